Background: an optimization exercise with open tools, aiming at small area. Do not read the settings as production practice.
The RTL was checked by simulation tests, not by an equivalence proof against the original design.
Runs are listed by start time; runs that overlapped did not see each other's results, and the first one shown may already differ from the original design.
Not every run is shown, and edits may drop behaviour that the tests do not exercise.
Power and IR drop assume default switching activity.

==> design.v <==
`timescale 1ns / 1ps
module memtiming
  (
    input logic clk,
    input logic rst,
    input logic ACT, PR, RD, RDA, REF, SRF, WR, WRA,
    output logic isACT,      
    output logic isPR,       
    output logic isRD,       
    output logic isWR,       
    output logic isReading   
  );
  localparam logic [3:0]
    S_IDLE = 4'd0,
    S_ACT  = 4'd1,
    S_BA1  = 4'd2,
    S_BA2  = 4'd3,
    S_PRE  = 4'd4,
    S_REFA = 4'd5,
    S_REFB = 4'd6,
    S_SR   = 4'd7,
    S_R    = 4'd8,
    S_RA   = 4'd9,
    S_W    = 4'd10,
    S_WA   = 4'd11;
  logic [3:0] state, nxt;
  logic [4:0] c, s;
  logic [2:0] e;
  logic sw;
  logic c15, c24, c31, s7, s8, s14, s24;
  assign c15 = &c[3:0];
  assign c24 = c[4] & c[3];
  assign c31 = &c;
  assign s8  = s[4] | s[3];
  assign s7  = s8 | (&s[2:0]);
  assign s14 = s[4] | (&s[3:1]);
  assign s24 = s[4] & s[3];
  always_comb begin
    nxt = state;
    case (state)
      S_IDLE: if (ACT) nxt = S_ACT;
              else if (REF) nxt = S_REFA;
              else if (SRF) nxt = S_SR;
      S_ACT:  if (c15) nxt = S_BA1;
      S_BA1:  if (WR && c24) nxt = S_W;
              else if (WRA && c24) nxt = S_WA;
              else if (RD && c31) nxt = S_R;
              else if (RDA && c31) nxt = S_RA;
              else if (PR && c31) nxt = S_PRE;
      S_BA2:  if (WR) nxt = S_W;
              else if (WRA) nxt = S_WA;
              else if (RD && e == 3'd0) nxt = S_R;
              else if (RDA && e == 3'd0) nxt = S_RA;
              else if (PR && c31) nxt = S_PRE;
      S_PRE:  if (c15) nxt = S_IDLE;
      S_REFA: if (c31) nxt = S_REFB;
      S_REFB: nxt = S_IDLE;
      S_R:    if (RDA) nxt = S_RA;
              else if (PR && s7 && c31) nxt = S_PRE;
              else if (WR) nxt = S_W;
              else if (s24) nxt = S_BA2;
              else if (WRA) nxt = S_WA;
      S_RA:   if ((s8 || (s7 && sw)) && c31) nxt = S_PRE;
      S_W:    if (WRA) nxt = S_WA;
              else if (PR && s14 && c31) nxt = S_PRE;
              else if (RD) nxt = S_R;
              else if (s24) nxt = S_BA2;
              else if (RDA) nxt = S_RA;
      S_WA:   if (s14 && c31) nxt = S_PRE;
      default: nxt = state;
    endcase
  end
  always_ff @(posedge clk)
    if (rst) state <= S_IDLE;
    else state <= nxt;
  logic rside, wside, rside_n, wside_n, same;
  assign rside   = state == S_R || state == S_RA;
  assign wside   = state == S_W || state == S_WA;
  assign rside_n = nxt == S_R || nxt == S_RA;
  assign wside_n = nxt == S_W || nxt == S_WA;
  assign same    = (rside && rside_n) || (wside && wside_n);
  logic [2:0] tcl1;
  assign tcl1 = (state == S_BA1) ? ~c[2:0] : e;
  always_ff @(posedge clk) begin
    if (state == S_IDLE || (nxt == S_PRE && state != S_PRE)) c <= '0;
    else if (!c31) c <= c + 1'b1;
    if (nxt == S_R) e <= tcl1;
    else e <= (tcl1 == 3'd0) ? 3'd0 : tcl1 - 1'b1;
    if (same) begin
      if (!s24) s <= s + 1'b1;
    end
    else begin
      s <= 5'd1;
      sw <= rside || wside;
    end
  end
  assign isACT = state == S_ACT;
  assign isPR = state == S_PRE;
  assign isRD = rside;
  assign isWR = wside;
  assign isReading = state == S_R;
endmodule
`timescale 1ns / 1ps
module TimingFSM
    #(parameter NBANKS = 8)
    (
    input logic clk,
    input logic reset_n,
    input logic [2:0] bank,
    input logic ACT, PR, RD, RDA, REF, SRF, WR, WRA,
    output logic [NBANKS-1:0] isACT, isPR, isRD, isWR, isReading
    );
    genvar b;
    generate
        for (b = 0; b < NBANKS; b = b + 1)
        begin:MT
            logic sel;
            assign sel = bank == b;
            memtiming MTi (
                .clk(clk), .rst(!reset_n),
                .ACT(sel && ACT), .PR(sel && PR), .RD(sel && RD), .RDA(sel && RDA),
                .REF(sel && REF), .SRF(sel && SRF), .WR(sel && WR), .WRA(sel && WRA),
                .isACT(isACT[b]), .isPR(isPR[b]), .isRD(isRD[b]), .isWR(isWR[b]),
                .isReading(isReading[b])
            );
        end
    endgenerate
endmodule
`timescale 1ns / 1ps
module CMD
    #(parameter ADDRWIDTH = 17,
    parameter COLWIDTH = 10,
    parameter NBANKS = 8
    )
    (
    input logic cke,
    input logic cs_n,
    input logic clk,
    input logic reset_n,
    input logic act_n,
    input logic [2:0] bank,
    input logic [ADDRWIDTH-1:0] A,
    output logic [NBANKS-1:0][ADDRWIDTH-1:0] RowId,
    output logic [NBANKS-1:0][COLWIDTH-1:0] ColId,
    output logic [NBANKS-1:0] rd_o_wr,
    output logic ACT, PR, RD, RDA, REF, SRF, WR, WRA
    );
    logic A16, A15, A14, A10, cmd;
    assign A16 = A[ADDRWIDTH-1];  
    assign A15 = A[ADDRWIDTH-2];  
    assign A14 = A[ADDRWIDTH-3];  
    assign A10 = A[ADDRWIDTH-4];  
    assign cmd = !cs_n && act_n;
    assign ACT = !cs_n && !act_n;
    assign PR  = cmd && !A16 &&  A15 && !A14 && !A10;
    assign RD  = cmd &&  A16 && !A15 &&  A14 && !A10;
    assign RDA = cmd &&  A16 && !A15 &&  A14 &&  A10;
    assign REF = cmd && !A16 && !A15 &&  A14 &&  cke;
    assign SRF = cmd && !A16 && !A15 &&  A14 && !cke;
    assign WR  = cmd &&  A16 && !A15 && !A14 && !A10;
    assign WRA = cmd &&  A16 && !A15 && !A14 &&  A10;
    logic CAS;  
    assign CAS = cmd && A16 && !A15;
    always_ff @(posedge clk)
        for (int b = 0; b < NBANKS; b++)
            if (ACT && bank == b) RowId[b] <= A;
    logic [NBANKS-1:0] Burst;
    always_ff @(posedge clk)
    begin
        if (!reset_n) begin
            ColId <= '0;
            Burst <= '0;
        end
        else if (CAS) begin
            ColId[bank] <= A[COLWIDTH-1:0];
            Burst[bank] <= 1'b1;
        end
        else if (PR) begin
            Burst[bank] <= 1'b0;
        end
        else begin
            for (int b = 0; b < NBANKS; b++)
                if (Burst[b]) ColId[b] <= ColId[b] + 1'b1;
        end
    end
    always_ff @(posedge clk)
    begin
        if (!reset_n) rd_o_wr <= '0;
        else if (WR || WRA) rd_o_wr[bank] <= 1'b1;
        else if (PR || RD || RDA) rd_o_wr[bank] <= 1'b0;
    end
endmodule
`timescale 1ns / 1ps
module MEMSync #(
    parameter CHWIDTH = 3,
    parameter ADDRWIDTH = 17,
    localparam CHROWS = 2**CHWIDTH
)
  (
  output logic [CHWIDTH-1:0] cRowId,
  output logic stall,
  input logic ACT,
  input logic PR,
  input logic RD,
  input logic WR,
  input logic [ADDRWIDTH-1:0] RowId,
  input logic clk,
  input logic rst,
  input logic sync
);
  localparam logic [3:0]
    M_IDLE  = 4'd0,
    M_ALLOC = 4'd1,
    M_CTH   = 4'd2,   
    M_CTM   = 4'd3,   
    M_UTD   = 4'd4,   
    M_UTC   = 4'd5,   
    M_WB    = 4'd6,
    M_HRD   = 4'd7,
    M_HWR   = 4'd8;
  logic [3:0] state, nxt;
  logic [CHWIDTH-1:0] nRowId;
  logic wrapped;
  logic [CHROWS-1:0] dirtyt;
  logic [CHROWS-1:0][ADDRWIDTH-1:0] rowaddr;
  logic [CHROWS-1:0] match;
  logic anyhit;
  logic [CHWIDTH-1:0] hidx;
  always_comb begin
    hidx = '0;
    for (int i = 0; i < CHROWS; i++) begin
      match[i] = (wrapped || i < nRowId) && (rowaddr[i] == RowId);
      if (match[i]) hidx = i;
    end
  end
  assign anyhit = |match;
  logic vdirty;
  assign vdirty = wrapped && dirtyt[nRowId];
  logic [3:0] ct, ut;
  assign ct = anyhit ? M_CTH : M_CTM;
  assign ut = vdirty ? M_UTD : M_UTC;
  always_comb begin
    nxt = state;
    case (state)
      M_IDLE:  if (ACT || RD || WR) nxt = ct;
      M_ALLOC: if (sync) nxt = ct;
      M_CTH:   if (RD) nxt = M_HRD;
               else if (WR) nxt = M_HWR;
               else if (PR) nxt = M_IDLE;
               else nxt = ct;
      M_CTM:   nxt = ut;
      M_UTD:   nxt = M_WB;
      M_UTC:   nxt = M_ALLOC;
      M_WB:    if (sync) nxt = M_ALLOC;
      M_HRD:   if (PR) nxt = M_IDLE;
               else if (WR) nxt = M_HWR;
               else if (!RD) nxt = ct;
      M_HWR:   if (PR) nxt = M_IDLE;
               else if (RD) nxt = M_HRD;
               else if (!WR) nxt = ct;
      default: nxt = state;
    endcase
  end
  logic toCT, toUT;
  assign toCT = nxt == M_CTH;
  assign toUT = nxt == M_UTD || nxt == M_UTC;
  always_ff @(posedge clk) begin
    if (rst) begin
      state <= M_IDLE;
      cRowId <= '0;
      nRowId <= '0;
      wrapped <= 1'b0;
    end
    else begin
      state <= nxt;
      if (toCT) cRowId <= hidx;
      else if (toUT) cRowId <= nRowId;
      if (toUT) begin
        nRowId <= nRowId + 1'b1;
        if (&nRowId) wrapped <= 1'b1;
      end
    end
  end
  always_ff @(posedge clk) begin
    for (int i = 0; i < CHROWS; i++) begin
      if (nxt == M_ALLOC && cRowId == i) rowaddr[i] <= RowId;
      if ((nxt == M_ALLOC || nxt == M_HWR) && cRowId == i) dirtyt[i] <= nxt == M_HWR;
    end
  end
  assign stall = state == M_ALLOC || state == M_WB;
endmodule
`timescale 1ns / 1ps
module MEMSyncTop #(
    parameter NBANKS = 8,
    parameter CHWIDTH = 3,
    parameter ADDRWIDTH = 17
    )
    (
    input logic clk,
    input logic reset_n,
    input logic [NBANKS-1:0][ADDRWIDTH-1:0] RowId,
    input logic [NBANKS-1:0] isACT, isPR, isRD, isWR,
    input logic [NBANKS-1:0] sync,
    output logic [NBANKS-1:0][CHWIDTH-1:0] cRowId,
    output logic stall
    );
    logic [NBANKS-1:0] stalls;
    assign stall = |stalls;
    genvar b;
    generate
        for (b = 0; b < NBANKS; b = b + 1)
        begin:B
            MEMSync #(.CHWIDTH(CHWIDTH), .ADDRWIDTH(ADDRWIDTH)) Mi (
                .cRowId(cRowId[b]),
                .stall(stalls[b]),
                .ACT(isACT[b]),
                .PR(isPR[b]),
                .RD(isRD[b]),
                .WR(isWR[b]),
                .RowId(RowId[b]),
                .clk(clk),
                .rst(!reset_n),
                .sync(sync[b])
            );
        end
    endgenerate
endmodule
`timescale 1ns / 1ps
module DIMM  
  #(parameter BGWIDTH = 1,
  parameter BAWIDTH = 2,
  parameter ADDRWIDTH = 17,
  parameter COLWIDTH = 10,
  parameter CHWIDTH = 3,
  localparam NBANKS = 2**(BGWIDTH+BAWIDTH)
  )
  (
  input logic act_n,
  input logic [ADDRWIDTH-1:0] A,
  input logic [BGWIDTH-1:0] bg,
  input logic [BAWIDTH-1:0] ba,
  input logic ck2x,
  input logic cke,
  input logic cs_n,
  input logic reset_n,
  output logic stall,
  input logic [NBANKS-1:0] sync,
  output logic rden,
  output logic dqs_en,
  output logic [NBANKS*CHWIDTH-1:0] cRowId,
  output logic [NBANKS*COLWIDTH-1:0] ColId,
  output logic [NBANKS-1:0] rd_o_wr
  );
  logic clk;
  assign clk = ck2x;
  logic [BGWIDTH+BAWIDTH-1:0] bank;
  assign bank = {bg, ba};
  logic ACT, PR, RD, RDA, REF, SRF, WR, WRA;
  logic [NBANKS-1:0][ADDRWIDTH-1:0] RowId;
  logic [NBANKS-1:0][COLWIDTH-1:0] ColIdA;
  CMD #(.ADDRWIDTH(ADDRWIDTH), .COLWIDTH(COLWIDTH), .NBANKS(NBANKS)) CMDi (
    .cke(cke), .cs_n(cs_n), .clk(clk), .reset_n(reset_n), .act_n(act_n),
    .bank(bank), .A(A), .RowId(RowId), .ColId(ColIdA), .rd_o_wr(rd_o_wr),
    .ACT(ACT), .PR(PR), .RD(RD), .RDA(RDA), .REF(REF), .SRF(SRF), .WR(WR), .WRA(WRA)
  );
  logic [NBANKS-1:0] isACT, isPR, isRD, isWR, isReading;
  TimingFSM #(.NBANKS(NBANKS)) TimingFSMi (
    .clk(clk), .reset_n(reset_n), .bank(bank),
    .ACT(ACT), .PR(PR), .RD(RD), .RDA(RDA), .REF(REF), .SRF(SRF), .WR(WR), .WRA(WRA),
    .isACT(isACT), .isPR(isPR), .isRD(isRD), .isWR(isWR), .isReading(isReading)
  );
  logic [NBANKS-1:0][CHWIDTH-1:0] cRowIdA;
  MEMSyncTop #(.NBANKS(NBANKS), .CHWIDTH(CHWIDTH), .ADDRWIDTH(ADDRWIDTH)) MEMSyncTopi (
    .clk(clk), .reset_n(reset_n), .RowId(RowId),
    .isACT(isACT), .isPR(isPR), .isRD(isRD), .isWR(isWR),
    .sync(sync), .cRowId(cRowIdA), .stall(stall)
  );
  assign rden = |isReading;
  assign dqs_en = RD || RDA;
  assign cRowId = cRowIdA;
  assign ColId = ColIdA;
endmodule
==> run.sh <==
#!/bin/bash
# synth_recipe.tcl (not shown) runs the flow's synth.tcl, then flattens the netlist and writes it again
# the make line also repeats each setting of config.mk as NAME=value (left out here)
make -C /OpenROAD-flow-scripts/flow DESIGN_CONFIG=/design/flow/config.mk WORK_HOME=/design/flow/orfs CLKGATE_MAP_FILE= SYNTH_SCRIPT=/design/flow/synth_recipe.tcl finish
==> config.mk <==
export PLATFORM = sky130hd
export DESIGN_NAME = DIMM
export DESIGN_NICKNAME = DIMM
export VERILOG_FILES = /design/flow/design.v
export SDC_FILE = /design/flow/constraint.sdc
export NUM_CORES = 4
export LEC_CHECK = 0
export CAP_MARGIN = 20
export CORE_MARGIN = 2
export CORE_UTILIZATION = 40
export SLEW_MARGIN = 20
==> constraint.sdc <==
create_clock -name core_clock -period 8.0 [get_ports {ck2x}]
set_input_delay 1.6000 -clock core_clock [delete_from_list [all_inputs] [get_ports {ck2x}]]
set_output_delay 1.6000 -clock core_clock [all_outputs]
set_load 0.01 [all_outputs]
==> flow_summary.json, run 1 <==
{
  "end_kind": "primary output",
  "p_sw_share_pct": 25.8,
  "critPathLaunch": "act_n",
  "drive_above_1_share_pct": 8.79,
  "fin_util_pct": 45.6,
  "areaGrowthSynthToFinish_pct": 13.2,
  "synthDominantCellAreaShare_pct": 49.0,
  "critical_path_class": "input pin to primary output",
  "cts_buffers": 173,
  "ios": 148,
  "critPathSlowestCell": "clkdlybuf4s50_1",
  "cts_resized": 0,
  "min_path_cells": 2,
  "period_share_pct": 70.9,
  "worst_slew_pin_slew_ns": 1.13,
  "synth_seq_area_share_pct": 57.1,
  "die_x_um": 449,
  "grt_pass1_vias": 53592,
  "comb_power_share_pct": 10.6,
  "regToRegEndpoint": "MEMSyncTopi.B[0].Mi.rowaddr[74]",
  "synthTopCellsByArea": "edfxtp_1, dfxtp_1, xor2_1, xnor2_1, nor2_1",
  "via_count": 55728,
  "htree_levels": 4,
  "reg2regPathDepth": 8,
  "start_util_pct": 40.2,
  "clk_path_buf_depth": 3,
  "fin_skew_ns": 0.0306,
  "antenna_found_initial": 21,
  "tns_ns": 0,
  "drt-initial-drc-count": 5126,
  "grt_pass1_wl_um": 335000,
  "relSlewSlack_pct": 24.4,
  "dp_cells": 9429,
  "r2r-start": "CMDi.RowId[6]",
  "slowest_delay_ns": 0.75,
  "intPower_mw": 14.6,
  "ff2ff_setup_slack_ns": 3.75,
  "grt_max_degree": 145,
  "design.core.area_um2": 197000,
  "portBuffers": 147,
  "clk_latency_ns": 0.85,
  "fin_nets": 7073,
  "rsz0062_at_grt": "false",
  "cts_setup_buffers": 0,
  "cp_num_buf_inv": 3,
  "post-place-ws_ns": 1.63,
  "nFillCells": 17825,
  "crit_family": "buffers and inverters",
  "critPathArrivalTime_ns": 4.08,
  "async_flop_share_pct": 0,
  "place.gp.congestion": 0.927,
  "multiInputGateArea_um2": 32200,
  "via_per_inst": 5.71,
  "seqPwrFrac_pct": 49.3,
  "crit_top_cell": "clkdlybuf4s50_1",
  "placed_area_um2": 84200,
  "finalHoldViolCount": 0,
  "outcome": "complete, no violations",
  "top_usage_layer": "met2",
  "overflow": 0,
  "power.leakage_nw": 29.0,
  "synth_edf_count": 1296,
  "synth.distinct_cells": 101,
  "ctsHoldBuffers": 0,
  "wl_per_cell_um": 22.6,
  "hold_class": "register to register",
  "syn_inst": 6866,
  "yosysTopAreaCell": "edfxtp_1",
  "clk_pin_slew_ns": 0.06,
  "postRouteAntennaNets": 0,
  "p_per_area_nw_per_um2": 220,
  "fin_hold_ws_ns": 0.505,
  "die_h_um": 449,
  "met2_usage_pct": 33.5,
  "min_period_ns": 5.68,
  "wirelength_um": 220000,
  "final_area_um2": 89800,
  "cp_max_fo": 11,
  "max_cap_violations": 0,
  "die_area_um2": 202000,
  "yosysWarnings": 3,
  "fin_cells": 9761,
  "crit_chain": "clkdlybuf4s50_1, nor4bb_4, nand2_1, clkinv_1, clkdlybuf4s50_1",
  "register_area_um2": 45300,
  "clock_sinks": 1616,
  "ys.flop_type": "edfxtp_1",
  "track_usage_pct": 21.3,
  "drc": 0,
  "setup_ws_ns": 2.32,
  "hpwl_um": 142000,
  "met3_usage_pct": 3.36,
  "firstDrtPassIters": 6,
  "netSwitchingPower_mw": 5.10,
  "cp.required_ns": 6.40,
  "start_kind": "input pin",
  "setup_viol": 0,
  "cts_tree": "done",
  "maxSlewViolCount": 0,
  "pwr-share-clk_pct": 40.1,
  "num_rows": 163,
  "fin_total_pwr_mw": 19.7,
  "ir_worst_vdd_mv": 0.171,
  "root_buffer": "clkbuf_16",
  "syn-num-nets": 6974,
  "ys_seq_elements": 1616,
  "synth.avg_cell_area_um2": 11.6,
  "grt_use_met1_pct": 29.0,
  "timing.fmax_ghz": 0.176,
  "syn_area_um2": 79400
}
==> kinds of logic (layout without fill, tap and decap cells) <==
group | count (synthesis) | after routing | share of synthesized area, %
AND/OR/NAND/NOR | 2220 | 2220 | 14.7
flip-flops | 1616 | 1616 | 57.1
AO/OA/AOI/OAI | 1178 | 1178 | 10.1
XOR/XNOR | 1144 | 1144 | 12.6
buffers and inverters | 525 | 772 | 2.61
multiplexers | 106 | 106 | 1.61
adder cells (fa/ha/maj) | 77 | 77 | 1.21
other | 0 | 8 | 0
==> registers in the layout, summed over array words and instances (netlist names), named ones only <==
register                  count
MEMSyncTopi.B.Mi.state       32
TimingFSMi.MT.MTi.s          40
MEMSyncTopi.B.Mi.nRowId      24
MEMSyncTopi.B.Mi.wrapped      8
CMDi.RowId                  136
MEMSyncTopi.B.Mi.cRowId      24
CMDi.ColId                   80
TimingFSMi.MT.MTi.state      32
TimingFSMi.MT.MTi.sw          8
MEMSyncTopi.B.Mi.rowaddr   1088
MEMSyncTopi.B.Mi.dirtyt      64
TimingFSMi.MT.MTi.e          24
TimingFSMi.MT.MTi.c          40
==> placed cells by master, fill, tap and decap left out, types with 28 or more instances in the layout <==
cell and count:
edfxtp_1 1296, xor2_1 664, xnor2_1 479, nor2_1 444, nand2_1 394, dfxtp_1 320
a21oi_1 274, nand3_1 226, nor3_1 215, buf_4 208, o21ai_0 207, nor4_1 204
nand4_1 183, clkbuf_16 176, clkdlybuf4s50_1 136, inv_1 91, nand2b_1 81, a31oi_1 80
ha_1 75, nor2b_1 72, mux2i_1 65, a221oi_1 54, a211oi_1 54, clkbuf_1 52
and3_1 49, nor3b_1 47, and2_1 45, or3_1 41, o211ai_1 36, o22ai_1 35
o31ai_1 34, a2111oi_0 31, nand3b_1 28
==> tightest hold or removal path, delay by kind of cell, from the launching register on <==
family	cells	cell delay, ns
DFF	1	0.32
AOI/OAI and AO/OA	2	0.14
==> power groups by stage <==
stage               Sequential [mW]  Combinational, mW  Clock (mW)
finish                         9.74               2.09        7.92
global route                   9.78               2.28        8.41
CTS                            9.74               2.07        8.08
detailed placement             9.92               2.05           0
global placement               9.90               2.02           0
floorplan                      9.79               1.44           0
==> layout make-up <==
cell class	instances	share of cell area (%)
sequential	1616	50.5
multi-input combinational	4725	35.9
clock buffer	235	5.23
tap	2640	3.68
timing repair buffer	356	3.35
clock inverter	88	1.02
inverter	93	0.394
antenna	8	0.0223
==> routing by layer <==
layer	share of wire [%]	vias up
met5	0.018	-
li1	-	25852
met3	6.1	416
met1	44	27496
met4	4.1	6
met2	46	1958
==> how the worst max path moves through the flow <==
stage	depth (start not counted)	to	slack, ns
after global routing	14	CMDi.ColId[27]	2.24
after global placement	14	CMDi.ColId[27]	1.66
after floorplan	9	MEMSyncTopi.B[0].Mi.rowaddr[0]	2.93
after CTS	5	dqs_en	2.33
final	5	dqs_en	2.32
after detailed placement	14	CMDi.ColId[27]	1.63
==> cells in the mapped netlist, types with 31 or more instances <==
library cell,n
o31ai_1,34
nand3_1,226
o22ai_1,35
ha_1,75
buf_2,76
buf_1,33
a21oi_1,275
mux2i_1,65
nor2_1,447
a221oi_1,54
o21ai_0,208
nand2_1,394
xor2_1,665
a31oi_1,80
and3_1,49
o211ai_1,36
nor2b_1,72
and2_1,45
xnor2_1,479
inv_1,91
nor3_1,242
clkbuf_1,320
or3_1,41
nor3b_1,47
edfxtp_1,1296
dfxtp_1,320
nand2b_1,81
nor4_1,211
a2111oi_0,31
nand4_1,183
a211oi_1,54
==> inputs of run 2 (changes only) <==
--- a/config.mk
+++ b/config.mk
@@ -5,6 +5,7 @@
 export SDC_FILE = /design/flow/constraint.sdc
 export NUM_CORES = 4
 export LEC_CHECK = 0
+export ABC_AREA = 1
 export CAP_MARGIN = 20
 export CORE_MARGIN = 2
 export CORE_UTILIZATION = 40
==> flow_summary.json, run 2 <==
{
  "crit_chain": "clkdlybuf4s50_1, inv_1, nand2_1, nor2_4, nand2_1, inv_1, clkdlybuf4s50_1",
  "largest-register": "MEMSyncTopi.B.Mi.rowaddr",
  "final_cell_mix": "nand2_1, edfxtp_1, nor2_1",
  "via_per_inst": 5.31,
  "min_period_ns": 6.26,
  "yosysTopAreaCell": "edfxtp_1",
  "place.gp.congestion": 0.922,
  "rsz0062_at_grt": "false",
  "ys_seq_elements": 1616,
  "slowest_delay_ns": 0.86,
  "wirelength_um": 241000,
  "cp.required_ns": 6.40,
  "synthDominantCellAreaShare_pct": 48.1,
  "synth_fa_ha_area_share_pct": 1.16,
  "cts_setup_buffers": 0,
  "top_usage_layer": "met2",
  "p_per_area_nw_per_um2": 236,
  "overflow": 0,
  "regToRegEndpoint": "MEMSyncTopi.B[1].Mi.rowaddr[48]",
  "synth-simple-area-share_pct": 22.2,
  "htree_levels": 4,
  "synth_top_cells_by_count": "nand2_1, edfxtp_1, nor2_1, inv_1, o21ai_0",
  "syn-num-nets": 9128,
  "min_path_cells": 2,
  "period_share_pct": 78.2,
  "ctsHoldBuffers": 0,
  "top_regs": "MEMSyncTopi.B.Mi.rowaddr: 1088 flops, CMDi.RowId: 136 flops, CMDi.ColId: 80 flops",
  "reg2regPathDepth": 15,
  "grt_pass1_vias": 60739,
  "synth_compound_area_share_pct": 8.90,
  "clk_pin_slew_ns": 0.06,
  "antenna_found_initial": 21,
  "synth_top_family_by_area": "simple AND/OR/NAND/NOR gates",
  "tns_ns": 0,
  "async_flop_share_pct": 0,
  "root_buffer": "clkbuf_16",
  "clk_path_buf_depth": 3,
  "critical_path_class": "input pin to primary output",
  "synth.distinct_cells": 69,
  "die_h_um": 454,
  "num_rows": 165,
  "synth_mux_area_share_pct": 0.198,
  "cts_tree": "done",
  "mostFrequentLayoutCell": "nand2_1",
  "fin_hold_ws_ns": 0.464,
  "ios": 148,
  "largest_reg_flops": 1088,
  "syn_area_um2": 80900,
  "cts_resized": 0,
  "die_area_um2": 206000,
  "grt_use_met1_pct": 31.4,
  "ir_worst_vdd_mv": 0.217,
  "clock_sinks": 1616,
  "die_x_um": 454,
  "drc": 0,
  "r2r-start": "CMDi.RowId[30]",
  "syn_inst": 9020,
  "finalHoldViolCount": 0,
  "outcome": "complete, no violations",
  "wl_per_cell_um": 19.9,
  "firstDrtPassIters": 6,
  "design.core.area_um2": 202000,
  "synth_most_common_cell": "nand2_1",
  "portBuffers": 147,
  "hpwl_um": 164000,
  "maxSlewViolCount": 0,
  "grt_max_degree": 115,
  "grt_pass1_wl_um": 365000,
  "critPathArrivalTime_ns": 4.66,
  "power.leakage_nw": 35.1,
  "cp_max_fo": 12,
  "fin_skew_ns": 0.0347,
  "via_count": 64210,
  "areaGrowthSynthToFinish_pct": 13.2,
  "ff2ff_setup_slack_ns": 4.07,
  "start_kind": "input pin",
  "synth.avg_cell_area_um2": 8.97,
  "met3_usage_pct": 3.36,
  "drt-initial-drc-count": 6333,
  "start_util_pct": 40.1,
  "track_usage_pct": 23.0,
  "ys.flop_type": "edfxtp_1",
  "met2_usage_pct": 36.9,
  "relSlewSlack_pct": 25.1,
  "drive_above_1_share_pct": 6.07,
  "postRouteAntennaNets": 0,
  "fin_total_pwr_mw": 21.6,
  "synthTopCellsByArea": "edfxtp_1, nand2_1, dfxtp_1, nor2_1, inv_1",
  "yosysWarnings": 3,
  "max_cap_violations": 0,
  "critPathSlowestCell": "inv_1",
  "fin_nets": 9368,
  "setup_viol": 0,
  "hold_class": "register to register",
  "synth_seq_area_share_pct": 56.0,
  "clk_latency_ns": 0.85,
  "synth_edf_count": 1296,
  "worst_slew_pin_slew_ns": 1.12,
  "cts_buffers": 173,
  "end_kind": "primary output",
  "timing.fmax_ghz": 0.160,
  "synth_xor_area_share_pct": 6.17
}
run 2: final cells by class:
cell class / instances / area [µm²]
antenna: 14 / 35.0
clock inverter: 104 / 1060
multi-input combinational: 6286 / 31300
sequential: 1616 / 45300
fill: 19196 / 110000
inverter: 870 / 3270
timing repair buffer: 313 / 2710
clock buffer: 219 / 4600
tap: 2672 / 3340
run 2: how the worst max path moves through the flow:
stage / start / to / slack [ns] / depth (start not counted)
floorplan: ba[0] / TimingFSMi.MT[0].MTi.e[0] / 3.74 / 15
global placement: A[15] / dqs_en / 1.69 / 7
detailed placement: A[15] / dqs_en / 1.66 / 7
CTS: A[15] / dqs_en / 1.64 / 7
global route: A[15] / dqs_en / 1.63 / 7
finish: A[15] / dqs_en / 1.74 / 7
run 2: worst max-delay path: cells and delay by family:
kind          cells  cell delay, ns
simple gates      3            0.80
buf+inv           4            2.23
run 2: kinds of logic (layout without fill, tap and decap cells):
| logic type | after synthesis | after routing |
|---|---|---|
| compound gates | 1302 | 1302 |
| buf+inv | 1118 | 1506 |
| flops | 1616 | 1616 |
| mux | 16 | 16 |
| simple gates | 4324 | 4324 |
| other cells | 0 | 14 |
| xor+xnor | 569 | 569 |
| fa+ha+maj | 75 | 75 |
run 2: metrics by stage:
step	area, µm²	worst slack, ns	std cells	utilization [%]
after floorplan	80900	3.74	9020	-
after global placement	85900	1.69	11757	42.6
after detailed placement	85900	1.66	11757	42.6
after CTS	91600	1.64	12080	45.4
after global routing	91600	1.63	12083	45.4
final	91600	1.74	12094	45.4
run 2: where the power goes:
| part | leakage [nW] | switching (mW) | internal [mW] | total, mW |
|---|---|---|---|---|
| Sequential | 14.2 | 0.460 | 9.83 | 10.3 |
| Clock | 2.74 | 3.50 | 4.54 | 8.04 |
| Combinational | 18.1 | 2.26 | 1.03 | 3.28 |
| Total | 35.1 | 6.22 | 15.4 | 21.6 |
run 2: routing by layer:
metal / share of wire (%) / vias to the layer above
met5: 0.025 / -
met4: 3.5 / 8
met3: 6.6 / 407
met2: 46 / 2173
met1: 44 / 30789
li1: - / 30833
==> inputs of run 3 (changes only) <==
--- a/design.v
+++ b/design.v
@@ -140,7 +140,6 @@
     input logic act_n,
     input logic [2:0] bank,
     input logic [ADDRWIDTH-1:0] A,
-    output logic [NBANKS-1:0][ADDRWIDTH-1:0] RowId,
     output logic [NBANKS-1:0][COLWIDTH-1:0] ColId,
     output logic [NBANKS-1:0] rd_o_wr,
     output logic ACT, PR, RD, RDA, REF, SRF, WR, WRA
@@ -161,34 +160,33 @@
     assign WRA = cmd &&  A16 && !A15 && !A14 &&  A10;
     logic CAS;  
     assign CAS = cmd && A16 && !A15;
-    always_ff @(posedge clk)
-        for (int b = 0; b < NBANKS; b++)
-            if (ACT && bank == b) RowId[b] <= A;
+    logic incen;  
+    assign incen = !CAS && !PR;
     logic [NBANKS-1:0] Burst;
-    always_ff @(posedge clk)
-    begin
-        if (!reset_n) begin
-            ColId <= '0;
-            Burst <= '0;
-        end
-        else if (CAS) begin
-            ColId[bank] <= A[COLWIDTH-1:0];
-            Burst[bank] <= 1'b1;
-        end
-        else if (PR) begin
-            Burst[bank] <= 1'b0;
-        end
-        else begin
-            for (int b = 0; b < NBANKS; b++)
-                if (Burst[b]) ColId[b] <= ColId[b] + 1'b1;
+    genvar b;
+    generate
+        for (b = 0; b < NBANKS; b = b + 1)
+        begin:BK
+            logic sel;
+            assign sel = bank == b;
+            always_ff @(posedge clk)
+            begin
+                if (!reset_n) begin
+                    ColId[b] <= '0;
+                    Burst[b] <= 1'b0;
+                    rd_o_wr[b] <= 1'b0;
+                end
+                else begin
+                    if (sel && CAS) ColId[b] <= A[COLWIDTH-1:0];
+                    else if (incen && Burst[b]) ColId[b] <= ColId[b] + 1'b1;
+                    if (sel && CAS) Burst[b] <= 1'b1;
+                    else if (sel && PR) Burst[b] <= 1'b0;
+                    if (sel && (WR || WRA)) rd_o_wr[b] <= 1'b1;
+                    else if (sel && (PR || RD || RDA)) rd_o_wr[b] <= 1'b0;
+                end
+            end
         end
-    end
-    always_ff @(posedge clk)
-    begin
-        if (!reset_n) rd_o_wr <= '0;
-        else if (WR || WRA) rd_o_wr[bank] <= 1'b1;
-        else if (PR || RD || RDA) rd_o_wr[bank] <= 1'b0;
-    end
+    endgenerate
 endmodule
 `timescale 1ns / 1ps
 module MEMSync #(
@@ -203,7 +201,8 @@
   input logic PR,
   input logic RD,
   input logic WR,
-  input logic [ADDRWIDTH-1:0] RowId,
+  input logic act_cmd,                
+  input logic [ADDRWIDTH-1:0] A,
   input logic clk,
   input logic rst,
   input logic sync
@@ -222,14 +221,15 @@
   logic [CHWIDTH-1:0] nRowId;
   logic wrapped;
   logic [CHROWS-1:0] dirtyt;
-  logic [CHROWS-1:0][ADDRWIDTH-1:0] rowaddr;
+  logic [ADDRWIDTH-1:0] RowId;
+  logic [CHROWS-1:0][ADDRWIDTH-1:0] diff;  
   logic [CHROWS-1:0] match;
   logic anyhit;
   logic [CHWIDTH-1:0] hidx;
   always_comb begin
     hidx = '0;
     for (int i = 0; i < CHROWS; i++) begin
-      match[i] = (wrapped || i < nRowId) && (rowaddr[i] == RowId);
+      match[i] = (wrapped || i < nRowId) && (diff[i] == '0);
       if (match[i]) hidx = i;
     end
   end
@@ -281,9 +281,12 @@
       end
     end
   end
+  logic [ADDRWIDTH-1:0] delta;
+  assign delta = act_cmd ? (RowId ^ A) : '0;
   always_ff @(posedge clk) begin
+    if (act_cmd) RowId <= A;
     for (int i = 0; i < CHROWS; i++) begin
-      if (nxt == M_ALLOC && cRowId == i) rowaddr[i] <= RowId;
+      diff[i] <= ((nxt == M_ALLOC && cRowId == i) ? '0 : diff[i]) ^ delta;
       if ((nxt == M_ALLOC || nxt == M_HWR) && cRowId == i) dirtyt[i] <= nxt == M_HWR;
     end
   end
@@ -298,7 +301,9 @@
     (
     input logic clk,
     input logic reset_n,
-    input logic [NBANKS-1:0][ADDRWIDTH-1:0] RowId,
+    input logic [2:0] bank,
+    input logic ACT,                        
+    input logic [ADDRWIDTH-1:0] A,
     input logic [NBANKS-1:0] isACT, isPR, isRD, isWR,
     input logic [NBANKS-1:0] sync,
     output logic [NBANKS-1:0][CHWIDTH-1:0] cRowId,
@@ -317,7 +322,8 @@
                 .PR(isPR[b]),
                 .RD(isRD[b]),
                 .WR(isWR[b]),
-                .RowId(RowId[b]),
+                .act_cmd(ACT && bank == b),
+                .A(A),
                 .clk(clk),
                 .rst(!reset_n),
                 .sync(sync[b])
@@ -356,11 +362,10 @@
   logic [BGWIDTH+BAWIDTH-1:0] bank;
   assign bank = {bg, ba};
   logic ACT, PR, RD, RDA, REF, SRF, WR, WRA;
-  logic [NBANKS-1:0][ADDRWIDTH-1:0] RowId;
   logic [NBANKS-1:0][COLWIDTH-1:0] ColIdA;
   CMD #(.ADDRWIDTH(ADDRWIDTH), .COLWIDTH(COLWIDTH), .NBANKS(NBANKS)) CMDi (
     .cke(cke), .cs_n(cs_n), .clk(clk), .reset_n(reset_n), .act_n(act_n),
-    .bank(bank), .A(A), .RowId(RowId), .ColId(ColIdA), .rd_o_wr(rd_o_wr),
+    .bank(bank), .A(A), .ColId(ColIdA), .rd_o_wr(rd_o_wr),
     .ACT(ACT), .PR(PR), .RD(RD), .RDA(RDA), .REF(REF), .SRF(SRF), .WR(WR), .WRA(WRA)
   );
   logic [NBANKS-1:0] isACT, isPR, isRD, isWR, isReading;
@@ -371,7 +376,7 @@
   );
   logic [NBANKS-1:0][CHWIDTH-1:0] cRowIdA;
   MEMSyncTop #(.NBANKS(NBANKS), .CHWIDTH(CHWIDTH), .ADDRWIDTH(ADDRWIDTH)) MEMSyncTopi (
-    .clk(clk), .reset_n(reset_n), .RowId(RowId),
+    .clk(clk), .reset_n(reset_n), .bank(bank), .ACT(ACT), .A(A),
     .isACT(isACT), .isPR(isPR), .isRD(isRD), .isWR(isWR),
     .sync(sync), .cRowId(cRowIdA), .stall(stall)
   );
--- a/config.mk
+++ b/config.mk
@@ -5,7 +5,6 @@
 export SDC_FILE = /design/flow/constraint.sdc
 export NUM_CORES = 4
 export LEC_CHECK = 0
-export ABC_AREA = 1
 export CAP_MARGIN = 20
 export CORE_MARGIN = 2
 export CORE_UTILIZATION = 40
==> flow_summary.json, run 3 <==
{
  "period_share_pct": 71.7,
  "drive_above_1_share_pct": 6.33,
  "wirelength_um": 216000,
  "die_x_um": 433,
  "hold_class": "register to register",
  "firstDrtPassIters": 6,
  "synth_edf_count": 208,
  "finalHoldViolCount": 0,
  "cp_max_fo": 19,
  "regToRegEndpoint": "TimingFSMi.MT[0].MTi.c[1]",
  "synth_most_common_cell": "dfxtp_1",
  "die_area_um2": 187000,
  "clk_pin_slew_ns": 0.06,
  "cp.required_ns": 6.40,
  "portBuffers": 147,
  "reg2regPathDepth": 12,
  "grt_pass1_wl_um": 333000,
  "start_util_pct": 40.2,
  "yosysTopAreaCell": "dfxtp_1",
  "fin_skew_ns": 0.0482,
  "max_cap_violations": 0,
  "rsz0062_at_grt": "false",
  "relSlewSlack_pct": 25.6,
  "root_buffer": "clkbuf_16",
  "tns_ns": 0,
  "synth.avg_cell_area_um2": 9.29,
  "critical_path_class": "input pin to primary output",
  "largest-register": "MEMSyncTopi.B.Mi.diff",
  "min-delay-start": "MEMSyncTopi.B[7].Mi.diff[56]",
  "final_cell_mix": "dfxtp_1, xor2_1, nand2_1",
  "outcome": "complete, no violations",
  "cts_resized": 0,
  "dp_cells": 10117,
  "synthDominantCellAreaShare_pct": 38.3,
  "cts_buffers": 175,
  "synthTopCellsByArea": "dfxtp_1, xor2_1, edfxtp_1, o21ai_0, nand2_1",
  "overflow": 0,
  "ys_seq_elements": 1616,
  "async_flop_share_pct": 0,
  "postRouteAntennaNets": 0,
  "synth_seq_area_share_pct": 46.8,
  "final_area_um2": 82700,
  "timing.fmax_ghz": 0.174,
  "clk_path_buf_depth": 3,
  "start_kind": "input pin",
  "syn-num-nets": 8011,
  "drc": 0,
  "grt_max_degree": 145,
  "clock_sinks": 1616,
  "yosysWarnings": 3,
  "top_regs": "MEMSyncTopi.B.Mi.diff: 1088 flops, MEMSyncTopi.B.Mi.RowId: 136 flops, CMDi.ColId: 80 flops",
  "placed_area_um2": 76800,
  "min_path_cells": 2,
  "min_period_ns": 5.74,
  "ff2ff_setup_slack_ns": 3.80,
  "grt_pass1_vias": 56562,
  "fin_hold_ws_ns": 0.465,
  "largest_reg_flops": 1088,
  "cts_setup_buffers": 0,
  "power.leakage_nw": 29.2,
  "maxSlewViolCount": 0,
  "cts_tree": "done",
  "end_kind": "primary output",
  "fin_cells": 10447,
  "drt-initial-drc-count": 4925,
  "hpwl_um": 143000,
  "ios": 148,
  "synth_top_cells_by_count": "dfxtp_1, xor2_1, nand2_1, o21ai_0, nor2_1",
  "mostFrequentLayoutCell": "dfxtp_1",
  "ys.flop_type": "dfxtp_1",
  "p_per_area_nw_per_um2": 332,
  "via_per_inst": 5.59,
  "design.core.area_um2": 183000,
  "syn_inst": 7914,
  "ir_worst_vdd_mv": 0.335,
  "fin_nets": 7928,
  "hold_end": "MEMSyncTopi.B[7].Mi.diff[56]",
  "via_count": 58406,
  "syn_area_um2": 73600,
  "track_usage_pct": 22.5,
  "areaGrowthSynthToFinish_pct": 12.4,
  "ctsHoldBuffers": 0,
  "synth.distinct_cells": 107,
  "antenna_found_initial": 8,
  "critPathArrivalTime_ns": 4.14,
  "nFillCells": 17534,
  "wl_per_cell_um": 20.7,
  "num_rows": 157,
  "die_h_um": 433,
  "place.gp.congestion": 0.941,
  "setup_viol": 0,
  "r2r-start": "TimingFSMi.MT[0].MTi.c[0]",
  "clk_latency_ns": 0.85,
  "htree_levels": 4,
  "fin_util_pct": 45.2,
  "worst_slew_pin_slew_ns": 1.12
}
run 3: cell count changes after synthesis, sizes merged, moves of 93 or more:
cell	before	now
dfxtp	320	1408
clkbuf	120	392
nand3	540	117
o22ai	119	26
nor4	17	237
a21oi	389	254
a31oi	18	158
xnor2	294	114
edfxtp	1296	208
nand2	2224	845
xor2	275	1163
nor2	1186	406
inv	851	163
o21ai	631	752
run 3: metal layers:
metal | vias up | GRT usage [%] | share of wire (%)
met2 | 1634 | 36.7 | 47
met1 | 28451 | 29.2 | 44
met4 | 2 | 11.1 | 5.0
met5 | - | 0 | 0.0037
li1 | 27873 | - | -
met3 | 446 | 2.98 | 4.7
run 3: final cells by class:
cell class / count / area [µm²] / area share [%]
Timing Repair Buffer: 223 / 1990 / 2.40
Inverter: 164 / 621 / 0.751
Multi-Input combinational cell: 5651 / 36700 / 44.4
Tap cell: 2464 / 3080 / 3.73
Clock inverter: 58 / 612 / 0.740
Clock buffer: 266 / 5200 / 6.29
Antenna cell: 5 / 12.5 / 0.0151
Sequential cell: 1616 / 34400 / 41.6
run 3: worst max-delay path by stage:
stage	from	to	slack [ns]	cells after the start
finish	cs_n	dqs_en	2.26	5
global route	cs_n	dqs_en	2.20	5
CTS	cs_n	dqs_en	2.30	5
detailed placement	act_n	TimingFSMi.MT[0].MTi.c[1]	2.06	8
global placement	act_n	TimingFSMi.MT[0].MTi.c[1]	2.26	8
floorplan	ba[1]	MEMSyncTopi.B[2].Mi.diff[100]	3.83	8
run 3: where the power goes:
part	internal [mW]	total (mW)	switching [mW]
logic	2.51	6.65	4.13
registers	11.1	12.6	1.51
clock network	4.66	8.16	3.50
total	18.3	27.5	9.15
run 3: metrics by stage:
| stage | power, mW | setup slack (ns) |
|---|---|---|
| global route | 29.1 | 2.20 |
| floorplan | 17.6 | 3.83 |
| global placement | 19.0 | 2.26 |
| finish | 27.5 | 2.26 |
| CTS | 27.6 | 2.30 |
| detailed placement | 19.3 | 2.06 |
run 3: cells by family after synthesis:
logic type,count (synthesis),share of synthesized area [%]
and+or+nand+nor,2523,17.7
buffers and inverters,647,3.45
xor gates and xnor gates,1277,15.2
DFF,1616,46.8
AOI/OAI and AO/OA,1694,14.2
adders and majority gates,64,1.09
muxes,93,1.54
run 3: critical path: stages:
cell             delay [ns]
clkdlybuf4s50_1        0.97
and3b_1                0.27
nand2_1                0.09
clkinv_1               0.48
clkdlybuf4s50_1        0.73
==> inputs of run 4 (changes only) <==
--- a/config.mk
+++ b/config.mk
@@ -7,5 +7,6 @@
 export LEC_CHECK = 0
 export CAP_MARGIN = 20
 export CORE_MARGIN = 2
-export CORE_UTILIZATION = 40
+export CORE_UTILIZATION = 60
+export CTS_BUF_LIST = sky130_fd_sc_hd__clkbuf_4 sky130_fd_sc_hd__clkbuf_8
 export SLEW_MARGIN = 20
==> flow_summary.json, run 4 <==
{
  "relSlewSlack_pct": 25.3,
  "grt_pass1_wl_um": 323000,
  "portBuffers": 147,
  "crit_family": "buffers and inverters",
  "ctsHoldBuffers": 0,
  "min-delay-start": "MEMSyncTopi.B[7].Mi.diff[37]",
  "synth.avg_cell_area_um2": 9.29,
  "finalHoldViolCount": 0,
  "r2r-start": "MEMSyncTopi.B[2].Mi.wrapped",
  "syn_inst": 7914,
  "grt_pass1_vias": 56004,
  "clk_pin_slew_ns": 0.05,
  "crit_top_cell": "buf_4",
  "num_rows": 128,
  "mostFrequentLayoutCell": "dfxtp_1",
  "top_regs": "MEMSyncTopi.B.Mi.diff: 1088 flops, MEMSyncTopi.B.Mi.RowId: 136 flops, CMDi.ColId: 80 flops",
  "critPathSlowestCell": "clkdlybuf4s50_1",
  "power.leakage_nw": 29.4,
  "die_x_um": 354,
  "via_per_inst": 6.08,
  "root_buffer": "clkbuf_8",
  "maxSlewViolCount": 0,
  "rsz0062_at_grt": "false",
  "yosysTopAreaCell": "dfxtp_1",
  "cts_buffers": 283,
  "nFillCells": 9918,
  "largest_reg_flops": 1088,
  "start_kind": "input pin",
  "final_cell_mix": "dfxtp_1, xor2_1, nand2_1",
  "grt_max_degree": 134,
  "async_flop_share_pct": 0,
  "syn_area_um2": 73600,
  "largest-register": "MEMSyncTopi.B.Mi.diff",
  "cp_max_fo": 29,
  "synth-simple-area-share_pct": 17.7,
  "ys.flop_type": "dfxtp_1",
  "timing.fmax_ghz": 0.165,
  "fin_skew_ns": 0.0667,
  "areaGrowthSynthToFinish_pct": 10.9,
  "drive_above_1_share_pct": 8.63,
  "cts_resized": 0,
  "tns_ns": 0,
  "postRouteAntennaNets": 0,
  "synth_most_common_cell": "dfxtp_1",
  "slowest_delay_ns": 0.70,
  "synth_top_cells_by_count": "dfxtp_1, xor2_1, nand2_1, o21ai_0, nor2_1",
  "yosysWarnings": 3,
  "synth_mux_area_share_pct": 1.54,
  "outcome": "complete, no violations",
  "antenna_found_initial": 14,
  "firstDrtPassIters": 6,
  "synth_top_family_by_area": "simple AND/OR/NAND/NOR gates",
  "cts_tree": "done",
  "worst_slew_pin_slew_ns": 1.11,
  "synth.distinct_cells": 107,
  "synth_compound_area_share_pct": 14.2,
  "fin_total_pwr_mw": 27.1,
  "cp.required_ns": 6.40,
  "p_per_area_nw_per_um2": 332,
  "design.core.area_um2": 122000,
  "clk_path_buf_depth": 4,
  "ir_worst_vdd_mv": 0.293,
  "synth_xor_area_share_pct": 15.2,
  "hold_class": "register to register",
  "syn-num-nets": 8011,
  "max_cap_violations": 0,
  "critPathArrivalTime_ns": 4.45,
  "synth_seq_area_share_pct": 46.8,
  "crit_chain": "buf_2, buf_4, nor2b_1, buf_4, nand2_1, clkinv_1, clkdlybuf4s50_1",
  "critPathLaunch": "A[15]",
  "synth_edf_count": 208,
  "end_kind": "primary output",
  "via_count": 59337,
  "cp_num_buf_inv": 5,
  "drt-initial-drc-count": 6132,
  "track_usage_pct": 32.2,
  "synthTopCellsByArea": "dfxtp_1, xor2_1, edfxtp_1, o21ai_0, nand2_1",
  "critical_path_class": "input pin to primary output",
  "wl_per_cell_um": 21.3,
  "cts_setup_buffers": 0,
  "die_area_um2": 125000,
  "die_h_um": 354,
  "clock_sinks": 1616,
  "fin_nets": 8025,
  "htree_levels": 5,
  "start_util_pct": 60.4,
  "synthDominantCellAreaShare_pct": 38.3,
  "drc": 0,
  "place.gp.congestion": 0.939,
  "synth_fa_ha_area_share_pct": 1.09,
  "hpwl_um": 136000,
  "min_period_ns": 6.05,
  "ys_seq_elements": 1616,
  "clk_latency_ns": 0.98,
  "wirelength_um": 208000,
  "setup_viol": 0,
  "period_share_pct": 75.7,
  "ios": 148,
  "overflow": 0
}
==> run 4: cell counts after synthesis <==
No cell type changed its count.
==> run 4: report_power, final <==
part | total (mW) | switching, mW | internal [mW]
Sequential | 12.6 | 1.52 | 11.1
Combinational | 6.55 | 4.07 | 2.48
Clock | 7.90 | 3.37 | 4.53
==> run 4: cell families after synthesis <==
group | count (synthesis)
multiplexers | 93
XOR/XNOR | 1277
AND/OR/NAND/NOR | 2523
flip-flops | 1616
AO/OA/AOI/OAI | 1694
adder cells (fa/ha/maj) | 64
buffers and inverters | 647
==> run 4: worst paths after layout <==
path | endpoint | slack (ns) | cells after the start
min reg2reg | MEMSyncTopi.B[7].Mi.diff[37] | 0.47 | 2
max reg2reg | MEMSyncTopi.B[2].Mi.dirtyt[0] | 3.64 | 9
max | dqs_en | 1.95 | 7
min | MEMSyncTopi.B[7].Mi.diff[37] | 0.47 | 2
==> run 4: area by class of cell <==
type	instances	area, µm²	area share (%)
diodes	9	22.5	0.0276
clock buffers	438	5470	6.70
clock inverters	52	410	0.503
inverters	164	623	0.764
multi-input cells	5651	36700	45.0
flip-flops and latches	1616	34400	42.2
well taps	1625	2030	2.49
repair buffers	212	1870	2.29
==> run 4: metrics by stage <==
step                area [µm²]  hold slack [ns]  worst slack, ns  instances  utilization [%]
detailed placement       75700            0.460             2.09       9268             62.2
CTS                      81600            0.468             2.09       9758             67.0
global route             81600            0.481             1.96       9765             67.0
global placement         75700            0.455             2.17       9267             62.2
finish                   81600            0.466             1.95       9767             67.0
floorplan                73600            0.446             3.83       7914                -
==> run 4: worst register-to-register path, delay by kind of cell (launching register included) <==
kind / cells / cell delay [ns]
simple gates: 5 / 1.84
compound gates: 3 / 1.03
buf+inv: 1 / 0.72
flops: 1 / 0.44
==> run 4: layer usage <==
layer	GRT usage, %	vias up	wire, µm
met5	0	-	43
met1	45.4	28409	92900
met3	5.52	500	15600
li1	-	28084	-
met4	12.3	6	7450
met2	49.4	2338	91700
==> inputs of run 5 (changes only) <==
--- a/config.mk
+++ b/config.mk
@@ -7,6 +7,7 @@
 export LEC_CHECK = 0
 export CAP_MARGIN = 20
 export CORE_MARGIN = 2
-export CORE_UTILIZATION = 60
-export CTS_BUF_LIST = sky130_fd_sc_hd__clkbuf_4 sky130_fd_sc_hd__clkbuf_8
+export CORE_UTILIZATION = 40
+export CTS_CLUSTER_DIAMETER = 80
+export CTS_CLUSTER_SIZE = 24
 export SLEW_MARGIN = 20
==> flow_summary.json, run 5 <==
{
  "via_per_inst": 5.59,
  "critPathArrivalTime_ns": 4.16,
  "ir_worst_vdd_mv": 0.332,
  "clk_latency_ns": 0.80,
  "cts_resized": 0,
  "syn_inst": 7914,
  "antenna_found_initial": 5,
  "min_period_ns": 5.76,
  "critical_path_class": "input pin to primary output",
  "grt_max_degree": 145,
  "grt_pass1_wl_um": 329000,
  "ctsHoldBuffers": 0,
  "areaGrowthSynthToFinish_pct": 9.27,
  "relSlewSlack_pct": 25.3,
  "dp_cells": 10117,
  "firstDrtPassIters": 6,
  "portBuffers": 147,
  "via_count": 57621,
  "synth_most_common_cell": "dfxtp_1",
  "drive_above_1_share_pct": 5.04,
  "num_rows": 157,
  "timing.fmax_ghz": 0.174,
  "synth_top_cells_by_count": "dfxtp_1, xor2_1, nand2_1, o21ai_0, nor2_1",
  "clock_sinks": 1616,
  "top_regs": "MEMSyncTopi.B.Mi.diff: 1088 flops, MEMSyncTopi.B.Mi.RowId: 136 flops, CMDi.ColId: 80 flops",
  "synth_edf_count": 208,
  "critPathSlowestCell": "clkdlybuf4s50_1",
  "ys.flop_type": "dfxtp_1",
  "yosysWarnings": 3,
  "die_area_um2": 187000,
  "tns_ns": 0,
  "cts_setup_buffers": 0,
  "rsz0062_at_grt": "false",
  "wl_per_cell_um": 20.7,
  "cp_num_buf_inv": 3,
  "placed_area_um2": 76800,
  "root_buffer": "clkbuf_16",
  "syn-num-nets": 8011,
  "p_per_area_nw_per_um2": 312,
  "max_cap_violations": 0,
  "cts_buffers": 100,
  "fin_cells": 10305,
  "fin_nets": 7853,
  "die_h_um": 433,
  "synth.distinct_cells": 107,
  "crit_chain": "clkdlybuf4s50_1, and3b_1, nand2_1, clkinv_1, clkdlybuf4s50_1",
  "track_usage_pct": 22.1,
  "mostFrequentLayoutCell": "dfxtp_1",
  "outcome": "complete, no violations",
  "die_x_um": 433,
  "cp_max_fo": 19,
  "overflow": 0,
  "clk_pin_slew_ns": 0.08,
  "drc": 0,
  "synth.avg_cell_area_um2": 9.29,
  "async_flop_share_pct": 0,
  "hpwl_um": 143000,
  "cp.required_ns": 6.40,
  "largest_reg_flops": 1088,
  "start_kind": "input pin",
  "synth_seq_area_share_pct": 46.8,
  "worst_slew_pin_slew_ns": 1.12,
  "grt_pass1_vias": 55470,
  "slowest_delay_ns": 0.99,
  "final_area_um2": 80400,
  "wirelength_um": 214000,
  "ios": 148,
  "crit_family": "buffers and inverters",
  "htree_levels": 3,
  "fin_skew_ns": 0.0551,
  "hold_class": "register to register",
  "cts_tree": "done",
  "design.core.area_um2": 183000,
  "clk_path_buf_depth": 3,
  "place.gp.congestion": 0.941,
  "postRouteAntennaNets": 0,
  "power.leakage_nw": 28.0,
  "fin_total_pwr_mw": 25.1,
  "syn_area_um2": 73600,
  "finalHoldViolCount": 0,
  "ff2ff_setup_slack_ns": 3.80,
  "start_util_pct": 40.2,
  "maxSlewViolCount": 0,
  "final_cell_mix": "dfxtp_1, xor2_1, nand2_1",
  "largest-register": "MEMSyncTopi.B.Mi.diff",
  "crit_top_cell": "clkdlybuf4s50_1",
  "period_share_pct": 72.0,
  "ys_seq_elements": 1616,
  "synthTopCellsByArea": "dfxtp_1, xor2_1, edfxtp_1, o21ai_0, nand2_1",
  "yosysTopAreaCell": "dfxtp_1",
  "setup_viol": 0,
  "fin_util_pct": 43.9,
  "end_kind": "primary output",
  "drt-initial-drc-count": 4975,
  "synthDominantCellAreaShare_pct": 38.3
}
run 5: cell counts after synthesis:
No cell type changed its count.
run 5: logic make-up (layout without fill, tap and decap cells):
family | after synthesis | after routing | share of synthesized area [%]
DFF | 1616 | 1616 | 46.8
xor gates and xnor gates | 1277 | 1277 | 15.2
muxes | 93 | 93 | 1.54
buffers and inverters | 647 | 570 | 3.45
AOI/OAI and AO/OA | 1694 | 1694 | 14.2
other | 0 | 4 | 0
and+or+nand+nor | 2523 | 2523 | 17.7
adders and majority gates | 64 | 64 | 1.09
run 5: per-stage QoR:
| stage | setup slack, ns | hold slack [ns] |
|---|---|---|
| after global routing | 2.20 | 0.487 |
| after global placement | 2.26 | 0.454 |
| after floorplan | 3.83 | 0.446 |
| after detailed placement | 2.06 | 0.460 |
| final | 2.24 | 0.469 |
| after CTS | 2.30 | 0.474 |
run 5: worst paths after layout:
check	end	cells after the start	startpoint
worst min-delay path	MEMSyncTopi.B[7].Mi.diff[56]	2	MEMSyncTopi.B[7].Mi.diff[56]
worst max register to register	TimingFSMi.MT[0].MTi.c[1]	12	TimingFSMi.MT[0].MTi.c[0]
worst max-delay path	dqs_en	5	cs_n
worst min register to register	MEMSyncTopi.B[7].Mi.diff[56]	2	MEMSyncTopi.B[7].Mi.diff[56]
run 5: power by group:
part	switching (mW)	internal, mW
Combinational	4.12	2.52
Sequential	1.50	11.1
Clock	3.22	2.63
run 5: area by class of cell:
class                   instances  area [µm²]
fillers                     17725      103000
multi-input cells            5651       36700
flip-flops and latches       1616       34400
well taps                    2464        3080
clock buffers                 127        2680
repair buffers                223        1990
clock inverters                56         817
inverters                     164         621
diodes                          4        10.0
run 5: tightest hold or removal path, delay by kind of cell (launching register included):
family	cells	cell delay, ns
DFF	1	0.31
xor gates and xnor gates	1	0.05
and+or+nand+nor	1	0.06
run 5: per-layer routing:
metal  vias to the layer above  global-route usage, %  part of all wire (%)
met2                      1527                   36.5                    47
met5                         -                      0                0.0037
met3                       351                   2.25                   4.4
met1                     28100                   29.2                    44
li1                      27641                      -                     -
met4                         2                   10.1                   4.6
==> inputs of run 6 (changes only) <==
--- a/config.mk
+++ b/config.mk
@@ -8,6 +8,6 @@
 export CAP_MARGIN = 20
 export CORE_MARGIN = 2
 export CORE_UTILIZATION = 40
-export CTS_CLUSTER_DIAMETER = 80
-export CTS_CLUSTER_SIZE = 24
+export CTS_CLUSTER_DIAMETER = 60
+export CTS_CLUSTER_SIZE = 20
 export SLEW_MARGIN = 20
==> flow_summary.json, run 6 <==
{
  "synth_xor_area_share_pct": 15.2,
  "die_h_um": 433,
  "die_area_um2": 187000,
  "firstDrtPassIters": 6,
  "yosysTopAreaCell": "dfxtp_1",
  "maxSlewViolCount": 0,
  "final_area_um2": 82000,
  "portBuffers": 147,
  "min_period_ns": 5.74,
  "hold_class": "register to register",
  "postRouteAntennaNets": 0,
  "cp.required_ns": 6.40,
  "fin_skew_ns": 0.0433,
  "nFillCells": 17534,
  "drc": 0,
  "synth.avg_cell_area_um2": 9.29,
  "areaGrowthSynthToFinish_pct": 11.5,
  "synth_most_common_cell": "dfxtp_1",
  "yosysWarnings": 3,
  "min_path_cells": 2,
  "fin_nets": 7895,
  "ff2ff_setup_slack_ns": 3.76,
  "design.core.area_um2": 183000,
  "finalHoldViolCount": 0,
  "max_cap_violations": 0,
  "tns_ns": 0,
  "drt-initial-drc-count": 5047,
  "root_buffer": "clkbuf_16",
  "post-place-ws_ns": 2.06,
  "die_x_um": 433,
  "htree_levels": 4,
  "critical_path_class": "input pin to primary output",
  "synthDominantCellAreaShare_pct": 38.3,
  "clk_path_buf_depth": 3,
  "synth_top_family_by_area": "simple AND/OR/NAND/NOR gates",
  "ir_worst_vdd_mv": 0.332,
  "end_kind": "primary output",
  "ys.flop_type": "dfxtp_1",
  "period_share_pct": 71.7,
  "synth-simple-area-share_pct": 17.7,
  "synth_seq_area_share_pct": 46.8,
  "grt_max_degree": 145,
  "wl_per_cell_um": 20.7,
  "via_count": 58012,
  "outcome": "complete, no violations",
  "cts_buffers": 141,
  "syn_inst": 7914,
  "power.leakage_nw": 28.8,
  "synthTopCellsByArea": "dfxtp_1, xor2_1, edfxtp_1, o21ai_0, nand2_1",
  "regToRegEndpoint": "TimingFSMi.MT[0].MTi.c[2]",
  "r2r-start": "TimingFSMi.MT[0].MTi.c[0]",
  "synth_compound_area_share_pct": 14.2,
  "synth.distinct_cells": 107,
  "synth_fa_ha_area_share_pct": 1.09,
  "async_flop_share_pct": 0,
  "fin_hold_ws_ns": 0.468,
  "setup_ws_ns": 2.26,
  "via_per_inst": 5.59,
  "hpwl_um": 143000,
  "worst_slew_pin_slew_ns": 1.11,
  "ys_seq_elements": 1616,
  "crit_top_cell": "clkdlybuf4s50_1",
  "antenna_found_initial": 7,
  "final_cell_mix": "dfxtp_1, xor2_1, nand2_1",
  "drive_above_1_share_pct": 6.09,
  "syn-num-nets": 8011,
  "grt_pass1_wl_um": 331000,
  "overflow": 0,
  "syn_area_um2": 73600,
  "slowest_delay_ns": 0.97,
  "place.gp.congestion": 0.941,
  "mostFrequentLayoutCell": "dfxtp_1",
  "rsz0062_at_grt": "false",
  "critPathSlowestCell": "clkdlybuf4s50_1",
  "start_kind": "input pin",
  "cp_max_fo": 19,
  "placed_area_um2": 76800,
  "ctsHoldBuffers": 0,
  "crit_chain": "clkdlybuf4s50_1, and3b_1, nand2_1, clkinv_1, clkdlybuf4s50_1",
  "cts_tree": "done",
  "reg2regPathDepth": 12,
  "setup_viol": 0,
  "p_per_area_nw_per_um2": 326,
  "relSlewSlack_pct": 25.7,
  "clk_latency_ns": 0.82,
  "grt_pass1_vias": 56037,
  "top_regs": "MEMSyncTopi.B.Mi.diff: 1088 flops, MEMSyncTopi.B.Mi.RowId: 136 flops, CMDi.ColId: 80 flops",
  "synth_edf_count": 208,
  "min-delay-start": "MEMSyncTopi.B[7].Mi.diff[56]",
  "ios": 148,
  "start_util_pct": 40.2,
  "critPathArrivalTime_ns": 4.14,
  "clk_pin_slew_ns": 0.07,
  "cts_resized": 0,
  "synth_mux_area_share_pct": 1.54,
  "wirelength_um": 215000,
  "synth_top_cells_by_count": "dfxtp_1, xor2_1, nand2_1, o21ai_0, nor2_1",
  "largest_reg_flops": 1088,
  "clock_sinks": 1616,
  "fin_util_pct": 44.8,
  "cts_setup_buffers": 0,
  "track_usage_pct": 22.3,
  "num_rows": 157,
  "timing.fmax_ghz": 0.174,
  "largest-register": "MEMSyncTopi.B.Mi.diff",
  "hold_end": "MEMSyncTopi.B[7].Mi.diff[56]"
}
## run 6: worst max-delay path, delay by kind of cell
family,cells,cell delay [ns]
buffers and inverters,3,2.18
and+or+nand+nor,2,0.36
## run 6: final cells by class
| type | instances | area (µm²) | share of cell area (%) |
|---|---|---|---|
| clock buffers | 167 | 3860 | 4.70 |
| clock inverters | 93 | 1250 | 1.52 |
| flip-flops and latches | 1616 | 34400 | 42.0 |
| repair buffers | 224 | 2000 | 2.44 |
| inverters | 164 | 621 | 0.757 |
| well taps | 2464 | 3080 | 3.76 |
| multi-input cells | 5651 | 36700 | 44.8 |
| diodes | 5 | 12.5 | 0.0153 |
## run 6: through the flow
step           std cells  total power, mW
3_5_place_dp       10117             19.3
6_report           10384             26.8
2_1_floorplan       7914             17.6
3_3_place_gp       10115             19.0
4_1_cts            10377             26.9
5_1_grt            10384             28.4
## run 6: per-layer routing
layer / vias up / GRT usage [%] / part of all wire [%]
met5: - / 0 / 0.0037
met2: 1611 / 36.5 / 46
li1: 27786 / - / -
met1: 28199 / 29.2 / 44
met3: 414 / 2.78 / 4.7
met4: 2 / 10.8 / 4.9
## run 6: how the worst max path moves through the flow
| stage | start | end | slack [ns] |
|---|---|---|---|
| after floorplan | ba[1] | MEMSyncTopi.B[2].Mi.diff[100] | 3.83 |
| after CTS | cs_n | dqs_en | 2.30 |
| after global placement | act_n | TimingFSMi.MT[0].MTi.c[1] | 2.26 |
| after global routing | cs_n | dqs_en | 2.20 |
| final | cs_n | dqs_en | 2.26 |
| after detailed placement | act_n | TimingFSMi.MT[0].MTi.c[1] | 2.06 |
## run 6: where the power goes
part | internal, mW | switching (mW) | leakage [nW]
combinational | 2.52 | 4.12 | 12.7
sequential | 11.1 | 1.51 | 13.7
clock | 3.90 | 3.60 | 2.46
total | 17.5 | 9.23 | 28.8
## run 6: kinds of logic (layout without fill, tap and decap cells)
group                    count (synthesis)  in the layout
AO/OA/AOI/OAI                         1694           1694
other                                    0              5
XOR/XNOR                              1277           1277
AND/OR/NAND/NOR                       2523           2523
multiplexers                            93             93
flip-flops                            1616           1616
adder cells (fa/ha/maj)                 64             64
buffers and inverters                  647            648
==> inputs of run 7 (changes only) <==
--- a/design.v
+++ b/design.v
@@ -12,17 +12,17 @@
   );
   localparam logic [3:0]
     S_IDLE = 4'd0,
-    S_ACT  = 4'd1,
-    S_BA1  = 4'd2,
-    S_BA2  = 4'd3,
-    S_PRE  = 4'd4,
-    S_REFA = 4'd5,
-    S_REFB = 4'd6,
-    S_SR   = 4'd7,
-    S_R    = 4'd8,
-    S_RA   = 4'd9,
-    S_W    = 4'd10,
-    S_WA   = 4'd11;
+    S_ACT  = 4'd9,
+    S_BA1  = 4'd3,
+    S_BA2  = 4'd7,
+    S_PRE  = 4'd2,
+    S_REFA = 4'd13,
+    S_REFB = 4'd15,
+    S_SR   = 4'd12,
+    S_R    = 4'd6,
+    S_RA   = 4'd14,
+    S_W    = 4'd11,
+    S_WA   = 4'd10;
   logic [3:0] state, nxt;
   logic [4:0] c, s;
   logic [2:0] e;
@@ -209,13 +209,13 @@
 );
   localparam logic [3:0]
     M_IDLE  = 4'd0,
-    M_ALLOC = 4'd1,
-    M_CTH   = 4'd2,   
-    M_CTM   = 4'd3,   
-    M_UTD   = 4'd4,   
-    M_UTC   = 4'd5,   
-    M_WB    = 4'd6,
-    M_HRD   = 4'd7,
+    M_ALLOC = 4'd11,
+    M_CTH   = 4'd10,   
+    M_CTM   = 4'd14,   
+    M_UTD   = 4'd1,   
+    M_UTC   = 4'd9,   
+    M_WB    = 4'd15,
+    M_HRD   = 4'd12,
     M_HWR   = 4'd8;
   logic [3:0] state, nxt;
   logic [CHWIDTH-1:0] nRowId;
@@ -283,10 +283,14 @@
   end
   logic [ADDRWIDTH-1:0] delta;
   assign delta = act_cmd ? (RowId ^ A) : '0;
+  logic [CHROWS-1:0] alloc;  
+  always_comb
+    for (int i = 0; i < CHROWS; i++)
+      alloc[i] = nxt == M_ALLOC && cRowId == i;
   always_ff @(posedge clk) begin
     if (act_cmd) RowId <= A;
     for (int i = 0; i < CHROWS; i++) begin
-      diff[i] <= ((nxt == M_ALLOC && cRowId == i) ? '0 : diff[i]) ^ delta;
+      diff[i] <= (alloc[i] ? '0 : diff[i]) ^ delta;
       if ((nxt == M_ALLOC || nxt == M_HWR) && cRowId == i) dirtyt[i] <= nxt == M_HWR;
     end
   end
--- a/config.mk
+++ b/config.mk
@@ -8,6 +8,6 @@
 export CAP_MARGIN = 20
 export CORE_MARGIN = 2
 export CORE_UTILIZATION = 40
-export CTS_CLUSTER_DIAMETER = 60
-export CTS_CLUSTER_SIZE = 20
+export CTS_CLUSTER_DIAMETER = 80
+export CTS_CLUSTER_SIZE = 24
 export SLEW_MARGIN = 20
==> flow_summary.json, run 7 <==
{
  "ff2ff_setup_slack_ns": 3.79,
  "largest_reg_flops": 1088,
  "mostFrequentLayoutCell": "nand2_1",
  "cts_tree": "done",
  "areaGrowthSynthToFinish_pct": 9.37,
  "fin_hold_ws_ns": 0.469,
  "top_regs": "MEMSyncTopi.B.Mi.diff: 1088 flops, MEMSyncTopi.B.Mi.RowId: 136 flops, CMDi.ColId: 80 flops",
  "wl_per_cell_um": 19.9,
  "slowest_delay_ns": 0.88,
  "ir_worst_vdd_mv": 0.177,
  "power.leakage_nw": 28.5,
  "intPower_mw": 16.0,
  "overflow": 0,
  "syn_area_um2": 70700,
  "min-delay-start": "MEMSyncTopi.B[1].Mi.diff[21]",
  "firstDrtPassIters": 5,
  "cp.required_ns": 6.40,
  "via_count": 53119,
  "critPathSlowestCell": "clkdlybuf4s50_1",
  "reg2regPathDepth": 8,
  "cts_buffers": 96,
  "num_rows": 154,
  "timing.fmax_ghz": 0.161,
  "regToRegEndpoint": "MEMSyncTopi.B[6].Mi.diff[104]",
  "ys.flop_type": "dfxtp_1",
  "register_area_um2": 34400,
  "p_sw_share_pct": 32.5,
  "critical_path_class": "input pin to primary output",
  "crit_family": "buffers and inverters",
  "clk_pin_slew_ns": 0.09,
  "cp_max_fo": 15,
  "synthDominantCellAreaShare_pct": 39.9,
  "crit_chain": "clkdlybuf4s50_1, nor3b_4, nand2_1, clkinv_1, clkdlybuf4s50_1",
  "maxSlewViolCount": 0,
  "hold_end": "MEMSyncTopi.B[1].Mi.diff[21]",
  "clk_path_buf_depth": 3,
  "placed_area_um2": 74000,
  "fin_cells": 9899,
  "fin_skew_ns": 0.0437,
  "cp_num_buf_inv": 3,
  "synthTopCellsByArea": "dfxtp_1, xor2_1, edfxtp_1, nand2_1, nor2_1",
  "wirelength_um": 197000,
  "yosysTopAreaCell": "dfxtp_1",
  "multiInputGateArea_um2": 34500,
  "via_per_inst": 5.37,
  "track_usage_pct": 21.3,
  "ios": 148,
  "largest-register": "MEMSyncTopi.B.Mi.diff",
  "post-place-ws_ns": 1.80,
  "clk_latency_ns": 0.75,
  "fin_nets": 7576,
  "design.core.area_um2": 176000,
  "grt_pass1_wl_um": 304000,
  "ctsHoldBuffers": 0,
  "pwr-share-clk_pct": 23.6,
  "comb_power_share_pct": 21.9,
  "tns_ns": 0,
  "setup_ws_ns": 1.79,
  "cts_setup_buffers": 0,
  "syn-num-nets": 7645,
  "synth_most_common_cell": "nand2_1",
  "critPathArrivalTime_ns": 4.61,
  "drive_above_1_share_pct": 4.83,
  "nFillCells": 16995,
  "min_period_ns": 6.21,
  "fin_total_pwr_mw": 23.7,
  "max_cap_violations": 0,
  "yosysWarnings": 3,
  "r2r-start": "TimingFSMi.MT[6].MTi.state[1]",
  "antenna_found_initial": 7,
  "start_kind": "input pin",
  "drc": 0,
  "clock_sinks": 1616,
  "grt_max_degree": 115,
  "final_area_um2": 77300,
  "die_h_um": 424,
  "final_cell_mix": "nand2_1, dfxtp_1, xor2_1",
  "synth_seq_area_share_pct": 48.7,
  "ys_seq_elements": 1616,
  "hpwl_um": 136000,
  "synth_edf_count": 208,
  "dp_cells": 9719,
  "end_kind": "primary output",
  "synth_top_cells_by_count": "nand2_1, dfxtp_1, xor2_1, nor2_1, clkbuf_1",
  "period_share_pct": 77.7,
  "relSlewSlack_pct": 22.4,
  "syn_inst": 7548,
  "rsz0062_at_grt": "false",
  "synth.avg_cell_area_um2": 9.37,
  "finalHoldViolCount": 0,
  "root_buffer": "clkbuf_16",
  "start_util_pct": 40.2,
  "setup_viol": 0,
  "crit_top_cell": "clkdlybuf4s50_1",
  "place.gp.congestion": 0.909,
  "die_area_um2": 180000,
  "grt_pass1_vias": 51125,
  "die_x_um": 424,
  "synth.distinct_cells": 111,
  "fin_util_pct": 44.0,
  "min_path_cells": 2,
  "worst_slew_pin_slew_ns": 1.15,
  "async_flop_share_pct": 0,
  "netSwitchingPower_mw": 7.72,
  "seqPwrFrac_pct": 54.5,
  "drt-initial-drc-count": 4158,
  "postRouteAntennaNets": 0,
  "hold_class": "register to register",
  "p_per_area_nw_per_um2": 307,
  "outcome": "complete, no violations",
  "cts_resized": 0,
  "portBuffers": 147,
  "htree_levels": 3
}
-- run 7: logic make-up after synthesis --
logic type	share of synthesized area, %
adder cells (fa/ha/maj)	1.15
AND/OR/NAND/NOR	21.7
buffers and inverters	2.56
multiplexers	1.31
AO/OA/AOI/OAI	8.62
XOR/XNOR	16.0
flip-flops	48.7
-- run 7: worst register-to-register path, cell delays in order, from the launching register on --
cell and delay [ns]:
dfxtp_1 0.69, inv_1 0.27, o31ai_1 0.38, a21oi_1 0.10
or2_2 0.32, a31oi_1 0.83, nand4_1 1.06, nand2_1 0.33
xor2_1 0.16
-- run 7: area by class of cell --
| class | instances | area share [%] |
|---|---|---|
| multi-input cells | 5481 | 44.7 |
| flip-flops and latches | 1616 | 44.5 |
| well taps | 2340 | 3.79 |
| clock buffers | 129 | 3.47 |
| repair buffers | 197 | 2.30 |
| clock inverters | 48 | 0.804 |
| inverters | 87 | 0.432 |
| diodes | 1 | 0.00324 |
-- run 7: power groups by stage --
stage                     clock network (mW)  registers [mW]  logic, mW
final                                   5.61            12.9       5.20
after global routing                    6.05            13.3       5.92
after CTS                               5.74            13.0       5.21
after detailed placement                   0            13.1       5.18
after global placement                     0            13.0       4.94
after floorplan                            0            12.5       4.34
-- run 7: how the worst max path moves through the flow --
stage	start	slack, ns	depth (start not counted)	endpoint
CTS	cs_n	1.79	5	dqs_en
finish	cs_n	1.79	5	dqs_en
global route	cs_n	1.65	5	dqs_en
detailed placement	cs_n	1.80	5	dqs_en
global placement	cs_n	1.91	5	dqs_en
floorplan	cs_n	3.68	8	MEMSyncTopi.B[2].Mi.diff[10]
-- run 7: layer usage --
| layer | up-vias | track usage (%) | part of all wire, % |
|---|---|---|---|
| met5 | - | 0 | 0.021 |
| met4 | 6 | 6.82 | 2.9 |
| met3 | 248 | 2.77 | 5.1 |
| met2 | 1309 | 34.3 | 45 |
| met1 | 25722 | 29.5 | 47 |
| li1 | 25834 | - | - |
==> inputs of run 8 (changes only) <==
--- a/config.mk
+++ b/config.mk
@@ -9,5 +9,5 @@
 export CORE_MARGIN = 2
 export CORE_UTILIZATION = 40
 export CTS_CLUSTER_DIAMETER = 80
-export CTS_CLUSTER_SIZE = 24
+export CTS_CLUSTER_SIZE = 30
 export SLEW_MARGIN = 20
==> flow_summary.json, run 8 <==
{
  "via_count": 53173,
  "period_share_pct": 77.9,
  "ys_seq_elements": 1616,
  "min-delay-start": "MEMSyncTopi.B[1].Mi.diff[21]",
  "min_path_cells": 2,
  "p_sw_share_pct": 33.1,
  "final_cell_mix": "nand2_1, dfxtp_1, xor2_1",
  "r2r-start": "TimingFSMi.MT[6].MTi.state[1]",
  "yosysTopAreaCell": "dfxtp_1",
  "tns_ns": 0,
  "hpwl_um": 136000,
  "clock_sinks": 1616,
  "critical_path_class": "input pin to primary output",
  "critPathLaunch": "cs_n",
  "cts_setup_buffers": 0,
  "via_per_inst": 5.37,
  "synth_most_common_cell": "nand2_1",
  "yosysWarnings": 3,
  "ir_worst_vdd_mv": 0.188,
  "netSwitchingPower_mw": 7.94,
  "start_kind": "input pin",
  "start_util_pct": 40.2,
  "firstDrtPassIters": 6,
  "critPathArrivalTime_ns": 4.63,
  "intPower_mw": 16.0,
  "register_area_um2": 34400,
  "design.core.area_um2": 176000,
  "postRouteAntennaNets": 0,
  "ff2ff_setup_slack_ns": 3.86,
  "num_rows": 154,
  "wirelength_um": 197000,
  "cts_resized": 0,
  "setup_viol": 0,
  "final_area_um2": 77600,
  "syn_area_um2": 70700,
  "areaGrowthSynthToFinish_pct": 9.70,
  "p_per_area_nw_per_um2": 309,
  "seqPwrFrac_pct": 54.0,
  "fin_nets": 7573,
  "cts_buffers": 93,
  "place.gp.congestion": 0.909,
  "end_kind": "primary output",
  "synth.avg_cell_area_um2": 9.37,
  "grt_pass1_wl_um": 304000,
  "maxSlewViolCount": 0,
  "nFillCells": 16957,
  "overflow": 0,
  "ctsHoldBuffers": 0,
  "reg2regPathDepth": 8,
  "cp.required_ns": 6.40,
  "power.leakage_nw": 28.5,
  "synth_top_cells_by_count": "nand2_1, dfxtp_1, xor2_1, nor2_1, clkbuf_1",
  "placed_area_um2": 74000,
  "post-place-ws_ns": 1.80,
  "grt_max_degree": 115,
  "async_flop_share_pct": 0,
  "multiInputGateArea_um2": 34500,
  "synthTopCellsByArea": "dfxtp_1, xor2_1, edfxtp_1, nand2_1, nor2_1",
  "comb_power_share_pct": 21.7,
  "die_x_um": 424,
  "largest-register": "MEMSyncTopi.B.Mi.diff",
  "grt_pass1_vias": 51156,
  "clk_pin_slew_ns": 0.09,
  "hold_end": "MEMSyncTopi.B[1].Mi.diff[21]",
  "relSlewSlack_pct": 22.8,
  "cts_tree": "done",
  "regToRegEndpoint": "MEMSyncTopi.B[6].Mi.diff[115]",
  "portBuffers": 147,
  "timing.fmax_ghz": 0.161,
  "pwr-share-clk_pct": 24.3,
  "synth_seq_area_share_pct": 48.7,
  "ys.flop_type": "dfxtp_1",
  "antenna_found_initial": 8,
  "clk_latency_ns": 0.78,
  "ios": 148,
  "top_regs": "MEMSyncTopi.B.Mi.diff: 1088 flops, MEMSyncTopi.B.Mi.RowId: 136 flops, CMDi.ColId: 80 flops",
  "drt-initial-drc-count": 4412,
  "setup_ws_ns": 1.77,
  "hold_class": "register to register",
  "syn-num-nets": 7645,
  "synth.distinct_cells": 111,
  "track_usage_pct": 21.3,
  "drc": 0,
  "worst_slew_pin_slew_ns": 1.15,
  "wl_per_cell_um": 19.9,
  "finalHoldViolCount": 0,
  "outcome": "complete, no violations",
  "min_period_ns": 6.23,
  "cp_max_fo": 15,
  "syn_inst": 7548,
  "htree_levels": 3,
  "clk_path_buf_depth": 3,
  "die_area_um2": 180000,
  "synth_edf_count": 208,
  "max_cap_violations": 0,
  "synthDominantCellAreaShare_pct": 39.9,
  "largest_reg_flops": 1088,
  "rsz0062_at_grt": "false",
  "fin_skew_ns": 0.0595,
  "root_buffer": "clkbuf_16",
  "drive_above_1_share_pct": 5.10,
  "mostFrequentLayoutCell": "nand2_1",
  "die_h_um": 424
}
[run 8: layout make-up]
class                   instances  share of cell area (%)
inverters                      87                   0.431
clock inverters                76                    1.47
diodes                          2                 0.00645
multi-input cells            5481                    44.5
repair buffers                197                    2.29
well taps                    2340                    3.78
flip-flops and latches       1616                    44.4
clock buffers                  98                    3.09
[run 8: through the flow]
stage | total power, mW | utilization (%) | instances | hold WS [ns]
6_report | 24.0 | 44.1 | 9897 | 0.470
5_1_grt | 25.5 | 44.1 | 9895 | 0.485
4_1_cts | 24.1 | 44.0 | 9893 | 0.472
3_5_place_dp | 18.3 | 42.0 | 9719 | 0.456
3_3_place_gp | 18.0 | 42.0 | 9718 | 0.454
2_1_floorplan | 16.9 | - | 7548 | 0.446
[run 8: power groups by stage]
stage | clock, mW | combinational, mW | sequential [mW]
after detailed placement | 0 | 5.18 | 13.1
after global routing | 6.24 | 5.92 | 13.3
final | 5.82 | 5.20 | 12.9
after CTS | 5.94 | 5.21 | 12.9
after global placement | 0 | 4.94 | 13.0
after floorplan | 0 | 4.34 | 12.5
[run 8: worst max-delay path by stage]
stage,slack (ns),to,cells after the start
after floorplan,3.68,MEMSyncTopi.B[2].Mi.diff[10],8
after global routing,1.64,dqs_en,5
final,1.77,dqs_en,5
after CTS,1.79,dqs_en,5
after global placement,1.91,dqs_en,5
after detailed placement,1.80,dqs_en,5
[run 8: per-layer routing]
layer  share of wire [%]  vias up  GRT usage, %
met2                  46     1286          34.3
met4                 3.0        6          6.56
met5               0.021        -             0
met1                  46    25811          29.5
met3                 5.0      235          2.84
li1                    -    25835             -
[run 8: logic make-up after synthesis]
kind of cell,synth area share (%)
adder cells (fa/ha/maj),1.15
XOR/XNOR,16.0
AND/OR/NAND/NOR,21.7
multiplexers,1.31
AO/OA/AOI/OAI,8.62
flip-flops,48.7
buffers and inverters,2.56
[run 8: critical path, cell delays in order]
cell,delay (ns)
clkdlybuf4s50_1,0.88
nor3b_4,0.77
nand2_1,0.27
clkinv_1,0.35
clkdlybuf4s50_1,0.74
==> inputs of run 9 (changes only) <==
==> flow/run.sh (new file) <==
#!/bin/bash
# The standard layout, with clock tree synthesis told not to add dummy loads
# for level balancing (same clustering as config.mk asks for).
set -e
export CTS_ARGS="-sink_clustering_enable -repair_clock_nets -sink_clustering_size 24 -sink_clustering_max_diameter 80 -dont_use_dummy_load"
bash standard.sh > standard.log 2>&1
==> standard.sh (new file) <==
#!/bin/bash
# synth_recipe.tcl (not shown) runs the flow's synth.tcl, then flattens the netlist and writes it again
# the make line also repeats each setting of config.mk as NAME=value (left out here)
make -C /OpenROAD-flow-scripts/flow DESIGN_CONFIG=/design/flow/config.mk WORK_HOME=/design/flow/orfs CLKGATE_MAP_FILE= SYNTH_SCRIPT=/design/flow/synth_recipe.tcl "${@:-finish}"
--- a/config.mk
+++ b/config.mk
@@ -9,5 +9,5 @@
 export CORE_MARGIN = 2
 export CORE_UTILIZATION = 40
 export CTS_CLUSTER_DIAMETER = 80
-export CTS_CLUSTER_SIZE = 30
+export CTS_CLUSTER_SIZE = 24
 export SLEW_MARGIN = 20
removed: run.sh
==> flow_summary.json, run 9 <==
{
  "synth_compound_area_share_pct": 8.62,
  "relSlewSlack_pct": 23.1,
  "slowest_delay_ns": 0.87,
  "firstDrtPassIters": 7,
  "synth_top_family_by_area": "simple AND/OR/NAND/NOR gates",
  "num_rows": 154,
  "maxSlewViolCount": 0,
  "hold_class": "register to register",
  "min-delay-start": "MEMSyncTopi.B[7].Mi.diff[21]",
  "die_h_um": 424,
  "met2_usage_pct": 34.2,
  "top_usage_layer": "met2",
  "crit_chain": "clkdlybuf4s50_1, nor3b_4, nand2_1, clkinv_1, clkdlybuf4s50_1",
  "synthTopCellsByArea": "dfxtp_1, xor2_1, edfxtp_1, nand2_1, nor2_1",
  "via_count": 53050,
  "yosysWarnings": 3,
  "yosysTopAreaCell": "dfxtp_1",
  "cp.required_ns": 6.40,
  "synth_top_cells_by_count": "nand2_1, dfxtp_1, xor2_1, nor2_1, clkbuf_1",
  "largest_reg_flops": 1088,
  "grt_use_met1_pct": 29.4,
  "min_path_cells": 2,
  "cts_resized": 0,
  "p_per_area_nw_per_um2": 300,
  "htree_levels": 3,
  "end_kind": "primary output",
  "fin_cells": 9818,
  "outcome": "complete, no violations",
  "hold_end": "MEMSyncTopi.B[7].Mi.diff[21]",
  "critical_path_class": "input pin to primary output",
  "start_util_pct": 40.2,
  "ir_worst_vdd_mv": 0.176,
  "synth_most_common_cell": "nand2_1",
  "cp_num_buf_inv": 3,
  "grt_pass1_wl_um": 303000,
  "fin_skew_ns": 0.0825,
  "synth_mux_area_share_pct": 1.31,
  "synth-simple-area-share_pct": 21.7,
  "critPathArrivalTime_ns": 4.60,
  "synth_xor_area_share_pct": 16.0,
  "drive_above_1_share_pct": 4.15,
  "ys_seq_elements": 1616,
  "grt_max_degree": 115,
  "cp_max_fo": 15,
  "critPathSlowestCell": "clkdlybuf4s50_1",
  "dp_cells": 9719,
  "portBuffers": 147,
  "largest-register": "MEMSyncTopi.B.Mi.diff",
  "synth_edf_count": 208,
  "clk_latency_ns": 0.73,
  "reg2regPathDepth": 8,
  "synth_seq_area_share_pct": 48.7,
  "grt_pass1_vias": 50955,
  "via_per_inst": 5.40,
  "met3_usage_pct": 2.71,
  "die_area_um2": 180000,
  "max_cap_violations": 0,
  "place.gp.congestion": 0.909,
  "timing.fmax_ghz": 0.161,
  "wl_per_cell_um": 20.0,
  "period_share_pct": 77.5,
  "fin_nets": 7576,
  "clock_sinks": 1616,
  "drc": 0,
  "postRouteAntennaNets": 0,
  "synth.distinct_cells": 111,
  "nFillCells": 17046,
  "overflow": 0,
  "crit_family": "buffers and inverters",
  "fin_total_pwr_mw": 22.9,
  "async_flop_share_pct": 0,
  "tns_ns": 0,
  "synth_fa_ha_area_share_pct": 1.15,
  "ys.flop_type": "dfxtp_1",
  "power.leakage_nw": 28.0,
  "synthDominantCellAreaShare_pct": 39.9,
  "syn_inst": 7548,
  "rsz0062_at_grt": "false",
  "start_kind": "input pin",
  "cts_buffers": 96,
  "syn-num-nets": 7645,
  "design.core.area_um2": 176000,
  "die_x_um": 424,
  "cts_tree": "done",
  "cts_setup_buffers": 0,
  "wirelength_um": 196000,
  "track_usage_pct": 21.2,
  "r2r-start": "TimingFSMi.MT[6].MTi.state[1]",
  "finalHoldViolCount": 0,
  "syn_area_um2": 70700,
  "worst_slew_pin_slew_ns": 1.15,
  "synth.avg_cell_area_um2": 9.37,
  "final_cell_mix": "nand2_1, dfxtp_1, xor2_1",
  "regToRegEndpoint": "MEMSyncTopi.B[6].Mi.diff[104]",
  "ios": 148,
  "crit_top_cell": "clkdlybuf4s50_1",
  "root_buffer": "clkbuf_16",
  "clk_pin_slew_ns": 0.06,
  "clk_path_buf_depth": 3,
  "setup_viol": 0,
  "antenna_found_initial": 8,
  "drt-initial-drc-count": 4329,
  "hpwl_um": 136000,
  "top_regs": "MEMSyncTopi.B.Mi.diff: 1088 flops, MEMSyncTopi.B.Mi.RowId: 136 flops, CMDi.ColId: 80 flops",
  "ff2ff_setup_slack_ns": 3.74,
  "ctsHoldBuffers": 0,
  "mostFrequentLayoutCell": "nand2_1",
  "areaGrowthSynthToFinish_pct": 8.09,
  "min_period_ns": 6.20
}
run 9: worst max path at each step:
stage	from	slack, ns	depth (start not counted)	endpoint
after CTS	cs_n	1.79	5	dqs_en
after detailed placement	cs_n	1.80	5	dqs_en
after global routing	cs_n	1.65	5	dqs_en
final	cs_n	1.80	5	dqs_en
after floorplan	cs_n	3.68	8	MEMSyncTopi.B[2].Mi.diff[10]
after global placement	cs_n	1.91	5	dqs_en
run 9: report_power, final:
part           switching [mW]  internal (mW)
logic                    3.01           2.19
registers                1.66           11.3
clock network            2.65           2.12
run 9: metal layers:
layer  part of all wire (%)  vias to the layer above
li1                       -                    25755
met1                     46                    25747
met2                     45                     1297
met3                    5.2                      245
met4                    3.0                        6
met5                  0.021                        -
run 9: cells by family after synthesis:
kind of cell    Yosys count
compound gates          927
mux                      70
fa+ha+maj                65
xor+xnor               1284
simple gates           3135
flops                  1616
buf+inv                 451
run 9: area by class of cell:
class	count	area (µm²)	share of cell area, %
sequential	1616	34400	45.1
multi-input combinational	5481	34500	45.2
antenna	1	2.50	0.00327
clock buffer	96	2400	3.14
inverter	87	334	0.437
tap	2340	2930	3.83
timing repair buffer	197	1780	2.33
run 9: worst reg2reg max path: cells and delay by family, from the launching register on:
family | cells | cell delay [ns]
and+or+nand+nor | 3 | 1.73
buffers and inverters | 1 | 0.27
DFF | 1 | 0.69
AOI/OAI and AO/OA | 3 | 1.31
xor gates and xnor gates | 1 | 0.17
run 9: per-stage QoR:
step	util [%]	setup slack (ns)	hold WS (ns)	area, µm²
floorplan	-	3.68	0.446	70700
global placement	42.0	1.91	0.454	73900
detailed placement	42.0	1.80	0.456	74000
CTS	43.4	1.79	0.469	76400
global route	43.4	1.65	0.482	76400
finish	43.4	1.80	0.468	76400
==> inputs of run 10 (changes only) <==
==> run.sh (new file) <==
#!/bin/bash
# synth_recipe.tcl (not shown) runs the flow's synth.tcl, then flattens the netlist and writes it again
# the make line also repeats each setting of config.mk as NAME=value (left out here)
make -C /OpenROAD-flow-scripts/flow DESIGN_CONFIG=/design/flow/config.mk WORK_HOME=/design/flow/orfs CLKGATE_MAP_FILE= SYNTH_SCRIPT=/design/flow/synth_recipe.tcl finish
--- a/config.mk
+++ b/config.mk
@@ -7,7 +7,7 @@
 export LEC_CHECK = 0
 export CAP_MARGIN = 20
 export CORE_MARGIN = 2
-export CORE_UTILIZATION = 40
+export CORE_UTILIZATION = 60
 export CTS_CLUSTER_DIAMETER = 80
 export CTS_CLUSTER_SIZE = 24
 export SLEW_MARGIN = 20
removed: flow/run.sh
removed: standard.sh
==> flow_summary.json, run 10 <==
{
  "critPathSlowestCell": "clkdlybuf4s50_1",
  "max_cap_violations": 0,
  "portBuffers": 147,
  "areaGrowthSynthToFinish_pct": 6.51,
  "async_flop_share_pct": 0,
  "placed_area_um2": 72900,
  "antenna_found_initial": 6,
  "fin_skew_ns": 0.0315,
  "hold_class": "register to register",
  "cp.required_ns": 6.40,
  "slowest_delay_ns": 0.73,
  "power.leakage_nw": 28.0,
  "crit_chain": "clkdlybuf4s50_1, nor3b_4, nand2_1, clkinv_1, clkdlybuf4s50_1",
  "synth.distinct_cells": 111,
  "largest-register": "MEMSyncTopi.B.Mi.diff",
  "maxSlewViolCount": 0,
  "fin_nets": 7554,
  "cp_max_fo": 15,
  "ys_seq_elements": 1616,
  "start_util_pct": 60.7,
  "critical_path_class": "input pin to primary output",
  "final_cell_mix": "nand2_1, dfxtp_1, xor2_1",
  "hpwl_um": 127000,
  "htree_levels": 3,
  "syn-num-nets": 7645,
  "place.gp.congestion": 0.942,
  "ir_worst_vdd_mv": 0.287,
  "synth_seq_area_share_pct": 48.7,
  "cts_setup_buffers": 0,
  "outcome": "complete, no violations",
  "relSlewSlack_pct": 18.8,
  "end_kind": "primary output",
  "via_count": 53382,
  "design.core.area_um2": 117000,
  "synth.avg_cell_area_um2": 9.37,
  "final_area_um2": 75300,
  "ios": 148,
  "worst_slew_pin_slew_ns": 1.21,
  "via_per_inst": 5.91,
  "finalHoldViolCount": 0,
  "period_share_pct": 74.2,
  "syn_area_um2": 70700,
  "diodes": 0,
  "largest_reg_flops": 1088,
  "tns_ns": 0,
  "grt_pass1_vias": 50345,
  "ys.flop_type": "dfxtp_1",
  "die_x_um": 347,
  "fin_cells": 9035,
  "firstDrtPassIters": 7,
  "setup_viol": 0,
  "die_h_um": 347,
  "cts_tree": "done",
  "setup_ws_ns": 2.06,
  "post-place-ws_ns": 2.06,
  "start_kind": "input pin",
  "overflow": 0,
  "cts_resized": 0,
  "yosysTopAreaCell": "dfxtp_1",
  "syn_inst": 7548,
  "wirelength_um": 184000,
  "dp_cells": 8897,
  "track_usage_pct": 29.9,
  "drt-initial-drc-count": 4919,
  "num_rows": 125,
  "timing.fmax_ghz": 0.168,
  "synth_edf_count": 208,
  "rsz0062_at_grt": "false",
  "nFillCells": 9777,
  "yosysWarnings": 3,
  "mostFrequentLayoutCell": "nand2_1",
  "clk_pin_slew_ns": 0.09,
  "top_regs": "MEMSyncTopi.B.Mi.diff: 1088 flops, MEMSyncTopi.B.Mi.RowId: 136 flops, CMDi.ColId: 80 flops",
  "clk_latency_ns": 0.70,
  "crit_top_cell": "clkdlybuf4s50_1",
  "wl_per_cell_um": 20.4,
  "critPathArrivalTime_ns": 4.34,
  "ctsHoldBuffers": 0,
  "drc": 0,
  "cts_buffers": 81,
  "drive_above_1_share_pct": 4.03,
  "clk_path_buf_depth": 3,
  "die_area_um2": 121000,
  "synth_most_common_cell": "nand2_1",
  "min_period_ns": 5.94,
  "postRouteAntennaNets": 0,
  "p_per_area_nw_per_um2": 303,
  "clock_sinks": 1616,
  "synth_top_cells_by_count": "nand2_1, dfxtp_1, xor2_1, nor2_1, clkbuf_1",
  "synthDominantCellAreaShare_pct": 39.9,
  "synthTopCellsByArea": "dfxtp_1, xor2_1, edfxtp_1, nand2_1, nor2_1",
  "root_buffer": "clkbuf_16",
  "grt_max_degree": 84,
  "grt_pass1_wl_um": 289000
}
-- run 10: cells by family after synthesis --
kind of cell	count (synthesis)	share of synthesized area [%]
muxes	70	1.31
xor gates and xnor gates	1284	16.0
and+or+nand+nor	3135	21.7
AOI/OAI and AO/OA	927	8.62
adders and majority gates	65	1.15
buffers and inverters	451	2.56
DFF	1616	48.7
-- run 10: final cells by class --
type                    instances  area (µm²)  area share [%]
repair buffers                190        1700            2.26
inverters                      87         332           0.440
flip-flops and latches       1616       34400            45.7
clock inverters                12         143           0.189
well taps                    1524        1910            2.53
clock buffers                 125        2270            3.01
multi-input cells            5481       34500            45.8
-- run 10: power by group --
group          leakage [nW]  internal, mW  switching, mW
Sequential             13.7          11.3           1.68
Combinational          13.1          2.19           2.95
Clock                  1.16          2.01           2.69
Total                  28.0          15.5           7.32
-- run 10: path summary, 6_finish.rpt --
kind | startpoint | end | slack, ns | depth (start not counted)
hold reg to reg | MEMSyncTopi.B[4].Mi.diff[35] | MEMSyncTopi.B[4].Mi.diff[35] | 0.47 | 2
hold / removal | MEMSyncTopi.B[4].Mi.diff[35] | MEMSyncTopi.B[4].Mi.diff[35] | 0.47 | 2
setup reg to reg | MEMSyncTopi.B[5].Mi.diff[34] | MEMSyncTopi.B[5].Mi.diff[40] | 3.79 | 8
setup / recovery | cs_n | dqs_en | 2.06 | 5
-- run 10: routing by layer --
metal | vias up | track usage, % | share of wire (%)
li1 | 25807 | - | -
met1 | 25635 | 42.1 | 45
met2 | 1650 | 48.0 | 45
met3 | 288 | 4.90 | 7.0
met4 | 2 | 7.76 | 2.6
met5 | - | 0 | 0.0076
-- run 10: stage by stage --
stage               hold slack [ns]  power [mW]  utilization [%]
detailed placement            0.457        18.2             62.5
finish                        0.471        22.8             64.6
floorplan                     0.446        16.9                -
CTS                           0.472        22.9             64.6
global route                  0.483        24.3             64.6
global placement              0.454        17.9             62.5
-- run 10: critical path, delay by kind of cell --
family                 cells  cell delay (ns)
AND/OR/NAND/NOR            2             0.95
buffers and inverters      3             1.78
==> inputs of run 11 (changes only) <==
==> flow/run.sh (new file) <==
#!/bin/bash
# The standard layout, with clock tree synthesis told not to add dummy loads
# for level balancing (same clustering as config.mk asks for).
set -e
export CTS_ARGS="-sink_clustering_enable -repair_clock_nets -sink_clustering_size 24 -sink_clustering_max_diameter 80 -dont_use_dummy_load"
bash standard.sh > standard.log 2>&1
==> standard.sh (new file) <==
#!/bin/bash
# synth_recipe.tcl (not shown) runs the flow's synth.tcl, then flattens the netlist and writes it again
# the make line also repeats each setting of config.mk as NAME=value (left out here)
make -C /OpenROAD-flow-scripts/flow DESIGN_CONFIG=/design/flow/config.mk WORK_HOME=/design/flow/orfs CLKGATE_MAP_FILE= SYNTH_SCRIPT=/design/flow/synth_recipe.tcl "${@:-finish}"
--- a/config.mk
+++ b/config.mk
@@ -7,7 +7,7 @@
 export LEC_CHECK = 0
 export CAP_MARGIN = 20
 export CORE_MARGIN = 2
-export CORE_UTILIZATION = 60
+export CORE_UTILIZATION = 65
 export CTS_CLUSTER_DIAMETER = 80
 export CTS_CLUSTER_SIZE = 24
 export SLEW_MARGIN = 20
removed: run.sh
==> flow_summary.json, run 11 <==
{
  "post-place-ws_ns": 1.98,
  "drc": 0,
  "final_cell_mix": "nand2_1, dfxtp_1, xor2_1",
  "clock_sinks": 1616,
  "ios": 148,
  "num_rows": 120,
  "slowest_delay_ns": 0.83,
  "path_depth": 5,
  "rsz0062_at_grt": "false",
  "reg2regPathDepth": 12,
  "power.leakage_nw": 27.8,
  "postRouteAntennaNets": 0,
  "maxSlewViolCount": 0,
  "min_path_cells": 2,
  "critPathArrivalTime_ns": 4.52,
  "syn_area_um2": 70700,
  "p_per_area_nw_per_um2": 300,
  "wl_per_cell_um": 20.3,
  "tns_ns": 0,
  "syn-num-nets": 7645,
  "ctsHoldBuffers": 0,
  "placed_area_um2": 72700,
  "synth_edf_count": 208,
  "end_kind": "primary output",
  "yosysTopAreaCell": "dfxtp_1",
  "crit_top_cell": "clkdlybuf4s50_1",
  "fin_skew_ns": 0.0619,
  "worst_slew_pin_slew_ns": 1.15,
  "min_period_ns": 6.12,
  "largest-register": "MEMSyncTopi.B.Mi.diff",
  "design.core.area_um2": 108000,
  "timing.fmax_ghz": 0.163,
  "min-delay-start": "MEMSyncTopi.B[6].Mi.diff[73]",
  "synth_most_common_cell": "nand2_1",
  "pwr-share-clk_pct": 19.0,
  "netSwitchingPower_mw": 7.19,
  "cp_num_buf_inv": 3,
  "clk_path_buf_depth": 3,
  "portBuffers": 147,
  "htree_levels": 3,
  "critical_path_class": "input pin to primary output",
  "setup_ws_ns": 1.88,
  "synth_top_cells_by_count": "nand2_1, dfxtp_1, xor2_1, nor2_1, clkbuf_1",
  "hpwl_um": 125000,
  "drt-initial-drc-count": 4697,
  "cts_buffers": 79,
  "ys_seq_elements": 1616,
  "fin_cells": 8861,
  "clk_pin_slew_ns": 0.09,
  "synth_seq_area_share_pct": 48.7,
  "cts_tree": "done",
  "cp_max_fo": 19,
  "async_flop_share_pct": 0,
  "fin_hold_ws_ns": 0.470,
  "start_kind": "input pin",
  "dp_cells": 8777,
  "hold_class": "register to register",
  "hold_end": "MEMSyncTopi.B[6].Mi.diff[73]",
  "comb_power_share_pct": 23.1,
  "synth.avg_cell_area_um2": 9.37,
  "via_count": 53630,
  "regToRegEndpoint": "TimingFSMi.MT[0].MTi.c[1]",
  "wirelength_um": 180000,
  "synthDominantCellAreaShare_pct": 39.9,
  "max_cap_violations": 0,
  "mostFrequentLayoutCell": "nand2_1",
  "synthTopCellsByArea": "dfxtp_1, xor2_1, edfxtp_1, nand2_1, nor2_1",
  "ff2ff_setup_slack_ns": 3.88,
  "drive_above_1_share_pct": 3.82,
  "die_area_um2": 111000,
  "clk_latency_ns": 0.70,
  "ir_worst_vdd_mv": 0.248,
  "via_per_inst": 6.05,
  "antenna_found_initial": 8,
  "nFillCells": 8514,
  "period_share_pct": 76.5,
  "areaGrowthSynthToFinish_pct": 5.74,
  "seqPwrFrac_pct": 57.8,
  "outcome": "complete, no violations",
  "grt_max_degree": 130,
  "overflow": 0,
  "cts_resized": 0,
  "synth.distinct_cells": 111,
  "ys.flop_type": "dfxtp_1",
  "start_util_pct": 65.8,
  "finalHoldViolCount": 0,
  "root_buffer": "clkbuf_16",
  "top_regs": "MEMSyncTopi.B.Mi.diff: 1088 flops, MEMSyncTopi.B.Mi.RowId: 136 flops, CMDi.ColId: 80 flops",
  "fin_nets": 7553,
  "r2r-start": "TimingFSMi.MT[0].MTi.c[1]",
  "relSlewSlack_pct": 22.9,
  "crit_chain": "clkdlybuf4s50_1, nor3b_4, nand2_1, clkinv_1, clkdlybuf4s50_1",
  "yosysWarnings": 3,
  "setup_viol": 0,
  "syn_inst": 7548,
  "track_usage_pct": 31.6,
  "cp.required_ns": 6.40,
  "grt_pass1_wl_um": 283000,
  "grt_pass1_vias": 50935,
  "critPathSlowestCell": "clkdlybuf4s50_1",
  "cts_setup_buffers": 0,
  "intPower_mw": 15.2,
  "p_sw_share_pct": 32.1,
  "crit_family": "buffers and inverters",
  "firstDrtPassIters": 6,
  "die_x_um": 334,
  "die_h_um": 334,
  "largest_reg_flops": 1088,
  "final_area_um2": 74800,
  "place.gp.congestion": 0.956
}
==> run 11: worst min-delay path: cells and delay by family, from the launching register on <==
kind	cells	cell delay (ns)
flops	1	0.31
xor+xnor	1	0.05
simple gates	1	0.06
==> run 11: cell type report <==
class                   count  area, µm²  share of cell area (%)
inverters                  87        332                   0.444
repair buffers            191       1730                    2.31
diodes                      4       10.0                  0.0134
clock buffers              79       1980                    2.64
well taps                1403       1760                    2.35
flip-flops and latches   1616      34400                    46.1
multi-input cells        5481      34500                    46.2
==> run 11: worst max path at each step <==
| stage | startpoint | end |
|---|---|---|
| after floorplan | cs_n | MEMSyncTopi.B[2].Mi.diff[10] |
| after global placement | cs_n | dqs_en |
| after detailed placement | cs_n | dqs_en |
| after CTS | cs_n | dqs_en |
| after global routing | cs_n | dqs_en |
| final | cs_n | dqs_en |
==> run 11: cells by family after synthesis <==
family / Yosys count / synth area share (%)
DFF: 1616 / 48.7
xor gates and xnor gates: 1284 / 16.0
and+or+nand+nor: 3135 / 21.7
adders and majority gates: 65 / 1.15
buffers and inverters: 451 / 2.56
muxes: 70 / 1.31
AOI/OAI and AO/OA: 927 / 8.62
==> run 11: metal layers <==
metal,part of all wire (%),track usage (%),vias to the layer above
li1,-,-,25759
met4,2.9,8.84,10
met1,45,44.5,25847
met5,0.036,0,-
met3,6.7,4.69,318
met2,45,51.0,1696
==> run 11: metrics by stage <==
| step | util, % | total power, mW |
|---|---|---|
| 2_1_floorplan | - | 16.9 |
| 3_3_place_gp | 67.7 | 17.9 |
| 3_5_place_dp | 67.7 | 18.2 |
| 4_1_cts | 69.5 | 22.5 |
| 5_1_grt | 69.5 | 23.8 |
| 6_report | 69.5 | 22.4 |
==> run 11: power groups by stage <==
stage                     Sequential (mW)  Combinational (mW)  Clock [mW]
after floorplan                      12.5                4.34           0
after global placement               13.0                4.84           0
after detailed placement             13.1                5.12           0
after CTS                            13.0                5.17        4.34
after global routing                 13.4                5.88        4.59
final                                13.0                5.19        4.27
==> inputs of run 12 (changes only) <==
==> flow/run.sh (replaced) <==
#!/bin/bash
# The standard layout, with clock tree synthesis told not to add dummy loads
# for level balancing (same clustering as config.mk asks for), and the port
# buffers made from the smallest plain buffer.
set -e
export CTS_ARGS="-sink_clustering_enable -repair_clock_nets -sink_clustering_size 24 -sink_clustering_max_diameter 80 -dont_use_dummy_load"
export BUFFER_PORTS_ARGS="-buffer_cell sky130_fd_sc_hd__buf_1"
bash standard.sh > standard.log 2>&1
==> flow_summary.json, run 12 <==
{
  "synthTopCellsByArea": "dfxtp_1, xor2_1, edfxtp_1, nand2_1, nor2_1",
  "ios": 148,
  "synth_edf_count": 208,
  "track_usage_pct": 31.6,
  "drt-initial-drc-count": 5092,
  "timing.fmax_ghz": 0.190,
  "place.gp.congestion": 0.947,
  "critPathArrivalTime_ns": 3.65,
  "final_cell_mix": "nand2_1, dfxtp_1, xor2_1",
  "p_per_area_nw_per_um2": 304,
  "nFillCells": 8653,
  "synth.avg_cell_area_um2": 9.37,
  "grt_pass1_vias": 50446,
  "cts_setup_buffers": 0,
  "r2r-start": "MEMSyncTopi.B[6].Mi.nRowId[0]",
  "tns_ns": 0,
  "root_buffer": "clkbuf_16",
  "cp.required_ns": 6.40,
  "via_per_inst": 6.06,
  "drive_above_1_share_pct": 3.81,
  "cts_tree": "done",
  "clk_latency_ns": 0.69,
  "hold_end": "MEMSyncTopi.B[3].Mi.diff[38]",
  "start_kind": "input pin",
  "power.leakage_nw": 27.5,
  "yosysWarnings": 3,
  "clk_path_buf_depth": 3,
  "yosysTopAreaCell": "dfxtp_1",
  "overflow": 0,
  "synth_seq_area_share_pct": 48.7,
  "fin_skew_ns": 0.0568,
  "worst_slew_pin_slew_ns": 1.18,
  "ys.flop_type": "dfxtp_1",
  "grt_pass1_wl_um": 283000,
  "mostFrequentLayoutCell": "nand2_1",
  "firstDrtPassIters": 6,
  "syn-num-nets": 7645,
  "ff2ff_setup_slack_ns": 3.90,
  "critical_path_class": "input pin to primary output",
  "ctsHoldBuffers": 0,
  "hold_class": "register to register",
  "cts_buffers": 80,
  "clk_pin_slew_ns": 0.09,
  "fin_cells": 8857,
  "period_share_pct": 65.7,
  "regToRegEndpoint": "MEMSyncTopi.B[6].Mi.diff[3]",
  "synth_top_cells_by_count": "nand2_1, dfxtp_1, xor2_1, nor2_1, clkbuf_1",
  "areaGrowthSynthToFinish_pct": 4.58,
  "min-delay-start": "MEMSyncTopi.B[3].Mi.diff[38]",
  "clock_sinks": 1616,
  "grt_max_degree": 101,
  "htree_levels": 3,
  "relSlewSlack_pct": 21.1,
  "end_kind": "primary output",
  "design.core.area_um2": 108000,
  "synthDominantCellAreaShare_pct": 39.9,
  "ir_worst_vdd_mv": 0.264,
  "die_area_um2": 111000,
  "outcome": "complete, no violations",
  "synth.distinct_cells": 111,
  "async_flop_share_pct": 0,
  "num_rows": 120,
  "syn_area_um2": 70700,
  "setup_viol": 0,
  "min_period_ns": 5.25,
  "wl_per_cell_um": 20.4,
  "fin_nets": 7551,
  "min_path_cells": 2,
  "fin_total_pwr_mw": 22.5,
  "finalHoldViolCount": 0,
  "maxSlewViolCount": 0,
  "via_count": 53668,
  "max_cap_violations": 0,
  "synth_most_common_cell": "nand2_1",
  "die_x_um": 334,
  "dp_cells": 8775,
  "antenna_found_initial": 7,
  "reg2regPathDepth": 8,
  "start_util_pct": 65.8,
  "portBuffers": 147,
  "wirelength_um": 181000,
  "rsz0062_at_grt": "false",
  "top_regs": "MEMSyncTopi.B.Mi.diff: 1088 flops, MEMSyncTopi.B.Mi.RowId: 136 flops, CMDi.ColId: 80 flops",
  "syn_inst": 7548,
  "drc": 0,
  "largest_reg_flops": 1088,
  "hpwl_um": 125000,
  "cp_max_fo": 21,
  "largest-register": "MEMSyncTopi.B.Mi.diff",
  "postRouteAntennaNets": 0,
  "cts_resized": 0,
  "ys_seq_elements": 1616,
  "die_h_um": 334
}
-- run 12: changes by cell type in the layout (fill, tap and decap cells not counted), sizes merged --
cell,delta
clkdlybuf4s50,-131
diode,-2
dlymetal6s2s,-1
clkbuf,+17
buf,+113
-- run 12: worst max path at each step --
stage | startpoint | end | slack (ns) | cells past startpoint
finish | A[16] | dqs_en | 2.75 | 6
CTS | A[16] | dqs_en | 2.84 | 6
global placement | A[16] | TimingFSMi.MT[1].MTi.c[4] | 2.56 | 8
global route | A[16] | dqs_en | 2.64 | 6
floorplan | cs_n | MEMSyncTopi.B[2].Mi.diff[10] | 3.68 | 8
detailed placement | A[16] | TimingFSMi.MT[1].MTi.c[4] | 2.47 | 8
-- run 12: where the power goes --
group	total (mW)	internal (mW)	switching, mW
Combinational	5.17	2.18	3.00
Sequential	13.0	11.3	1.70
Clock	4.30	1.79	2.51
-- run 12: cell type report --
type	instances	area, µm²	area share (%)
multi-input combinational	5481	34500	46.7
sequential	1616	34400	46.6
clock buffer	80	2000	2.71
tap	1403	1760	2.37
timing repair buffer	188	882	1.19
inverter	87	332	0.448
antenna	2	5.00	0.00677
-- run 12: metrics by stage --
step                      hold slack, ns  setup slack (ns)  area, µm²  utilization, %
after floorplan                    0.446              3.68      70700               -
after global placement             0.454              2.56      71900            66.9
after detailed placement           0.456              2.47      71900            66.9
after CTS                          0.473              2.84      73900            68.8
after global routing               0.487              2.64      73900            68.8
final                              0.470              2.75      73900            68.8
-- run 12: metal layers --
metal / vias up / track usage [%] / wire [µm]
li1: 25737 / - / -
met1: 25807 / 45.3 / 81500
met2: 1828 / 50.5 / 81400
met3: 286 / 4.52 / 13100
met4: 10 / 7.90 / 4460
met5: - / 0 / 69
-- run 12: critical path: stages --
cell	delay [ns]
clkbuf_2	0.46
nor3b_4	0.60
nand2_1	0.32
clkinv_1	0.09
buf_4	0.23
buf_1	0.32
-- run 12: logic make-up (layout without fill, tap and decap cells) --
| group | Yosys count | in the layout | synth area share, % |
|---|---|---|---|
| AO/OA/AOI/OAI | 927 | 927 | 8.62 |
| XOR/XNOR | 1284 | 1284 | 16.0 |
| adder cells (fa/ha/maj) | 65 | 65 | 1.15 |
| buffers and inverters | 451 | 355 | 2.56 |
| flip-flops | 1616 | 1616 | 48.7 |
| multiplexers | 70 | 70 | 1.31 |
| other | 0 | 2 | 0 |
| AND/OR/NAND/NOR | 3135 | 3135 | 21.7 |
==> inputs of run 13 (changes only) <==
--- a/config.mk
+++ b/config.mk
@@ -7,7 +7,7 @@
 export LEC_CHECK = 0
 export CAP_MARGIN = 20
 export CORE_MARGIN = 2
-export CORE_UTILIZATION = 65
+export CORE_UTILIZATION = 75
 export CTS_CLUSTER_DIAMETER = 80
 export CTS_CLUSTER_SIZE = 24
 export SLEW_MARGIN = 20
==> flow_summary.json, run 13 <==
{
  "ios": 148,
  "comb_power_share_pct": 23.6,
  "ctsHoldBuffers": 0,
  "wl_per_cell_um": 21.4,
  "via_per_inst": 6.36,
  "overflow": 0,
  "largest_reg_flops": 1088,
  "num_rows": 112,
  "slowest_delay_ns": 0.60,
  "portBuffers": 147,
  "synth_most_common_cell": "nand2_1",
  "clk_latency_ns": 0.69,
  "cp_max_fo": 17,
  "wirelength_um": 186000,
  "largest-register": "MEMSyncTopi.B.Mi.diff",
  "nFillCells": 6062,
  "yosysTopAreaCell": "dfxtp_1",
  "critPathArrivalTime_ns": 3.97,
  "fin_cells": 8715,
  "htree_levels": 3,
  "place.gp.congestion": 0.977,
  "fin_nets": 7554,
  "cts_resized": 0,
  "intPower_mw": 15.2,
  "yosysWarnings": 3,
  "drt-initial-drc-count": 6479,
  "antenna_found_initial": 11,
  "drive_above_1_share_pct": 3.86,
  "final_area_um2": 73800,
  "min_path_cells": 2,
  "ys.flop_type": "dfxtp_1",
  "fin_skew_ns": 0.0483,
  "critical_path_class": "input pin to primary output",
  "mostFrequentLayoutCell": "nand2_1",
  "die_h_um": 311,
  "areaGrowthSynthToFinish_pct": 4.33,
  "async_flop_share_pct": 0,
  "rsz0062_at_grt": "false",
  "dp_cells": 8628,
  "maxSlewViolCount": 0,
  "netSwitchingPower_mw": 7.47,
  "crit_family": "buffers and inverters",
  "synthDominantCellAreaShare_pct": 39.9,
  "cts_buffers": 79,
  "worst_slew_pin_slew_ns": 1.18,
  "top_regs": "MEMSyncTopi.B.Mi.diff: 1088 flops, MEMSyncTopi.B.Mi.RowId: 136 flops, CMDi.ColId: 80 flops",
  "cts_setup_buffers": 0,
  "clock_sinks": 1616,
  "tns_ns": 0,
  "crit_chain": "clkbuf_2, buf_4, nor3b_4, nand2_1, clkinv_1, buf_1",
  "root_buffer": "clkbuf_16",
  "hold_class": "register to register",
  "min_period_ns": 5.57,
  "final_cell_mix": "nand2_1, dfxtp_1, xor2_1",
  "synth.avg_cell_area_um2": 9.37,
  "relSlewSlack_pct": 21.5,
  "start_util_pct": 75.7,
  "seqPwrFrac_pct": 57.6,
  "critPathLaunch": "A[15]",
  "ir_worst_vdd_mv": 0.311,
  "syn-num-nets": 7645,
  "p_sw_share_pct": 32.9,
  "clk_pin_slew_ns": 0.09,
  "grt_pass1_wl_um": 289000,
  "max_cap_violations": 0,
  "syn_inst": 7548,
  "post-place-ws_ns": 2.32,
  "setup_ws_ns": 2.43,
  "clk_path_buf_depth": 3,
  "via_count": 55398,
  "multiInputGateArea_um2": 34500,
  "period_share_pct": 69.7,
  "ff2ff_setup_slack_ns": 3.58,
  "timing.fmax_ghz": 0.179,
  "firstDrtPassIters": 6,
  "synthTopCellsByArea": "dfxtp_1, xor2_1, edfxtp_1, nand2_1, nor2_1",
  "synth.distinct_cells": 111,
  "critPathSlowestCell": "nor3b_4",
  "outcome": "complete, no violations",
  "cts_tree": "done",
  "drc": 0,
  "track_usage_pct": 37.0,
  "pwr-share-clk_pct": 18.9,
  "p_per_area_nw_per_um2": 308,
  "ys_seq_elements": 1616,
  "synth_top_cells_by_count": "nand2_1, dfxtp_1, xor2_1, nor2_1, clkbuf_1",
  "r2r-start": "MEMSyncTopi.B[5].Mi.nRowId[2]",
  "die_x_um": 311,
  "hold_end": "MEMSyncTopi.B[2].Mi.diff[21]",
  "syn_area_um2": 70700,
  "design.core.area_um2": 93300,
  "start_kind": "input pin",
  "postRouteAntennaNets": 0,
  "cp_num_buf_inv": 4,
  "synth_edf_count": 208,
  "grt_pass1_vias": 53397,
  "power.leakage_nw": 27.5,
  "die_area_um2": 96700,
  "setup_viol": 0,
  "reg2regPathDepth": 8,
  "regToRegEndpoint": "MEMSyncTopi.B[5].Mi.diff[16]",
  "finalHoldViolCount": 0,
  "placed_area_um2": 71700,
  "min-delay-start": "MEMSyncTopi.B[2].Mi.diff[21]",
  "hpwl_um": 126000,
  "cp.required_ns": 6.40,
  "grt_max_degree": 110,
  "register_area_um2": 34400,
  "synth_seq_area_share_pct": 48.7,
  "end_kind": "primary output"
}
run 13: cell types whose count changed in the layout (fill, tap and decap cells not counted), moves of 2 or more:
| cell | delta |
|---|---|
| nor3_2 | +2 |
| clkbuf_2 | +2 |
| diode_2 | +4 |
| buf_4 | +2 |
run 13: worst max-delay path by stage:
stage / endpoint / depth (start not counted) / slack, ns
after global routing: dqs_en / 6 / 2.38
after detailed placement: TimingFSMi.MT[5].MTi.c[1] / 10 / 2.32
final: dqs_en / 6 / 2.43
after global placement: TimingFSMi.MT[5].MTi.c[1] / 10 / 2.49
after CTS: dqs_en / 6 / 2.57
after floorplan: MEMSyncTopi.B[2].Mi.diff[10] / 8 / 3.68
run 13: metal layers:
| layer | GRT usage (%) | routed length [µm] | up-vias | share of wire (%) |
|---|---|---|---|---|
| met4 | 14.2 | 6830 | 10 | 3.7 |
| met3 | 6.10 | 16000 | 425 | 8.6 |
| met1 | 48.8 | 75600 | 26753 | 41 |
| li1 | - | - | 25760 | - |
| met5 | 0 | 69 | - | 0.037 |
| met2 | 61.3 | 87800 | 2450 | 47 |
run 13: worst register-to-register path, stage by stage (launching register included):
cell and delay (ns):
dfxtp_1 0.59, nor2_1 0.14, a2111oi_0 0.83, a32oi_1 0.24, nor4b_1 0.23, a211oi_2 0.86
nand4b_1 0.93, nand2_1 0.37, xor2_1 0.17
run 13: power groups by stage:
stage / Sequential, mW / Clock, mW / Combinational (mW)
6_report: 13.1 / 4.28 / 5.35
5_1_grt: 13.4 / 4.54 / 5.94
4_1_cts: 13.1 / 4.28 / 5.29
3_5_place_dp: 13.2 / 0 / 5.18
3_3_place_gp: 13.0 / 0 / 4.78
2_1_floorplan: 12.5 / 0 / 4.34
run 13: cells by family (layout without fill, tap and decap cells):
group           count (synthesis)  count (layout)  share of synthesized area (%)
xor+xnor                     1284            1284                           16.0
other cells                     0               6                              0
buf+inv                       451             358                           2.56
mux                            70              70                           1.31
compound gates                927             927                           8.62
flops                        1616            1616                           48.7
fa+ha+maj                      65              65                           1.15
simple gates                 3135            3135                           21.7
run 13: cell type report:
class	instances	area share (%)
multi-input cells	5481	46.8
flip-flops and latches	1616	46.7
clock buffers	79	2.68
well taps	1254	2.13
repair buffers	192	1.25
inverters	87	0.450
diodes	6	0.0204
run 13: through the flow:
| step | hold slack, ns | power, mW | util, % |
|---|---|---|---|
| 3_3_place_gp | 0.454 | 17.8 | 76.9 |
| 6_report | 0.470 | 22.7 | 79.0 |
| 2_1_floorplan | 0.446 | 16.9 | - |
| 4_1_cts | 0.472 | 22.6 | 79.0 |
| 5_1_grt | 0.486 | 23.9 | 79.0 |
| 3_5_place_dp | 0.456 | 18.3 | 76.9 |
==> inputs of run 14 (changes only) <==
--- a/config.mk
+++ b/config.mk
@@ -7,7 +7,8 @@
 export LEC_CHECK = 0
 export CAP_MARGIN = 20
 export CORE_MARGIN = 2
-export CORE_UTILIZATION = 75
+export CORE_UTILIZATION = 70
 export CTS_CLUSTER_DIAMETER = 80
 export CTS_CLUSTER_SIZE = 24
+export PLACE_DENSITY = 0.8
 export SLEW_MARGIN = 20
==> flow_summary.json, run 14 <==
{
  "ys.flop_type": "dfxtp_1",
  "synth.distinct_cells": 111,
  "grt_pass1_vias": 51732,
  "worst_slew_pin_slew_ns": 1.18,
  "wirelength_um": 184000,
  "outcome": "complete, no violations",
  "via_per_inst": 6.21,
  "min_period_ns": 5.71,
  "cts_buffers": 80,
  "ios": 148,
  "synthTopCellsByArea": "dfxtp_1, xor2_1, edfxtp_1, nand2_1, nor2_1",
  "synth_top_cells_by_count": "nand2_1, dfxtp_1, xor2_1, nor2_1, clkbuf_1",
  "crit_family": "buffers and inverters",
  "rsz0062_at_grt": "false",
  "cts_tree": "done",
  "syn_inst": 7548,
  "clk_pin_slew_ns": 0.09,
  "maxSlewViolCount": 0,
  "portBuffers": 147,
  "post-place-ws_ns": 2.18,
  "top_regs": "MEMSyncTopi.B.Mi.diff: 1088 flops, MEMSyncTopi.B.Mi.RowId: 136 flops, CMDi.ColId: 80 flops",
  "tns_ns": 0,
  "num_rows": 116,
  "min-delay-start": "MEMSyncTopi.B[5].Mi.diff[38]",
  "largest_reg_flops": 1088,
  "fin_skew_ns": 0.0546,
  "cp_num_buf_inv": 3,
  "ff2ff_setup_slack_ns": 3.87,
  "reg2regPathDepth": 8,
  "ys_seq_elements": 1616,
  "critPathSlowestCell": "clkbuf_2",
  "track_usage_pct": 34.7,
  "ir_worst_vdd_mv": 0.274,
  "end_kind": "primary output",
  "min_path_cells": 2,
  "clock_sinks": 1616,
  "hold_class": "register to register",
  "syn_area_um2": 70700,
  "setup_viol": 0,
  "async_flop_share_pct": 0,
  "synthDominantCellAreaShare_pct": 39.9,
  "die_x_um": 322,
  "clk_path_buf_depth": 3,
  "critPathLaunch": "A[16]",
  "drc": 0,
  "clk_latency_ns": 0.70,
  "synth_seq_area_share_pct": 48.7,
  "yosysWarnings": 3,
  "via_count": 54390,
  "period_share_pct": 71.4,
  "synth_edf_count": 208,
  "postRouteAntennaNets": 0,
  "regToRegEndpoint": "MEMSyncTopi.B[5].Mi.diff[6]",
  "critical_path_class": "input pin to primary output",
  "slowest_delay_ns": 0.83,
  "areaGrowthSynthToFinish_pct": 4.41,
  "finalHoldViolCount": 0,
  "place.gp.congestion": 0.966,
  "yosysTopAreaCell": "dfxtp_1",
  "root_buffer": "clkbuf_16",
  "nFillCells": 7368,
  "synth.avg_cell_area_um2": 9.37,
  "cp.required_ns": 6.40,
  "cp_max_fo": 36,
  "design.core.area_um2": 100000,
  "critPathArrivalTime_ns": 4.11,
  "largest-register": "MEMSyncTopi.B.Mi.diff",
  "mostFrequentLayoutCell": "nand2_1",
  "grt_pass1_wl_um": 286000,
  "die_h_um": 322,
  "start_util_pct": 70.6,
  "grt_max_degree": 132,
  "htree_levels": 3,
  "wl_per_cell_um": 21.0,
  "die_area_um2": 104000,
  "final_cell_mix": "nand2_1, dfxtp_1, xor2_1",
  "start_kind": "input pin",
  "antenna_found_initial": 6,
  "r2r-start": "MEMSyncTopi.B[5].Mi.nRowId[0]",
  "cts_setup_buffers": 0,
  "ctsHoldBuffers": 0,
  "syn-num-nets": 7645,
  "drive_above_1_share_pct": 3.86,
  "max_cap_violations": 0,
  "synth_most_common_cell": "nand2_1",
  "firstDrtPassIters": 9,
  "cts_resized": 0,
  "fin_nets": 7553,
  "power.leakage_nw": 27.5,
  "hold_end": "MEMSyncTopi.B[5].Mi.diff[38]",
  "hpwl_um": 126000,
  "setup_ws_ns": 2.29,
  "p_per_area_nw_per_um2": 305,
  "drt-initial-drc-count": 5934,
  "crit_chain": "clkbuf_2, nor3b_4, nand2_1, clkinv_1, buf_1",
  "timing.fmax_ghz": 0.175,
  "overflow": 0,
  "relSlewSlack_pct": 21.1
}
==> run 14: how the worst max path moves through the flow <==
stage,end,cells past startpoint
after floorplan,MEMSyncTopi.B[2].Mi.diff[10],8
after global placement,TimingFSMi.MT[3].MTi.s[0],9
after detailed placement,TimingFSMi.MT[3].MTi.s[0],9
after CTS,dqs_en,5
after global routing,dqs_en,5
final,dqs_en,5
==> run 14: metal layers <==
layer / global-route usage [%] / vias to the layer above / routed length, µm
met2: 56.1 / 2060 / 83500
met4: 10.9 / 4 / 6000
met5: 0 / - / 30
met1: 47.4 / 26204 / 78600
met3: 6.06 / 384 / 15400
li1: - / 25738 / -
==> run 14: per-stage QoR <==
stage	util, %	hold slack (ns)	std cells	power (mW)	area, µm²
floorplan	-	0.446	7548	16.9	70700
detailed placement	71.7	0.457	8671	18.3	71800
finish	73.7	0.471	8755	22.5	73800
global placement	71.7	0.454	8671	17.8	71800
global route	73.7	0.480	8752	23.9	73800
CTS	73.7	0.471	8751	22.5	73800
==> run 14: logic make-up (layout without fill, tap and decap cells) <==
| logic type | after synthesis | in the layout | synth area share [%] |
|---|---|---|---|
| other | 0 | 3 | 0 |
| DFF | 1616 | 1616 | 48.7 |
| and+or+nand+nor | 3135 | 3135 | 21.7 |
| muxes | 70 | 70 | 1.31 |
| xor gates and xnor gates | 1284 | 1284 | 16.0 |
| buffers and inverters | 451 | 357 | 2.56 |
| adders and majority gates | 65 | 65 | 1.15 |
| AOI/OAI and AO/OA | 927 | 927 | 8.62 |
==> run 14: final cells by class <==
class,count,area (µm²),share of cell area [%]
Multi-Input combinational cell,5481,34500,46.8
Antenna cell,3,7.51,0.0102
Sequential cell,1616,34400,46.6
Timing Repair Buffer,190,895,1.21
Tap cell,1298,1620,2.20
Clock buffer,80,2000,2.71
Inverter,87,332,0.449
==> run 14: power by group <==
part / internal (mW) / leakage (nW) / switching [mW] / total (mW)
clock: 1.79 / 0.986 / 2.51 / 4.30
combinational: 2.18 / 12.8 / 3.06 / 5.24
sequential: 11.3 / 13.7 / 1.72 / 13.0
==> run 14: worst min-delay path: stages, from the launching register on <==
cell and delay, ns:
dfxtp_1 0.31, nand2_1 0.06, xor2_1 0.05
==> inputs of run 15 (changes only) <==
--- a/design.v
+++ b/design.v
@@ -291,7 +291,7 @@
     if (act_cmd) RowId <= A;
     for (int i = 0; i < CHROWS; i++) begin
       diff[i] <= (alloc[i] ? '0 : diff[i]) ^ delta;
-      if ((nxt == M_ALLOC || nxt == M_HWR) && cRowId == i) dirtyt[i] <= nxt == M_HWR;
+      dirtyt[i] <= (dirtyt[i] && !alloc[i]) || (nxt == M_HWR && cRowId == i);
     end
   end
   assign stall = state == M_ALLOC || state == M_WB;
==> flow/run.sh (replaced) <==
#!/bin/bash
# The standard layout, with clock tree synthesis told not to add dummy loads
# for level balancing (same clustering as config.mk asks for), and the port
# buffers made from the smallest plain buffer.
set -e
export CTS_ARGS="-sink_clustering_enable -repair_clock_nets -sink_clustering_size 32 -sink_clustering_max_diameter 70 -dont_use_dummy_load"
export BUFFER_PORTS_ARGS="-buffer_cell sky130_fd_sc_hd__buf_1"
bash standard.sh > standard.log 2>&1
--- a/config.mk
+++ b/config.mk
@@ -7,8 +7,7 @@
 export LEC_CHECK = 0
 export CAP_MARGIN = 20
 export CORE_MARGIN = 2
-export CORE_UTILIZATION = 70
-export CTS_CLUSTER_DIAMETER = 80
-export CTS_CLUSTER_SIZE = 24
-export PLACE_DENSITY = 0.8
+export CORE_UTILIZATION = 65
+export CTS_CLUSTER_DIAMETER = 70
+export CTS_CLUSTER_SIZE = 32
 export SLEW_MARGIN = 20
==> flow_summary.json, run 15 <==
{
  "outcome": "complete, no violations",
  "largest-register": "MEMSyncTopi.B.Mi.diff",
  "portBuffers": 147,
  "period_share_pct": 74.6,
  "cts_tree": "done",
  "clk_pin_slew_ns": 0.06,
  "synth_edf_count": 144,
  "hold_class": "register to register",
  "clk_latency_ns": 0.72,
  "placed_area_um2": 71600,
  "drt-initial-drc-count": 4736,
  "syn_area_um2": 70400,
  "firstDrtPassIters": 6,
  "wl_per_cell_um": 20.4,
  "fin_nets": 7608,
  "drc": 0,
  "synth.avg_cell_area_um2": 9.24,
  "ff2ff_setup_slack_ns": 3.78,
  "cts_resized": 0,
  "crit_top_cell": "buf_1",
  "r2r-start": "MEMSyncTopi.B[6].Mi.diff[95]",
  "post-place-ws_ns": 2.18,
  "clock_sinks": 1616,
  "mostFrequentLayoutCell": "dfxtp_1",
  "overflow": 0,
  "synthDominantCellAreaShare_pct": 41.9,
  "largest_reg_flops": 1088,
  "grt_pass1_wl_um": 286000,
  "final_cell_mix": "dfxtp_1, nand2_1, xor2_1",
  "via_per_inst": 6.10,
  "setup_viol": 0,
  "critPathLaunch": "act_n",
  "ys.flop_type": "dfxtp_1",
  "syn_inst": 7614,
  "worst_slew_pin_slew_ns": 1.23,
  "place.gp.congestion": 0.936,
  "final_area_um2": 73800,
  "rsz0062_at_grt": "false",
  "end_kind": "primary output",
  "root_buffer": "clkbuf_16",
  "ys_seq_elements": 1616,
  "yosysWarnings": 3,
  "async_flop_share_pct": 0,
  "crit_family": "buffers and inverters",
  "critPathArrivalTime_ns": 4.37,
  "critPathSlowestCell": "and2_1",
  "synthTopCellsByArea": "dfxtp_1, xor2_1, nand2_1, edfxtp_1, o21ai_0",
  "clk_path_buf_depth": 3,
  "cp.required_ns": 6.40,
  "start_kind": "input pin",
  "tns_ns": 0,
  "yosysTopAreaCell": "dfxtp_1",
  "num_rows": 120,
  "synth.distinct_cells": 102,
  "max_cap_violations": 0,
  "timing.fmax_ghz": 0.168,
  "track_usage_pct": 32.0,
  "synth_top_cells_by_count": "dfxtp_1, nand2_1, xor2_1, o21ai_0, nor2_1",
  "power.leakage_nw": 26.8,
  "top_regs": "MEMSyncTopi.B.Mi.diff: 1088 flops, MEMSyncTopi.B.Mi.RowId: 136 flops, CMDi.ColId: 80 flops",
  "areaGrowthSynthToFinish_pct": 4.80,
  "cts_setup_buffers": 0,
  "reg2regPathDepth": 8,
  "setup_ws_ns": 2.03,
  "path_depth": 6,
  "die_x_um": 333,
  "synth_seq_area_share_pct": 48.0,
  "syn-num-nets": 7711,
  "start_util_pct": 65.7,
  "design.core.area_um2": 107000,
  "finalHoldViolCount": 0,
  "fin_skew_ns": 0.101,
  "postRouteAntennaNets": 0,
  "hpwl_um": 124000,
  "min_period_ns": 5.97,
  "wirelength_um": 182000,
  "endpoint": "dqs_en",
  "ir_worst_vdd_mv": 0.272,
  "die_h_um": 333,
  "die_area_um2": 111000,
  "cts_buffers": 85,
  "cp_max_fo": 19,
  "maxSlewViolCount": 0,
  "regToRegEndpoint": "MEMSyncTopi.B[6].Mi.diff[68]",
  "slowest_delay_ns": 0.69,
  "drive_above_1_share_pct": 3.69,
  "grt_pass1_vias": 51135,
  "htree_levels": 3,
  "critical_path_class": "input pin to primary output",
  "ctsHoldBuffers": 0,
  "ios": 148,
  "relSlewSlack_pct": 18.0,
  "antenna_found_initial": 7,
  "synth_most_common_cell": "dfxtp_1",
  "via_count": 54420,
  "crit_chain": "buf_1, buf_4, and2_1, nand2_1, inv_1, buf_1",
  "p_per_area_nw_per_um2": 307,
  "cp_num_buf_inv": 4,
  "grt_max_degree": 108
}
run 15: worst min path at each step:
stage / startpoint / end / slack [ns] / cells past startpoint
floorplan: MEMSyncTopi.B[3].Mi.dirtyt[2] / MEMSyncTopi.B[3].Mi.dirtyt[2] / 0.42 / 2
global placement: MEMSyncTopi.B[6].Mi.dirtyt[4] / MEMSyncTopi.B[6].Mi.dirtyt[4] / 0.43 / 2
detailed placement: MEMSyncTopi.B[5].Mi.dirtyt[2] / MEMSyncTopi.B[5].Mi.dirtyt[2] / 0.44 / 2
CTS: MEMSyncTopi.B[3].Mi.dirtyt[2] / MEMSyncTopi.B[3].Mi.dirtyt[2] / 0.45 / 2
global route: MEMSyncTopi.B[2].Mi.diff[132] / MEMSyncTopi.B[2].Mi.diff[132] / 0.48 / 2
finish: MEMSyncTopi.B[3].Mi.dirtyt[2] / MEMSyncTopi.B[3].Mi.dirtyt[2] / 0.45 / 2
run 15: per-stage QoR:
step / utilization, % / hold WS [ns] / std cells / total power [mW]
final: 68.8 / 0.452 / 8917 / 22.7
after global routing: 68.8 / 0.484 / 8914 / 24.1
after CTS: 68.8 / 0.454 / 8911 / 22.7
after detailed placement: 66.8 / 0.435 / 8826 / 18.3
after global placement: 66.8 / 0.430 / 8826 / 18.0
after floorplan: - / 0.420 / 7614 / 17.0
run 15: layout make-up:
type,instances,area [µm²]
antenna,5,12.5
clock buffer,85,2130
fill,8623,33400
inverter,76,290
multi-input combinational,5538,34900
sequential,1616,33800
tap,1403,1760
timing repair buffer,194,925
run 15: worst min-delay path, stage by stage (launching register included):
cell and delay, ns:
dfxtp_1 0.32, nand2_1 0.05, o31ai_1 0.05
run 15: routing by layer:
metal / GRT usage [%] / vias to the layer above / wire length (µm)
met5: 0 / - / 41
met4: 8.34 / 6 / 4620
met3: 5.40 / 329 / 13600
met2: 50.2 / 1819 / 80900
met1: 45.7 / 26117 / 83000
li1: - / 26149 / -
run 15: cells by family (layout without fill, tap and decap cells):
logic type / Yosys count / in the layout / share of synthesized area [%]
simple gates: 2885 / 2885 / 19.8
flops: 1616 / 1616 / 48.0
xor+xnor: 1276 / 1276 / 15.9
compound gates: 1232 / 1232 / 11.1
buf+inv: 460 / 355 / 2.55
mux: 81 / 81 / 1.47
fa+ha+maj: 64 / 64 / 1.14
other cells: 0 / 5 / 0
run 15: power breakdown:
group	internal, mW	switching (mW)
logic	2.26	3.06
registers	11.2	1.70
clock network	1.90	2.51
total	15.4	7.27
==> inputs of run 16 (changes only) <==
==> flow/run.sh (replaced) <==
#!/bin/bash
# The standard layout, with clock tree synthesis told not to add dummy loads
# for level balancing (same clustering as config.mk asks for), and the port
# buffers made from the smallest plain buffer.
set -e
export CTS_ARGS="-sink_clustering_enable -repair_clock_nets -sink_clustering_size 24 -sink_clustering_max_diameter 80 -dont_use_dummy_load"
export BUFFER_PORTS_ARGS="-buffer_cell sky130_fd_sc_hd__buf_1"
bash standard.sh > standard.log 2>&1
--- a/config.mk
+++ b/config.mk
@@ -8,6 +8,6 @@
 export CAP_MARGIN = 20
 export CORE_MARGIN = 2
 export CORE_UTILIZATION = 65
-export CTS_CLUSTER_DIAMETER = 70
-export CTS_CLUSTER_SIZE = 32
+export CTS_CLUSTER_DIAMETER = 80
+export CTS_CLUSTER_SIZE = 24
 export SLEW_MARGIN = 20
==> flow_summary.json, run 16 <==
{
  "portBuffers": 147,
  "cp.required_ns": 6.40,
  "drive_above_1_share_pct": 3.61,
  "largest_reg_flops": 1088,
  "maxSlewViolCount": 0,
  "critPathSlowestCell": "and2_1",
  "p_per_area_nw_per_um2": 306,
  "critical_path_class": "input pin to primary output",
  "synth_seq_area_share_pct": 48.0,
  "end_kind": "primary output",
  "cts_buffers": 79,
  "cp_num_buf_inv": 4,
  "setup_ws_ns": 2.01,
  "drt-initial-drc-count": 4756,
  "hold_class": "register to register",
  "areaGrowthSynthToFinish_pct": 4.57,
  "crit_top_cell": "buf_1",
  "die_h_um": 333,
  "synth_top_cells_by_count": "dfxtp_1, nand2_1, xor2_1, o21ai_0, nor2_1",
  "max_cap_violations": 0,
  "clk_path_buf_depth": 3,
  "htree_levels": 3,
  "min_period_ns": 5.99,
  "firstDrtPassIters": 7,
  "die_x_um": 333,
  "cts_tree": "done",
  "cts_resized": 0,
  "start_kind": "input pin",
  "syn_inst": 7614,
  "fin_nets": 7602,
  "crit_family": "buffers and inverters",
  "top_regs": "MEMSyncTopi.B.Mi.diff: 1088 flops, MEMSyncTopi.B.Mi.RowId: 136 flops, CMDi.ColId: 80 flops",
  "ys_seq_elements": 1616,
  "final_cell_mix": "dfxtp_1, nand2_1, xor2_1",
  "hpwl_um": 124000,
  "timing.fmax_ghz": 0.167,
  "relSlewSlack_pct": 21.0,
  "drc": 0,
  "synth_edf_count": 144,
  "antenna_found_initial": 6,
  "root_buffer": "clkbuf_16",
  "track_usage_pct": 32.0,
  "syn-num-nets": 7711,
  "overflow": 0,
  "grt_pass1_wl_um": 286000,
  "cp_max_fo": 19,
  "postRouteAntennaNets": 0,
  "die_area_um2": 111000,
  "synth.avg_cell_area_um2": 9.24,
  "tns_ns": 0,
  "outcome": "complete, no violations",
  "grt_pass1_vias": 51094,
  "worst_slew_pin_slew_ns": 1.19,
  "critPathArrivalTime_ns": 4.39,
  "synth_most_common_cell": "dfxtp_1",
  "critPathLaunch": "act_n",
  "slowest_delay_ns": 0.70,
  "ys.flop_type": "dfxtp_1",
  "regToRegEndpoint": "MEMSyncTopi.B[6].Mi.diff[68]",
  "design.core.area_um2": 107000,
  "rsz0062_at_grt": "false",
  "yosysWarnings": 3,
  "mostFrequentLayoutCell": "dfxtp_1",
  "yosysTopAreaCell": "dfxtp_1",
  "via_per_inst": 6.10,
  "fin_skew_ns": 0.0764,
  "start_util_pct": 65.7,
  "nFillCells": 8644,
  "setup_viol": 0,
  "ff2ff_setup_slack_ns": 3.70,
  "wl_per_cell_um": 20.5,
  "ios": 148,
  "clk_pin_slew_ns": 0.09,
  "ctsHoldBuffers": 0,
  "path_depth": 6,
  "cts_setup_buffers": 0,
  "place.gp.congestion": 0.936,
  "syn_area_um2": 70400,
  "period_share_pct": 74.9,
  "largest-register": "MEMSyncTopi.B.Mi.diff",
  "clock_sinks": 1616,
  "async_flop_share_pct": 0,
  "post-place-ws_ns": 2.18,
  "synth.distinct_cells": 102,
  "finalHoldViolCount": 0,
  "clk_latency_ns": 0.71,
  "via_count": 54358,
  "reg2regPathDepth": 8,
  "power.leakage_nw": 26.7,
  "register_area_um2": 33800,
  "crit_chain": "buf_1, buf_4, and2_1, nand2_1, inv_1, buf_1",
  "r2r-start": "MEMSyncTopi.B[6].Mi.diff[95]",
  "synthTopCellsByArea": "dfxtp_1, xor2_1, nand2_1, edfxtp_1, o21ai_0",
  "grt_max_degree": 108,
  "endpoint": "dqs_en",
  "synthDominantCellAreaShare_pct": 41.9,
  "num_rows": 120,
  "wirelength_um": 182000,
  "ir_worst_vdd_mv": 0.268,
  "multiInputGateArea_um2": 34900
}
[run 16: cell counts after synthesis]
No cell type changed its count.
[run 16: worst min-delay path by stage]
stage,from,slack (ns),cells past startpoint,endpoint
after floorplan,MEMSyncTopi.B[3].Mi.dirtyt[2],0.42,2,MEMSyncTopi.B[3].Mi.dirtyt[2]
after global placement,MEMSyncTopi.B[6].Mi.dirtyt[4],0.43,2,MEMSyncTopi.B[6].Mi.dirtyt[4]
after detailed placement,MEMSyncTopi.B[5].Mi.dirtyt[2],0.44,2,MEMSyncTopi.B[5].Mi.dirtyt[2]
after CTS,MEMSyncTopi.B[5].Mi.dirtyt[2],0.46,2,MEMSyncTopi.B[5].Mi.dirtyt[2]
after global routing,MEMSyncTopi.B[5].Mi.diff[88],0.49,2,MEMSyncTopi.B[5].Mi.diff[88]
final,MEMSyncTopi.B[5].Mi.dirtyt[2],0.46,2,MEMSyncTopi.B[5].Mi.dirtyt[2]
[run 16: worst register-to-register path, cell delays in order (launching register included)]
cell,delay (ns)
dfxtp_1,0.33
nor4_1,0.49
nand4b_1,0.15
nor4_1,0.48
nor4_1,0.22
a41oi_1,0.89
nand4_1,1.08
nand2_1,0.39
xor2_1,0.19
[run 16: cell type report]
type	instances	share of cell area [%]
Clock buffer	79	2.69
Timing Repair Buffer	194	1.26
Inverter	76	0.394
Tap cell	1403	2.38
Sequential cell	1616	45.9
Antenna cell	2	0.00680
Multi-Input combinational cell	5538	47.4
[run 16: through the flow]
step | utilization (%) | total power, mW | instances | hold slack [ns] | area, µm²
global placement | 66.8 | 18.0 | 8826 | 0.430 | 71600
detailed placement | 66.8 | 18.3 | 8826 | 0.435 | 71600
CTS | 68.6 | 22.6 | 8905 | 0.457 | 73600
finish | 68.7 | 22.5 | 8908 | 0.457 | 73600
floorplan | - | 17.0 | 7614 | 0.420 | 70400
global route | 68.7 | 24.0 | 8908 | 0.487 | 73600
[run 16: routing by layer]
layer | track usage, % | wire [µm] | vias up
li1 | - | - | 26142
met1 | 45.8 | 83300 | 26127
met2 | 50.1 | 81400 | 1782
met3 | 5.24 | 13100 | 301
met4 | 8.70 | 4460 | 6
met5 | 0 | 34 | -
[run 16: logic make-up (layout without fill, tap and decap cells)]
group                    after synthesis  count (layout)  synth area share [%]
multiplexers                          81              81                  1.47
AO/OA/AOI/OAI                       1232            1232                  11.1
AND/OR/NAND/NOR                     2885            2885                  19.8
flip-flops                          1616            1616                  48.0
buffers and inverters                460             349                  2.55
adder cells (fa/ha/maj)               64              64                  1.14
other                                  0               2                     0
XOR/XNOR                            1276            1276                  15.9
[run 16: report_power, final]
group          internal [mW]  switching, mW  total, mW
Sequential              11.2           1.70       12.9
Combinational           2.26           3.06       5.32
Clock                   1.77           2.51       4.28
Total                   15.3           7.26       22.5
==> inputs of run 17 (changes only) <==
==> flow/run.sh (replaced) <==
#!/bin/bash
# The standard layout, with clock tree synthesis told not to add dummy loads
# for level balancing (same clustering as config.mk asks for), and the port
# buffers made from the smallest plain buffer.
set -e
export CTS_ARGS="-sink_clustering_enable -repair_clock_nets -sink_clustering_size 28 -sink_clustering_max_diameter 75 -dont_use_dummy_load"
export BUFFER_PORTS_ARGS="-buffer_cell sky130_fd_sc_hd__buf_1"
bash standard.sh > standard.log 2>&1
--- a/config.mk
+++ b/config.mk
@@ -8,6 +8,6 @@
 export CAP_MARGIN = 20
 export CORE_MARGIN = 2
 export CORE_UTILIZATION = 65
-export CTS_CLUSTER_DIAMETER = 80
-export CTS_CLUSTER_SIZE = 24
+export CTS_CLUSTER_DIAMETER = 75
+export CTS_CLUSTER_SIZE = 28
 export SLEW_MARGIN = 20
==> flow_summary.json, run 17 <==
{
  "grt_pass1_vias": 51004,
  "ir_worst_vdd_mv": 0.271,
  "synthTopCellsByArea": "dfxtp_1, xor2_1, nand2_1, edfxtp_1, o21ai_0",
  "cts_tree": "done",
  "via_per_inst": 6.09,
  "finalHoldViolCount": 0,
  "drive_above_1_share_pct": 3.60,
  "top_regs": "MEMSyncTopi.B.Mi.diff: 1088 flops, MEMSyncTopi.B.Mi.RowId: 136 flops, CMDi.ColId: 80 flops",
  "syn-num-nets": 7711,
  "grt_max_degree": 108,
  "seqPwrFrac_pct": 57.5,
  "areaGrowthSynthToFinish_pct": 4.54,
  "intPower_mw": 15.3,
  "antenna_found_initial": 7,
  "overflow": 0,
  "critPathArrivalTime_ns": 4.36,
  "synth_edf_count": 144,
  "drt-initial-drc-count": 4885,
  "regToRegEndpoint": "MEMSyncTopi.B[6].Mi.diff[68]",
  "ios": 148,
  "fin_nets": 7601,
  "cts_resized": 0,
  "syn_area_um2": 70400,
  "ys_seq_elements": 1616,
  "reg2regPathDepth": 8,
  "mostFrequentLayoutCell": "dfxtp_1",
  "portBuffers": 147,
  "cp.required_ns": 6.40,
  "maxSlewViolCount": 0,
  "p_sw_share_pct": 32.2,
  "postRouteAntennaNets": 0,
  "die_h_um": 333,
  "wl_per_cell_um": 20.5,
  "setup_viol": 0,
  "syn_inst": 7614,
  "critical_path_class": "input pin to primary output",
  "clock_sinks": 1616,
  "p_per_area_nw_per_um2": 306,
  "worst_slew_pin_slew_ns": 1.21,
  "die_area_um2": 111000,
  "end_kind": "primary output",
  "clk_path_buf_depth": 3,
  "largest_reg_flops": 1088,
  "die_x_um": 333,
  "synth_most_common_cell": "dfxtp_1",
  "yosysTopAreaCell": "dfxtp_1",
  "ys.flop_type": "dfxtp_1",
  "async_flop_share_pct": 0,
  "final_cell_mix": "dfxtp_1, nand2_1, xor2_1",
  "cts_buffers": 78,
  "ff2ff_setup_slack_ns": 3.71,
  "nFillCells": 8609,
  "hold_end": "MEMSyncTopi.B[6].Mi.dirtyt[5]",
  "wirelength_um": 182000,
  "start_util_pct": 65.7,
  "start_kind": "input pin",
  "hold_class": "register to register",
  "cts_setup_buffers": 0,
  "relSlewSlack_pct": 19.0,
  "num_rows": 120,
  "min_path_cells": 2,
  "firstDrtPassIters": 6,
  "via_count": 54295,
  "timing.fmax_ghz": 0.168,
  "netSwitchingPower_mw": 7.25,
  "tns_ns": 0,
  "largest-register": "MEMSyncTopi.B.Mi.diff",
  "pwr-share-clk_pct": 18.9,
  "fin_util_pct": 68.6,
  "clk_latency_ns": 0.72,
  "power.leakage_nw": 26.7,
  "design.core.area_um2": 107000,
  "synth.avg_cell_area_um2": 9.24,
  "place.gp.congestion": 0.936,
  "outcome": "complete, no violations",
  "htree_levels": 3,
  "cp_max_fo": 19,
  "ctsHoldBuffers": 0,
  "fin_total_pwr_mw": 22.5,
  "min-delay-start": "MEMSyncTopi.B[6].Mi.dirtyt[5]",
  "yosysWarnings": 3,
  "hpwl_um": 124000,
  "root_buffer": "clkbuf_16",
  "synth.distinct_cells": 102,
  "synthDominantCellAreaShare_pct": 41.9,
  "period_share_pct": 74.5,
  "track_usage_pct": 31.9,
  "max_cap_violations": 0,
  "grt_pass1_wl_um": 286000,
  "rsz0062_at_grt": "false",
  "clk_pin_slew_ns": 0.08,
  "fin_skew_ns": 0.110,
  "synth_top_cells_by_count": "dfxtp_1, nand2_1, xor2_1, o21ai_0, nor2_1",
  "comb_power_share_pct": 23.6,
  "r2r-start": "MEMSyncTopi.B[6].Mi.diff[95]",
  "min_period_ns": 5.96,
  "synth_seq_area_share_pct": 48.0,
  "drc": 0
}
run 17: how the worst max path moves through the flow:
| stage | start | endpoint |
|---|---|---|
| finish | act_n | dqs_en |
| CTS | act_n | dqs_en |
| global placement | act_n | dqs_en |
| floorplan | ba[0] | MEMSyncTopi.B[0].Mi.diff[100] |
| global route | act_n | dqs_en |
| detailed placement | act_n | dqs_en |
run 17: per-layer routing:
layer / up-vias / global-route usage, % / routed length [µm]
met5: - / 0 / 34
met4: 6 / 8.22 / 4420
met3: 310 / 5.23 / 13200
met2: 1709 / 50.3 / 81400
met1: 26141 / 45.7 / 83400
li1: 26129 / - / -
run 17: cells by family (layout without fill, tap and decap cells):
group           after synthesis  count (layout)  synth area share, %
other cells                   0               4                    0
mux                          81              81                 1.47
buf+inv                     460             348                 2.55
simple gates               2885            2885                 19.8
xor+xnor                   1276            1276                 15.9
compound gates             1232            1232                 11.1
fa+ha+maj                    64              64                 1.14
flops                      1616            1616                 48.0
run 17: power groups by stage:
| stage | clock network (mW) | logic, mW | registers, mW |
|---|---|---|---|
| global route | 4.56 | 6.02 | 13.3 |
| finish | 4.25 | 5.32 | 12.9 |
| floorplan | 0 | 4.47 | 12.5 |
| detailed placement | 0 | 5.25 | 13.1 |
| global placement | 0 | 4.99 | 13.0 |
| CTS | 4.30 | 5.31 | 12.9 |
run 17: cell type report:
| class | instances | area [µm²] | share of cell area [%] |
|---|---|---|---|
| Multi-Input combinational cell | 5538 | 34900 | 47.4 |
| Sequential cell | 1616 | 33800 | 45.9 |
| Clock buffer | 78 | 1950 | 2.65 |
| Tap cell | 1403 | 1760 | 2.39 |
| Timing Repair Buffer | 194 | 925 | 1.26 |
| Inverter | 76 | 290 | 0.394 |
| Antenna cell | 4 | 10.0 | 0.0136 |
run 17: metrics by stage:
step,setup WS [ns],hold WS (ns),instances,area [µm²]
after floorplan,3.62,0.420,7614,70400
after global placement,2.30,0.430,8826,71600
after detailed placement,2.18,0.435,8826,71600
after CTS,2.18,0.460,8904,73600
after global routing,2.06,0.487,8907,73600
final,2.04,0.458,8909,73600
run 17: critical path, cell delays in order:
cell     delay, ns
buf_1         0.18
buf_4         0.28
and2_1        0.69
nand2_1       0.59
inv_1         0.66
buf_1         0.33

[re-timing with driven ports]
In the flow no input, the clock included, has a driving cell. The finished layouts below were timed again as built, in two steps.
Step 1 sets driving cells, clkbuf_16 on the clock port and buf_2 on the other inputs (assumed; they add their load-dependent delay and slew).
Step 2 adds t to the input delays and takes it off the output delays; t is the mean of the earliest and latest rising clock arrival at the registers after step 1. Input paths then give back, and output paths get back, about the clock's delay inside the block.
Three values: ideal ports, drivers, drivers and shift; two values: the first two.
run | t (ns) | setup slack, ns | clock arrival spread, ns | worst slew at a driven data input, ns | pins driven straight from the clock port
run 1 | 0.913 | 2.324 / 2.107 / 1.529 | 0.034 / 0.034 | 0.21 | 1
run 2 | 0.919 | 1.742 / 1.704 / 1.704 | 0.035 / 0.035 | 0.17 | 1
run 3 | 0.913 | 2.262 / 2.174 / 1.888 | 0.050 / 0.051 | 0.11 | 1
run 4 | 1.027 | 1.947 / 1.852 / 1.852 | 0.079 / 0.079 | 0.15 | 1
run 5 | 0.849 | 2.240 / 2.151 / 1.872 | 0.058 / 0.058 | 0.11 | 1
run 6 | 0.883 | 2.260 / 2.172 / 1.917 | 0.043 / 0.043 | 0.11 | 1
run 7 | 0.817 | 1.788 / 1.764 / 1.764 | 0.046 / 0.046 | 0.17 | 1
run 8 | 0.834 | 1.770 / 1.746 / 1.744 | 0.062 / 0.062 | 0.17 | 1
run 9 | 0.787 | 1.801 / 1.778 / 1.778 | 0.097 / 0.097 | 0.16 | 1
run 10 | 0.770 | 2.063 / 2.041 / 2.006 | 0.034 / 0.033 | 0.11 | 1
run 11 | 0.742 | 1.881 / 1.775 / 1.676 | 0.084 / 0.084 | 0.21 | 1
run 12 | 0.750 | 2.746 / 2.617 / 2.220 | 0.081 / 0.081 | 0.12 | 1
run 13 | 0.744 | 2.427 / 2.403 / 2.107 | 0.061 / 0.061 | 0.14 | 1
run 14 | 0.746 | 2.285 / 2.266 / 1.902 | 0.059 / 0.059 | 0.11 | 1
run 15 | 0.757 | 2.034 / 2.003 / 2.003 | 0.106 / 0.106 | 0.15 | 1
run 16 | 0.752 | 2.006 / 1.973 / 1.973 | 0.077 / 0.078 | 0.15 | 1
run 17 | 0.748 | 2.039 / 2.006 / 2.006 | 0.113 / 0.113 | 0.15 | 1
After both steps every run listed still meets setup and hold. The setup slack of run 1, which loses most, moves by -0.217 ns with the drivers and by -0.795 ns with both steps.
